Context: an optimization exercise on an open-source flow, tuned for small area and a short achievable clock period. The choices shown serve that exercise and are no tape-out recipe.
At most, simulation tests tie the RTL to the original design; equivalence was not proved.
Order is by start time. A run may have started before the one above it ended, and the first run may already hold edits.
The series may have gaps, and a smaller design here may also do less where the tests do not look.
Only the layout flow was run in runs 3 to 11 and 14; the RTL was not checked for function there.
No activity file was given, so power comes from the tool's default toggle rates.

$ cat flow/config.mk
export PLATFORM = sky130hd
export DESIGN_NAME = ViterbiDecoder
export DESIGN_NICKNAME = ViterbiDecoder
export VERILOG_FILES = /design/flow/design.v
export SDC_FILE = /design/flow/constraint.sdc
export NUM_CORES = 4
export LEC_CHECK = 0
export CAP_MARGIN = 20
export CORE_MARGIN = 2
export CORE_UTILIZATION = 40
export SLEW_MARGIN = 20
$ cat flow/constraint.sdc
create_clock -name core_clock -period 7.0 [get_ports {clock}]
set_input_delay 1.4000 -clock core_clock [delete_from_list [all_inputs] [get_ports {clock}]]
set_output_delay 1.4000 -clock core_clock [all_outputs]
set_load 0.01 [all_outputs]
$ cat flow/design.v
module ACS #(parameter Q_BM = 6, parameter Q_SM = 10) (
    input  wire                   clock,
    input  wire                   reset,
    input  wire                   i_valid,
    input  wire                   i_init,
    input  wire signed [Q_BM-1:0] i_BM_0,
    input  wire signed [Q_BM-1:0] i_BM_1,
    input  wire        [Q_SM-1:0] i_SM_0,
    input  wire        [Q_SM-1:0] i_SM_1,
    output wire        [Q_SM-1:0] o_SM,
    output wire                   o_valid,
    output wire                   o_decision
);
    wire signed [Q_SM-1:0] sum0 = {{(Q_SM-Q_BM){i_BM_0[Q_BM-1]}}, i_BM_0} + i_SM_0;
    wire signed [Q_SM-1:0] sum1 = {{(Q_SM-Q_BM){i_BM_1[Q_BM-1]}}, i_BM_1} + i_SM_1;
    wire sel = sum0 > sum1;
    reg [Q_SM-1:0] regSM;
    reg            regValid;
    reg            regDec;
    always @(posedge clock) begin
        if (reset) begin
            regSM    <= {Q_SM{1'b0}};
            regValid <= 1'b0;
            regDec   <= 1'b0;
        end else begin
            if (i_init)
                regSM <= {Q_SM{1'b0}};
            else if (i_valid)
                regSM <= sel ? sum0 : sum1;
            regValid <= i_valid;
            if (i_valid)
                regDec <= !sel;
        end
    end
    assign o_valid    = regValid;
    assign o_decision = regDec;
    assign o_SM       = regSM;
endmodule
module BranchMetricUnit #(parameter Q_LLR = 4, parameter Q_BM = 6) (
    input  wire [2*Q_LLR-1:0] i_y,
    output wire [4*Q_BM-1:0]  o_BM
);
    wire signed [Q_BM-1:0] y0 = {{(Q_BM-Q_LLR){i_y[Q_LLR-1]}}, i_y[Q_LLR-1:0]};
    wire signed [Q_BM-1:0] y1 = {{(Q_BM-Q_LLR){i_y[2*Q_LLR-1]}}, i_y[2*Q_LLR-1:Q_LLR]};
    wire signed [Q_BM-1:0] n0 = -y0;
    wire signed [Q_BM-1:0] n1 = -y1;
    assign o_BM[0*Q_BM +: Q_BM] = y0 + y1;
    assign o_BM[1*Q_BM +: Q_BM] = n0 + y1;
    assign o_BM[2*Q_BM +: Q_BM] = y0 + n1;
    assign o_BM[3*Q_BM +: Q_BM] = n0 + n1;
endmodule
module StateMetricUnit #(
    parameter POLY0 = 6'o53,
    parameter POLY1 = 6'o75,
    parameter DEG = 5,
    parameter Q_BM = 6,
    parameter Q_SM = 10
) (
    input  wire                   clock,
    input  wire                   reset,
    input  wire                   i_valid,
    input  wire                   i_init,
    input  wire [4*Q_BM-1:0]      i_BM,
    output wire [(1<<DEG)-1:0]    o_decision,
    output wire                   o_valid
);
    localparam NS = 1 << DEG;
    localparam [Q_SM-1:0] HALF = 1 << (Q_SM-2);
    wire [Q_SM-1:0] sm    [0:NS-1];
    wire [NS-1:0]   smbit;
    wire [NS-1:0]   vvalid;
    genvar g;
    generate
        for (g = 0; g < NS; g = g + 1) begin : g_bit
            assign smbit[g] = sm[g][Q_SM-2];
        end
    endgenerate
    wire half_max = &smbit;
    generate
        for (g = 0; g < NS/2; g = g + 1) begin : g_acs
            localparam [DEG:0] C00 = 2*g;
            localparam [DEG:0] C01 = 2*g + 1;
            localparam [DEG:0] C10 = NS + 2*g;
            localparam [DEG:0] C11 = NS + 2*g + 1;
            localparam [1:0] Z00 = {^(C00 & POLY1), ^(C00 & POLY0)};
            localparam [1:0] Z01 = {^(C01 & POLY1), ^(C01 & POLY0)};
            localparam [1:0] Z10 = {^(C10 & POLY1), ^(C10 & POLY0)};
            localparam [1:0] Z11 = {^(C11 & POLY1), ^(C11 & POLY0)};
            wire [Q_SM-1:0] in0 = half_max ? sm[2*g]   - HALF : sm[2*g];
            wire [Q_SM-1:0] in1 = half_max ? sm[2*g+1] - HALF : sm[2*g+1];
            ACS #(.Q_BM(Q_BM), .Q_SM(Q_SM)) acs_lo (
                .clock(clock), .reset(reset),
                .i_valid(i_valid), .i_init(i_init),
                .i_BM_0(i_BM[Z00*Q_BM +: Q_BM]),
                .i_BM_1(i_BM[Z01*Q_BM +: Q_BM]),
                .i_SM_0(in0), .i_SM_1(in1),
                .o_SM(sm[g]), .o_valid(vvalid[g]), .o_decision(o_decision[g]));
            ACS #(.Q_BM(Q_BM), .Q_SM(Q_SM)) acs_hi (
                .clock(clock), .reset(reset),
                .i_valid(i_valid), .i_init(i_init),
                .i_BM_0(i_BM[Z10*Q_BM +: Q_BM]),
                .i_BM_1(i_BM[Z11*Q_BM +: Q_BM]),
                .i_SM_0(in0), .i_SM_1(in1),
                .o_SM(sm[g+NS/2]), .o_valid(vvalid[g+NS/2]), .o_decision(o_decision[g+NS/2]));
        end
    endgenerate
    assign o_valid = vvalid[0];
endmodule
module SurvivorPathStage #(parameter NS = 32) (
    input  wire          clock,
    input  wire          reset,
    input  wire          i_valid,
    input  wire [NS-1:0] i_data,
    input  wire [NS-1:0] i_decision,
    output wire [NS-1:0] o_data
);
    reg [NS-1:0] DataReg;
    genvar g;
    generate
        for (g = 0; g < NS/2; g = g + 1) begin : g_mux
            assign o_data[g]        = i_decision[g]        ? DataReg[2*g+1] : DataReg[2*g];
            assign o_data[g + NS/2] = i_decision[g + NS/2] ? DataReg[2*g+1] : DataReg[2*g];
        end
    endgenerate
    always @(posedge clock) begin
        if (reset)
            DataReg <= {NS{1'b0}};
        else if (i_valid)
            DataReg <= i_data;
    end
endmodule
module SurvivorPath #(parameter NS = 32, parameter SP_LENGTH = 48) (
    input  wire          clock,
    input  wire          reset,
    input  wire          i_valid,
    input  wire [NS-1:0] i_decision,
    output wire          o_data,
    output wire          o_valid
);
    wire [NS-1:0] s_data     = i_valid ? {{(NS/2){1'b1}}, {(NS/2){1'b0}}} : {NS{1'b0}};
    wire [NS-1:0] s_decision = i_valid ? i_decision : {NS{1'b0}};
    wire [NS-1:0] stage_out [0:SP_LENGTH-1];
    genvar g;
    generate
        for (g = 0; g < SP_LENGTH; g = g + 1) begin : g_stage
            SurvivorPathStage #(.NS(NS)) stage (
                .clock(clock), .reset(reset),
                .i_valid(i_valid),
                .i_data(g == 0 ? s_data : stage_out[g == 0 ? 0 : g-1]),
                .i_decision(s_decision),
                .o_data(stage_out[g]));
        end
    endgenerate
    assign o_data = stage_out[SP_LENGTH-1][0];
    reg [SP_LENGTH-1:0] shiftReg;
    always @(posedge clock) begin
        if (reset)
            shiftReg <= {SP_LENGTH{1'b0}};
        else if (i_valid)
            shiftReg <= {1'b1, shiftReg[SP_LENGTH-1:1]};
    end
    assign o_valid = i_valid & shiftReg[0];
endmodule
module ViterbiDecoder (
    input  wire       clock,
    input  wire       reset,
    input  wire       io_enq_valid,
    input  wire [7:0] io_enq_bits,
    output wire       io_deq_valid,
    output wire       io_deq_bits
);
    reg [6:0] cycleCounter;
    always @(posedge clock) begin
        if (reset)
            cycleCounter <= 7'd0;
        else if (io_enq_valid) begin
            if (cycleCounter == 7'd127)
                cycleCounter <= 7'd0;
            else
                cycleCounter <= cycleCounter + 7'd1;
        end
    end
    wire init = (cycleCounter == 7'd127);
    wire [23:0] bm;
    wire [31:0] decision;
    wire        smu_valid;
    BranchMetricUnit #(.Q_LLR(4), .Q_BM(6)) bmu (
        .i_y(io_enq_bits), .o_BM(bm));
    StateMetricUnit #(.POLY0(6'o53), .POLY1(6'o75), .DEG(5), .Q_BM(6), .Q_SM(10)) smu (
        .clock(clock), .reset(reset),
        .i_valid(io_enq_valid), .i_init(init),
        .i_BM(bm), .o_decision(decision), .o_valid(smu_valid));
    SurvivorPath #(.NS(32), .SP_LENGTH(48)) spu (
        .clock(clock), .reset(reset),
        .i_valid(smu_valid), .i_decision(decision),
        .o_data(io_deq_bits), .o_valid(io_deq_valid));
endmodule
$ cat flow/run.sh
#!/bin/bash
# synth_recipe.tcl (not shown) runs the flow's synth.tcl, then flattens the netlist and writes it again
# the make line also repeats each setting of config.mk as NAME=value (left out here)
make -C /OpenROAD-flow-scripts/flow DESIGN_CONFIG=/design/flow/config.mk WORK_HOME=/design/flow/orfs CLKGATE_MAP_FILE= SYNTH_SCRIPT=/design/flow/synth_recipe.tcl finish
==> results of run 1 <==
==> final cells by class <==
type,instances,share of cell area
Clock inverter,77,0.00932
Clock buffer,268,0.0467
Multi-Input combinational cell,8836,0.551
Antenna cell,4,0.0000850
Sequential cell,1718,0.293
Timing Repair Buffer,771,0.0560
Inverter,251,0.00811
Tap cell,3384,0.0359
==> registers in the layout (all words and copies together), names as in the netlist <==
name,flops
smu.g_acs.acs_hi.regSM,160
smu.g_acs.acs_lo.regValid,1
spu.shiftReg,48
spu.g_stage.stage.DataReg,1310
smu.g_acs.acs_lo.regDec,16
smu.g_acs.acs_lo.regSM,160
smu.g_acs.acs_hi.regDec,16
cycleCounter,7
==> layer usage <==
| layer | wire length, um | GRT usage | vias to the layer above |
|---|---|---|---|
| met5 | 0 | 0 | - |
| met2 | 156000 | 0.418 | 1394 |
| met3 | 10800 | 0.0252 | 473 |
| met1 | 153000 | 0.323 | 41200 |
| li1 | - | - | 42500 |
| met4 | 10800 | 0.0781 | 0 |
==> cell usage after synthesis (8+ instances only) <==
library cell / count
a211o_1: 8
a211oi_1: 1406
a21o_1: 181
a21oi_1: 694
a221oi_1: 8
a31o_2: 15
a31oi_1: 38
a31oi_2: 13
and2_1: 43
and3_1: 12
and4_1: 10
buf_1: 119
buf_2: 30
clkbuf_1: 616
dfxtp_1: 1718
fa_1: 68
ha_1: 877
inv_1: 249
mux2_2: 12
mux2i_1: 1464
nand2_1: 180
nand2b_1: 137
nand3_1: 147
nand4_1: 67
nor2_1: 1911
nor2b_1: 117
nor3_1: 65
nor4_1: 16
o211ai_1: 23
o21a_1: 62
o21ai_0: 447
o21bai_1: 30
o22ai_1: 16
o31ai_1: 17
o41ai_1: 37
or2_2: 11
or3_1: 8
or4_1: 11
xnor2_1: 354
xnor2_2: 9
xor2_1: 232
==> worst max-delay path, stage by stage <==
cell	delay, ps
clkdlybuf4s50_1	500
inv_1	50
ha_1	210
xnor2_1	290
buf_4	170
ha_1	230
o21ai_0	170
o21bai_1	110
a21oi_2	250
xnor2_4	100
inv_4	360
buf_4	300
ha_1	220
nor2_1	70
nor2b_1	160
nand2_1	70
o21ai_0	320
xor2_2	140
ha_1	310
and4_1	230
nand3_1	100
nor2_1	290
a2111oi_2	120
o32ai_4	470
mux2i_1	180
mux2i_1	180
nor2_1	50
==> cell families after synthesis <==
kind of cell	after synthesis	synth area share
fa+ha+maj	945	0.120
simple gates	2757	0.115
xor+xnor	604	0.0533
flops	1718	0.334
buf+inv	1020	0.0379
compound gates	3053	0.197
mux	1477	0.144
==> worst paths after layout <==
kind                                                 from                                            to  cells after the start
max                                        io_enq_bits[0]     smu.g_acs[0].acs_lo.regSM[1]$_SDFFE_PP0P_                     27
min reg2reg  spu.g_stage[4].stage.DataReg[1]$_SDFFE_PP0P_  spu.g_stage[5].stage.DataReg[0]$_SDFFE_PP0P_                      2
min          spu.g_stage[4].stage.DataReg[1]$_SDFFE_PP0P_  spu.g_stage[5].stage.DataReg[0]$_SDFFE_PP0P_                      2
max reg2reg    smu.g_acs[12].acs_hi.regSM[8]$_SDFFE_PP0P_     smu.g_acs[0].acs_lo.regSM[1]$_SDFFE_PP0P_                     18
==> through the flow <==
| stage | cells | instance area [um2] | setup TNS [ps] | hold WS (ps) | setup slack [ps] |
|---|---|---|---|---|---|
| after floorplan | 11600 | 103000 | -57.2 | 434 | -20.1 |
| after global placement | 15000 | 111000 | -1540 | 447 | -141 |
| after detailed placement | 15000 | 111000 | -6380 | 454 | -193 |
| after CTS | 15300 | 118000 | 0 | 432 | 669 |
| after global routing | 15300 | 118000 | 0 | 463 | 190 |
| final | 15300 | 118000 | 0 | 445 | 578 |
==> reports/metrics.yaml, run 1 <==
place:
  dp_hpwl_mm: 236
  numPortBuffers: 12
  place.gp.congestion: 0.945
clock_network:
  cts_setup_buffers: 0
  numClockSinks: 1718
  worstSkewPairLatency_ps: 870
  cts-hold-fix-buffers: 0
  clockBufferDepth: 3
  post_cts_resize_count: 0
  clk_pin_slew_ps: 60
  cts_tree: "done"
  cts_buffers: 191
  cts.htree.levels: 4
  cts_root_buf: "clkbuf_16"
layout:
  register_area_mm2: 0.0345
  areaGrowthSynthToFinish_pct: 14.3
  fin_nets: 12700
  layout_commonest_cell: "nor2_1"
  final_cell_mix: "nor2_1 (1910), dfxtp_1 (1685), mux2i_1 (1464)"
  utilization: 0.459
  fillers: 24700
  multi_input_area_mm2: 0.0649
  layout-drive-gt1-share: 0.102
timing:
  rsz0062_at_grt: "no"
  worstMarginPinSlew_ps: 1260
  fmax_ghz: 0.156
  clock_skew_ps: 79.8
  layout_min_cycle_time_ps: 6420
  drv_slew: 0
  final_hold_viol_count: 0
  slew_headroom: 0.161
  period_share: 0.917
  setup-violations-final: 0
grt:
  grt_pass1_vias: 84300
  grt_usage: 0.245
  grt-ovfl-total: 0
  grt_pass1_wl_mm: 506
  antenna_found_initial: 6
  grt_max_degree: 282
synthesis:
  syn_area_per_cell_um2: 8.90
  synth_cell_types: 88
  async_flop_share: 0
  ys.flop_type: "dfxtp_1"
  synthTopCellsByArea: "dfxtp_1 (33%), mux2i_1 (14%), ha_1 (11%), a211oi_1 (10%), nor2_1 (7.0%)"
  syn_inst: 11600
  synth_area_mm2: 0.103
  yosysTopAreaCellShare: 0.334
  synth_area_leader_cell: "dfxtp_1"
  yosys_warnings: 5
  ys_seq_area_frac: 0.334
  synth-edff-count: 0
  ys_ff_latch: 1718
  syn_nets: 12500
floorplanning:
  coreArea_mm2: 0.256
  rows: 186
  start_util: 0.402
  dieArea_mm2: 0.262
  chipWidth_um: 512
  die_h_um: 512
  io_pins: 13
critical_path:
  cp.required_ps: 7680
  critical_path.max_fanout: 20
  cp.arrival_ps: 7100
  crit_type: "in2reg"
  r2r_slack_ps: 1110
  start_kind: "input port"
  worstSetupEndpointType: "flop"
min_path:
  hold_class: "reg2reg"
routing:
  avgRoutedWirePerCell_um: 21.6
  drcViolationCount: 0
  drtAntennaViolNets: 0
  viasPerCell: 5.59
  drt_first_pass_iters: 6
  drt_iter0_markers: 5736
  wirelength_mm: 331
  vias: 85500
job:
  drv_cap: 0
status:
  outcome: "no timing/DRC/antenna violations"
Power of run 1 is not shown: the default activity estimate is doubtful for this run.
==> inputs of run 2 (changes only) <==
==> flow/design.v (replaced) <==
module ViterbiDecoder (
    input  wire       clock,
    input  wire       reset,
    input  wire       io_enq_valid,
    input  wire [7:0] io_enq_bits,
    output wire       io_deq_valid,
    output wire       io_deq_bits
);
    localparam W = 9;
    function automatic par6(input [5:0] x);
        par6 = ^x;
    endfunction
    wire signed [4:0] y0 = {io_enq_bits[3], io_enq_bits[3:0]};
    wire signed [4:0] y1 = {io_enq_bits[7], io_enq_bits[7:4]};
    reg  [6:0]        frameCnt;
    reg               v1, i1;
    reg  signed [4:0] bmA, bmB;       
    always @(posedge clock) begin
        bmA <= y0 + y1;
        bmB <= y1 - y0;
        v1  <= io_enq_valid & ~reset;
        i1  <= reset | (&frameCnt);
        if (reset)
            frameCnt <= 7'd0;
        else if (io_enq_valid)
            frameCnt <= frameCnt + 7'd1;
    end
    reg  [W-1:0] sm [0:31];
    wire [31:0]  sel;
    reg  [31:0]  dec;
    reg          dvalid;
    genvar m;
    generate
        for (m = 0; m < 16; m = m + 1) begin : g_acs
            localparam [5:0] C = 2*m;
            localparam [1:0] L = {par6(C & 6'o75), par6(C & 6'o53)};
            wire signed [4:0] b  = (L == 2'd0 || L == 2'd3) ? bmA : bmB;
            wire signed [W-1:0] bx = {{(W-5){b[4]}}, b};
            wire signed [W-1:0] x  = (L == 2'd0 || L == 2'd1) ? bx : -bx;
            wire [W-1:0] m0 = sm[2*m];
            wire [W-1:0] m1 = sm[2*m+1];
            wire [W-1:0] t0lo = m0 + x;
            wire [W-1:0] t1lo = m1 - x;
            wire [W-1:0] t0hi = m0 - x;
            wire [W-1:0] t1hi = m1 + x;
            wire [W-1:0] vlo  = m1 - m0 - {x[W-2:0], 1'b0};
            wire [W-1:0] vhi  = m1 - m0 + {x[W-2:0], 1'b0};
            assign sel[m]      = vlo[W-1];
            assign sel[m + 16] = vhi[W-1];
            always @(posedge clock) begin
                if (i1) begin
                    sm[m]      <= {W{1'b0}};
                    sm[m + 16] <= {W{1'b0}};
                end else if (v1) begin
                    sm[m]      <= sel[m]      ? t0lo : t1lo;
                    sm[m + 16] <= sel[m + 16] ? t0hi : t1hi;
                end
            end
        end
    endgenerate
    always @(posedge clock) begin
        dec    <= ~sel;
        dvalid <= v1 & ~reset;
    end
    localparam NST = 48;
    wire [31:0] sa = {32{dvalid}} & ~dec;    
    wire [31:0] sb = {32{dvalid}} &  dec;    
    wire        sh = ~dvalid;
    reg  [31:0] r [5:NST-1];
    always @(posedge clock)
        r[5] <= (dec & {32{dvalid}}) | (r[5] & {32{sh}});
    genvar g, j;
    generate
        for (g = 6; g < NST; g = g + 1) begin : g_stage
            for (j = 0; j < 32; j = j + 1) begin : g_bit
                always @(posedge clock)
                    r[g][j] <= (r[g-1][2*(j%16)]   & sa[j])
                             | (r[g-1][2*(j%16)+1] & sb[j])
                             | (r[g][j]            & sh);
            end
        end
    endgenerate
    reg obit, ovalid;
    reg [5:0] nDec;
    always @(posedge clock) begin
        obit <= dec[0] ? r[NST-1][1] : r[NST-1][0];
        if (reset) begin
            nDec   <= 6'd0;
            ovalid <= 1'b0;
        end else begin
            if (dvalid && nDec != 6'd48)
                nDec <= nDec + 6'd1;
            ovalid <= dvalid && nDec == 6'd48;
        end
    end
    assign io_deq_valid = ovalid;
    assign io_deq_bits  = obit;
endmodule
==> reports/metrics.yaml, run 2 <==
routing:
  viasPerCell: 5.41  # was 5.59
  drt_first_pass_iters: 8  # was 6
  drtAntennaViolNets: 0  # unchanged
  avgRoutedWirePerCell_um: 21.1  # was 21.6 um
  drcViolationCount: 0  # unchanged
  wirelength_mm: 289  # was 331 mm
  drt_iter0_markers: 5114  # was 5736
  vias: 74100  # was 85500
layout:
  multi_input_area_mm2: 0.0573  # was 0.0649 mm2
  stdcell_area_mm2: 0.103  # was 0.118 mm2
  reg_top3: "r: 1246 flops, sm: 288 flops, dec: 32 flops"  # was spu.g_stage.stage.DataReg: 1310 flops, smu.g_acs.acs_hi.regSM: 160 flops, smu.g_acs.acs_lo.regSM: 160 flops
  register_area_mm2: 0.0329  # was 0.0345 mm2
  final_cell_mix: "nor2_1 (1756), a21oi_1 (1676), dfxtp_1 (1555)"  # was nor2_1 (1910), dfxtp_1 (1685), mux2i_1 (1464)
  layout-drive-gt1-share: 0.0537  # was 0.102
  regMostFlops: "r"  # was spu.g_stage.stage.DataReg
  largest_reg_flops: 1246  # was 1310
  layout_commonest_cell: "nor2_1"  # unchanged
  instances_no_fill: 13700  # was 15300
  areaGrowthSynthToFinish_pct: 9.85  # was 14.3%
  fin_nets: 11300  # was 12700
  fillers: 22600  # was 24700
grt:
  antenna_found_initial: 5  # was 6
  grt_max_degree: 271  # was 282
  grt_usage: 0.236  # was 0.245
  grt-ovfl-total: 0  # unchanged
  grt_pass1_wl_mm: 438  # was 506 mm
  grt_pass1_vias: 71800  # was 84300
floorplanning:
  start_util: 0.403  # was 0.402
  rows: 177  # was 186
  io_pins: 13  # unchanged
  dieArea_mm2: 0.239  # was 0.262 mm2
  coreArea_mm2: 0.233  # was 0.256 mm2
  die_h_um: 489  # was 512 um
  chipWidth_um: 489  # was 512 um
critical_path:
  r2r_slack_ps: 2200  # was 1110 ps
  cp.buffers_inverters: 4  # was 5
  cp.arrival_ps: 5490  # was 7100 ps
  critical_path.max_fanout: 18  # was 20
  crit_top_cell: "ha_1"  # unchanged
  crit_family: "adder cells"  # was compound AO/OA/AOI/OAI gates
  crit_chain: "inv_2 > ha_1 > and3_1 > inv_1 > ha_1 > inv_1 > ha_1 > a21oi_1 > o21ai_0 > a31oi_1 > xnor2_1 > buf_4 > nor3_1 > a2111oi_0"
  cp.required_ps: 7680  # about the same
  slowest_stage: "ha_1"  # was clkdlybuf4s50_1
  cp_slowest_stage_delay_ps: 830  # was 500 ps
  crit_type: "reg2reg"  # was in2reg
  worstSetupEndpointType: "flop"  # unchanged
  start_kind: "flop"  # was input port
synthesis:
  synth-edff-count: 32  # was 0
  ys.flop_type: "dfxtp_1"  # unchanged
  ys_ff_latch: 1625  # was 1718
  ys_seq_area_frac: 0.350  # was 0.334
  yosys.area_share.xor_xnor: 0.0614  # was 0.0533
  synth_cell_types: 80  # was 88
  synth_area_mm2: 0.0940  # was 0.103 mm2
  synth_top_family_by_area: "compound AO/OA/AOI/OAI gates"  # unchanged
  synth_compound_area_frac: 0.155  # was 0.197
  synthMuxAreaShare: 0.151  # was 0.144
  syn_inst: 10700  # was 11600
  yosysMostFrequentCell: "nor2_1"  # unchanged
  syn_nets: 11600  # was 12500
  yosys.area_share.simple: 0.112  # was 0.115
  synth_fa_ha_area_frac: 0.130  # was 0.120
  async_flop_share: 0  # unchanged
  synth_common_cells: "nor2_1 (1758), a21oi_1 (1676), dfxtp_1 (1593)"  # was nor2_1 (1911), dfxtp_1 (1718), mux2i_1 (1464)
  synthTopCellsByArea: "dfxtp_1 (34%), mux2i_1 (15%), ha_1 (11%), a21oi_1 (8.9%), nor2_1 (7.0%)"  # was dfxtp_1 (33%), mux2i_1 (14%), ha_1 (11%), a211oi_1 (10%), nor2_1 (7.0%)
  yosys_warnings: 3  # was 5
  synth_area_leader_cell: "dfxtp_1"  # unchanged
  yosysTopAreaCellShare: 0.339  # was 0.334
  syn_area_per_cell_um2: 8.82  # was 8.90 um2
clock_network:
  cts.htree.levels: 4  # unchanged
  post_cts_resize_count: 0  # unchanged
  cts_tree: "done"  # unchanged
  cts_root_buf: "clkbuf_16"  # unchanged
  clk_pin_slew_ps: 60  # about the same
  cts_setup_buffers: 0  # unchanged
  worstSkewPairLatency_ps: 870  # about the same
  cts_buffers: 180  # was 191
  clockBufferDepth: 3  # unchanged
  numClockSinks: 1625  # was 1718
  cts-hold-fix-buffers: 0  # unchanged
job:
  drv_cap: 0  # unchanged
timing:
  final_hold_viol_count: 0  # unchanged
  rsz0062_at_grt: "no"  # unchanged
  setup-violations-final: 0  # unchanged
  slew_headroom: 0.235  # was 0.161
  fin_setup_tns_ps: 0  # unchanged
  clock_skew_ps: 76.2  # was 79.8 ps
  layout_min_cycle_time_ps: 4800  # was 6420 ps
  drv_slew: 0  # unchanged
  worstMarginPinSlew_ps: 1150  # was 1260 ps
  fmax_ghz: 0.208  # was 0.156 GHz
  period_share: 0.686  # was 0.917
place:
  post-place-cells: 13400  # was 15000
  dp_hpwl_mm: 206  # was 236 mm
  place.gp.congestion: 0.927  # was 0.945
  numPortBuffers: 12  # unchanged
  dpl_cell_area_mm2: 0.0971  # was 0.111 mm2
status:
  outcome: "no timing/DRC/antenna violations"  # unchanged
min_path:
  hold_class: "reg2reg"  # unchanged
run 2: changes by cell type after synthesis, moves of 153 or more:
cell      delta
nor2_1     -153
a21oi_1    +982
o21ai_0    -206
a211oi_1  -1362
inv_1      +210
clkbuf_1   -189
run 2: kinds of logic (layout without fill, tap and decap cells):
kind of cell	after synthesis	count (layout)
fa+ha+maj	924	924
other cells	0	3
compound gates	2534	2534
flops	1625	1625
mux	1418	1418
simple gates	2513	2513
buf+inv	1028	933
xor+xnor	613	613
run 2: worst paths after layout:
kind	startpoint	to	cells past startpoint
worst max-delay path	bmB[0]$_DFF_P_	sm[31][8]$_SDFFE_PP0P_	14
worst min-delay path	frameCnt[6]$_SDFFE_PP0P_	i1$_DFF_P_	1
worst max register to register	bmB[0]$_DFF_P_	sm[31][8]$_SDFFE_PP0P_	14
worst min register to register	frameCnt[6]$_SDFFE_PP0P_	i1$_DFF_P_	1
run 2: area by class of cell:
cell class,count,area share
repair buffers,136,0.0115
clock buffers,263,0.0522
diodes,3,0.0000727
multi-input cells,8002,0.555
inverters,464,0.0169
flip-flops and latches,1625,0.319
clock inverters,70,0.00771
well taps,3132,0.0380
run 2: through the flow:
| step | hold slack [ps] | util | setup slack, ps |
|---|---|---|---|
| 6_report | 468 | 0.443 | 2200 |
| 5_1_grt | 487 | 0.443 | 1960 |
| 4_1_cts | 474 | 0.443 | 2230 |
| 3_5_place_dp | 462 | 0.416 | 2200 |
| 3_3_place_gp | 458 | 0.416 | 2330 |
| 2_1_floorplan | 406 | - | 1800 |
run 2: worst register-to-register path, delay by kind of cell, from the launching register on:
kind	cells	cell delay, ps
adders and majority gates	3	1630
buffers and inverters	4	1400
xor gates and xnor gates	1	140
AOI/OAI and AO/OA	4	820
DFF	1	430
and+or+nand+nor	2	280
run 2: layer usage:
metal / part of all wire / global-route usage / up-vias
li1: - / - / 36500
met1: 0.48 / 0.328 / 35700
met2: 0.45 / 0.385 / 1524
met3: 0.044 / 0.0274 / 400
met4: 0.027 / 0.0639 / 0
met5: 0 / 0 / -
Power of run 2 is not shown: the default activity estimate is doubtful for this run.
==> inputs of run 3 (changes only) <==
--- a/flow/design.v
+++ b/flow/design.v
@@ -27,8 +27,6 @@
     end
     reg  [W-1:0] sm [0:31];
     wire [31:0]  sel;
-    reg  [31:0]  dec;
-    reg          dvalid;
     genvar m;
     generate
         for (m = 0; m < 16; m = m + 1) begin : g_acs
@@ -58,17 +56,19 @@
             end
         end
     endgenerate
+    reg  [31:0] sa, sb;
+    reg         dvalid;
+    wire        vnow = v1 & ~reset;
     always @(posedge clock) begin
-        dec    <= ~sel;
-        dvalid <= v1 & ~reset;
+        sa     <= {32{vnow}} &  sel;
+        sb     <= {32{vnow}} & ~sel;
+        dvalid <= vnow;
     end
+    wire sh = ~dvalid;
     localparam NST = 48;
-    wire [31:0] sa = {32{dvalid}} & ~dec;    
-    wire [31:0] sb = {32{dvalid}} &  dec;    
-    wire        sh = ~dvalid;
     reg  [31:0] r [5:NST-1];
     always @(posedge clock)
-        r[5] <= (dec & {32{dvalid}}) | (r[5] & {32{sh}});
+        r[5] <= sb | (r[5] & {32{sh}});
     genvar g, j;
     generate
         for (g = 6; g < NST; g = g + 1) begin : g_stage
@@ -83,7 +83,7 @@
     reg obit, ovalid;
     reg [5:0] nDec;
     always @(posedge clock) begin
-        obit <= dec[0] ? r[NST-1][1] : r[NST-1][0];
+        obit <= (r[NST-1][0] & sa[0]) | (r[NST-1][1] & sb[0]);
         if (reset) begin
             nDec   <= 6'd0;
             ovalid <= 1'b0;
--- a/flow/config.mk
+++ b/flow/config.mk
@@ -8,4 +8,5 @@
 export CAP_MARGIN = 20
 export CORE_MARGIN = 2
 export CORE_UTILIZATION = 40
+export SETUP_SLACK_MARGIN = 4.0
 export SLEW_MARGIN = 20
==> reports/metrics.yaml, run 3 <==
clock_network:
  clockBufferDepth: 3  # unchanged
  cts.htree.levels: 4  # unchanged
  cts_buffers: 178  # was 180
  numClockSinks: 1657  # was 1625
  cts_tree: "done"  # unchanged
  worstSkewPairLatency_ps: 870  # about the same
  clk_pin_slew_ps: 60  # about the same
  cts_root_buf: "clkbuf_16"  # unchanged
routing:
  viasPerCell: 5.70  # was 5.41
  drt_first_pass_iters: 6  # was 8
  drcViolationCount: 0  # unchanged
  drtAntennaViolNets: 0  # unchanged
  drt_iter0_markers: 7956  # was 5114
  wirelength_mm: 344  # was 289 mm
  avgRoutedWirePerCell_um: 24.3  # was 21.1 um
  vias: 80600  # was 74100
critical_path:
  reg2reg_depth: 18  # was 14
  crit_chain: "inv_4 > ha_4 > inv_2 > o21bai_1 > a21oi_2 > o21bai_1 > a21oi_2 > o21bai_1 > a21oi_1 > xnor2_1 > ha_1 > nor2b_4 > a221oi_4 > xnor2_2 > buf_4 > buf_16 > mux2i_4 > a22o_1"  # was inv_2 > ha_1 > and3_1 > inv_1 > ha_1 > inv_1 > ha_1 > a21oi_1 > o21ai_0 > a31oi_1 > xnor2_1 > buf_4 > nor3_1 > a2111oi_0
  slowest_stage: "dfxtp_4"  # was ha_1
  cp.required_ps: 7740  # was 7680 ps
  reg2reg_from: "sm[20][1]$_SDFFE_PP0P_"  # was bmB[0]$_DFF_P_
  r2r_slack_ps: 3550  # was 2200 ps
  cp.arrival_ps: 4190  # was 5490 ps
  crit_top_cell: "o21bai_1"  # was ha_1
  critical_path.max_fanout: 5  # was 18
  endpoint: "sm[26][0]$_SDFFE_PP0P_"  # was sm[31][8]$_SDFFE_PP0P_
  worstSetupEndpointType: "flop"  # unchanged
  crit_type: "reg2reg"  # unchanged
  timing.rr.end: "sm[26][0]$_SDFFE_PP0P_"  # was sm[31][8]$_SDFFE_PP0P_
  cp_slowest_stage_delay_ps: 380  # was 830 ps
  setup.worst_path.start: "sm[20][1]$_SDFFE_PP0P_"  # was bmB[0]$_DFF_P_
  start_kind: "flop"  # unchanged
layout:
  layout_commonest_cell: "inv_1"  # was nor2_1
  layout-drive-gt1-share: 0.161  # was 0.0537
  fillers: 21300  # was 22600
  fin_nets: 11900  # was 11300
  final_cell_mix: "inv_1 (1611), dfxtp_1 (1518), o21ai_0 (1427)"  # was nor2_1 (1756), a21oi_1 (1676), dfxtp_1 (1555)
  register_area_mm2: 0.0335  # was 0.0329 mm2
  areaGrowthSynthToFinish_pct: 21.9  # was 9.85%
  largest_reg_flops: 1278  # was 1246
  regMostFlops: "r"  # unchanged
  multi_input_area_mm2: 0.0554  # was 0.0573 mm2
  reg_top3: "r: 1278 flops, sm: 288 flops"  # was r: 1246 flops, sm: 288 flops, dec: 32 flops
floorplanning:
  start_util: 0.402  # was 0.403
  io_pins: 13  # unchanged
  dieArea_mm2: 0.233  # was 0.239 mm2
  die_h_um: 482  # was 489 um
  coreArea_mm2: 0.227  # was 0.233 mm2
  chipWidth_um: 482  # was 489 um
  rows: 175  # was 177
timing:
  worstMarginPinSlew_ps: 1140  # was 1150 ps
  period_share: 0.493  # was 0.686
  fmax_ghz: 0.290  # was 0.208 GHz
  rsz0062_at_grt: "yes"  # was no
  final_hold_viol_count: 0  # unchanged
  drv_slew: 0  # unchanged
  clock_skew_ps: 68.0  # was 76.2 ps
  setup-violations-final: 0  # unchanged
  whs_ps: 431  # was 468 ps
  slew_headroom: 0.241  # was 0.235
  fin_setup_tns_ps: 0  # unchanged
  layout_min_cycle_time_ps: 3450  # was 4800 ps
synthesis:
  async_flop_share: 0  # unchanged
  synth_cell_types: 72  # was 80
  yosysTopAreaCellShare: 0.362  # was 0.339
  syn_area_per_cell_um2: 8.48  # was 8.82 um2
  ys.flop_type: "dfxtp_1"  # unchanged
  synth_area_leader_cell: "dfxtp_1"  # unchanged
  synth_common_cells: "inv_1 (1672), dfxtp_1 (1657), o21ai_0 (1593)"  # was nor2_1 (1758), a21oi_1 (1676), dfxtp_1 (1593)
  synth-edff-count: 0  # was 32
  ys_seq_area_frac: 0.362  # was 0.350
  synth_area_mm2: 0.0915  # was 0.0940 mm2
  synthTopCellsByArea: "dfxtp_1 (36%), ha_1 (11%), a22oi_1 (10%), o21ai_0 (8.7%), inv_1 (6.9%)"  # was dfxtp_1 (34%), mux2i_1 (15%), ha_1 (11%), a21oi_1 (8.9%), nor2_1 (7.0%)
  syn_nets: 11700  # was 11600
  ys_ff_latch: 1657  # was 1625
  yosys_warnings: 3  # unchanged
  syn_inst: 10800  # was 10700
  yosysMostFrequentCell: "inv_1"  # was nor2_1
grt:
  grt_max_degree: 270  # was 271
  grt_use_met3: 0.0410  # was 0.0274
  met2_usage: 0.465  # was 0.385
  grt_pass1_vias: 77900  # was 71800
  grt_pass1_wl_mm: 502  # was 438 mm
  grt-busiest-layer: "met2"  # unchanged
  grtUsageMet1: 0.373  # was 0.328
  grt_usage: 0.283  # was 0.236
  antenna_found_initial: 10  # was 5
  grt-ovfl-total: 0  # unchanged
status:
  outcome: "no timing/DRC/antenna violations"  # unchanged
min_path:
  hold_class: "reg2reg"  # unchanged
place:
  numPortBuffers: 12  # unchanged
  place.gp.congestion: 0.897  # was 0.927
  dp_hpwl_mm: 220  # was 206 mm
job:
  drv_cap: 0  # unchanged
[run 3: changes by cell type in the layout (fill, tap and decap cells not counted), sizes merged, moves of 32 or more]
| cell | change |
|---|---|
| o21ai | +1287 |
| a21oi | -1255 |
| a22oi | +1246 |
| mux2i | -1233 |
| nor2 | -1205 |
| inv | +1202 |
| buf | +419 |
| dfxtp | +64 |
| xnor2 | +53 |
| a21o | +47 |
| and2 | +34 |
| xor2 | -34 |
| edfxtp | -32 |
[run 3: worst max-delay path, delay by kind of cell, from the launching register on]
kind | cells | cell delay, ps
xor+xnor | 2 | 370
mux | 1 | 290
buf+inv | 4 | 380
flops | 1 | 380
compound gates | 8 | 1250
fa+ha+maj | 2 | 550
simple gates | 1 | 140
[run 3: routing by layer]
| metal | routed length, um | vias to the layer above |
|---|---|---|
| met5 | 47 | - |
| met4 | 15700 | 6 |
| met3 | 23300 | 643 |
| met2 | 158000 | 2881 |
| met1 | 147000 | 39500 |
| li1 | - | 37500 |
[run 3: cells by family after synthesis]
group	count (synthesis)	share of synthesized area
XOR/XNOR	631	0.0613
adder cells (fa/ha/maj)	921	0.133
flip-flops	1657	0.362
AND/OR/NAND/NOR	1322	0.0669
buffers and inverters	2242	0.0933
multiplexers	185	0.0203
AO/OA/AOI/OAI	3835	0.263
[run 3: worst min-delay path by stage]
stage | endpoint | slack [ps] | cells past startpoint | from
after CTS | i1$_DFF_P_ | 430 | 1 | frameCnt[6]$_SDFFE_PP0P_
final | i1$_DFF_P_ | 430 | 1 | frameCnt[6]$_SDFFE_PP0P_
after global placement | r[43][14]$_DFF_P_ | 440 | 2 | r[43][14]$_DFF_P_
after floorplan | r[43][11]$_DFF_P_ | 430 | 2 | r[43][11]$_DFF_P_
after detailed placement | r[46][2]$_DFF_P_ | 450 | 2 | r[46][2]$_DFF_P_
after global routing | i1$_DFF_P_ | 450 | 1 | frameCnt[6]$_SDFFE_PP0P_
[run 3: repair_timing]
item	4_1_cts	5_1_grt
setup buffers	296	77
hold buffers	0	0
pin swaps	319	258
gates resized for setup	1059	517
setup endpoints to repair	354	352
gates cloned	33	2
[run 3: area by class of cell]
class                           instances  share of cell area
Multi-Input combinational cell       6895               0.497
Sequential cell                      1657               0.300
Timing Repair inverter                  2            0.000135
Antenna cell                           10            0.000224
Clock buffer                          259              0.0471
Timing Repair Buffer                  568              0.0552
Clock inverter                         67             0.00860
Tap cell                             3009              0.0338
Inverter                             1676              0.0576
[run 3: through the flow]
| step | std cells | area, um2 | utilization | setup WS, ps |
|---|---|---|---|---|
| 4_1_cts | 14100 | 109000 | 0.477 | 3540 |
| 6_report | 14100 | 112000 | 0.490 | 3550 |
| 3_3_place_gp | 13400 | 95000 | 0.417 | 2020 |
| 3_5_place_dp | 13400 | 95000 | 0.417 | 1940 |
| 5_1_grt | 14100 | 112000 | 0.490 | 3400 |
| 2_1_floorplan | 10800 | 92100 | - | 3150 |
Power of run 3 is left out: the tool's default activity adds up to more than one toggle a clock period on the data nets, which glitch-free logic cannot reach.
==> inputs of run 4 (changes only) <==
--- a/flow/design.v
+++ b/flow/design.v
@@ -6,18 +6,20 @@
     output wire       io_deq_valid,
     output wire       io_deq_bits
 );
-    localparam W = 9;
+    localparam W = 8;
     function automatic par6(input [5:0] x);
         par6 = ^x;
     endfunction
-    wire signed [4:0] y0 = {io_enq_bits[3], io_enq_bits[3:0]};
-    wire signed [4:0] y1 = {io_enq_bits[7], io_enq_bits[7:4]};
+    wire signed [5:0] y0 = {{2{io_enq_bits[3]}}, io_enq_bits[3:0]};
+    wire signed [5:0] y1 = {{2{io_enq_bits[7]}}, io_enq_bits[7:4]};
     reg  [6:0]        frameCnt;
     reg               v1, i1;
-    reg  signed [4:0] bmA, bmB;       
+    reg  signed [5:0] bm [0:3];       
     always @(posedge clock) begin
-        bmA <= y0 + y1;
-        bmB <= y1 - y0;
+        bm[0] <=  y0 + y1;
+        bm[1] <=  y1 - y0;
+        bm[2] <=  y0 - y1;
+        bm[3] <= -y0 - y1;
         v1  <= io_enq_valid & ~reset;
         i1  <= reset | (&frameCnt);
         if (reset)
@@ -26,32 +28,32 @@
             frameCnt <= frameCnt + 7'd1;
     end
     reg  [W-1:0] sm [0:31];
-    wire [31:0]  sel;
+    wire [31:0]  sel;               
     genvar m;
     generate
         for (m = 0; m < 16; m = m + 1) begin : g_acs
             localparam [5:0] C = 2*m;
             localparam [1:0] L = {par6(C & 6'o75), par6(C & 6'o53)};
-            wire signed [4:0] b  = (L == 2'd0 || L == 2'd3) ? bmA : bmB;
-            wire signed [W-1:0] bx = {{(W-5){b[4]}}, b};
-            wire signed [W-1:0] x  = (L == 2'd0 || L == 2'd1) ? bx : -bx;
+            wire signed [5:0] x  = bm[L];         
+            wire signed [5:0] nx = bm[~L];
             wire [W-1:0] m0 = sm[2*m];
             wire [W-1:0] m1 = sm[2*m+1];
-            wire [W-1:0] t0lo = m0 + x;
-            wire [W-1:0] t1lo = m1 - x;
-            wire [W-1:0] t0hi = m0 - x;
-            wire [W-1:0] t1hi = m1 + x;
-            wire [W-1:0] vlo  = m1 - m0 - {x[W-2:0], 1'b0};
-            wire [W-1:0] vhi  = m1 - m0 + {x[W-2:0], 1'b0};
-            assign sel[m]      = vlo[W-1];
-            assign sel[m + 16] = vhi[W-1];
+            wire signed [W-1:0] e = m1 - m0;
+            assign sel[m]      = e < $signed({x,  1'b0});
+            assign sel[m + 16] = e < $signed({nx, 1'b0});
+            wire [W-1:0]      alo = sel[m] ? m0 : m1;
+            wire signed [5:0] blo = sel[m] ? x : nx;
+            wire [W-1:0]      ahi = sel[m+16] ? m0 : m1;
+            wire signed [5:0] bhi = sel[m+16] ? nx : x;
+            wire [W-1:0] nlo = alo + {{(W-6){blo[5]}}, blo};
+            wire [W-1:0] nhi = ahi + {{(W-6){bhi[5]}}, bhi};
             always @(posedge clock) begin
                 if (i1) begin
                     sm[m]      <= {W{1'b0}};
                     sm[m + 16] <= {W{1'b0}};
                 end else if (v1) begin
-                    sm[m]      <= sel[m]      ? t0lo : t1lo;
-                    sm[m + 16] <= sel[m + 16] ? t0hi : t1hi;
+                    sm[m]      <= nlo;
+                    sm[m + 16] <= nhi;
                 end
             end
         end
==> reports/metrics.yaml, run 4 <==
status:
  outcome: "no timing/DRC/antenna violations"  # unchanged
timing:
  layout_min_cycle_time_ps: 4970  # was 3450 ps
  slew_headroom: 0.242  # was 0.241
  setup-violations-final: 0  # unchanged
  clock_skew_ps: 55.4  # was 68.0 ps
  period_share: 0.709  # was 0.493
  worstMarginPinSlew_ps: 1140  # about the same
  whs_ps: 441  # was 431 ps
  fin_setup_tns_ps: 0  # unchanged
  rsz0062_at_grt: "yes"  # unchanged
  worst_slack_ps: 2030  # was 3550 ps
  final_hold_viol_count: 0  # unchanged
  drv_slew: 0  # unchanged
  fmax_ghz: 0.201  # was 0.290 GHz
clock_network:
  cts-hold-fix-buffers: 0  # unchanged
  numClockSinks: 1634  # was 1657
  cts.htree.levels: 4  # unchanged
  cts_tree: "done"  # unchanged
  cts_buffers: 176  # was 178
  clk_pin_slew_ps: 60  # about the same
  worstSkewPairLatency_ps: 860  # was 870 ps
  clockBufferDepth: 3  # unchanged
  cts_root_buf: "clkbuf_16"  # unchanged
grt:
  antenna_found_initial: 11  # was 10
  grt_max_degree: 246  # was 270
  grt_pass1_vias: 74700  # was 77900
  grt_pass1_wl_mm: 451  # was 502 mm
  grt-ovfl-total: 0  # unchanged
  grt_usage: 0.270  # was 0.283
synthesis:
  async_flop_share: 0  # unchanged
  yosysMostFrequentCell: "dfxtp_1"  # was inv_1
  synth_cell_types: 81  # was 72
  ys_ff_latch: 1634  # was 1657
  syn_nets: 10700  # was 11700
  yosys_warnings: 4  # was 3
  synth_area_mm2: 0.0842  # was 0.0915 mm2
  ys.flop_type: "dfxtp_1"  # unchanged
  synth_area_leader_cell: "dfxtp_1"  # unchanged
  synth-edff-count: 0  # unchanged
  syn_inst: 10100  # was 10800
  synth_common_cells: "dfxtp_1 (1634), o21ai_0 (1619), inv_1 (1526)"  # was inv_1 (1672), dfxtp_1 (1657), o21ai_0 (1593)
  yosysTopAreaCellShare: 0.388  # was 0.362
  syn_area_per_cell_um2: 8.32  # was 8.48 um2
  synthTopCellsByArea: "dfxtp_1 (39%), a22oi_1 (11%), o21ai_0 (9.6%), ha_1 (7.7%), inv_1 (6.8%)"  # was dfxtp_1 (36%), ha_1 (11%), a22oi_1 (10%), o21ai_0 (8.7%), inv_1 (6.9%)
  ys_seq_area_frac: 0.388  # was 0.362
floorplanning:
  rows: 168  # was 175
  dieArea_mm2: 0.214  # was 0.233 mm2
  coreArea_mm2: 0.209  # was 0.227 mm2
  io_pins: 13  # unchanged
  start_util: 0.402  # about the same
  die_h_um: 463  # was 482 um
  chipWidth_um: 463  # was 482 um
min_path:
  hold_class: "reg2reg"  # unchanged
layout:
  fin_nets: 11000  # was 11900
  layout_commonest_cell: "dfxtp_1"  # was inv_1
  reg_top3: "r: 1278 flops, sm: 256 flops"  # was r: 1278 flops, sm: 288 flops
  layout-drive-gt1-share: 0.223  # was 0.161
  fillers: 19500  # was 21300
  largest_reg_flops: 1278  # unchanged
  final_cell_mix: "dfxtp_1 (1520), o21ai_0 (1454), inv_1 (1436)"  # was inv_1 (1611), dfxtp_1 (1518), o21ai_0 (1427)
  areaGrowthSynthToFinish_pct: 25.6  # was 21.9%
  regMostFlops: "r"  # unchanged
  stdcell_area_mm2: 0.106  # was 0.112 mm2
routing:
  drtAntennaViolNets: 0  # unchanged
  drt_first_pass_iters: 8  # was 6
  vias: 76600  # was 80600
  avgRoutedWirePerCell_um: 22.7  # was 24.3 um
  drt_iter0_markers: 6378  # was 7956
  viasPerCell: 5.71  # was 5.70
  wirelength_mm: 304  # was 344 mm
  drcViolationCount: 0  # unchanged
place:
  dp_hpwl_mm: 196  # was 220 mm
  numPortBuffers: 12  # unchanged
  dpl_cell_area_mm2: 0.0883  # was 0.0950 mm2
  place.gp.congestion: 0.898  # was 0.897
  place_ws_ps: 1560  # was 1940 ps
critical_path:
  crit_top_cell: "a21o_1"  # was o21bai_1
  worstSetupEndpointType: "flop"  # unchanged
  cp.arrival_ps: 5620  # was 4190 ps
  start_kind: "flop"  # unchanged
  critical_path.max_fanout: 4  # was 5
  crit_family: "compound AO/OA/AOI/OAI gates"  # unchanged
  cp.buffers_inverters: 2  # was 4
  crit_chain: "nand2b_4 > fa_2 > a21o_1 > a21oi_2 > nor2b_1 > o21ai_1 > nand2_1 > xor2_2 > ha_1 > and2_4 > a221o_1 > nor2_4 > a21oi_4 > mux2_4 > ha_4 > fa_2 > a21o_1 > a21o_1 > a21oi_2 > buf_4 > buf_4 > mux2i_1 > xnor2_1 > o31ai_1"  # was inv_4 > ha_4 > inv_2 > o21bai_1 > a21oi_2 > o21bai_1 > a21oi_2 > o21bai_1 > a21oi_1 > xnor2_1 > ha_1 > nor2b_4 > a221oi_4 > xnor2_2 > buf_4 > buf_16 > mux2i_4 > a22o_1
  cp_slowest_stage_delay_ps: 380  # about the same
  cp.required_ps: 7660  # was 7740 ps
  slowest_stage: "fa_2"  # was dfxtp_4
  crit_type: "reg2reg"  # unchanged
job:
  drv_cap: 0  # unchanged
[run 4: cell count changes in the layout (fill, tap and decap cells not counted), moves of 92 or more]
cell / change
buf_4: +201
ha_1: -396
a21oi_1: -161
inv_1: -175
xnor2_1: -268
nand2_1: +142
nor2_1: -131
a21o_1: +92
[run 4: timing repair]
| action | in CTS | in global routing |
|---|---|---|
| resized for setup | 938 | 486 |
| setup endpoints to repair | 302 | 316 |
| cloned | 35 | 2 |
| buffers inserted | 435 | 182 |
| pin swaps | 662 | 547 |
[run 4: metal layers]
metal | part of all wire | wire (um) | global-route usage
met1 | 0.38 | 114000 | 0.300
met2 | 0.48 | 147000 | 0.465
met3 | 0.052 | 15900 | 0.0378
met4 | 0.087 | 26400 | 0.206
met5 | 0.000089 | 27 | 0
[run 4: layout make-up]
class	count	area, um2	share of cell area
inverters	1529	5820	0.0550
diodes	6	15.0	0.000142
well taps	2805	3510	0.0332
clock buffers	256	5130	0.0485
multi-input cells	6343	50500	0.477
clock inverters	66	876	0.00828
repair buffers	777	7020	0.0663
flip-flops and latches	1634	33000	0.312
[run 4: path summary, 6_finish.rpt]
kind	startpoint	to	slack [ps]	cells past startpoint
setup / recovery	sm[9][0]$_SDFFE_PP0P_	sm[4][6]$_SDFFE_PP0P_	2030	24
setup reg to reg	sm[9][0]$_SDFFE_PP0P_	sm[4][6]$_SDFFE_PP0P_	2030	24
hold reg to reg	sb[16]$_DFF_P_	r[5][16]$_DFF_P_	440	1
hold / removal	sb[16]$_DFF_P_	r[5][16]$_DFF_P_	440	1
[run 4: worst register-to-register path, cell delays in order, from the launching register on]
cell and delay [ps]:
dfxtp_2 320, nand2b_4 150, fa_2 380, a21o_1 170, a21oi_2 180, nor2b_1 60
o21ai_1 110, nand2_1 100, xor2_2 160, ha_1 300, and2_4 150, a221o_1 350
nor2_4 140, a21oi_4 110, mux2_4 330, ha_4 190, fa_2 360, a21o_1 170
a21o_1 200, a21oi_2 170, buf_4 130, buf_4 100, mux2i_1 250, xnor2_1 160
o31ai_1 80
[run 4: through the flow]
step | util | cells
global placement | 0.422 | 12400
detailed placement | 0.422 | 12400
CTS | 0.489 | 13200
finish | 0.505 | 13400
floorplan | - | 10100
global route | 0.505 | 13400
[run 4: cells by family (layout without fill, tap and decap cells)]
| kind of cell | after synthesis | in the layout | share of synthesized area |
|---|---|---|---|
| buf+inv | 2177 | 2628 | 0.0976 |
| fa+ha+maj | 580 | 580 | 0.0905 |
| other cells | 0 | 6 | 0 |
| xor+xnor | 342 | 342 | 0.0356 |
| flops | 1634 | 1634 | 0.388 |
| compound gates | 3763 | 3763 | 0.283 |
| mux | 216 | 216 | 0.0269 |
| simple gates | 1414 | 1442 | 0.0785 |
Power of run 4 is left out for the same reason.
==> inputs of run 5 (changes only) <==
==> flow/design.v: back to that of run 3 <==
--- a/flow/config.mk
+++ b/flow/config.mk
@@ -7,6 +7,6 @@
 export LEC_CHECK = 0
 export CAP_MARGIN = 20
 export CORE_MARGIN = 2
-export CORE_UTILIZATION = 40
+export CORE_UTILIZATION = 60
 export SETUP_SLACK_MARGIN = 4.0
 export SLEW_MARGIN = 20
==> reports/metrics.yaml, run 5 <==
critical_path:
  crit_chain: "clkinvlp_4 > buf_6 > fa_1 > or2_2 > a21oi_1 > or3_1 > a21oi_1 > a21oi_2 > xnor2_1 > o211ai_1 > o211a_1"  # was nand2b_4 > fa_2 > a21o_1 > a21oi_2 > nor2b_1 > o21ai_1 > nand2_1 > xor2_2 > ha_1 > and2_4 > a221o_1 > nor2_4 > a21oi_4 > mux2_4 > ha_4 > fa_2 > a21o_1 > a21o_1 > a21oi_2 > buf_4 > buf_4 > mux2i_1 > xnor2_1 > o31ai_1
  crit_family: "compound AO/OA/AOI/OAI gates"  # unchanged
  critical_path.max_fanout: 20  # was 4
  slowest_stage: "o211ai_1"  # was fa_2
  cp.buffers_inverters: 2  # unchanged
  crit_top_cell: "a21oi_1"  # was a21o_1
  cp_slowest_stage_delay_ps: 1030  # was 380 ps
  cp.arrival_ps: 4550  # was 5620 ps
  cp.required_ps: 7760  # was 7660 ps
  crit_type: "reg2reg"  # unchanged
  r2r_slack_ps: 3210  # was 2030 ps
  start_kind: "flop"  # unchanged
  worstSetupEndpointType: "flop"  # unchanged
floorplanning:
  rows: 143  # was 168
  io_pins: 13  # unchanged
  coreArea_mm2: 0.152  # was 0.209 mm2
  dieArea_mm2: 0.156  # was 0.214 mm2
  start_util: 0.603  # was 0.402
  die_h_um: 395  # was 463 um
  chipWidth_um: 395  # was 463 um
job:
  drv_cap: 0  # unchanged
layout:
  layout-drive-gt1-share: 0.166  # was 0.223
  register_area_mm2: 0.0335  # was 0.0330 mm2
  areaGrowthSynthToFinish_pct: 20.2  # was 25.6%
  regMostFlops: "r"  # unchanged
  layout_commonest_cell: "inv_1"  # was dfxtp_1
  fin_nets: 11900  # was 11000
  fillers: 11500  # was 19500
  multi_input_area_mm2: 0.0553  # was 0.0505 mm2
  reg_top3: "r: 1278 flops, sm: 288 flops"  # was r: 1278 flops, sm: 256 flops
  largest_reg_flops: 1278  # unchanged
  final_cell_mix: "inv_1 (1612), dfxtp_1 (1505), o21ai_0 (1403)"  # was dfxtp_1 (1520), o21ai_0 (1454), inv_1 (1436)
synthesis:
  synth_common_cells: "inv_1 (1672), dfxtp_1 (1657), o21ai_0 (1593)"  # was dfxtp_1 (1634), o21ai_0 (1619), inv_1 (1526)
  synth-edff-count: 0  # unchanged
  synth_area_leader_cell: "dfxtp_1"  # unchanged
  synth_area_mm2: 0.0915  # was 0.0842 mm2
  syn_nets: 11700  # was 10700
  syn_area_per_cell_um2: 8.48  # was 8.32 um2
  synthTopCellsByArea: "dfxtp_1 (36%), ha_1 (11%), a22oi_1 (10%), o21ai_0 (8.7%), inv_1 (6.9%)"  # was dfxtp_1 (39%), a22oi_1 (11%), o21ai_0 (9.6%), ha_1 (7.7%), inv_1 (6.8%)
  yosysTopAreaCellShare: 0.362  # was 0.388
  async_flop_share: 0  # unchanged
  ys_ff_latch: 1657  # was 1634
  synth_cell_types: 72  # was 81
  yosysMostFrequentCell: "inv_1"  # was dfxtp_1
  syn_inst: 10800  # was 10100
  ys.flop_type: "dfxtp_1"  # unchanged
  yosys_warnings: 3  # was 4
  ys_seq_area_frac: 0.362  # was 0.388
routing:
  avgRoutedWirePerCell_um: 25.7  # was 22.7 um
  drt_first_pass_iters: 12  # was 8
  drtAntennaViolNets: 0  # unchanged
  viasPerCell: 6.28  # was 5.71
  drcViolationCount: 0  # unchanged
  wirelength_mm: 338  # was 304 mm
  vias: 82700  # was 76600
  drt_iter0_markers: 9057  # was 6378
clock_network:
  numClockSinks: 1657  # was 1634
  worstSkewPairLatency_ps: 820  # was 860 ps
  cts.htree.levels: 4  # unchanged
  clockBufferDepth: 3  # unchanged
  clk_pin_slew_ps: 60  # about the same
  cts-hold-fix-buffers: 0  # unchanged
  cts_buffers: 173  # was 176
  cts_root_buf: "clkbuf_16"  # unchanged
  cts_tree: "done"  # unchanged
timing:
  rsz0062_at_grt: "yes"  # unchanged
  worstMarginPinSlew_ps: 1280  # was 1140 ps
  layout_min_cycle_time_ps: 3790  # was 4970 ps
  fmax_ghz: 0.264  # was 0.201 GHz
  slew_headroom: 0.145  # was 0.242
  drv_slew: 0  # unchanged
  setup-violations-final: 0  # unchanged
  period_share: 0.542  # was 0.709
  clock_skew_ps: 70.6  # was 55.4 ps
  fin_setup_tns_ps: 0  # unchanged
  final_hold_viol_count: 0  # unchanged
grt:
  antenna_found_initial: 4  # was 11
  grt-ovfl-total: 0  # unchanged
  grt_max_degree: 258  # was 246
  grt_pass1_vias: 80600  # was 74700
  grt_pass1_wl_mm: 499  # was 451 mm
  grt_usage: 0.417  # was 0.270
place:
  dp_hpwl_mm: 209  # was 196 mm
  numPortBuffers: 12  # unchanged
  place.gp.congestion: 0.944  # was 0.898
min_path:
  hold_class: "reg2reg"  # unchanged
status:
  outcome: "no timing/DRC/antenna violations"  # unchanged
-- run 5: cells by family (layout without fill, tap and decap cells) --
kind of cell,count (synthesis),after routing,share of synthesized area
adders and majority gates,921,921,0.133
other,0,2,0
muxes,185,185,0.0203
xor gates and xnor gates,631,631,0.0613
buffers and inverters,2242,2589,0.0933
AOI/OAI and AO/OA,3835,3835,0.263
and+or+nand+nor,1322,1322,0.0669
DFF,1657,1657,0.362
-- run 5: worst paths after layout --
kind | startpoint | end | cells past startpoint
worst max-delay path | bmB[1]$_DFF_P_ | sm[11][8]$_SDFFE_PP0P_ | 11
worst min-delay path | r[47][1]$_DFF_P_ | r[47][1]$_DFF_P_ | 2
worst max register to register | bmB[1]$_DFF_P_ | sm[11][8]$_SDFFE_PP0P_ | 11
worst min register to register | r[47][1]$_DFF_P_ | r[47][1]$_DFF_P_ | 2
-- run 5: area by class of cell --
class / count / area share
Clock inverter: 64 / 0.00784
Inverter: 1676 / 0.0582
Tap cell: 2030 / 0.0231
Clock buffer: 250 / 0.0462
Timing Repair Buffer: 596 / 0.0572
Timing Repair inverter: 3 / 0.000205
Antenna cell: 2 / 0.0000455
Sequential cell: 1657 / 0.305
Multi-Input combinational cell: 6894 / 0.502
-- run 5: worst reg2reg max path: stages, from the launching register on --
cell and delay [ps]:
dfxtp_4 460, clkinvlp_4 170, buf_6 230, fa_1 510
or2_2 290, a21oi_1 190, or3_1 140, a21oi_1 120
a21oi_2 170, xnor2_1 150, o211ai_1 1030, o211a_1 280
-- run 5: routing by layer --
layer  vias to the layer above  global-route usage  share of wire
li1                      37500                   -              -
met1                     39800               0.502           0.38
met2                      4091               0.673           0.45
met3                      1249              0.0795          0.085
met4                         6               0.288          0.083
met5                         -                   0        0.00012
-- run 5: per-stage QoR --
stage	utilization	instance area, um2	instances	hold slack, ps	setup WS (ps)
floorplan	-	92100	10800	430	3150
global placement	0.617	93700	12400	441	2260
detailed placement	0.618	93700	12400	445	2190
CTS	0.708	107000	13100	448	3410
global route	0.725	110000	13200	475	3140
finish	0.725	110000	13200	453	3210
-- run 5: what timing repair did --
action / CTS / global route
setup buffers: 325 / 85
setup endpoints to repair: 354 / 352
cloned: 30 / 1
pin swaps: 357 / 252
gates resized for setup: 1121 / 455
Power of run 5 is left out for the same reason.
==> inputs of run 6 (changes only) <==
--- a/flow/design.v
+++ b/flow/design.v
@@ -6,18 +6,20 @@
     output wire       io_deq_valid,
     output wire       io_deq_bits
 );
-    localparam W = 9;
+    localparam W = 8;
     function automatic par6(input [5:0] x);
         par6 = ^x;
     endfunction
-    wire signed [4:0] y0 = {io_enq_bits[3], io_enq_bits[3:0]};
-    wire signed [4:0] y1 = {io_enq_bits[7], io_enq_bits[7:4]};
+    wire signed [5:0] y0 = {{2{io_enq_bits[3]}}, io_enq_bits[3:0]};
+    wire signed [5:0] y1 = {{2{io_enq_bits[7]}}, io_enq_bits[7:4]};
     reg  [6:0]        frameCnt;
     reg               v1, i1;
-    reg  signed [4:0] bmA, bmB;       
+    reg  signed [5:0] bm [0:3];       
     always @(posedge clock) begin
-        bmA <= y0 + y1;
-        bmB <= y1 - y0;
+        bm[0] <=  y0 + y1;
+        bm[1] <=  y1 - y0;
+        bm[2] <=  y0 - y1;
+        bm[3] <= -y0 - y1;
         v1  <= io_enq_valid & ~reset;
         i1  <= reset | (&frameCnt);
         if (reset)
@@ -26,32 +28,30 @@
             frameCnt <= frameCnt + 7'd1;
     end
     reg  [W-1:0] sm [0:31];
-    wire [31:0]  sel;
+    wire [31:0]  sel;               
     genvar m;
     generate
         for (m = 0; m < 16; m = m + 1) begin : g_acs
             localparam [5:0] C = 2*m;
             localparam [1:0] L = {par6(C & 6'o75), par6(C & 6'o53)};
-            wire signed [4:0] b  = (L == 2'd0 || L == 2'd3) ? bmA : bmB;
-            wire signed [W-1:0] bx = {{(W-5){b[4]}}, b};
-            wire signed [W-1:0] x  = (L == 2'd0 || L == 2'd1) ? bx : -bx;
+            wire signed [5:0] x  = bm[L];         
+            wire signed [5:0] nx = bm[~L];
             wire [W-1:0] m0 = sm[2*m];
             wire [W-1:0] m1 = sm[2*m+1];
-            wire [W-1:0] t0lo = m0 + x;
-            wire [W-1:0] t1lo = m1 - x;
-            wire [W-1:0] t0hi = m0 - x;
-            wire [W-1:0] t1hi = m1 + x;
-            wire [W-1:0] vlo  = m1 - m0 - {x[W-2:0], 1'b0};
-            wire [W-1:0] vhi  = m1 - m0 + {x[W-2:0], 1'b0};
-            assign sel[m]      = vlo[W-1];
-            assign sel[m + 16] = vhi[W-1];
+            wire signed [W-1:0] e = m1 - m0;
+            assign sel[m]      = e < $signed({x,  1'b0});
+            assign sel[m + 16] = e < $signed({nx, 1'b0});
+            wire [W-1:0] sx  = {{(W-6){x[5]}},  x};
+            wire [W-1:0] snx = {{(W-6){nx[5]}}, nx};
+            wire [W-1:0] nlo = sel[m]      ? m0 + sx  : m1 + snx;
+            wire [W-1:0] nhi = sel[m + 16] ? m0 + snx : m1 + sx;
             always @(posedge clock) begin
                 if (i1) begin
                     sm[m]      <= {W{1'b0}};
                     sm[m + 16] <= {W{1'b0}};
                 end else if (v1) begin
-                    sm[m]      <= sel[m]      ? t0lo : t1lo;
-                    sm[m + 16] <= sel[m + 16] ? t0hi : t1hi;
+                    sm[m]      <= nlo;
+                    sm[m + 16] <= nhi;
                 end
             end
         end
--- a/flow/config.mk
+++ b/flow/config.mk
@@ -7,6 +7,6 @@
 export LEC_CHECK = 0
 export CAP_MARGIN = 20
 export CORE_MARGIN = 2
-export CORE_UTILIZATION = 60
+export CORE_UTILIZATION = 40
 export SETUP_SLACK_MARGIN = 4.0
 export SLEW_MARGIN = 20
==> reports/metrics.yaml, run 6 <==
timing:
  period_share: 0.490  # was 0.542
  clock_skew_ps: 51.5  # was 70.6 ps
  rsz0062_at_grt: "yes"  # unchanged
  drv_slew: 0  # unchanged
  fin_setup_tns_ps: 0  # unchanged
  worst_slack_ps: 3570  # was 3210 ps
  slew_headroom: 0.183  # was 0.145
  final_hold_viol_count: 0  # unchanged
  worstMarginPinSlew_ps: 1220  # was 1280 ps
  layout_min_cycle_time_ps: 3430  # was 3790 ps
  setup-violations-final: 0  # unchanged
  fmax_ghz: 0.292  # was 0.264 GHz
synthesis:
  async_flop_share: 0  # unchanged
  synthTopCellsByArea: "dfxtp_1 (37%), a22oi_1 (11%), ha_1 (10%), o21ai_0 (8.3%), inv_1 (6.8%)"  # was dfxtp_1 (36%), ha_1 (11%), a22oi_1 (10%), o21ai_0 (8.7%), inv_1 (6.9%)
  syn_nets: 11300  # was 11700
  yosysTopAreaCellShare: 0.369  # was 0.362
  yosysMostFrequentCell: "dfxtp_1"  # was inv_1
  syn_area_per_cell_um2: 8.49  # was 8.48 um2
  synth-edff-count: 0  # unchanged
  synth_area_leader_cell: "dfxtp_1"  # unchanged
  ys_ff_latch: 1634  # was 1657
  yosys_warnings: 4  # was 3
  synth_area_mm2: 0.0887  # was 0.0915 mm2
  synth_cell_types: 67  # was 72
  ys_seq_area_frac: 0.369  # was 0.362
  ys.flop_type: "dfxtp_1"  # unchanged
  synth_common_cells: "dfxtp_1 (1634), inv_1 (1607), o21ai_0 (1467)"  # was inv_1 (1672), dfxtp_1 (1657), o21ai_0 (1593)
  syn_inst: 10400  # was 10800
clock_network:
  cts.htree.levels: 4  # unchanged
  clk_pin_slew_ps: 60  # about the same
  worstSkewPairLatency_ps: 870  # was 820 ps
  cts_tree: "done"  # unchanged
  cts-hold-fix-buffers: 0  # unchanged
  numClockSinks: 1634  # was 1657
  cts_buffers: 177  # was 173
  cts_root_buf: "clkbuf_16"  # unchanged
  clockBufferDepth: 3  # unchanged
routing:
  avgRoutedWirePerCell_um: 23.7  # was 25.7 um
  drt_first_pass_iters: 6  # was 12
  drtAntennaViolNets: 0  # unchanged
  viasPerCell: 5.86  # was 6.28
  vias: 80700  # was 82700
  drt_iter0_markers: 7462  # was 9057
  drcViolationCount: 0  # unchanged
  wirelength_mm: 327  # was 338 mm
grt:
  grt-ovfl-total: 0  # unchanged
  antenna_found_initial: 4  # unchanged
  grt_pass1_wl_mm: 487  # was 499 mm
  grt_usage: 0.280  # was 0.417
  grt_pass1_vias: 77600  # was 80600
  grt_max_degree: 265  # was 258
critical_path:
  cp.arrival_ps: 4160  # was 4550 ps
  cp_slowest_stage_delay_ps: 380  # was 1030 ps
  crit_type: "reg2reg"  # unchanged
  cp.required_ps: 7730  # was 7760 ps
  cp.buffers_inverters: 2  # unchanged
  crit_chain: "inv_6 > ha_4 > a21o_1 > a21o_1 > a211oi_2 > nor2_1 > a311o_1 > ha_4 > nand4_1 > o22a_4 > buf_12 > nand3b_1 > mux2_2 > a31oi_1"  # was clkinvlp_4 > buf_6 > fa_1 > or2_2 > a21oi_1 > or3_1 > a21oi_1 > a21oi_2 > xnor2_1 > o211ai_1 > o211a_1
  start_kind: "flop"  # unchanged
  slowest_stage: "a311o_1"  # was o211ai_1
  worstSetupEndpointType: "flop"  # unchanged
  critical_path.max_fanout: 5  # was 20
  crit_family: "compound AO/OA/AOI/OAI gates"  # unchanged
layout:
  final_cell_mix: "inv_1 (1564), dfxtp_1 (1499), o21ai_0 (1400)"  # was inv_1 (1612), dfxtp_1 (1505), o21ai_0 (1403)
  reg_top3: "r: 1278 flops, sm: 256 flops"  # was r: 1278 flops, sm: 288 flops
  layout_commonest_cell: "inv_1"  # unchanged
  fillers: 20700  # was 11500
  largest_reg_flops: 1278  # unchanged
  areaGrowthSynthToFinish_pct: 21.1  # was 20.2%
  layout-drive-gt1-share: 0.156  # was 0.166
  regMostFlops: "r"  # unchanged
  fin_nets: 11500  # was 11900
min_path:
  hold_class: "reg2reg"  # unchanged
floorplanning:
  coreArea_mm2: 0.220  # was 0.152 mm2
  rows: 172  # was 143
  start_util: 0.403  # was 0.603
  io_pins: 13  # unchanged
  chipWidth_um: 475  # was 395 um
  die_h_um: 475  # was 395 um
  dieArea_mm2: 0.225  # was 0.156 mm2
place:
  place.gp.congestion: 0.903  # was 0.944
  dp_hpwl_mm: 202  # was 209 mm
  numPortBuffers: 12  # unchanged
  place_ws_ps: 2660  # was 2190 ps
job:
  drv_cap: 0  # unchanged
status:
  outcome: "no timing/DRC/antenna violations"  # unchanged
run 6: cell types whose count changed after synthesis, moves of 49 or more:
cell	change
xnor2_1	-176
a211oi_1	+133
o21ai_0	-126
nand3_1	+117
nand2_1	-115
ha_1	-113
a21oi_1	-98
inv_1	-65
o21bai_1	-65
o21a_1	+53
xor2_1	-53
nor3_1	+49
run 6: kinds of logic (layout without fill, tap and decap cells):
logic type                 count (synthesis)  after routing  share of synthesized area
AOI/OAI and AO/OA                       3906           3918                      0.285
xor gates and xnor gates                 392            392                     0.0387
adders and majority gates                811            811                      0.122
buffers and inverters                   2144           2495                     0.0912
DFF                                     1634           1634                      0.369
muxes                                    166            166                     0.0188
other                                      0              2                          0
and+or+nand+nor                         1387           1391                     0.0757
run 6: path summary, 6_finish.rpt:
check	from	to	slack [ps]	depth (start not counted)
max	sm[22][1]$_SDFFE_PP0P_	sm[27][7]$_SDFFE_PP0P_	3570	14
min	r[43][25]$_DFF_P_	r[43][25]$_DFF_P_	450	2
max reg2reg	sm[22][1]$_SDFFE_PP0P_	sm[27][7]$_SDFFE_PP0P_	3570	14
min reg2reg	r[43][25]$_DFF_P_	r[43][25]$_DFF_P_	450	2
run 6: tightest hold or removal path: stages, from the launching register on:
cell     delay (ps)
dfxtp_1         310
inv_1            40
o21ai_0          60
run 6: timing repair:
action                     4_1_cts  5_1_grt
gates resized for setup        738      411
setup endpoints to repair      318      330
hold endpoints to repair         0        0
gates cloned                    20        0
pin swaps                      389      290
setup buffers                  326      111
run 6: stage by stage:
step | instances | hold WS, ps | instance area, um2 | util
global placement | 13000 | 438 | 92400 | 0.420
floorplan | 10400 | 430 | 89800 | -
finish | 13800 | 455 | 107000 | 0.488
global route | 13800 | 474 | 107000 | 0.488
detailed placement | 13000 | 447 | 92400 | 0.420
CTS | 13700 | 455 | 105000 | 0.475
run 6: area by class of cell:
cell class | instances | area [um2] | area share
multi-input combinational | 6678 | 53000 | 0.493
timing repair buffer | 562 | 5360 | 0.0499
inverter | 1607 | 6160 | 0.0574
sequential | 1634 | 33000 | 0.308
timing repair inverter | 3 | 22.5 | 0.000210
antenna | 2 | 5.00 | 0.0000466
clock buffer | 257 | 5190 | 0.0483
clock inverter | 66 | 913 | 0.00851
tap | 2958 | 3700 | 0.0345
run 6: per-layer routing:
layer | routed length (um) | GRT usage
met5 | 12 | 0
met4 | 17900 | 0.140
met3 | 21300 | 0.0388
met2 | 147000 | 0.445
met1 | 141000 | 0.371
Power of run 6 is not shown: the default activity estimate is doubtful for this run.
==> inputs of run 7 (changes only) <==
--- a/flow/config.mk
+++ b/flow/config.mk
@@ -8,5 +8,5 @@
 export CAP_MARGIN = 20
 export CORE_MARGIN = 2
 export CORE_UTILIZATION = 40
-export SETUP_SLACK_MARGIN = 4.0
+export SETUP_SLACK_MARGIN = 4.5
 export SLEW_MARGIN = 20
==> reports/metrics.yaml, run 7 <==
min_path:
  hold_class: "reg2reg"  # unchanged
  min_from: "r[43][19]$_DFF_P_"  # was r[43][25]$_DFF_P_
  hold_end: "r[43][19]$_DFF_P_"  # was r[43][25]$_DFF_P_
  min_delay_path_depth: 2  # unchanged
floorplanning:
  start_util: 0.403  # unchanged
  chipWidth_um: 475  # unchanged
  coreArea_mm2: 0.220  # unchanged
  dieArea_mm2: 0.225  # unchanged
  rows: 172  # unchanged
  io_pins: 13  # unchanged
  die_h_um: 475  # unchanged
clock_network:
  cts_tree: "done"  # unchanged
  cts.htree.levels: 4  # unchanged
  clockBufferDepth: 3  # unchanged
  worstSkewPairLatency_ps: 860  # was 870 ps
  cts_buffers: 177  # unchanged
  cts_root_buf: "clkbuf_16"  # unchanged
  numClockSinks: 1634  # unchanged
  cts-hold-fix-buffers: 0  # unchanged
  clk_pin_slew_ps: 60  # about the same
layout:
  fillers: 20700  # about the same
  largest_reg_flops: 1278  # unchanged
  final_cell_mix: "inv_1 (1560), dfxtp_1 (1472), o21ai_0 (1411)"  # was inv_1 (1564), dfxtp_1 (1499), o21ai_0 (1400)
  utilization: 0.491  # was 0.488
  layout_commonest_cell: "inv_1"  # unchanged
  stdcell_area_mm2: 0.108  # was 0.107 mm2
  regMostFlops: "r"  # unchanged
  reg_top3: "r: 1278 flops, sm: 256 flops"  # unchanged
  layout-drive-gt1-share: 0.161  # was 0.156
  areaGrowthSynthToFinish_pct: 21.8  # was 21.1%
  fin_nets: 11500  # about the same
timing:
  rsz0062_at_grt: "yes"  # unchanged
  slew_headroom: 0.0679  # was 0.183
  clock_skew_ps: 54.8  # was 51.5 ps
  worstMarginPinSlew_ps: 1390  # was 1220 ps
  layout_min_cycle_time_ps: 3510  # was 3430 ps
  fin_setup_tns_ps: 0  # unchanged
  whs_ps: 452  # was 455 ps
  drv_slew: 0  # unchanged
  setup-violations-final: 0  # unchanged
  fmax_ghz: 0.285  # was 0.292 GHz
  final_hold_viol_count: 0  # unchanged
  period_share: 0.502  # was 0.490
synthesis:
  ys_ff_latch: 1634  # unchanged
  ys.flop_type: "dfxtp_1"  # unchanged
  synth_common_cells: "dfxtp_1 (1634), inv_1 (1607), o21ai_0 (1467)"  # unchanged
  syn_nets: 11300  # unchanged
  synth_cell_types: 67  # unchanged
  synth_area_mm2: 0.0887  # unchanged
  ys_seq_area_frac: 0.369  # unchanged
  yosysMostFrequentCell: "dfxtp_1"  # unchanged
  async_flop_share: 0  # unchanged
  syn_inst: 10400  # unchanged
  yosys_warnings: 4  # unchanged
  syn_area_per_cell_um2: 8.49  # unchanged
  synth_area_leader_cell: "dfxtp_1"  # unchanged
  synthTopCellsByArea: "dfxtp_1 (37%), a22oi_1 (11%), ha_1 (10%), o21ai_0 (8.3%), inv_1 (6.8%)"  # unchanged
  synth-edff-count: 0  # unchanged
  yosysTopAreaCellShare: 0.369  # unchanged
critical_path:
  reg2reg_depth: 15  # was 14
  cp.buffers_inverters: 3  # was 2
  r2r_slack_ps: 3490  # was 3570 ps
  slowest_stage: "dfxtp_4"  # was a311o_1
  start_kind: "flop"  # unchanged
  crit_type: "reg2reg"  # unchanged
  cp.arrival_ps: 4210  # was 4160 ps
  cp.required_ps: 7690  # was 7730 ps
  worstSetupEndpointType: "flop"  # unchanged
  crit_family: "compound AO/OA/AOI/OAI gates"  # unchanged
  reg2reg_from: "sm[10][1]$_SDFFE_PP0P_"  # was sm[22][1]$_SDFFE_PP0P_
  cp_slowest_stage_delay_ps: 410  # was 380 ps
  critical_path.max_fanout: 3  # was 5
  timing.rr.end: "sm[21][6]$_SDFFE_PP0P_"  # was sm[27][7]$_SDFFE_PP0P_
  crit_chain: "inv_6 > ha_4 > a21o_1 > a21o_1 > a211oi_2 > buf_4 > o21a_1 > a311o_1 > ha_4 > nand3b_1 > a221oi_4 > nor2_4 > buf_6 > or3_4 > a311oi_1"  # was inv_6 > ha_4 > a21o_1 > a21o_1 > a211oi_2 > nor2_1 > a311o_1 > ha_4 > nand4_1 > o22a_4 > buf_12 > nand3b_1 > mux2_2 > a31oi_1
place:
  numPortBuffers: 12  # unchanged
  place.gp.congestion: 0.923  # was 0.903
  dpl_cell_area_mm2: 0.0929  # was 0.0924 mm2
  dp_hpwl_mm: 213  # was 202 mm
routing:
  wirelength_mm: 347  # was 327 mm
  drt_iter0_markers: 8293  # was 7462
  vias: 81600  # was 80700
  viasPerCell: 5.92  # was 5.86
  drtAntennaViolNets: 0  # unchanged
  drt_first_pass_iters: 8  # was 6
  avgRoutedWirePerCell_um: 25.2  # was 23.7 um
  drcViolationCount: 0  # unchanged
grt:
  met2_usage: 0.481  # was 0.445
  grtUsageMet1: 0.372  # was 0.371
  grt_use_met3: 0.0481  # was 0.0388
  grt_pass1_vias: 78700  # was 77600
  antenna_found_initial: 10  # was 4
  grt_pass1_wl_mm: 507  # was 487 mm
  grt_usage: 0.296  # was 0.280
  grt-ovfl-total: 0  # unchanged
  grt-busiest-layer: "met2"  # unchanged
  grt_max_degree: 203  # was 265
status:
  outcome: "no timing/DRC/antenna violations"  # unchanged
job:
  drv_cap: 0  # unchanged
-- run 7: cell counts after synthesis --
No cell type changed its count.
-- run 7: cell type report --
cell class | instances | area, um2 | area share
Multi-Input combinational cell | 6676 | 53100 | 0.492
Sequential cell | 1634 | 33100 | 0.307
Inverter | 1607 | 6190 | 0.0573
Timing Repair Buffer | 577 | 5480 | 0.0508
Clock buffer | 245 | 5030 | 0.0466
Tap cell | 2958 | 3700 | 0.0343
Clock inverter | 82 | 1280 | 0.0119
Timing Repair inverter | 3 | 22.5 | 0.000209
Antenna cell | 2 | 5.00 | 0.0000464
-- run 7: logic make-up (layout without fill, tap and decap cells) --
group | Yosys count | in the layout | synth area share
AOI/OAI and AO/OA | 3906 | 3915 | 0.285
xor gates and xnor gates | 392 | 392 | 0.0387
adders and majority gates | 811 | 811 | 0.122
buffers and inverters | 2144 | 2514 | 0.0912
DFF | 1634 | 1634 | 0.369
muxes | 166 | 166 | 0.0188
other | 0 | 2 | 0
and+or+nand+nor | 1387 | 1392 | 0.0757
-- run 7: through the flow --
stage	setup slack, ps	cells
2_1_floorplan	3910	10400
3_3_place_gp	2070	13000
3_5_place_dp	2600	13000
4_1_cts	3480	13700
5_1_grt	3340	13800
6_report	3490	13800
-- run 7: routing by layer --
| layer | part of all wire | vias up |
|---|---|---|
| met5 | 0.000098 | - |
| met4 | 0.071 | 6 |
| met3 | 0.077 | 1001 |
| met2 | 0.45 | 3507 |
| met1 | 0.40 | 39600 |
| li1 | - | 37500 |
-- run 7: worst max path at each step --
stage	start	to	cells past startpoint
2_1_floorplan	bm[1][4]$_DFF_P_	sm[18][6]$_SDFFE_PP0P_	9
6_report	sm[10][1]$_SDFFE_PP0P_	sm[21][6]$_SDFFE_PP0P_	15
4_1_cts	sm[18][1]$_SDFFE_PP0P_	sm[25][6]$_SDFFE_PP0P_	15
3_3_place_gp	bm[3][1]$_DFF_P_	sm[16][6]$_SDFFE_PP0P_	8
5_1_grt	sm[6][1]$_SDFFE_PP0P_	sm[19][2]$_SDFFE_PP0P_	16
3_5_place_dp	bm[3][1]$_DFF_P_	sm[3][6]$_SDFFE_PP0P_	8
-- run 7: worst reg2reg max path, stage by stage (launching register included) --
cell      delay [ps]
dfxtp_4          410
inv_6             60
ha_4             250
a21o_1           100
a21o_1           160
a211oi_2         110
buf_4            150
o21a_1           180
a311o_1          410
ha_4             300
nand3b_1         120
a221oi_4         290
nor2_4            70
buf_6            130
or3_4            370
a311oi_1         250
-- run 7: timing repair --
| item | 4_1_cts | 5_1_grt |
|---|---|---|
| buffers inserted | 331 | 122 |
| gates resized for setup | 762 | 347 |
| pin swaps | 287 | 223 |
| gates cloned | 18 | 0 |
| setup endpoints to repair | 340 | 377 |
Power of run 7 is not shown: the default activity estimate is doubtful for this run.
==> inputs of run 8 (changes only) <==
--- a/flow/config.mk
+++ b/flow/config.mk
@@ -8,5 +8,5 @@
 export CAP_MARGIN = 20
 export CORE_MARGIN = 2
 export CORE_UTILIZATION = 40
-export SETUP_SLACK_MARGIN = 4.5
+export SETUP_SLACK_MARGIN = 3.5
 export SLEW_MARGIN = 20
==> reports/metrics.yaml, run 8 <==
synthesis:
  synth_compound_area_frac: 0.285  # unchanged
  synth_cell_types: 67  # unchanged
  yosys_warnings: 4  # unchanged
  synth_top_family_by_area: "compound AO/OA/AOI/OAI gates"  # unchanged
  synthMuxAreaShare: 0.0188  # unchanged
  synth_area_mm2: 0.0887  # unchanged
  synth_area_leader_cell: "dfxtp_1"  # unchanged
  yosysTopAreaCellShare: 0.369  # unchanged
  async_flop_share: 0  # unchanged
  syn_inst: 10400  # unchanged
  synthTopCellsByArea: "dfxtp_1 (37%), a22oi_1 (11%), ha_1 (10%), o21ai_0 (8.3%), inv_1 (6.8%)"  # unchanged
  synth_fa_ha_area_frac: 0.122  # unchanged
  syn_area_per_cell_um2: 8.49  # unchanged
  yosys.area_share.xor_xnor: 0.0387  # unchanged
  synth_common_cells: "dfxtp_1 (1634), inv_1 (1607), o21ai_0 (1467)"  # unchanged
  syn_nets: 11300  # unchanged
  ys_ff_latch: 1634  # unchanged
  synth-edff-count: 0  # unchanged
  ys_seq_area_frac: 0.369  # unchanged
  yosys.area_share.simple: 0.0757  # unchanged
  ys.flop_type: "dfxtp_1"  # unchanged
  yosysMostFrequentCell: "dfxtp_1"  # unchanged
critical_path:
  reg2reg_from: "sm[16][1]$_SDFFE_PP0P_"  # was sm[10][1]$_SDFFE_PP0P_
  cp_slowest_stage_delay_ps: 410  # about the same
  crit_top_cell: "buf_4"
  worstSetupEndpointType: "flop"  # unchanged
  cp.arrival_ps: 4120  # was 4210 ps
  start_kind: "flop"  # unchanged
  crit_chain: "inv_8 > ha_4 > a21o_1 > a21o_1 > a211oi_2 > buf_4 > o21a_1 > a311o_1 > buf_4 > ha_4 > nand3b_1 > a221oi_4 > buf_4 > o21ai_1 > o311ai_2 > buf_4 > a21oi_1"  # was inv_6 > ha_4 > a21o_1 > a21o_1 > a211oi_2 > buf_4 > o21a_1 > a311o_1 > ha_4 > nand3b_1 > a221oi_4 > nor2_4 > buf_6 > or3_4 > a311oi_1
  critical_path.max_fanout: 4  # was 3
  cp.required_ps: 7660  # was 7690 ps
  setup.worst_path.start: "sm[16][1]$_SDFFE_PP0P_"  # was sm[10][1]$_SDFFE_PP0P_
  crit_type: "reg2reg"  # unchanged
  slowest_stage: "dfxtp_4"  # unchanged
power_and_ir_drop:
  p_seq_frac: 0.325
  ir_drop_mv: 0.369
  p_clk_frac: 0.186
  swShare: 0.431
  power_frac_comb: 0.489
  leakage_nw: 38.6
  power.net_switching_mw: 22.7
  powerDensity_mw_per_mm2: 520
  internal-power_mw: 30.0
floorplanning:
  dieArea_mm2: 0.225  # unchanged
  io_pins: 13  # unchanged
  chipWidth_um: 475  # unchanged
  die_h_um: 475  # unchanged
  rows: 172  # unchanged
  coreArea_mm2: 0.220  # unchanged
  start_util: 0.403  # unchanged
routing:
  avgRoutedWirePerCell_um: 23.8  # was 25.2 um
  viasPerCell: 5.85  # was 5.92
  drtAntennaViolNets: 0  # unchanged
  vias: 79000  # was 81600
  wirelength_mm: 321  # was 347 mm
  drcViolationCount: 0  # unchanged
  drt_first_pass_iters: 6  # was 8
  drt_iter0_markers: 7712  # was 8293
layout:
  instances_no_fill: 13500  # was 13800
  final_cell_mix: "inv_1 (1577), dfxtp_1 (1514), o21ai_0 (1445)"  # was inv_1 (1560), dfxtp_1 (1472), o21ai_0 (1411)
  reg_top3: "r: 1278 flops, sm: 256 flops"  # unchanged
  largest_reg_flops: 1278  # unchanged
  layout_commonest_cell: "inv_1"  # unchanged
  areaGrowthSynthToFinish_pct: 14.3  # was 21.8%
  regMostFlops: "r"  # unchanged
  fillers: 21300  # was 20700
  fin_nets: 11200  # was 11500
  layout-drive-gt1-share: 0.0965  # was 0.161
  stdcell_area_mm2: 0.101  # was 0.108 mm2
clock_network:
  numClockSinks: 1634  # unchanged
  cts_tree: "done"  # unchanged
  clockBufferDepth: 3  # unchanged
  worstSkewPairLatency_ps: 880  # was 860 ps
  cts_root_buf: "clkbuf_16"  # unchanged
  cts.htree.levels: 4  # unchanged
  cts_buffers: 175  # was 177
  clk_pin_slew_ps: 60  # about the same
grt:
  antenna_found_initial: 9  # was 10
  grt-busiest-layer: "met2"  # unchanged
  grt-ovfl-total: 0  # unchanged
  grt_use_met3: 0.0370  # was 0.0481
  grt_pass1_wl_mm: 474  # was 507 mm
  met2_usage: 0.452  # was 0.481
  grt_pass1_vias: 76100  # was 78700
  grt_max_degree: 271  # was 203
  grtUsageMet1: 0.353  # was 0.372
  grt_usage: 0.273  # was 0.296
timing:
  slew_headroom: 0.0931  # was 0.0679
  fmax_ghz: 0.289  # was 0.285 GHz
  fin_setup_tns_ps: 0  # unchanged
  drv_slew: 0  # unchanged
  setup-violations-final: 0  # unchanged
  rsz0062_at_grt: "yes"  # unchanged
  clock_skew_ps: 79.6  # was 54.8 ps
  period_share: 0.494  # was 0.502
  layout_min_cycle_time_ps: 3460  # was 3510 ps
  final_hold_viol_count: 0  # unchanged
  worstMarginPinSlew_ps: 1360  # was 1390 ps
min_path:
  hold_class: "reg2reg"  # unchanged
  min_from: "r[46][1]$_DFF_P_"  # was r[43][19]$_DFF_P_
place:
  numPortBuffers: 12  # unchanged
  place.gp.congestion: 0.907  # was 0.923
  post-place-cells: 13000  # about the same
  dpl_cell_area_mm2: 0.0914  # was 0.0929 mm2
  dp_hpwl_mm: 203  # was 213 mm
job:
  drv_cap: 0  # unchanged
status:
  outcome: "no timing/DRC/antenna violations"  # unchanged
## run 8: cell counts after synthesis
Identical to the previous run, type by type.
## run 8: cell type report
type | instances | area [um2] | share of cell area
inverters | 1607 | 6090 | 0.0601
repair buffers | 312 | 2740 | 0.0271
well taps | 2958 | 3700 | 0.0365
flip-flops and latches | 1634 | 33000 | 0.325
multi-input cells | 6665 | 49700 | 0.491
clock buffers | 262 | 5200 | 0.0513
clock inverters | 59 | 881 | 0.00870
diodes | 2 | 5.00 | 0.0000494
## run 8: cells by family (layout without fill, tap and decap cells)
| kind of cell | Yosys count | in the layout |
|---|---|---|
| fa+ha+maj | 811 | 811 |
| xor+xnor | 392 | 392 |
| other cells | 0 | 2 |
| mux | 166 | 166 |
| flops | 1634 | 1634 |
| compound gates | 3906 | 3908 |
| buf+inv | 2144 | 2240 |
| simple gates | 1387 | 1388 |
## run 8: stage by stage
stage	total power, mW	setup WS, ps	hold WS (ps)	util
2_1_floorplan	30.0	3500	430	-
3_3_place_gp	36.3	2450	439	0.416
3_5_place_dp	37.0	2560	445	0.416
4_1_cts	49.5	3500	454	0.451
5_1_grt	55.8	3420	464	0.461
6_report	52.7	3540	452	0.461
## run 8: repair_timing
| action | in CTS | in global routing |
|---|---|---|
| hold buffers | 0 | 0 |
| pin swaps | 45 | 163 |
| setup buffers | 100 | 94 |
| cloned | 1 | 3 |
| resized for setup | 197 | 276 |
| endpoints found under the setup margin | 292 | 253 |
## run 8: critical path: cells and delay by family (launching register included)
family / cells / cell delay (ps)
adders and majority gates: 2 / 500
AOI/OAI and AO/OA: 9 / 1490
buffers and inverters: 5 / 770
and+or+nand+nor: 1 / 130
DFF: 1 / 410
## run 8: per-layer routing
layer  vias to the layer above  share of wire
met5                         -       0.000087
met4                         6          0.052
met3                       839          0.071
met2                      3087           0.46
met1                     38100           0.42
li1                      36900              -
## run 8: path summary, 6_finish.rpt
check / end / slack (ps) / cells past startpoint
setup / recovery: sm[8][1]$_SDFFE_PP0P_ / 3540 / 17
hold reg to reg: r[46][1]$_DFF_P_ / 450 / 2
setup reg to reg: sm[8][1]$_SDFFE_PP0P_ / 3540 / 17
hold / removal: r[46][1]$_DFF_P_ / 450 / 2
## run 8: power groups by stage
stage / registers, mW / logic, mW / clock network, mW
2_1_floorplan: 15.3 / 14.7 / 0
3_3_place_gp: 17.0 / 19.3 / 0
3_5_place_dp: 17.1 / 19.9 / 0
4_1_cts: 16.9 / 22.6 / 9.90
5_1_grt: 17.5 / 28.1 / 10.3
6_report: 17.1 / 25.7 / 9.79
==> inputs of run 9 (changes only) <==
--- a/flow/design.v
+++ b/flow/design.v
@@ -29,30 +29,28 @@
     end
     reg  [W-1:0] sm [0:31];
     wire [31:0]  sel;               
-    genvar m;
+    genvar k;
     generate
-        for (m = 0; m < 16; m = m + 1) begin : g_acs
-            localparam [5:0] C = 2*m;
-            localparam [1:0] L = {par6(C & 6'o75), par6(C & 6'o53)};
-            wire signed [5:0] x  = bm[L];         
-            wire signed [5:0] nx = bm[~L];
-            wire [W-1:0] m0 = sm[2*m];
-            wire [W-1:0] m1 = sm[2*m+1];
-            wire signed [W-1:0] e = m1 - m0;
-            assign sel[m]      = e < $signed({x,  1'b0});
-            assign sel[m + 16] = e < $signed({nx, 1'b0});
-            wire [W-1:0] sx  = {{(W-6){x[5]}},  x};
-            wire [W-1:0] snx = {{(W-6){nx[5]}}, nx};
-            wire [W-1:0] nlo = sel[m]      ? m0 + sx  : m1 + snx;
-            wire [W-1:0] nhi = sel[m + 16] ? m0 + snx : m1 + sx;
+        for (k = 0; k < 32; k = k + 1) begin : g_acs
+            localparam [5:0] C  = (k >= 16 ? 32 : 0) + 2*(k % 16);
+            localparam [1:0] LB = {par6(C & 6'o75), par6(C & 6'o53)};
+            wire signed [5:0] b0 = bm[LB];
+            wire signed [5:0] b1 = bm[~LB];
+            wire [W-1:0] m0 = sm[2*(k % 16)];
+            wire [W-1:0] m1 = sm[2*(k % 16) + 1];
+            wire [W-1:0] t0 = m0 + {{(W-6){b0[5]}}, b0};
+            wire [W-1:0] t1 = m1 + {{(W-6){b1[5]}}, b1};
+            wire [W-1:0] r  = m1 - m0 - {b0[5], b0, 1'b0};
+            if (LB == 2'd0) begin : g_wide
+                assign sel[k] = r[W-1] & (|r[W-2:2]);
+            end else begin : g_norm
+                assign sel[k] = r[W-1];
+            end
             always @(posedge clock) begin
-                if (i1) begin
-                    sm[m]      <= {W{1'b0}};
-                    sm[m + 16] <= {W{1'b0}};
-                end else if (v1) begin
-                    sm[m]      <= nlo;
-                    sm[m + 16] <= nhi;
-                end
+                if (i1)
+                    sm[k] <= {W{1'b0}};
+                else if (v1)
+                    sm[k] <= sel[k] ? t0 : t1;
             end
         end
     endgenerate
==> reports/metrics.yaml, run 9 <==
clock_network:
  clockBufferDepth: 3  # unchanged
  cts_buffers: 180  # was 175
  cts.htree.levels: 4  # unchanged
  clk_pin_slew_ps: 60  # about the same
  cts_tree: "done"  # unchanged
  cts-hold-fix-buffers: 0  # unchanged
  cts_root_buf: "clkbuf_16"  # unchanged
  worstSkewPairLatency_ps: 880  # about the same
  numClockSinks: 1634  # unchanged
timing:
  fin_setup_tns_ps: 0  # unchanged
  rsz0062_at_grt: "yes"  # unchanged
  clock_skew_ps: 90.8  # was 79.6 ps
  drv_slew: 0  # unchanged
  layout_min_cycle_time_ps: 3710  # was 3460 ps
  slew_headroom: 0.213  # was 0.0931
  worstMarginPinSlew_ps: 1180  # was 1360 ps
  setup-violations-final: 0  # unchanged
  fmax_ghz: 0.269  # was 0.289 GHz
  period_share: 0.531  # was 0.494
  final_hold_viol_count: 0  # unchanged
floorplanning:
  rows: 172  # unchanged
  start_util: 0.403  # about the same
  die_h_um: 474  # was 475 um
  io_pins: 13  # unchanged
  coreArea_mm2: 0.220  # about the same
  dieArea_mm2: 0.225  # about the same
  chipWidth_um: 474  # was 475 um
critical_path:
  setup.worst_path.start: "sm[28][1]$_SDFFE_PP0P_"  # was sm[16][1]$_SDFFE_PP0P_
  cp.arrival_ps: 4380  # was 4120 ps
  crit_type: "reg2reg"  # unchanged
  reg2reg_from: "sm[28][1]$_SDFFE_PP0P_"  # was sm[16][1]$_SDFFE_PP0P_
  reg2reg_depth: 17  # unchanged
  cp_slowest_stage_delay_ps: 390  # was 410 ps
  timing.rr.end: "sm[30][4]$_SDFFE_PP0P_"  # was sm[8][1]$_SDFFE_PP0P_
  crit_family: "compound AO/OA/AOI/OAI gates"  # unchanged
  cp.buffers_inverters: 4  # was 5
  worstSetupEndpointType: "flop"  # unchanged
  start_kind: "flop"  # unchanged
  crit_chain: "clkinvlp_4 > fa_2 > a21o_1 > a21oi_2 > o21bai_1 > a21oi_2 > xnor2_2 > ha_4 > a311oi_2 > o211ai_1 > buf_4 > nor3_2 > buf_4 > buf_6 > o21ba_4 > mux2i_2 > a211oi_2"  # was inv_8 > ha_4 > a21o_1 > a21o_1 > a211oi_2 > buf_4 > o21a_1 > a311o_1 > buf_4 > ha_4 > nand3b_1 > a221oi_4 > buf_4 > o21ai_1 > o311ai_2 > buf_4 > a21oi_1
  r2r_slack_ps: 3290  # was 3540 ps
  cp.required_ps: 7670  # was 7660 ps
  slowest_stage: "fa_2"  # was dfxtp_4
  critical_path.max_fanout: 5  # was 4
min_path:
  min_delay_path_depth: 2  # unchanged
  hold_class: "reg2reg"  # unchanged
  hold_end: "r[47][0]$_DFF_P_"  # was r[46][1]$_DFF_P_
  min_from: "r[47][0]$_DFF_P_"  # was r[46][1]$_DFF_P_
synthesis:
  yosysMostFrequentCell: "dfxtp_1"  # unchanged
  syn_area_per_cell_um2: 8.57  # was 8.49 um2
  syn_inst: 10300  # was 10400
  yosys_warnings: 4  # unchanged
  async_flop_share: 0  # unchanged
  ys_ff_latch: 1634  # unchanged
  syn_nets: 11100  # was 11300
  synth_cell_types: 85  # was 67
  ys_seq_area_frac: 0.370  # was 0.369
  synth_area_leader_cell: "dfxtp_1"  # unchanged
  yosysTopAreaCellShare: 0.370  # was 0.369
  synth-edff-count: 0  # unchanged
  synth_common_cells: "dfxtp_1 (1634), inv_1 (1522), o21ai_0 (1486)"  # was dfxtp_1 (1634), inv_1 (1607), o21ai_0 (1467)
  ys.flop_type: "dfxtp_1"  # unchanged
  synth_area_mm2: 0.0885  # was 0.0887 mm2
  synthTopCellsByArea: "dfxtp_1 (37%), a22oi_1 (11%), ha_1 (9.8%), o21ai_0 (8.4%), inv_1 (6.5%)"  # was dfxtp_1 (37%), a22oi_1 (11%), ha_1 (10%), o21ai_0 (8.3%), inv_1 (6.8%)
routing:
  drt_iter0_markers: 7271  # was 7712
  avgRoutedWirePerCell_um: 23.7  # was 23.8 um
  drcViolationCount: 0  # unchanged
  wirelength_mm: 319  # was 321 mm
  drt_first_pass_iters: 6  # unchanged
  vias: 77700  # was 79000
  drtAntennaViolNets: 0  # unchanged
  viasPerCell: 5.78  # was 5.85
job:
  drv_cap: 0  # unchanged
grt:
  grt_pass1_vias: 75500  # was 76100
  grt_max_degree: 270  # was 271
  grt-ovfl-total: 0  # unchanged
  grt_pass1_wl_mm: 467  # was 474 mm
  grt_usage: 0.271  # was 0.273
  antenna_found_initial: 4  # was 9
status:
  outcome: "no timing/DRC/antenna violations"  # unchanged
layout:
  layout-drive-gt1-share: 0.123  # was 0.0965
  final_cell_mix: "inv_1 (1489), dfxtp_1 (1472), o21ai_0 (1447)"  # was inv_1 (1577), dfxtp_1 (1514), o21ai_0 (1445)
  fillers: 21000  # was 21300
  largest_reg_flops: 1278  # unchanged
  layout_commonest_cell: "inv_1"  # unchanged
  areaGrowthSynthToFinish_pct: 16.5  # was 14.3%
  reg_top3: "r: 1278 flops, sm: 256 flops"  # unchanged
  fin_nets: 11100  # was 11200
  regMostFlops: "r"  # unchanged
place:
  dp_hpwl_mm: 198  # was 203 mm
  numPortBuffers: 12  # unchanged
  place.gp.congestion: 0.906  # was 0.907
-- run 9: kinds of logic after synthesis --
| family | count (synthesis) | share of synthesized area |
|---|---|---|
| AOI/OAI and AO/OA | 3798 | 0.274 |
| xor gates and xnor gates | 537 | 0.0545 |
| adders and majority gates | 787 | 0.119 |
| buffers and inverters | 2079 | 0.0889 |
| DFF | 1634 | 0.370 |
| muxes | 189 | 0.0216 |
| and+or+nand+nor | 1300 | 0.0722 |
-- run 9: through the flow --
| stage | hold WS, ps | area [um2] | setup slack [ps] | std cells | util |
|---|---|---|---|---|---|
| floorplan | 430 | 88500 | 3510 | 10300 | - |
| global placement | 439 | 91300 | 2280 | 12900 | 0.416 |
| detailed placement | 445 | 91300 | 2210 | 12900 | 0.416 |
| CTS | 446 | 100000 | 3320 | 13300 | 0.456 |
| global route | 471 | 103000 | 3240 | 13400 | 0.469 |
| finish | 452 | 103000 | 3290 | 13400 | 0.469 |
-- run 9: cell type report --
| class | instances | area [um2] | area share |
|---|---|---|---|
| diodes | 6 | 15.0 | 0.000146 |
| repair buffers | 375 | 3480 | 0.0338 |
| multi-input cells | 6613 | 50800 | 0.493 |
| inverters | 1525 | 5770 | 0.0560 |
| flip-flops and latches | 1634 | 33100 | 0.321 |
| clock inverters | 69 | 1010 | 0.00982 |
| well taps | 2958 | 3700 | 0.0359 |
| clock buffers | 259 | 5270 | 0.0511 |
-- run 9: routing by layer --
metal  vias up  part of all wire  wire length, um  GRT usage
met2      2904              0.47           150000      0.460
met5         -          0.000041               13          0
li1      36300                 -                -          -
met4         2             0.055            17700      0.134
met1     37700              0.41           131000      0.336
met3       860             0.062            19800     0.0356
-- run 9: tightest hold or removal path: stages, from the launching register on --
cell and delay (ps):
dfxtp_1 310, inv_1 40, o21ai_0 50
-- run 9: how the worst max path moves through the flow --
stage | to | depth (start not counted)
after floorplan | sm[9][1]$_SDFFE_PP0P_ | 13
after global placement | sm[30][7]$_SDFFE_PP0P_ | 15
after detailed placement | sm[30][7]$_SDFFE_PP0P_ | 15
after CTS | sm[30][7]$_SDFFE_PP0P_ | 17
after global routing | sm[26][4]$_SDFFE_PP0P_ | 16
final | sm[30][4]$_SDFFE_PP0P_ | 17
-- run 9: timing repair --
action	4_1_cts	5_1_grt
pin swaps	127	276
endpoints found under the hold margin	0	0
gates cloned	4	10
gates resized for setup	345	467
setup buffers	125	101
setup endpoints to repair	292	268
Power of run 9 is not shown: the default activity estimate is doubtful for this run.
==> inputs of run 10 (changes only) <==
--- a/flow/config.mk
+++ b/flow/config.mk
@@ -8,5 +8,5 @@
 export CAP_MARGIN = 20
 export CORE_MARGIN = 2
 export CORE_UTILIZATION = 40
-export SETUP_SLACK_MARGIN = 3.5
+export SETUP_SLACK_MARGIN = 3.8
 export SLEW_MARGIN = 20
==> reports/metrics.yaml, run 10 <==
layout:
  regMostFlops: "r"  # unchanged
  final_cell_mix: "dfxtp_1 (1498), inv_1 (1480), o21ai_0 (1405)"  # was inv_1 (1489), dfxtp_1 (1472), o21ai_0 (1447)
  reg_top3: "r: 1278 flops, sm: 256 flops"  # unchanged
  layout_commonest_cell: "dfxtp_1"  # was inv_1
  areaGrowthSynthToFinish_pct: 19.7  # was 16.5%
  multi_input_area_mm2: 0.0523  # was 0.0508 mm2
  layout-drive-gt1-share: 0.153  # was 0.123
  register_area_mm2: 0.0330  # was 0.0331 mm2
  fin_nets: 11200  # was 11100
  fillers: 20700  # was 21000
  largest_reg_flops: 1278  # unchanged
status:
  outcome: "no timing/DRC/antenna violations"  # unchanged
clock_network:
  clockBufferDepth: 3  # unchanged
  cts_buffers: 175  # was 180
  cts.htree.levels: 4  # unchanged
  numClockSinks: 1634  # unchanged
  cts-hold-fix-buffers: 0  # unchanged
  cts_root_buf: "clkbuf_16"  # unchanged
  worstSkewPairLatency_ps: 860  # was 880 ps
  cts_tree: "done"  # unchanged
  clk_pin_slew_ps: 60  # about the same
timing:
  final_hold_viol_count: 0  # unchanged
  worstMarginPinSlew_ps: 1380  # was 1180 ps
  clock_skew_ps: 71.2  # was 90.8 ps
  period_share: 0.516  # was 0.531
  rsz0062_at_grt: "yes"  # unchanged
  worst_slack_ps: 3390  # was 3290 ps
  setup-violations-final: 0  # unchanged
  drv_slew: 0  # unchanged
  whs_ps: 449  # was 452 ps
  layout_min_cycle_time_ps: 3610  # was 3710 ps
  slew_headroom: 0.0817  # was 0.213
  fin_setup_tns_ps: 0  # unchanged
  fmax_ghz: 0.277  # was 0.269 GHz
critical_path:
  worstSetupEndpointType: "flop"  # unchanged
  critical_path.max_fanout: 5  # unchanged
  cp.arrival_ps: 4290  # was 4380 ps
  cp.required_ps: 7680  # was 7670 ps
  crit_type: "reg2reg"  # unchanged
  start_kind: "flop"  # unchanged
synthesis:
  ys.flop_type: "dfxtp_1"  # unchanged
  synth_common_cells: "dfxtp_1 (1634), inv_1 (1522), o21ai_0 (1486)"  # unchanged
  synth-edff-count: 0  # unchanged
  yosysTopAreaCellShare: 0.370  # unchanged
  syn_inst: 10300  # unchanged
  syn_area_per_cell_um2: 8.57  # unchanged
  synth_cell_types: 85  # unchanged
  yosys_warnings: 4  # unchanged
  synth_area_mm2: 0.0885  # unchanged
  async_flop_share: 0  # unchanged
  ys_ff_latch: 1634  # unchanged
  synthTopCellsByArea: "dfxtp_1 (37%), a22oi_1 (11%), ha_1 (9.8%), o21ai_0 (8.4%), inv_1 (6.5%)"  # unchanged
  yosysMostFrequentCell: "dfxtp_1"  # unchanged
  ys_seq_area_frac: 0.370  # unchanged
  synth_area_leader_cell: "dfxtp_1"  # unchanged
  syn_nets: 11100  # unchanged
routing:
  drt_first_pass_iters: 6  # unchanged
  vias: 78000  # was 77700
  avgRoutedWirePerCell_um: 23.3  # was 23.7 um
  drt_iter0_markers: 7502  # was 7271
  viasPerCell: 5.75  # was 5.78
  wirelength_mm: 315  # was 319 mm
  drcViolationCount: 0  # unchanged
  drtAntennaViolNets: 0  # unchanged
floorplanning:
  rows: 172  # unchanged
  dieArea_mm2: 0.225  # unchanged
  io_pins: 13  # unchanged
  chipWidth_um: 474  # unchanged
  coreArea_mm2: 0.220  # unchanged
  die_h_um: 474  # unchanged
  start_util: 0.403  # unchanged
place:
  place.gp.congestion: 0.918  # was 0.906
  numPortBuffers: 12  # unchanged
  place_ws_ps: 2500  # was 2210 ps
  dp_hpwl_mm: 196  # was 198 mm
min_path:
  hold_class: "reg2reg"  # unchanged
grt:
  grt-ovfl-total: 0  # unchanged
  grt_pass1_wl_mm: 470  # was 467 mm
  grt_pass1_vias: 75500  # about the same
  antenna_found_initial: 5  # was 4
  grt_max_degree: 320  # was 270
  grt_usage: 0.270  # was 0.271
job:
  drv_cap: 0  # unchanged
==> run 10: what timing repair did <==
action	in CTS	in global routing
gates cloned	18	1
gates resized for setup	713	440
setup endpoints to repair	319	313
endpoints found under the hold margin	0	0
pin swaps	363	286
buffers inserted	250	97
==> run 10: logic make-up after synthesis <==
group / Yosys count / synth area share
mux: 189 / 0.0216
fa+ha+maj: 787 / 0.119
simple gates: 1300 / 0.0722
xor+xnor: 537 / 0.0545
compound gates: 3798 / 0.274
buf+inv: 2079 / 0.0889
flops: 1634 / 0.370
==> run 10: layout make-up <==
class                           instances  share of cell area
Antenna cell                            2           0.0000473
Clock buffer                          265              0.0492
Clock inverter                         58             0.00808
Inverter                             1525              0.0548
Multi-Input combinational cell       6614               0.494
Sequential cell                      1634               0.312
Tap cell                             2958              0.0349
Timing Repair Buffer                  497              0.0470
==> run 10: critical path: stages, from the launching register on <==
cell      delay [ps]
dfxtp_2          430
inv_1            180
ha_1             440
inv_1             70
o21bai_1         230
a21oi_2          110
xnor2_2          160
buf_4            150
ha_4             150
or3_1            350
o32a_1           190
a211o_1          300
a21oi_4          210
buf_12           140
buf_16           120
mux2i_1          180
o31ai_1           80
==> run 10: layer usage <==
metal,vias up,share of wire,global-route usage
li1,36500,-,-
met2,2931,0.46,0.439
met5,-,0,0
met1,37800,0.43,0.355
met3,798,0.067,0.0379
met4,0,0.052,0.122
==> run 10: worst paths after layout <==
path,slack (ps),startpoint,end,depth (start not counted)
setup / recovery,3390,sm[20][4]$_SDFFE_PP0P_,sm[10][1]$_SDFFE_PP0P_,16
hold / removal,450,r[35][23]$_DFF_P_,r[36][11]$_DFF_P_,2
setup reg to reg,3390,sm[20][4]$_SDFFE_PP0P_,sm[10][1]$_SDFFE_PP0P_,16
hold reg to reg,450,r[35][23]$_DFF_P_,r[36][11]$_DFF_P_,2
==> run 10: stage by stage <==
step / cells / utilization / instance area (um2)
2_1_floorplan: 10300 / - / 88900
3_3_place_gp: 12900 / 0.417 / 91600
3_5_place_dp: 12900 / 0.417 / 91600
4_1_cts: 13500 / 0.469 / 103000
5_1_grt: 13600 / 0.482 / 106000
6_report: 13600 / 0.482 / 106000
Power of run 10 is not shown: the default activity estimate is doubtful for this run.
==> inputs of run 11 (changes only) <==
--- a/flow/design.v
+++ b/flow/design.v
@@ -29,28 +29,30 @@
     end
     reg  [W-1:0] sm [0:31];
     wire [31:0]  sel;               
-    genvar k;
+    genvar m;
     generate
-        for (k = 0; k < 32; k = k + 1) begin : g_acs
-            localparam [5:0] C  = (k >= 16 ? 32 : 0) + 2*(k % 16);
-            localparam [1:0] LB = {par6(C & 6'o75), par6(C & 6'o53)};
-            wire signed [5:0] b0 = bm[LB];
-            wire signed [5:0] b1 = bm[~LB];
-            wire [W-1:0] m0 = sm[2*(k % 16)];
-            wire [W-1:0] m1 = sm[2*(k % 16) + 1];
-            wire [W-1:0] t0 = m0 + {{(W-6){b0[5]}}, b0};
-            wire [W-1:0] t1 = m1 + {{(W-6){b1[5]}}, b1};
-            wire [W-1:0] r  = m1 - m0 - {b0[5], b0, 1'b0};
-            if (LB == 2'd0) begin : g_wide
-                assign sel[k] = r[W-1] & (|r[W-2:2]);
-            end else begin : g_norm
-                assign sel[k] = r[W-1];
-            end
+        for (m = 0; m < 16; m = m + 1) begin : g_acs
+            localparam [5:0] C = 2*m;
+            localparam [1:0] L = {par6(C & 6'o75), par6(C & 6'o53)};
+            wire signed [5:0] x  = bm[L];         
+            wire signed [5:0] nx = bm[~L];
+            wire [W-1:0] m0 = sm[2*m];
+            wire [W-1:0] m1 = sm[2*m+1];
+            wire signed [W-1:0] e = m1 - m0;
+            assign sel[m]      = e < $signed({x,  1'b0});
+            assign sel[m + 16] = e < $signed({nx, 1'b0});
+            wire [W-1:0] sx  = {{(W-6){x[5]}},  x};
+            wire [W-1:0] snx = {{(W-6){nx[5]}}, nx};
+            wire [W-1:0] nlo = sel[m]      ? m0 + sx  : m1 + snx;
+            wire [W-1:0] nhi = sel[m + 16] ? m0 + snx : m1 + sx;
             always @(posedge clock) begin
-                if (i1)
-                    sm[k] <= {W{1'b0}};
-                else if (v1)
-                    sm[k] <= sel[k] ? t0 : t1;
+                if (i1) begin
+                    sm[m]      <= {W{1'b0}};
+                    sm[m + 16] <= {W{1'b0}};
+                end else if (v1) begin
+                    sm[m]      <= nlo;
+                    sm[m + 16] <= nhi;
+                end
             end
         end
     endgenerate
--- a/flow/config.mk
+++ b/flow/config.mk
@@ -8,5 +8,7 @@
 export CAP_MARGIN = 20
 export CORE_MARGIN = 2
 export CORE_UTILIZATION = 40
-export SETUP_SLACK_MARGIN = 3.8
+export CTS_CLUSTER_DIAMETER = 100
+export CTS_CLUSTER_SIZE = 30
+export SETUP_SLACK_MARGIN = 3.5
 export SLEW_MARGIN = 20
==> reports/metrics.yaml, run 11 <==
synthesis:
  ys_seq_area_frac: 0.369  # was 0.370
  async_flop_share: 0  # unchanged
  yosysMostFrequentCell: "dfxtp_1"  # unchanged
  ys.flop_type: "dfxtp_1"  # unchanged
  syn_area_per_cell_um2: 8.49  # was 8.57 um2
  synth_area_mm2: 0.0887  # was 0.0885 mm2
  synthTopCellsByArea: "dfxtp_1 (37%), a22oi_1 (11%), ha_1 (10%), o21ai_0 (8.3%), inv_1 (6.8%)"  # was dfxtp_1 (37%), a22oi_1 (11%), ha_1 (9.8%), o21ai_0 (8.4%), inv_1 (6.5%)
  synth_common_cells: "dfxtp_1 (1634), inv_1 (1607), o21ai_0 (1467)"  # was dfxtp_1 (1634), inv_1 (1522), o21ai_0 (1486)
  yosys_warnings: 4  # unchanged
  yosysTopAreaCellShare: 0.369  # was 0.370
  synth_area_leader_cell: "dfxtp_1"  # unchanged
  syn_inst: 10400  # was 10300
  synth-edff-count: 0  # unchanged
  syn_nets: 11300  # was 11100
  synth_cell_types: 67  # was 85
  ys_ff_latch: 1634  # unchanged
clock_network:
  worstSkewPairLatency_ps: 810  # was 860 ps
  cts_tree: "done"  # unchanged
  clockBufferDepth: 3  # unchanged
  cts_buffers: 76  # was 175
  clk_pin_slew_ps: 110  # was 60 ps
  cts.htree.levels: 3  # was 4
  numClockSinks: 1634  # unchanged
  cts_root_buf: "clkbuf_16"  # unchanged
layout:
  utilization: 0.443  # was 0.482
  multi_input_area_mm2: 0.0497  # was 0.0523 mm2
  areaGrowthSynthToFinish_pct: 9.92  # was 19.7%
  instances_no_fill: 13300  # was 13600
  largest_reg_flops: 1278  # unchanged
  layout-drive-gt1-share: 0.0808  # was 0.153
  register_area_mm2: 0.0330  # about the same
  final_cell_mix: "inv_1 (1579), dfxtp_1 (1512), o21ai_0 (1448)"  # was dfxtp_1 (1498), inv_1 (1480), o21ai_0 (1405)
  reg_top3: "r: 1278 flops, sm: 256 flops"  # unchanged
  fillers: 21700  # was 20700
  regMostFlops: "r"  # unchanged
  fin_nets: 11100  # was 11200
  layout_commonest_cell: "inv_1"  # was dfxtp_1
grt:
  grt_pass1_vias: 75000  # was 75500
  grt_pass1_wl_mm: 471  # was 470 mm
  antenna_found_initial: 11  # was 5
  grt-ovfl-total: 0  # unchanged
  grt_max_degree: 271  # was 320
  grt_usage: 0.272  # was 0.270
critical_path:
  crit_chain: "inv_4 > ha_1 > a21o_1 > a21o_1 > a211oi_2 > buf_4 > o21a_1 > a311o_1 > ha_4 > nor2_2 > nand3b_1 > a221oi_4 > nor2_4 > or3_4 > a311oi_2"  # was inv_1 > ha_1 > inv_1 > o21bai_1 > a21oi_2 > xnor2_2 > buf_4 > ha_4 > or3_1 > o32a_1 > a211o_1 > a21oi_4 > buf_12 > buf_16 > mux2i_1 > o31ai_1
  crit_top_cell: "a21o_1"  # was inv_1
  cp.arrival_ps: 4130  # was 4290 ps
  crit_type: "reg2reg"  # unchanged
  worstSetupEndpointType: "flop"  # unchanged
  cp.required_ps: 7700  # was 7680 ps
  slowest_stage: "or3_4"  # was ha_1
  cp_slowest_stage_delay_ps: 420  # was 440 ps
  start_kind: "flop"  # unchanged
  critical_path.max_fanout: 4  # was 5
routing:
  wirelength_mm: 317  # was 315 mm
  met2WireLength_mm: 146  # was 144 mm
  drcViolationCount: 0  # unchanged
  avgRoutedWirePerCell_um: 23.9  # was 23.3 um
  viasPerCell: 5.89  # was 5.75
  wl_met1_mm: 133  # was 134 mm
  highest_layer: "met5"  # was met4
  drt_iter0_markers: 7577  # was 7502
  drt_first_pass_iters: 9  # was 6
  vias: 78300  # was 78000
  drtAntennaViolNets: 0  # unchanged
  routed-wl-met3_mm: 21.3  # was 21.2 mm
floorplanning:
  io_pins: 13  # unchanged
  die_h_um: 475  # was 474 um
  coreArea_mm2: 0.220  # about the same
  start_util: 0.403  # about the same
  chipWidth_um: 475  # was 474 um
  dieArea_mm2: 0.225  # about the same
  rows: 172  # unchanged
timing:
  fmax_ghz: 0.291  # was 0.277 GHz
  setup-violations-final: 0  # unchanged
  worst_slack_ps: 3560  # was 3390 ps
  rsz0062_at_grt: "yes"  # unchanged
  layout_min_cycle_time_ps: 3440  # was 3610 ps
  slew_headroom: 0.172  # was 0.0817
  final_hold_viol_count: 0  # unchanged
  clock_skew_ps: 60.9  # was 71.2 ps
  fin_setup_tns_ps: 0  # unchanged
  period_share: 0.491  # was 0.516
  worstMarginPinSlew_ps: 1240  # was 1380 ps
  drv_slew: 0  # unchanged
place:
  numPortBuffers: 12  # unchanged
  dp_hpwl_mm: 203  # was 196 mm
  post-place-cells: 13000  # was 12900
  place.gp.congestion: 0.907  # was 0.918
  place_ws_ps: 2560  # was 2500 ps
power_and_ir_drop:
  powerDensity_mw_per_mm2: 494
  ir_drop_mv: 0.429
  power_mw: 48.2
  leakage_nw: 36.7
min_path:
  hold_class: "reg2reg"  # unchanged
status:
  outcome: "no timing/DRC/antenna violations"  # unchanged
job:
  drv_cap: 0  # unchanged
run 11: cell type report:
type,instances,area share
antenna,1,0.0000257
sequential,1634,0.338
tap,2958,0.0380
clock inverter,27,0.00449
multi-input combinational,6668,0.510
timing repair buffer,314,0.0273
inverter,1607,0.0623
clock buffer,80,0.0197
run 11: what timing repair did:
action / 4_1_cts / 5_1_grt
pin swaps: 47 / 164
gates cloned: 5 / 3
setup buffers: 116 / 79
resized for setup: 223 / 236
hold buffers: 0 / 0
setup endpoints to repair: 297 / 259
endpoints found under the hold margin: 0 / 0
run 11: metal layers:
metal  global-route usage  vias up
met5                    0        -
met4                0.124       10
met3               0.0354      804
met2                0.447     2921
met1                0.353    37900
li1                     -    36700
run 11: worst paths after layout:
kind | start | endpoint | slack [ps] | cells past startpoint
min | r[45][2]$_DFF_P_ | r[45][2]$_DFF_P_ | 460 | 2
max | sm[12][1]$_SDFFE_PP0P_ | sm[22][6]$_SDFFE_PP0P_ | 3560 | 15
max reg2reg | sm[12][1]$_SDFFE_PP0P_ | sm[22][6]$_SDFFE_PP0P_ | 3560 | 15
min reg2reg | r[45][2]$_DFF_P_ | r[45][2]$_DFF_P_ | 460 | 2
run 11: per-stage QoR:
step | hold slack [ps] | area (um2)
floorplan | 430 | 88700
global placement | 439 | 91400
detailed placement | 445 | 91400
CTS | 461 | 95600
global route | 473 | 97500
finish | 459 | 97500
run 11: kinds of logic (layout without fill, tap and decap cells):
kind of cell	Yosys count	in the layout	synth area share
buf+inv	2144	2028	0.0912
simple gates	1387	1388	0.0757
other cells	0	1	0
compound gates	3906	3911	0.285
fa+ha+maj	811	811	0.122
xor+xnor	392	392	0.0387
flops	1634	1634	0.369
mux	166	166	0.0188
run 11: worst max-delay path, delay by kind of cell (launching register included):
| kind | cells | cell delay [ps] |
|---|---|---|
| AOI/OAI and AO/OA | 7 | 1460 |
| adders and majority gates | 2 | 470 |
| buffers and inverters | 2 | 210 |
| DFF | 1 | 400 |
| and+or+nand+nor | 4 | 800 |
run 11: where the power goes:
part           total (mW)  internal (mW)  switching, mW
Clock                5.57           2.15           3.42
Combinational        25.5           11.2           14.3
Sequential           17.1           13.0           4.07
==> inputs of run 12 (changes only) <==
--- a/flow/design.v
+++ b/flow/design.v
@@ -39,8 +39,10 @@
             wire [W-1:0] m0 = sm[2*m];
             wire [W-1:0] m1 = sm[2*m+1];
             wire signed [W-1:0] e = m1 - m0;
-            assign sel[m]      = e < $signed({x,  1'b0});
-            assign sel[m + 16] = e < $signed({nx, 1'b0});
+            wire signed [6:0] cx  = {x,  1'b0};
+            wire signed [6:0] cnx = {nx, 1'b0};
+            assign sel[m]      = e < cx;
+            assign sel[m + 16] = e < cnx;
             wire [W-1:0] sx  = {{(W-6){x[5]}},  x};
             wire [W-1:0] snx = {{(W-6){nx[5]}}, nx};
             wire [W-1:0] nlo = sel[m]      ? m0 + sx  : m1 + snx;
--- a/flow/config.mk
+++ b/flow/config.mk
@@ -8,7 +8,5 @@
 export CAP_MARGIN = 20
 export CORE_MARGIN = 2
 export CORE_UTILIZATION = 40
-export CTS_CLUSTER_DIAMETER = 100
-export CTS_CLUSTER_SIZE = 30
 export SETUP_SLACK_MARGIN = 3.5
 export SLEW_MARGIN = 20
==> reports/metrics.yaml, run 12 <==
status:
  outcome: "no timing/DRC/antenna violations"  # unchanged
layout:
  areaGrowthSynthToFinish_pct: 14.3  # was 9.92%
  reg_top3: "r: 1278 flops, sm: 256 flops"  # unchanged
  final_cell_mix: "inv_1 (1577), dfxtp_1 (1514), o21ai_0 (1445)"  # was inv_1 (1579), dfxtp_1 (1512), o21ai_0 (1448)
  layout-drive-gt1-share: 0.0965  # was 0.0808
  stdcell_area_mm2: 0.101  # was 0.0975 mm2
  layout_commonest_cell: "inv_1"  # unchanged
  fin_nets: 11200  # was 11100
  largest_reg_flops: 1278  # unchanged
  regMostFlops: "r"  # unchanged
synthesis:
  synth_area_leader_cell: "dfxtp_1"  # unchanged
  syn_area_per_cell_um2: 8.49  # unchanged
  synthTopCellsByArea: "dfxtp_1 (37%), a22oi_1 (11%), ha_1 (10%), o21ai_0 (8.3%), inv_1 (6.8%)"  # unchanged
  ys.flop_type: "dfxtp_1"  # unchanged
  yosysMostFrequentCell: "dfxtp_1"  # unchanged
  syn_nets: 11300  # unchanged
  syn_inst: 10400  # unchanged
  async_flop_share: 0  # unchanged
  synth_cell_types: 67  # unchanged
  synth-edff-count: 0  # unchanged
  synth_common_cells: "dfxtp_1 (1634), inv_1 (1607), o21ai_0 (1467)"  # unchanged
  ys_ff_latch: 1634  # unchanged
  yosysTopAreaCellShare: 0.369  # unchanged
  synth_area_mm2: 0.0887  # unchanged
  yosys_warnings: 4  # unchanged
  ys_seq_area_frac: 0.369  # unchanged
place:
  dp_hpwl_mm: 203  # unchanged
  place.gp.congestion: 0.907  # unchanged
  dpl_cell_area_mm2: 0.0914  # unchanged
  numPortBuffers: 12  # unchanged
timing:
  layout_min_cycle_time_ps: 3460  # was 3440 ps
  clock_skew_ps: 79.6  # was 60.9 ps
  final_hold_viol_count: 0  # unchanged
  fin_setup_tns_ps: 0  # unchanged
  drv_slew: 0  # unchanged
  setup-violations-final: 0  # unchanged
  worstMarginPinSlew_ps: 1360  # was 1240 ps
  fmax_ghz: 0.289  # was 0.291 GHz
  rsz0062_at_grt: "yes"  # unchanged
  slew_headroom: 0.0931  # was 0.172
  period_share: 0.494  # was 0.491
routing:
  drt_first_pass_iters: 6  # was 9
  drt_iter0_markers: 7712  # was 7577
  avgRoutedWirePerCell_um: 23.8  # was 23.9 um
  wirelength_mm: 321  # was 317 mm
  viasPerCell: 5.85  # was 5.89
  drtAntennaViolNets: 0  # unchanged
  vias: 79000  # was 78300
  drcViolationCount: 0  # unchanged
clock_network:
  cts-hold-fix-buffers: 0  # unchanged
  clk_pin_slew_ps: 60  # was 110 ps
  cts_buffers: 175  # was 76
  clockBufferDepth: 3  # unchanged
  numClockSinks: 1634  # unchanged
  cts_tree: "done"  # unchanged
  worstSkewPairLatency_ps: 880  # was 810 ps
  cts_root_buf: "clkbuf_16"  # unchanged
  cts.htree.levels: 4  # was 3
grt:
  antenna_found_initial: 9  # was 11
  grt_pass1_vias: 76100  # was 75000
  grt-ovfl-total: 0  # unchanged
  grt_pass1_wl_mm: 474  # was 471 mm
  grt_max_degree: 271  # unchanged
  grt_usage: 0.273  # was 0.272
critical_path:
  setup.worst_path.start: "sm[16][1]$_SDFFE_PP0P_"  # was sm[12][1]$_SDFFE_PP0P_
  start_kind: "flop"  # unchanged
  crit_family: "compound AO/OA/AOI/OAI gates"  # unchanged
  worstSetupEndpointType: "flop"  # unchanged
  cp.buffers_inverters: 5  # was 2
  slowest_stage: "dfxtp_4"  # was or3_4
  cp.required_ps: 7660  # was 7700 ps
  crit_top_cell: "buf_4"  # was a21o_1
  critical_path.max_fanout: 4  # unchanged
  timing.rr.end: "sm[8][1]$_SDFFE_PP0P_"  # was sm[22][6]$_SDFFE_PP0P_
  endpoint: "sm[8][1]$_SDFFE_PP0P_"  # was sm[22][6]$_SDFFE_PP0P_
  reg2reg_from: "sm[16][1]$_SDFFE_PP0P_"  # was sm[12][1]$_SDFFE_PP0P_
  crit_type: "reg2reg"  # unchanged
  critical_path_depth: 17  # was 15
  crit_chain: "inv_8 > ha_4 > a21o_1 > a21o_1 > a211oi_2 > buf_4 > o21a_1 > a311o_1 > buf_4 > ha_4 > nand3b_1 > a221oi_4 > buf_4 > o21ai_1 > o311ai_2 > buf_4 > a21oi_1"  # was inv_4 > ha_1 > a21o_1 > a21o_1 > a211oi_2 > buf_4 > o21a_1 > a311o_1 > ha_4 > nor2_2 > nand3b_1 > a221oi_4 > nor2_4 > or3_4 > a311oi_2
  r2r_slack_ps: 3540  # was 3560 ps
  reg2reg_depth: 17  # was 15
  cp.arrival_ps: 4120  # was 4130 ps
  cp_slowest_stage_delay_ps: 410  # was 420 ps
floorplanning:
  rows: 172  # unchanged
  chipWidth_um: 475  # unchanged
  die_h_um: 475  # unchanged
  coreArea_mm2: 0.220  # unchanged
  dieArea_mm2: 0.225  # unchanged
  start_util: 0.403  # unchanged
  io_pins: 13  # unchanged
power_and_ir_drop:
  powerDensity_mw_per_mm2: 520  # was 494 mW/mm2
  ir_drop_mv: 0.369  # was 0.429 mV
  leakage_nw: 38.6  # was 36.7 nW
job:
  drv_cap: 0  # unchanged
min_path:
  hold_class: "reg2reg"  # unchanged
-- run 12: cells by family after synthesis --
kind of cell    share of synthesized area
mux                                0.0188
fa+ha+maj                           0.122
simple gates                       0.0757
compound gates                      0.285
xor+xnor                           0.0387
flops                               0.369
buf+inv                            0.0912
-- run 12: layout make-up --
| type | instances | area (um2) |
|---|---|---|
| Fill cell | 21300 | 119000 |
| Multi-Input combinational cell | 6665 | 49700 |
| Sequential cell | 1634 | 33000 |
| Inverter | 1607 | 6090 |
| Clock buffer | 262 | 5200 |
| Tap cell | 2958 | 3700 |
| Timing Repair Buffer | 312 | 2740 |
| Clock inverter | 59 | 881 |
| Antenna cell | 2 | 5.00 |
-- run 12: worst min path at each step --
| stage | startpoint | endpoint | slack, ps | depth (start not counted) |
|---|---|---|---|---|
| 2_1_floorplan | r[43][11]$_DFF_P_ | r[43][11]$_DFF_P_ | 430 | 2 |
| 3_3_place_gp | r[45][6]$_DFF_P_ | r[45][6]$_DFF_P_ | 440 | 2 |
| 3_5_place_dp | r[45][2]$_DFF_P_ | r[45][2]$_DFF_P_ | 440 | 2 |
| 4_1_cts | r[45][2]$_DFF_P_ | r[45][2]$_DFF_P_ | 450 | 2 |
| 5_1_grt | r[46][2]$_DFF_P_ | r[46][2]$_DFF_P_ | 460 | 2 |
| 6_report | r[46][1]$_DFF_P_ | r[46][1]$_DFF_P_ | 450 | 2 |
-- run 12: through the flow --
step / setup WS [ps] / utilization / power, mW / hold WS [ps] / std cells
6_report: 3540 / 0.461 / 52.7 / 452 / 13500
3_5_place_dp: 2560 / 0.416 / 37.0 / 445 / 13000
2_1_floorplan: 3500 / - / 30.0 / 430 / 10400
4_1_cts: 3500 / 0.451 / 49.5 / 454 / 13400
5_1_grt: 3420 / 0.461 / 55.8 / 464 / 13500
3_3_place_gp: 2450 / 0.416 / 36.3 / 439 / 13000
-- run 12: worst reg2reg max path: stages, from the launching register on --
cell	delay (ps)
dfxtp_4	410
inv_8	60
ha_4	250
a21o_1	110
a21o_1	180
a211oi_2	100
buf_4	150
o21a_1	160
a311o_1	350
buf_4	160
ha_4	250
nand3b_1	130
a221oi_4	320
buf_4	190
o21ai_1	70
o311ai_2	130
buf_4	220
a21oi_1	70
-- run 12: layer usage --
| layer | vias up | track usage | share of wire |
|---|---|---|---|
| met5 | - | 0 | 0.000087 |
| met4 | 6 | 0.125 | 0.052 |
| met3 | 839 | 0.0370 | 0.071 |
| met2 | 3087 | 0.452 | 0.46 |
| met1 | 38100 | 0.353 | 0.42 |
| li1 | 36900 | - | - |
-- run 12: power breakdown --
part | switching [mW] | total (mW) | internal [mW]
Sequential | 4.10 | 17.1 | 13.0
Combinational | 14.4 | 25.7 | 11.3
Clock | 4.20 | 9.79 | 5.59
-- run 12: repair_timing --
action                     in CTS  in global routing
gates cloned                    1                  3
buffers inserted              100                 94
pin swaps                      45                163
hold endpoints to repair        0                  0
setup endpoints to repair     292                253
gates resized for setup       197                276
==> inputs of run 13 (changes only) <==
--- a/flow/config.mk
+++ b/flow/config.mk
@@ -8,5 +8,8 @@
 export CAP_MARGIN = 20
 export CORE_MARGIN = 2
 export CORE_UTILIZATION = 40
+export CTS_CLUSTER_DIAMETER = 100
+export CTS_CLUSTER_SIZE = 22
 export SETUP_SLACK_MARGIN = 3.5
 export SLEW_MARGIN = 20
+export TNS_END_PERCENT = 20
==> reports/metrics.yaml, run 13 <==
synthesis:
  synth_cell_types: 67  # unchanged
  ys_seq_area_frac: 0.369  # unchanged
  ys_ff_latch: 1634  # unchanged
  yosys.area_share.xor_xnor: 0.0387  # unchanged
  synthMuxAreaShare: 0.0188  # unchanged
  synth_area_mm2: 0.0887  # unchanged
  synthTopCellsByArea: "dfxtp_1 (37%), a22oi_1 (11%), ha_1 (10%), o21ai_0 (8.3%), inv_1 (6.8%)"  # unchanged
  async_flop_share: 0  # unchanged
  yosys_warnings: 4  # unchanged
  ys.flop_type: "dfxtp_1"  # unchanged
  yosysMostFrequentCell: "dfxtp_1"  # unchanged
  synth-edff-count: 0  # unchanged
  synth_compound_area_frac: 0.285  # unchanged
  synth_common_cells: "dfxtp_1 (1634), inv_1 (1607), o21ai_0 (1467)"  # unchanged
  syn_area_per_cell_um2: 8.49  # unchanged
  yosys.area_share.simple: 0.0757  # unchanged
  yosysTopAreaCellShare: 0.369  # unchanged
  syn_inst: 10400  # unchanged
  synth_fa_ha_area_frac: 0.122  # unchanged
  synth_top_family_by_area: "compound AO/OA/AOI/OAI gates"  # unchanged
  syn_nets: 11300  # unchanged
  synth_area_leader_cell: "dfxtp_1"  # unchanged
clock_network:
  numClockSinks: 1634  # unchanged
  cts_root_buf: "clkbuf_16"  # unchanged
  worstSkewPairLatency_ps: 790  # was 880 ps
  cts_tree: "done"  # unchanged
  clockBufferDepth: 3  # unchanged
  clk_pin_slew_ps: 100  # was 60 ps
  cts-hold-fix-buffers: 0  # unchanged
  cts_buffers: 91  # was 175
  cts.htree.levels: 3  # was 4
power_and_ir_drop:
  p_clk_frac: 0.124  # was 0.186
  p_seq_frac: 0.348  # was 0.325
  powerDensity_mw_per_mm2: 492  # was 520 mW/mm2
  power_frac_comb: 0.528  # was 0.489
  swShare: 0.450  # was 0.431
  leakage_nw: 36.8  # was 38.6 nW
  internal-power_mw: 26.3  # was 30.0 mW
  power.net_switching_mw: 21.5  # was 22.7 mW
  ir_drop_mv: 0.306  # was 0.369 mV
floorplanning:
  die_h_um: 475  # unchanged
  start_util: 0.403  # unchanged
  io_pins: 13  # unchanged
  dieArea_mm2: 0.225  # unchanged
  chipWidth_um: 475  # unchanged
  coreArea_mm2: 0.220  # unchanged
  rows: 172  # unchanged
critical_path:
  crit_type: "reg2reg"  # unchanged
  cp.arrival_ps: 4270  # was 4120 ps
  worstSetupEndpointType: "flop"  # unchanged
  start_kind: "flop"  # unchanged
  cp.required_ps: 7700  # was 7660 ps
  critical_path.max_fanout: 5  # was 4
layout:
  layout-drive-gt1-share: 0.0734  # was 0.0965
  register_area_mm2: 0.0329  # was 0.0330 mm2
  areaGrowthSynthToFinish_pct: 9.75  # was 14.3%
  layout_commonest_cell: "inv_1"  # unchanged
  fillers: 21800  # was 21300
  regMostFlops: "r"  # unchanged
  reg_top3: "r: 1278 flops, sm: 256 flops"  # unchanged
  largest_reg_flops: 1278  # unchanged
  final_cell_mix: "inv_1 (1583), dfxtp_1 (1559), o21ai_0 (1448)"  # was inv_1 (1577), dfxtp_1 (1514), o21ai_0 (1445)
  multi_input_area_mm2: 0.0494  # was 0.0497 mm2
  fin_nets: 11100  # was 11200
timing:
  worst_slack_ps: 3430  # was 3540 ps
  final_hold_viol_count: 0  # unchanged
  fin_setup_tns_ps: 0  # unchanged
  clock_skew_ps: 50.0  # was 79.6 ps
  slew_headroom: 0.154  # was 0.0931
  layout_min_cycle_time_ps: 3570  # was 3460 ps
  fmax_ghz: 0.280  # was 0.289 GHz
  period_share: 0.510  # was 0.494
  setup-violations-final: 0  # unchanged
  drv_slew: 0  # unchanged
  rsz0062_at_grt: "yes"  # unchanged
  worstMarginPinSlew_ps: 1270  # was 1360 ps
min_path:
  hold_class: "reg2reg"  # unchanged
grt:
  met2_usage: 0.419  # was 0.452
  grt_use_met3: 0.0326  # was 0.0370
  grt_usage: 0.266  # was 0.273
  grt-busiest-layer: "met2"  # unchanged
  grt_pass1_vias: 73800  # was 76100
  antenna_found_initial: 8  # was 9
  grt_pass1_wl_mm: 463  # was 474 mm
  grtUsageMet1: 0.370  # was 0.353
  grt_max_degree: 272  # was 271
  grt-ovfl-total: 0  # unchanged
routing:
  drt_iter0_markers: 8020  # was 7712
  drcViolationCount: 0  # unchanged
  viasPerCell: 5.84  # was 5.85
  vias: 77600  # was 79000
  drtAntennaViolNets: 0  # unchanged
  drt_first_pass_iters: 6  # unchanged
  wirelength_mm: 312  # was 321 mm
  avgRoutedWirePerCell_um: 23.5  # was 23.8 um
place:
  numPortBuffers: 12  # unchanged
  place.gp.congestion: 0.907  # about the same
  dp_hpwl_mm: 203  # about the same
  place_ws_ps: 2490  # was 2560 ps
job:
  drv_cap: 0  # unchanged
status:
  outcome: "no timing/DRC/antenna violations"  # unchanged
run 13: cell counts after synthesis:
No cell type changed its count.
run 13: path summary, 6_finish.rpt:
path | from | cells past startpoint | slack (ps) | to
max | sm[23][2]$_SDFFE_PP0P_ | 14 | 3430 | sm[27][7]$_SDFFE_PP0P_
min | r[47][1]$_DFF_P_ | 2 | 460 | r[47][1]$_DFF_P_
max reg2reg | sm[23][2]$_SDFFE_PP0P_ | 14 | 3430 | sm[27][7]$_SDFFE_PP0P_
min reg2reg | r[47][1]$_DFF_P_ | 2 | 460 | r[47][1]$_DFF_P_
run 13: stage by stage:
| stage | hold slack, ps | instances | instance area (um2) | util | total power [mW] |
|---|---|---|---|---|---|
| floorplan | 430 | 10400 | 88700 | - | 30.0 |
| global placement | 439 | 13000 | 91500 | 0.416 | 36.3 |
| detailed placement | 444 | 13000 | 91500 | 0.416 | 36.9 |
| CTS | 458 | 13200 | 95300 | 0.433 | 44.8 |
| global route | 475 | 13300 | 97300 | 0.442 | 50.9 |
| finish | 457 | 13300 | 97300 | 0.442 | 47.8 |
run 13: cell families after synthesis:
logic type	after synthesis
buffers and inverters	2144
AO/OA/AOI/OAI	3906
multiplexers	166
AND/OR/NAND/NOR	1387
XOR/XNOR	392
flip-flops	1634
adder cells (fa/ha/maj)	811
run 13: power groups by stage:
| stage | Sequential, mW | Combinational [mW] | Clock, mW |
|---|---|---|---|
| 6_report | 16.6 | 25.3 | 5.95 |
| 5_1_grt | 17.0 | 27.6 | 6.36 |
| 4_1_cts | 16.5 | 22.2 | 6.06 |
| 3_5_place_dp | 16.6 | 20.3 | 0 |
| 3_3_place_gp | 16.5 | 19.7 | 0 |
| 2_1_floorplan | 15.3 | 14.7 | 0 |
run 13: metal layers:
layer	up-vias	share of wire	routed length, um
li1	36700	-	-
met1	37700	0.45	139000
met2	2697	0.44	138000
met3	556	0.070	21700
met4	8	0.042	13100
met5	-	0.00018	55
run 13: timing repair:
item,CTS,global route
buffers inserted,59,116
gates resized for setup,170,226
pin swaps,28,122
gates cloned,3,5
hold endpoints to repair,0,0
endpoints found under the setup margin,300,275
run 13: cell type report:
class / instances / share of cell area
clock inverters: 24 / 0.00384
inverters: 1607 / 0.0624
repair buffers: 310 / 0.0262
clock buffers: 97 / 0.0239
multi-input cells: 6669 / 0.508
well taps: 2958 / 0.0380
flip-flops and latches: 1634 / 0.338
diodes: 4 / 0.000103
run 13: critical path, cell delays in order, from the launching register on:
cell and delay [ps]:
dfxtp_1 570, ha_1 340, a21o_1 210, a211oi_2 290
buf_4 170, o21a_1 120, a311o_1 210, ha_4 230
inv_1 100, a2111oi_4 50, buf_4 160, o22a_4 270
or3_1 340, mux2_2 260, a31oi_1 160
==> inputs of run 14 (changes only) <==
--- a/flow/design.v
+++ b/flow/design.v
@@ -9,6 +9,17 @@
     localparam W = 8;
     function automatic par6(input [5:0] x);
         par6 = ^x;
+    endfunction
+    function automatic [W-1:0] rca(input [W-1:0] a, input [W-1:0] b);
+        integer i;
+        reg c;
+        begin
+            c = 1'b0;
+            for (i = 0; i < W; i = i + 1) begin
+                rca[i] = a[i] ^ b[i] ^ c;
+                c = (a[i] & b[i]) | (c & (a[i] ^ b[i]));
+            end
+        end
     endfunction
     wire signed [5:0] y0 = {{2{io_enq_bits[3]}}, io_enq_bits[3:0]};
     wire signed [5:0] y1 = {{2{io_enq_bits[7]}}, io_enq_bits[7:4]};
@@ -45,8 +56,12 @@
             assign sel[m + 16] = e < cnx;
             wire [W-1:0] sx  = {{(W-6){x[5]}},  x};
             wire [W-1:0] snx = {{(W-6){nx[5]}}, nx};
-            wire [W-1:0] nlo = sel[m]      ? m0 + sx  : m1 + snx;
-            wire [W-1:0] nhi = sel[m + 16] ? m0 + snx : m1 + sx;
+            wire [W-1:0] t0lo = rca(m0, sx);
+            wire [W-1:0] t1lo = rca(m1, snx);
+            wire [W-1:0] t0hi = rca(m0, snx);
+            wire [W-1:0] t1hi = rca(m1, sx);
+            wire [W-1:0] nlo = sel[m]      ? t0lo : t1lo;
+            wire [W-1:0] nhi = sel[m + 16] ? t0hi : t1hi;
             always @(posedge clock) begin
                 if (i1) begin
                     sm[m]      <= {W{1'b0}};
--- a/flow/config.mk
+++ b/flow/config.mk
@@ -12,4 +12,3 @@
 export CTS_CLUSTER_SIZE = 22
 export SETUP_SLACK_MARGIN = 3.5
 export SLEW_MARGIN = 20
-export TNS_END_PERCENT = 20
==> reports/metrics.yaml, run 14 <==
layout:
  reg_top3: "r: 1278 flops, sm: 256 flops"  # unchanged
  layout-drive-gt1-share: 0.118  # was 0.0734
  regMostFlops: "r"  # unchanged
  largest_reg_flops: 1278  # unchanged
  final_cell_mix: "inv_1 (1542), dfxtp_1 (1511), o21ai_0 (1405)"  # was inv_1 (1583), dfxtp_1 (1559), o21ai_0 (1448)
  layout_commonest_cell: "inv_1"  # unchanged
  fin_nets: 9595  # was 11100
  areaGrowthSynthToFinish_pct: 10.4  # was 9.75%
routing:
  wirelength_mm: 288  # was 312 mm
  viasPerCell: 5.88  # was 5.84
  drt_first_pass_iters: 6  # unchanged
  drcViolationCount: 0  # unchanged
  vias: 67900  # was 77600
  drt_iter0_markers: 7226  # was 8020
  avgRoutedWirePerCell_um: 24.9  # was 23.5 um
  drtAntennaViolNets: 0  # unchanged
place:
  numPortBuffers: 12  # unchanged
  dp_hpwl_mm: 181  # was 203 mm
  place.gp.congestion: 0.898  # was 0.907
clock_network:
  cts_buffers: 90  # was 91
  cts-hold-fix-buffers: 0  # unchanged
  cts.htree.levels: 3  # unchanged
  cts_tree: "done"  # unchanged
  cts_root_buf: "clkbuf_16"  # unchanged
  numClockSinks: 1634  # unchanged
  worstSkewPairLatency_ps: 790  # about the same
  clockBufferDepth: 3  # unchanged
  clk_pin_slew_ps: 90  # was 100 ps
floorplanning:
  dieArea_mm2: 0.210  # was 0.225 mm2
  die_h_um: 458  # was 475 um
  chipWidth_um: 458  # was 475 um
  rows: 166  # was 172
  io_pins: 13  # unchanged
  start_util: 0.403  # about the same
  coreArea_mm2: 0.205  # was 0.220 mm2
power_and_ir_drop:
  power_mw: 44.9  # was 47.8 mW
  power_frac_comb: 0.485  # was 0.528
  leakage_nw: 33.1  # was 36.8 nW
  powerDensity_mw_per_mm2: 493  # was 492 mW/mm2
  p_seq_frac: 0.385  # was 0.348
  power.net_switching_mw: 20.7  # was 21.5 mW
  ir_drop_mv: 0.263  # was 0.306 mV
  swShare: 0.462  # was 0.450
  internal-power_mw: 24.2  # was 26.3 mW
  p_clk_frac: 0.130  # was 0.124
grt:
  grt_max_degree: 267  # was 272
  antenna_found_initial: 3  # was 8
  grt_pass1_wl_mm: 427  # was 463 mm
  grt-ovfl-total: 0  # unchanged
  grt_usage: 0.265  # was 0.266
  grt_pass1_vias: 65600  # was 73800
synthesis:
  yosysTopAreaCellShare: 0.396  # was 0.369
  yosysMostFrequentCell: "dfxtp_1"  # unchanged
  syn_inst: 9093  # was 10400
  synth_area_mm2: 0.0826  # was 0.0887 mm2
  async_flop_share: 0  # unchanged
  syn_nets: 9851  # was 11300
  yosys_warnings: 4  # unchanged
  synth_area_leader_cell: "dfxtp_1"  # unchanged
  ys.flop_type: "dfxtp_1"  # unchanged
  synth_common_cells: "dfxtp_1 (1634), inv_1 (1586), o21ai_0 (1425)"  # was dfxtp_1 (1634), inv_1 (1607), o21ai_0 (1467)
  syn_area_per_cell_um2: 9.08  # was 8.49 um2
  ys_ff_latch: 1634  # unchanged
  synthTopCellsByArea: "dfxtp_1 (40%), a22oi_1 (11%), fa_1 (9.8%), o21ai_0 (8.6%), inv_1 (7.2%)"  # was dfxtp_1 (37%), a22oi_1 (11%), ha_1 (10%), o21ai_0 (8.3%), inv_1 (6.8%)
  synth-edff-count: 0  # unchanged
  synth_cell_types: 72  # was 67
  ys_seq_area_frac: 0.396  # was 0.369
min_path:
  min_delay_path_depth: 2  # unchanged
  hold_class: "reg2reg"  # unchanged
critical_path:
  crit_type: "reg2reg"  # unchanged
  worstSetupEndpointType: "flop"  # unchanged
  cp.required_ps: 7670  # was 7700 ps
  cp.arrival_ps: 4590  # was 4270 ps
  critical_path.max_fanout: 4  # was 5
  reg2reg_depth: 16  # was 14
  start_kind: "flop"  # unchanged
timing:
  whs_ps: 460  # was 457 ps
  setup-violations-final: 0  # unchanged
  fmax_ghz: 0.255  # was 0.280 GHz
  slew_headroom: 0.235  # was 0.154
  worstMarginPinSlew_ps: 1150  # was 1270 ps
  drv_slew: 0  # unchanged
  rsz0062_at_grt: "yes"  # unchanged
  fin_setup_tns_ps: 0  # unchanged
  period_share: 0.560  # was 0.510
  layout_min_cycle_time_ps: 3920  # was 3570 ps
  clock_skew_ps: 47.4  # was 50.0 ps
  final_hold_viol_count: 0  # unchanged
status:
  outcome: "no timing/DRC/antenna violations"  # unchanged
job:
  drv_cap: 0  # unchanged
run 14: cell types whose count changed in the layout (fill, tap and decap cells not counted), sizes merged, moves of 51 or more:
cell	delta
xnor2	-122
ha	-384
o21a	-72
a311oi	+78
a21oi	-203
a211oi	-83
buf	-104
nor3	-51
fa	+320
mux2i	-58
nor2b	-125
nor2	-289
run 14: power by group through the flow:
| stage | logic [mW] | clock network (mW) | registers [mW] |
|---|---|---|---|
| after global placement | 18.4 | 0 | 17.2 |
| after global routing | 24.0 | 6.25 | 17.6 |
| after CTS | 20.2 | 5.93 | 17.1 |
| after detailed placement | 19.0 | 0 | 17.3 |
| final | 21.8 | 5.84 | 17.3 |
| after floorplan | 14.2 | 0 | 15.2 |
run 14: worst paths after layout:
path         slack (ps)               from                      to
min reg2reg         460  r[43][10]$_DFF_P_       r[43][10]$_DFF_P_
min                 460  r[43][10]$_DFF_P_       r[43][10]$_DFF_P_
max reg2reg        3080   bm[3][0]$_DFF_P_  sm[11][7]$_SDFFE_PP0P_
max                3080   bm[3][0]$_DFF_P_  sm[11][7]$_SDFFE_PP0P_
run 14: area by class of cell:
type / count / area [um2]
Fill cell: 19600 / 114000
Clock buffer: 101 / 2320
Inverter: 1590 / 6000
Multi-Input combinational cell: 5314 / 44200
Antenna cell: 1 / 2.50
Clock inverter: 20 / 268
Timing Repair Buffer: 207 / 2040
Tap cell: 2688 / 3360
Sequential cell: 1634 / 33000
run 14: per-stage QoR:
stage | std cells | worst slack [ps] | instance area (um2) | util
global placement | 11300 | 2590 | 85100 | 0.415
CTS | 11500 | 3190 | 89600 | 0.437
finish | 11600 | 3080 | 91200 | 0.445
global route | 11600 | 3040 | 91200 | 0.445
floorplan | 9093 | 3250 | 82900 | -
detailed placement | 11300 | 2650 | 85200 | 0.415
run 14: kinds of logic (layout without fill, tap and decap cells):
logic type | count (synthesis) | in the layout | synth area share
compound gates | 3406 | 3406 | 0.272
mux | 108 | 108 | 0.0134
simple gates | 829 | 830 | 0.0464
fa+ha+maj | 747 | 747 | 0.150
xor+xnor | 223 | 223 | 0.0237
buf+inv | 2146 | 1918 | 0.0986
other cells | 0 | 1 | 0
flops | 1634 | 1634 | 0.396
run 14: per-layer routing:
metal / GRT usage / vias up / wire length, um
met5: 0 / - / 0
met4: 0.0962 / 0 / 10900
met3: 0.0400 / 560 / 21700
met2: 0.412 / 2708 / 128000
met1: 0.373 / 33700 / 127000
li1: - / 31000 / -
run 14: worst max-delay path, cell delays in order (launching register included):
cell and delay [ps]:
dfxtp_4 400, buf_12 150, buf_6 120, ha_4 160
fa_2 340, fa_2 360, fa_2 340, inv_2 60
fa_2 190, inv_2 40, fa_2 340, fa_2 350
xor2_1 170, xnor2_1 280, mux2_4 200, o21ai_2 50
o31a_1 250
run 14: repair_timing:
item                                   in CTS  in global routing
endpoints found under the hold margin       0                  0
gates cloned                                3                  3
setup endpoints to repair                 275                258
setup buffers                              46                 49
gates resized for setup                   383                319
pin swaps                                 123                159
==> inputs of run 15 (changes only) <==
--- a/flow/design.v
+++ b/flow/design.v
@@ -9,17 +9,6 @@
     localparam W = 8;
     function automatic par6(input [5:0] x);
         par6 = ^x;
-    endfunction
-    function automatic [W-1:0] rca(input [W-1:0] a, input [W-1:0] b);
-        integer i;
-        reg c;
-        begin
-            c = 1'b0;
-            for (i = 0; i < W; i = i + 1) begin
-                rca[i] = a[i] ^ b[i] ^ c;
-                c = (a[i] & b[i]) | (c & (a[i] ^ b[i]));
-            end
-        end
     endfunction
     wire signed [5:0] y0 = {{2{io_enq_bits[3]}}, io_enq_bits[3:0]};
     wire signed [5:0] y1 = {{2{io_enq_bits[7]}}, io_enq_bits[7:4]};
@@ -56,12 +45,8 @@
             assign sel[m + 16] = e < cnx;
             wire [W-1:0] sx  = {{(W-6){x[5]}},  x};
             wire [W-1:0] snx = {{(W-6){nx[5]}}, nx};
-            wire [W-1:0] t0lo = rca(m0, sx);
-            wire [W-1:0] t1lo = rca(m1, snx);
-            wire [W-1:0] t0hi = rca(m0, snx);
-            wire [W-1:0] t1hi = rca(m1, sx);
-            wire [W-1:0] nlo = sel[m]      ? t0lo : t1lo;
-            wire [W-1:0] nhi = sel[m + 16] ? t0hi : t1hi;
+            wire [W-1:0] nlo = sel[m]      ? m0 + sx  : m1 + snx;
+            wire [W-1:0] nhi = sel[m + 16] ? m0 + snx : m1 + sx;
             always @(posedge clock) begin
                 if (i1) begin
                     sm[m]      <= {W{1'b0}};
==> reports/metrics.yaml, run 15 <==
critical_path:
  timing.rr.end: "sm[22][6]$_SDFFE_PP0P_"  # was sm[11][7]$_SDFFE_PP0P_
  reg2reg_from: "sm[12][1]$_SDFFE_PP0P_"  # was bm[3][0]$_DFF_P_
  cp.arrival_ps: 4190  # was 4590 ps
  crit_chain: "inv_4 > ha_1 > a21o_1 > a21o_1 > a211oi_2 > buf_4 > o21a_1 > a311o_1 > ha_4 > nor2_2 > nand3b_1 > a221oi_4 > nor2_4 > or3_1 > a311oi_1"  # was buf_12 > buf_6 > ha_4 > fa_2 > fa_2 > fa_2 > inv_2 > fa_2 > inv_2 > fa_2 > fa_2 > xor2_1 > xnor2_1 > mux2_4 > o21ai_2 > o31a_1
  critical_path.max_fanout: 5  # was 4
  crit_type: "reg2reg"  # unchanged
  r2r_slack_ps: 3530  # was 3080 ps
  slowest_stage: "or3_1"  # was dfxtp_4
  cp_slowest_stage_delay_ps: 440  # was 400 ps
  crit_top_cell: "a21o_1"  # was fa_2
  start_kind: "flop"  # unchanged
  cp.required_ps: 7720  # was 7670 ps
  reg2reg_depth: 15  # was 16
  worstSetupEndpointType: "flop"  # unchanged
timing:
  slew_headroom: 0.210  # was 0.235
  fmax_ghz: 0.288  # was 0.255 GHz
  fin_setup_tns_ps: 0  # unchanged
  final_hold_viol_count: 0  # unchanged
  rsz0062_at_grt: "yes"  # unchanged
  drv_slew: 0  # unchanged
  clock_skew_ps: 62.3  # was 47.4 ps
  setup-violations-final: 0  # unchanged
  worstMarginPinSlew_ps: 1180  # was 1150 ps
  layout_min_cycle_time_ps: 3470  # was 3920 ps
  period_share: 0.496  # was 0.560
floorplanning:
  chipWidth_um: 475  # was 458 um
  die_h_um: 475  # was 458 um
  coreArea_mm2: 0.220  # was 0.205 mm2
  rows: 172  # was 166
  dieArea_mm2: 0.225  # was 0.210 mm2
  io_pins: 13  # unchanged
  start_util: 0.403  # about the same
synthesis:
  syn_area_per_cell_um2: 8.49  # was 9.08 um2
  async_flop_share: 0  # unchanged
  synth_common_cells: "dfxtp_1 (1634), inv_1 (1607), o21ai_0 (1467)"  # was dfxtp_1 (1634), inv_1 (1586), o21ai_0 (1425)
  synthTopCellsByArea: "dfxtp_1 (37%), a22oi_1 (11%), ha_1 (10%), o21ai_0 (8.3%), inv_1 (6.8%)"  # was dfxtp_1 (40%), a22oi_1 (11%), fa_1 (9.8%), o21ai_0 (8.6%), inv_1 (7.2%)
  ys.flop_type: "dfxtp_1"  # unchanged
  synth-edff-count: 0  # unchanged
  syn_inst: 10400  # was 9093
  syn_nets: 11300  # was 9851
  yosys_warnings: 4  # unchanged
  ys_ff_latch: 1634  # unchanged
  synth_area_leader_cell: "dfxtp_1"  # unchanged
  ys_seq_area_frac: 0.369  # was 0.396
  yosysTopAreaCellShare: 0.369  # was 0.396
  yosysMostFrequentCell: "dfxtp_1"  # unchanged
  synth_area_mm2: 0.0887  # was 0.0826 mm2
  synth_cell_types: 67  # was 72
place:
  post-place-cells: 13000  # was 11300
  dp_hpwl_mm: 203  # was 181 mm
  numPortBuffers: 12  # unchanged
  place.gp.congestion: 0.907  # was 0.898
clock_network:
  cts.htree.levels: 3  # unchanged
  clockBufferDepth: 3  # unchanged
  worstSkewPairLatency_ps: 820  # was 790 ps
  cts_root_buf: "clkbuf_16"  # unchanged
  cts-hold-fix-buffers: 0  # unchanged
  cts_buffers: 94  # was 90
  cts_tree: "done"  # unchanged
  numClockSinks: 1634  # unchanged
  clk_pin_slew_ps: 100  # was 90 ps
grt:
  antenna_found_initial: 10  # was 3
  grt_max_degree: 271  # was 267
  grt_usage: 0.272  # was 0.265
  grt-ovfl-total: 0  # unchanged
  grt_pass1_wl_mm: 472  # was 427 mm
  grt_pass1_vias: 75400  # was 65600
layout:
  layout_commonest_cell: "inv_1"  # unchanged
  layout-drive-gt1-share: 0.0834  # was 0.118
  fillers: 21600  # was 19600
  final_cell_mix: "inv_1 (1580), dfxtp_1 (1506), o21ai_0 (1444)"  # was inv_1 (1542), dfxtp_1 (1511), o21ai_0 (1405)
  areaGrowthSynthToFinish_pct: 10.6  # was 10.4%
  reg_top3: "r: 1278 flops, sm: 256 flops"  # unchanged
  regMostFlops: "r"  # unchanged
  instances_no_fill: 13300  # was 11600
  largest_reg_flops: 1278  # unchanged
  fin_nets: 11100  # was 9595
job:
  drv_cap: 0  # unchanged
routing:
  vias: 78500  # was 67900
  drt_iter0_markers: 7948  # was 7226
  drt_first_pass_iters: 8  # was 6
  avgRoutedWirePerCell_um: 23.9  # was 24.9 um
  drcViolationCount: 0  # unchanged
  drtAntennaViolNets: 0  # unchanged
  viasPerCell: 5.89  # was 5.88
  wirelength_mm: 318  # was 288 mm
min_path:
  min_delay_path_depth: 2  # unchanged
  hold_class: "reg2reg"  # unchanged
  hold_end: "r[45][2]$_DFF_P_"  # was r[43][10]$_DFF_P_
  min_from: "r[45][2]$_DFF_P_"  # was r[43][10]$_DFF_P_
power_and_ir_drop:
  ir_drop_mv: 0.390  # was 0.263 mV
  powerDensity_mw_per_mm2: 499  # was 493 mW/mm2
  leakage_nw: 37.0  # was 33.1 nW
status:
  outcome: "no timing/DRC/antenna violations"  # unchanged
## run 15: repair_timing
| action | 4_1_cts | 5_1_grt |
|---|---|---|
| pin swaps | 45 | 169 |
| setup buffers | 109 | 90 |
| setup endpoints to repair | 295 | 259 |
| cloned | 5 | 3 |
| gates resized for setup | 222 | 254 |
## run 15: worst max-delay path by stage
| stage | start | end | depth (start not counted) |
|---|---|---|---|
| floorplan | sm[6][1]$_SDFFE_PP0P_ | sm[3][1]$_SDFFE_PP0P_ | 15 |
| global placement | sm[4][1]$_SDFFE_PP0P_ | sm[18][6]$_SDFFE_PP0P_ | 14 |
| detailed placement | sm[26][1]$_SDFFE_PP0P_ | sm[13][1]$_SDFFE_PP0P_ | 14 |
| CTS | sm[10][1]$_SDFFE_PP0P_ | sm[21][6]$_SDFFE_PP0P_ | 14 |
| global route | sm[12][1]$_SDFFE_PP0P_ | sm[22][6]$_SDFFE_PP0P_ | 15 |
| finish | sm[12][1]$_SDFFE_PP0P_ | sm[22][6]$_SDFFE_PP0P_ | 15 |
## run 15: kinds of logic after synthesis
| kind of cell | synth area share |
|---|---|
| DFF | 0.369 |
| buffers and inverters | 0.0912 |
| xor gates and xnor gates | 0.0387 |
| and+or+nand+nor | 0.0757 |
| adders and majority gates | 0.122 |
| muxes | 0.0188 |
| AOI/OAI and AO/OA | 0.285 |
## run 15: critical path, delay by kind of cell (launching register included)
family / cells / cell delay (ps)
AO/OA/AOI/OAI: 7 / 1490
buffers and inverters: 2 / 210
flip-flops: 1 / 390
adder cells (fa/ha/maj): 2 / 470
AND/OR/NAND/NOR: 4 / 830
## run 15: report_power, final
group,total (mW),switching (mW),internal [mW]
Clock,6.13,3.53,2.59
Combinational,25.7,14.4,11.3
Sequential,17.1,4.08,13.0
Total,49.0,22.0,26.9
## run 15: metal layers
layer	part of all wire	GRT usage	vias to the layer above
li1	-	-	36700
met1	0.42	0.351	38100
met2	0.46	0.450	2893
met3	0.067	0.0377	801
met4	0.050	0.122	12
met5	0.00018	0	-
## run 15: final cells by class
class	instances	area (um2)	share of cell area
Antenna cell	3	7.51	0.0000766
Clock inverter	27	438	0.00447
Sequential cell	1634	33000	0.336
Timing Repair Buffer	317	2690	0.0274
Multi-Input combinational cell	6669	49800	0.508
Inverter	1607	6080	0.0620
Clock buffer	101	2390	0.0244
Tap cell	2958	3700	0.0378
## run 15: metrics by stage
step	hold WS, ps	utilization	power, mW	area (um2)	setup WS (ps)
3_3_place_gp	439	0.416	36.3	91400	2450
4_1_cts	458	0.436	45.9	96000	3500
3_5_place_dp	445	0.416	37.0	91400	2560
6_report	454	0.446	49.0	98000	3530
5_1_grt	470	0.446	52.0	98000	3400
2_1_floorplan	430	-	30.0	88700	3500
==> inputs of run 16 (changes only) <==
--- a/flow/design.v
+++ b/flow/design.v
@@ -59,14 +59,14 @@
         end
     endgenerate
     reg  [31:0] sa, sb;
-    reg         dvalid;
+    reg         dvalid, sh;
     wire        vnow = v1 & ~reset;
     always @(posedge clock) begin
         sa     <= {32{vnow}} &  sel;
         sb     <= {32{vnow}} & ~sel;
         dvalid <= vnow;
+        sh     <= ~vnow;
     end
-    wire sh = ~dvalid;
     localparam NST = 48;
     reg  [31:0] r [5:NST-1];
     always @(posedge clock)
==> reports/metrics.yaml, run 16 <==
synthesis:
  synthTopCellsByArea: "dfxtp_1 (38%), a222oi_1 (15%), ha_1 (11%), inv_1 (7.0%), xnor2_1 (2.9%)"  # was dfxtp_1 (37%), a22oi_1 (11%), ha_1 (10%), o21ai_0 (8.3%), inv_1 (6.8%)
  synth_common_cells: "dfxtp_1 (1635), inv_1 (1605), a222oi_1 (1246)"  # was dfxtp_1 (1634), inv_1 (1607), o21ai_0 (1467)
  syn_nets: 10000  # was 11300
  synth_top_family_by_area: "compound AO/OA/AOI/OAI gates"  # unchanged
  syn_inst: 9198  # was 10400
  synth_fa_ha_area_frac: 0.126  # was 0.122
  synth_cell_types: 69  # was 67
  syn_area_per_cell_um2: 9.30  # was 8.49 um2
  ys_seq_area_frac: 0.382  # was 0.369
  synth_area_mm2: 0.0856  # was 0.0887 mm2
  synth-edff-count: 0  # unchanged
  yosys.area_share.simple: 0.0794  # was 0.0757
  synth_compound_area_frac: 0.258  # was 0.285
  yosysMostFrequentCell: "dfxtp_1"  # unchanged
  synthMuxAreaShare: 0.0195  # was 0.0188
  yosysTopAreaCellShare: 0.382  # was 0.369
  yosys_warnings: 4  # unchanged
  ys_ff_latch: 1635  # was 1634
  synth_area_leader_cell: "dfxtp_1"  # unchanged
  async_flop_share: 0  # unchanged
  ys.flop_type: "dfxtp_1"  # unchanged
  yosys.area_share.xor_xnor: 0.0399  # was 0.0387
floorplanning:
  coreArea_mm2: 0.212  # was 0.220 mm2
  rows: 169  # was 172
  dieArea_mm2: 0.218  # was 0.225 mm2
  die_h_um: 467  # was 475 um
  chipWidth_um: 467  # was 475 um
  start_util: 0.403  # about the same
  io_pins: 13  # unchanged
layout:
  final_cell_mix: "inv_1 (1580), dfxtp_1 (1510), a222oi_1 (1246)"  # was inv_1 (1580), dfxtp_1 (1506), o21ai_0 (1444)
  layout-drive-gt1-share: 0.0920  # was 0.0834
  instances_no_fill: 11900  # was 13300
  reg_top3: "r: 1278 flops, sm: 256 flops"  # unchanged
  layout_commonest_cell: "inv_1"  # unchanged
  regMostFlops: "r"  # unchanged
  largest_reg_flops: 1278  # unchanged
  fin_nets: 9891  # was 11100
  fillers: 20300  # was 21600
  areaGrowthSynthToFinish_pct: 10.5  # was 10.6%
critical_path:
  slowest_stage: "a311o_1"  # was or3_1
  reg2reg_depth: 13  # was 15
  crit_type: "reg2reg"  # unchanged
  cp.required_ps: 7630  # was 7720 ps
  reg2reg_from: "sm[12][1]$_SDFFE_PP0P_"  # unchanged
  cp.arrival_ps: 4130  # was 4190 ps
  start_kind: "flop"  # unchanged
  crit_family: "compound AO/OA/AOI/OAI gates"  # unchanged
  crit_chain: "inv_8 > ha_4 > a21o_1 > a21o_1 > a211oi_2 > nor2_1 > a311o_1 > ha_4 > nand3b_1 > a221oi_4 > nor2_4 > or3_1 > a311oi_2"  # was inv_4 > ha_1 > a21o_1 > a21o_1 > a211oi_2 > buf_4 > o21a_1 > a311o_1 > ha_4 > nor2_2 > nand3b_1 > a221oi_4 > nor2_4 > or3_1 > a311oi_1
  cp_slowest_stage_delay_ps: 450  # was 440 ps
  timing.rr.end: "sm[6][6]$_SDFFE_PP0P_"  # was sm[22][6]$_SDFFE_PP0P_
  cp.buffers_inverters: 1  # was 2
  critical_path.max_fanout: 5  # unchanged
  worstSetupEndpointType: "flop"  # unchanged
  r2r_slack_ps: 3500  # was 3530 ps
clock_network:
  clk_pin_slew_ps: 90  # was 100 ps
  cts_root_buf: "clkbuf_16"  # unchanged
  worstSkewPairLatency_ps: 780  # was 820 ps
  cts_tree: "done"  # unchanged
  cts_buffers: 91  # was 94
  cts.htree.levels: 3  # unchanged
  numClockSinks: 1635  # was 1634
  clockBufferDepth: 3  # unchanged
min_path:
  hold_end: "r[46][1]$_DFF_P_"  # was r[45][2]$_DFF_P_
  min_from: "r[46][1]$_DFF_P_"  # was r[45][2]$_DFF_P_
  hold_class: "reg2reg"  # unchanged
  min_delay_path_depth: 2  # unchanged
timing:
  clock_skew_ps: 77.1  # was 62.3 ps
  slew_headroom: 0.189  # was 0.210
  fin_setup_tns_ps: 0  # unchanged
  worst_slack_ps: 3500  # was 3530 ps
  period_share: 0.500  # was 0.496
  rsz0062_at_grt: "yes"  # unchanged
  final_hold_viol_count: 0  # unchanged
  setup-violations-final: 0  # unchanged
  fmax_ghz: 0.286  # was 0.288 GHz
  worstMarginPinSlew_ps: 1220  # was 1180 ps
  drv_slew: 0  # unchanged
  layout_min_cycle_time_ps: 3500  # was 3470 ps
job:
  drv_cap: 0  # unchanged
place:
  numPortBuffers: 12  # unchanged
  place_ws_ps: 2480  # was 2560 ps
  place.gp.congestion: 0.894  # was 0.907
  dp_hpwl_mm: 195  # was 203 mm
  post-place-cells: 11600  # was 13000
grt:
  grt_usage: 0.263  # was 0.272
  grt_max_degree: 252  # was 271
  grt_pass1_wl_mm: 447  # was 472 mm
  grt_pass1_vias: 71000  # was 75400
  antenna_found_initial: 6  # was 10
  grt-ovfl-total: 0  # unchanged
routing:
  viasPerCell: 6.31  # was 5.89
  drt_iter0_markers: 13700  # was 7948
  drt_first_pass_iters: 15  # was 8
  drcViolationCount: 0  # unchanged
  drtAntennaViolNets: 0  # unchanged
  avgRoutedWirePerCell_um: 25.4  # was 23.9 um
  wirelength_mm: 302  # was 318 mm
  vias: 75200  # was 78500
power_and_ir_drop:
  p_seq_frac: 0.296  # was 0.349
  leakage_nw: 45.4  # was 37.0 nW
  powerDensity_mw_per_mm2: 449  # was 499 mW/mm2
  power.net_switching_mw: 18.9  # was 22.0 mW
  swShare: 0.446  # was 0.450
  internal-power_mw: 23.5  # was 26.9 mW
  p_clk_frac: 0.139  # was 0.125
  ir_drop_mv: 0.324  # was 0.390 mV
  power_frac_comb: 0.565  # was 0.526
status:
  outcome: "no timing/DRC/antenna violations"  # unchanged
[run 16: per-stage QoR]
step | hold slack (ps) | area (um2) | utilization | power, mW
finish | 477 | 94600 | 0.446 | 42.4
global route | 499 | 94600 | 0.446 | 44.7
CTS | 479 | 92400 | 0.435 | 39.2
detailed placement | 454 | 88300 | 0.416 | 30.9
global placement | 447 | 88300 | 0.416 | 30.4
floorplan | 436 | 85600 | - | 24.9
[run 16: worst max path at each step]
stage | cells past startpoint | slack [ps] | from | end
4_1_cts | 14 | 3470 | sm[16][1]$_SDFFE_PP0P_ | sm[24][6]$_SDFFE_PP0P_
2_1_floorplan | 12 | 3540 | sm[0][1]$_SDFFE_PP0P_ | sm[0][7]$_SDFFE_PP0P_
3_5_place_dp | 14 | 2480 | sm[24][1]$_SDFFE_PP0P_ | sm[28][4]$_SDFFE_PP0P_
3_3_place_gp | 14 | 2460 | sm[24][1]$_SDFFE_PP0P_ | sm[28][4]$_SDFFE_PP0P_
5_1_grt | 14 | 3380 | sm[17][0]$_SDFFE_PP0P_ | sm[24][6]$_SDFFE_PP0P_
6_report | 13 | 3500 | sm[12][1]$_SDFFE_PP0P_ | sm[6][6]$_SDFFE_PP0P_
[run 16: routing by layer]
metal,global-route usage,vias up,share of wire
li1,-,34200,-
met1,0.350,36800,0.42
met2,0.431,3602,0.45
met3,0.0344,640,0.086
met4,0.106,2,0.044
met5,0,-,0.000046
[run 16: cells by family (layout without fill, tap and decap cells)]
kind of cell	after synthesis	after routing
compound gates	2655	2657
simple gates	1398	1401
other cells	0	2
flops	1635	1635
mux	166	166
xor+xnor	390	390
buf+inv	2143	2037
fa+ha+maj	811	811
[run 16: power by group through the flow]
stage          clock, mW  combinational, mW  sequential, mW
2_1_floorplan          0               13.1            11.7
3_3_place_gp           0               17.8            12.6
3_5_place_dp           0               18.2            12.6
4_1_cts             5.98               20.8            12.5
5_1_grt             6.29               25.8            12.7
6_report            5.88               24.0            12.6
[run 16: layout make-up]
type                            instances  area [um2]  share of cell area
Clock inverter                         26         403             0.00426
Sequential cell                      1635       33000               0.348
Tap cell                             2821        3530              0.0373
Timing Repair Buffer                  311        2670              0.0282
Antenna cell                            2        5.00           0.0000529
Clock buffer                           95        2290              0.0242
Inverter                             1605        6090              0.0643
Multi-Input combinational cell       5425       46700               0.493
[run 16: what timing repair did]
action / 4_1_cts / 5_1_grt
buffers inserted: 95 / 86
gates resized for setup: 196 / 301
hold buffers: 0 / 0
pin swaps: 49 / 184
endpoints found under the setup margin: 291 / 267
gates cloned: 1 / 7
[run 16: worst min-delay path, cell delays in order (launching register included)]
cell and delay [ps]:
dfxtp_1 340, a222oi_1 60, inv_1 50

re-timing with driven ports:
The flow's constraints put no driver on any port. The routed layouts listed below were extracted and timed again, unchanged, in two steps.
Step 1, drivers: a clkbuf_16 drives clock and a buf_2 each remaining input, both assumed.
Step 2 moves the port delays by t, midway between the first and last clock arrival at a register: inputs arrive t later, outputs are due t later. That takes back most of the time a late clock gives input paths.
a / b / c = no drivers / after step 1 / after step 2; a / b = the first two.
| run | shift t [ns] | setup slack, ns | worst setup path at the end | latest minus earliest clock arrival (ns) |
|---|---|---|---|---|
| run 1 | 0.921 | 0.578 / 0.649 / -0.272 | input to register | 0.091 / 0.090 |
| run 2 | 0.926 | 2.195 / 2.195 / 2.195 | register to register | 0.080 / 0.081 |
| run 3 | 0.926 | 3.547 / 3.547 / 3.303 | input to register | 0.078 / 0.078 |
| run 4 | 0.921 | 2.034 / 2.034 / 2.034 | register to register | 0.057 / 0.057 |
| run 5 | 0.871 | 3.208 / 3.208 / 3.155 | input to register | 0.078 / 0.078 |
| run 6 | 0.934 | 3.571 / 3.571 / 3.346 | input to register | 0.052 / 0.053 |
| run 7 | 0.924 | 3.487 / 3.487 / 3.431 | input to register | 0.063 / 0.064 |
| run 8 | 0.927 | 3.539 / 3.539 / 3.177 | input to register | 0.079 / 0.080 |
| run 9 | 0.928 | 3.286 / 3.286 / 2.930 | input to register | 0.095 / 0.095 |
| run 10 | 0.930 | 3.386 / 3.386 / 3.027 | input to register | 0.073 / 0.073 |
| run 11 | 0.859 | 3.562 / 3.562 / 3.174 | input to register | 0.061 / 0.061 |
| run 12 | 0.927 | 3.539 / 3.539 / 3.177 | input to register | 0.079 / 0.080 |
| run 13 | 0.858 | 3.429 / 3.429 / 2.689 | input to register | 0.056 / 0.056 |
| run 14 | 0.851 | 3.083 / 3.083 / 2.833 | input to register | 0.058 / 0.058 |
| run 15 | 0.877 | 3.527 / 3.527 / 3.190 | input to register | 0.064 / 0.064 |
| run 16 | 0.842 | 3.501 / 3.501 / 2.986 | input to register | 0.079 / 0.080 |
With both steps, setup timing fails in run 1, where it was met with ideal ports. For run 1, which loses most, drivers alone change the setup slack by +0.071 ns; drivers and shift together by -0.850 ns.
